What follows belongs to an exercise in optimizing a design on an open flow for small area; a production flow would make more cautious choices.
At most, simulation tests tie the RTL to the original design; equivalence was not proved.
The runs stand in the order in which they began. Some may have run side by side, so a run need not build on the results above it, and the first need not be the original design.
The series may have gaps, and a smaller design here may also do less where the tests do not look.
Function not checked in runs 1 and 3 to 8: the RTL went through the layout flow alone. The flow treats the clock pin as an ideal source, which a real chip does not have.

==> design/flow/config.mk <==
export PLATFORM = sky130hd
export DESIGN_NAME = tpu
export DESIGN_NICKNAME = tpu
export VERILOG_FILES = /design/flow/design.v
export SDC_FILE = /design/flow/constraint.sdc
export NUM_CORES = 4
export LEC_CHECK = 0
export CAP_MARGIN = 20
export CORE_MARGIN = 2
export CORE_UTILIZATION = 40
export PLACE_DENSITY = 0.6
export SLEW_MARGIN = 20
==> design/flow/constraint.sdc <==
create_clock -name core_clock -period 6.0 [get_ports {s_clk}]
set_input_delay 1.2000 -clock core_clock [delete_from_list [all_inputs] [get_ports {s_clk}]]
set_output_delay 1.2000 -clock core_clock [all_outputs]
set_load 0.01 [all_outputs]
==> design/flow/design.v <==
module FMA_8bit(
input wire [7:0] a,
input wire signed [7:0] b, c,
input wire signed_num,
output wire signed [7:0] result
);
wire [3:0] b_truncated, c_truncated;
assign b_truncated = b[3:0];
assign c_truncated = c[3:0];
wire signed [8:0] summand = (signed_num & a[7]) ? ({1'b1,a}) : ({1'b0,a});
wire signed [8:0] signed_product = b_truncated * c_truncated;
wire signed [9:0] sum = summand + signed_product;
assign result = sum[7:0];  
endmodule
module ProcessingElement(
input wire clk,
input wire reset_n,
input wire signed_num,
input wire weight_ctr, systolic_ctr, FMA_ctr,
input wire [7:0] FMA_input, systolic_input, weight_input,
output wire [7:0] systolic_fwd, weight_fwd,
output wire [7:0] FMA_result
);
reg [7:0] weight;
reg [7:0] systolic;
reg [7:0] add;
assign systolic_fwd = systolic;
assign weight_fwd = weight;
FMA_8bit FMA(.a(add),
             .b(systolic),
             .c(weight),
             .signed_num(signed_num),
             .result(FMA_result));
always @(posedge clk) begin
    if(!reset_n) begin
        weight <= 8'b0;
        systolic <= 8'b0;
        add <= 8'b0;
    end else begin
        if(weight_ctr)
            weight <= weight_input;
        if(systolic_ctr)
            systolic <= systolic_input;
        if(FMA_ctr)
            add <= FMA_input;
    end
end
endmodule
module MatrixArray #(parameter N = 4) (
input wire clk,
input wire reset_n,
input wire weight_ctr, systolic_ctr, FMA_ctr,
input wire [N-1:0][7:0] systolic_input,
input wire [N-1:0][7:0] weight_input,
output wire [N-1:0][7:0] result
);
genvar i, j;
generate
    wire [N-1:0][N-1:0][7:0] systolic_in;
    wire [N-1:0][N-1:0][7:0] systolic_out;
    wire [N-1:0][N-1:0][7:0] weight_in;
    wire [N-1:0][N-1:0][7:0] weight_out;
    wire [N-1:0][N-1:0][7:0] FMA_in;
    wire [N-1:0][N-1:0][7:0] FMA_out;
    for (i = 0; i <= N-1; i=i+1) begin
        for (j = 0; j <= N-1; j=j+1) begin
            ProcessingElement PE (
                .clk(clk),
                .reset_n(reset_n),
                .signed_num(1'b0),  
                .weight_ctr(weight_ctr),
                .systolic_ctr(systolic_ctr),
                .FMA_ctr(FMA_ctr),
                .FMA_input(FMA_in[i][j]),
                .systolic_input(systolic_in[i][j]),
                .weight_input(weight_in[i][j]),
                .systolic_fwd(systolic_out[i][j]),
                .weight_fwd(weight_out[i][j]),
                .FMA_result(FMA_out[i][j])
            );
            assign FMA_in[i][j] = ((i == 0) ? (8'h00) : (FMA_out[i-1][j]));
            assign systolic_in[i][j] = ((j == 0) ? (systolic_input[i]) : (systolic_out[i][j-1]));
            assign weight_in[i][j] = ((i == 0) ? (weight_input[j]) : (weight_out[i-1][j]));
            if (i == N-1) begin : g_result
                assign result[j] = FMA_out[N-1][j];
            end
        end
    end
endgenerate
endmodule
module BitwiseOrN #(parameter N = 4) (
    input logic [N-1:0][7:0] in_values,
    output logic [7:0] out_result
);
    integer i;
    always_comb begin
        out_result = 8'b0;
        for (i = 0; i < N; i = i + 1) begin
            out_result = out_result | in_values[i];
        end
    end
endmodule
module Demux1toN #(
    parameter N = 8   
)(
    input  logic [7:0] data_in,                  
    input  logic [$clog2(N)-1:0] select,        
    output logic [N-1:0][7:0] data_out             
);
    integer i;
    always_comb begin
        for (i = 0; i < N; i = i + 1) begin
            data_out[i] = 8'b0;  
        end
        data_out[select] = data_in;  
    end
endmodule
module SystolicArranger #(parameter N = 4) (
input wire clk,
input wire reset_n,
input wire systolic_ctr,
input wire systolic_en,
input wire [8*N*N-1 : 0] systolic_in,
output wire [N-1:0][7:0] systolic_out
);
reg [8*N*N-1 : 0] systolic;
reg [($clog2(2*N-1)) : 0] count;
reg [N-1:0][N-1:0] counter;
localparam [N-1:0] counter_mask = 1;
always @(posedge clk) begin
    if(!reset_n) begin
        count <= 0;
        for (int i = N-1; i >= 0; i=i-1) begin
            counter[i] <= 0;
        end
        systolic <= 0;
    end else begin
        if(systolic_en) begin
            systolic <= systolic_in;
        end else if(systolic_ctr) begin
            if(count < (2*N-1)) begin
                for (int i = N-1; i >= 1; i=i-1) begin
                    counter[i] <= counter[i-1];
                end
                counter[0] <= (count == 0) ? (8'h1) : (counter[0] << 1);
                count <= count + 1;
            end else begin
                count <= 0;
                for (int i = N-1; i >= 0; i=i-1) begin
                    counter[i] <= 0;
                end
            end
        end else begin
            count <= 0;
            for (int i = N-1; i >= 0; i=i-1) begin
                counter[i] <= 0;
            end
        end
    end
end
genvar k, j;
generate
    wire [N-1:0][N-1:0][7:0] mux_in;
    wire [N-1:0][N-1:0][7:0] mux_out;
    for (k = 0; k <= N-1; k=k+1) begin
        for (j = 0; j <= N-1; j=j+1) begin
            assign mux_in[k][j] = (count == 0) ? (systolic_in[ ((k*N+j)<<3)+7 : ((k*N+j)<<3) ]) : (systolic[ ((k*N+j)<<3)+7 : ((k*N+j)<<3) ]);
            assign mux_out[k][j] = ((counter[k] >> j) & counter_mask) ? (mux_in[k][j]) : (8'h0);
        end
        BitwiseOrN #(N) OR_N (
            .in_values(mux_out[k]),
            .out_result(systolic_out[k])
        );
    end
endgenerate 
endmodule
module WeightArranger #(parameter N = 4) (
input wire clk,
input wire reset_n,
input wire weight_ctr,
input wire weight_en,
input wire [8*N*N-1 : 0] weight_in,
output reg [N-1:0][7:0] weight_out
);
reg [($clog2(N)) : 0] count;
reg [8*N*N-1 : 0] weight;
always @(posedge clk) begin
    if(!reset_n) begin
        count <= 0;
        weight <= 0;
        for (int i = N-1; i >= 0; i=i-1) begin
            weight_out[i] <= 0;
        end
    end else begin
        if(weight_en) begin
            weight <= weight_in;
        end else if(weight_ctr) begin
            if(count < N) begin
                for(int j = N-1; j >= 0; j--) begin
                    weight_out[j] <= (weight >> ((N * j + (N - 1 - count)) << 3));
                end
                count <= count + 1;
            end else begin
                count <= 0;
                for(int j = N-1; j >= 0; j--) begin
                    weight_out[j] <= 0;
                end
            end
        end else begin
            count <= 0;
            for (int i = N-1; i >= 0; i=i-1) begin
                weight_out[i] <= 0;
            end
        end
    end
end
endmodule
module ResultArranger #(parameter N = 4) (
input wire clk,
input wire reset_n,
input wire start_arranging,
input wire [N-1:0][7:0] in_data,
output wire [8*N*N-1 : 0] out_data
);
reg [8*N*N-1 : 0] result;
reg [ $clog2(2*N) : 0 ] count;
wire [8*N*N-1 : 0] merged;
assign out_data = result;
always @(posedge clk) begin
    if(!reset_n) begin
        result <= 0;
        count <= 0;
    end else begin
        if(start_arranging) begin
            if(count < (2*N)) begin
                result <= result | merged;
                count <= count + 1;
            end 
        end else begin
            result <= 0;
            count <= 0;
        end 
    end
end
genvar k;
generate
    wire [N-1:0][N-1:0][7:0] dmux_out;
    wire [N-1:0][7:0] dmux_out_or;
    for (k = 0; k <= N-1; k=k+1) begin
        wire [$clog2(N)-1:0] select = count - k;
        Demux1toN #(N) DEMUX_N (
            .data_in(in_data[k]),         
            .select(select),  
            .data_out(dmux_out[N - 1 - k])       
        );
        BitwiseOrN #(N) OR_N (
            .in_values(dmux_out[N - 1 - k]),
            .out_result(dmux_out_or[k])
        );
        assign merged[ (((N*(k+1)) << 3) - 1):((N*k) << 3) ] = dmux_out_or[k] << ((count - k - 1) << 3);
    end
endgenerate 
endmodule
module sram_reg_file #(
    parameter N = 4,    
    parameter K = 8       
)(
    input  logic clk,              
    input  logic write_enable,     
    input  logic [$clog2(K)-1:0] write_address,  
    input  logic [(8*N*N)-1:0] write_data,  
    input  logic [$clog2(K)-1:0] read_address,  
    input  logic reg_in,
    output logic [(8*N*N)-1:0] read_data  
);
    logic [(8*N*N)-1:0] reg_file [K];
    always_ff @(posedge clk) begin
        if (write_enable & reg_in)
            reg_file[write_address] <= write_data;
    end
    assign read_data = reg_file[read_address];
endmodule
module control #(parameter N = 4, parameter K = 8) (
    input logic clk,
    input logic rst_n,
    input logic s_update,
    input logic [2 + $clog2(K) : 0] instruction,
    output logic [11:0] control_signals,
    output logic [$clog2(K)-1 : 0] instr_reg
);
    typedef enum logic [3:0] {
        Start, Decode, RHM, LW, LW_Wait, LS, LS_Wait, Result_Wait, MM_Result, WHM
    } state_t;
    typedef enum logic [2:0] {
        RHW_op, LW_op, LS_op, MM_op, WHM_op
    } opcode_t;
    state_t current_state, next_state;
    reg [2 + $clog2(K) : 0] instr;
    reg [$clog2(2*N) : 0] count;
    wire [2:0] opcode;
    assign opcode = instr[$clog2(K)+2:$clog2(K)];
    assign instr_reg = instr[$clog2(K)-1 : 0];
    always_ff @(posedge clk or negedge rst_n) begin
        if (!rst_n) begin
            current_state <= Start;
            instr <= '0;
            count <= '0;
        end else begin
            current_state <= next_state;
            instr <= (next_state == Decode) ? (instruction) : ((next_state == Start) ? ('0) : (instr));
            case(next_state)
            LW_Wait:        count <= (current_state != next_state) ? (N) : (count - 1);
            LS_Wait:        count <= (current_state != next_state) ? (N-1) : (count - 1);
            Result_Wait:    count <= (current_state != next_state) ? ((2*N) - 1) : (count - 1);
            default:        count <= '0;
            endcase
        end
    end
    always_comb begin
        next_state = current_state;
        case (current_state)
            Start: begin
                next_state = (s_update) ? (Decode) : (Start);
            end
            Decode: begin
                case (instr[$clog2(K)+2:$clog2(K)])  
                    RHW_op:  next_state = RHM;
                    LW_op:   next_state = LW;
                    LS_op:   next_state = LS;
                    MM_op:   next_state = LS_Wait;
                    WHM_op:  next_state = WHM;
                    default: next_state = Start;
                endcase
            end
            RHM:            next_state = Start;
            LW:             next_state = LW_Wait;
            LW_Wait:        next_state = (count == 0) ? (Start) : (LW_Wait);
            LS:             next_state = Start;
            LS_Wait:        next_state = (count == 0) ? (Result_Wait) : (LS_Wait);
            Result_Wait:    next_state = (count == 0) ? (MM_Result) : (Result_Wait);
            MM_Result:      next_state = Start;
            WHM:            next_state = Start;
            default:        next_state = Start;
        endcase
    end
    always_comb begin
        control_signals = 12'b000000000000;
        case (current_state)
            Start:          control_signals = 12'b000000000000;
            Decode:         control_signals = 12'b000000000000;
            RHM:            control_signals = 12'b010110000000;
            LW:             control_signals = 12'b001001000000;
            LW_Wait:        control_signals = 12'b000000100000;
            LS:             control_signals = 12'b001000010000;
            LS_Wait:        control_signals = 12'b000000001100;
            Result_Wait:    control_signals = 12'b000000001101;
            MM_Result:      control_signals = 12'b000110000010;
            WHM:            control_signals = 12'b101000000000;
            default:        control_signals = 12'b000000000000;
        endcase
    end
endmodule
module scan_chain #(parameter N = 4, parameter K = 8) (
    input  logic s_clk,
    input  logic s_rst_n,
    input  logic s_update,
    input  logic s_in,
    output logic s_out,
    output logic [8*N*N-1 : 0] data,
    input  logic [8*N*N-1 : 0] result,
    output logic [2 + $clog2(K) : 0] instruction,
    input  logic data_out
);
    localparam W = 3 + $clog2(K) + 8*N*N;
    reg [W-1:0] chain;
    always_ff @(posedge s_clk) begin
        if (!s_rst_n) begin
            chain <= '0;
        end else if (data_out) begin
            chain[8*N*N-1:0] <= result;
        end else if (!s_update) begin
            chain <= {s_in, chain[W-1:1]};
        end
    end
    assign s_out       = chain[0];
    assign data        = chain[8*N*N-1:0];
    assign instruction = chain[W-1:8*N*N];
endmodule
module tpu #(parameter N = 4, parameter K = 8) (
    input logic s_clk,              
    input logic s_rst_n,            
    input logic s_update,           
    input logic s_in,               
    output logic s_out              
);
wire [8*N*N-1 : 0] sc_data;
wire [2 + $clog2(K) : 0] sc_instruction;
wire [N-1:0][7:0] matrix_result;
wire [N-1:0][7:0] systolic_out;
wire [N-1:0][7:0] weight_out;
wire [$clog2(K)-1 : 0] instr_reg;
wire [8*N*N-1 : 0] arranged_result;
wire [8*N*N-1 : 0] read_data;
wire [11:0] control_signals;
wire weight_ctr, systolic_ctr, FMA_ctr;
wire write_en; 
wire start_arranging;
wire result_en, data_in, reg_out;
wire weight_en, systolic_en, data_out, reg_in;
wire [8*N*N-1 : 0] bus;
assign bus = (result_en) ? (arranged_result) :
             (data_in)   ? (sc_data)         :
             (reg_out)   ? (read_data)       :
             {(8*N*N){1'b0}};
assign start_arranging =    control_signals[0];
assign result_en =          control_signals[1];
assign FMA_ctr =            control_signals[2];
assign systolic_ctr =       control_signals[3];
assign systolic_en =        control_signals[4];
assign weight_ctr =         control_signals[5];
assign weight_en =          control_signals[6];
assign write_en =           control_signals[7];
assign reg_in =             control_signals[8];
assign reg_out =            control_signals[9];
assign data_in =            control_signals[10];
assign data_out =           control_signals[11];
scan_chain #( .N(N),
              .K(K) ) scan_chain (
              .s_clk(s_clk),              
              .s_rst_n(s_rst_n),            
              .s_update(s_update),           
              .s_in(s_in),               
              .s_out(s_out),             
              .data(sc_data),  
              .result(bus),  
              .instruction(sc_instruction),  
              .data_out(data_out)
);
sram_reg_file #( .N(N),   
                 .K(K) ) REG_FILE (
                 .clk(s_clk),             
                 .write_enable(write_en),    
                 .write_address(instr_reg),
                 .write_data(bus),   
                 .read_address(instr_reg), 
                 .reg_in(reg_in),
                 .read_data(read_data)   
);
SystolicArranger #( .N(N) ) SystolicBuffer (
                    .clk(s_clk),
                    .reset_n(s_rst_n),
                    .systolic_ctr(systolic_ctr),
                    .systolic_en(systolic_en),
                    .systolic_in(bus),  
                    .systolic_out(systolic_out)
);
WeightArranger #( .N(N) ) WeightBuffer (
                  .clk(s_clk),
                  .reset_n(s_rst_n),
                  .weight_ctr(weight_ctr),
                  .weight_en(weight_en),
                  .weight_in(bus),  
                  .weight_out(weight_out)
);
MatrixArray #( .N(N) ) MMU (
               .clk(s_clk),
               .reset_n(s_rst_n),
               .weight_ctr(weight_ctr),
               .systolic_ctr(systolic_ctr),
               .FMA_ctr(FMA_ctr), 
               .systolic_input(systolic_out),
               .weight_input(weight_out),
               .result(matrix_result)
);
ResultArranger #( .N(N) ) ResultBuffer (
                  .clk(s_clk),
                  .reset_n(s_rst_n),
                  .start_arranging(start_arranging),
                  .in_data(matrix_result),
                  .out_data(arranged_result)  
);
control #( .N(N), 
           .K(K)) Control (
           .clk(s_clk),
           .rst_n(s_rst_n),
           .s_update(s_update),
           .instruction(sc_instruction),
           .control_signals(control_signals),
           .instr_reg(instr_reg)  
);
endmodule
==> design/flow/run.sh <==
#!/bin/bash
# synth_recipe.tcl (not shown) runs the flow's synth.tcl, then flattens the netlist and writes it again
# the make line also repeats each setting of config.mk as NAME=value (left out here)
make -C /OpenROAD-flow-scripts/flow DESIGN_CONFIG=/design/flow/config.mk WORK_HOME=/design/flow/orfs CLKGATE_MAP_FILE= SYNTH_SCRIPT=/design/flow/synth_recipe.tcl finish
==> run notes, run 1 <==
Final nets=6584; GPL Wtd Cong=0.858; area grow syn2layout=11.3%; Critical Path Sink Type=register; EDFF count, synth=1024; status=complete, no violations; Avg WL per Cell=24.4 microns; max cap viols=0; dpl hpwl=134 mm; Initial Util=40.4%; Post-DP Area=79700 sq um; Skew-Pair Late Insertion Delay=0.85 ns; worst rel slew slack=15.8%; Die W=443 microns; layout cells sized above 1=10.9%; Hold Fails Final Rpt=0; final setup skew=0.0776 ns; Syn. warnings=9; Cells after DPL=8533; DR vias=51000; Root Buffer Master=clkbuf_16; CP Data Required Time=6.77 ns; Max Buffers Root-to-Sink=3; final cycle utilization of the critical path=70.1%; vias per cell=5.75; die area=196000 sq um; Synth Flop Type=edfxtp_1; fill count=17300; max reg flops=1024; Tmin final=4.21 ns; final worst slack=1.79 ns; most common cell after layout, fill and taps aside=edfxtp_1; post-synth top area share=40.0%; 1st-iter DRT viols=5155; library cells used by synthesis=88; design area=85600 sq um; PortBufs=4; multi-input logic area=29800 sq um; Regs by FF count=REG_FILE.reg_file (1024), scan_chain.chain (134), ResultBuffer.result (128); sequential area share after synthesis=57.5%; Resize count post-CTS=0; # DRC=0; worst-margin pin slew=1.25 ns; postcts setup bufs=0; CP Launch Type=register; H-tree depth=4; Syn Inst Count=6302; GR Overflow Total=0; num rows=160; first drt pass iteration count=8; CTS Buf Count=176; Post-DRT Antenna Nets=0; flip-flop and latch count after synthesis=1695; final hold slack=0.452 ns; Die Y=443 microns; cts hold-fix bufs=0; Post-Syn Area=76900 sq um; commonest cells after routing, fill and taps aside=edfxtp_1, dfxtp_1, nand2_1, a21oi_1, nor2_1; FF+latch area=44300 sq um; largest net degree at the start of global routing=158; largest cells by area after synthesis=edfxtp_1, dfxtp_1, ha_1, mux4_2, fa_1; Worst Hold Class=reg -> reg; unrepaired setup endpoints after global routing=no; Clock Sink Count=1695; Syn Nets=6686; fin. max-slew vios=0; GRT Resource Usage Total=21.9%; vias in the first global route=50200; Worst Path Arrival=4.98 ns; final setup fails=0; initial antenna violation count=4; Setup CP Type=reg -> reg; CTS tree=built; Synth area leader=edfxtp_1; pre-CTS setup slack=1.83 ns; Max Clock Freq=238 MHz; non-filler cells, final=8869; drt total wl=216 mm; Clk pin slew, worst setup/hold paths=0.06 ns; first-pass GRT wire length=327 mm; largest register by flop count=REG_FILE.reg_file; Post-synth ARST share=0.826%; critical path peak fanout=6; I/O pin count=5; Mean Syn Cell Area=12.2 sq um; Core Area=191000 sq um
==> worst paths after layout <==
kind / startpoint / end / slack [ns] / depth (start not counted)
max in group asynchronous: s_rst_n / Control.instr[0] / 4.45 / 2
min in group asynchronous: s_rst_n / Control.count[1] / 0.88 / 2
worst max register to register: MMU.genblk1[3].genblk1[1].PE.systolic[0] / ResultBuffer.result[46] / 1.79 / 11
worst max-delay path: MMU.genblk1[3].genblk1[1].PE.systolic[0] / ResultBuffer.result[46] / 1.79 / 11
worst min-delay path: MMU.genblk1[1].genblk1[0].PE.add[6] / MMU.genblk1[1].genblk1[0].PE.add[6] / 0.45 / 2
worst min register to register: MMU.genblk1[1].genblk1[0].PE.add[6] / MMU.genblk1[1].genblk1[0].PE.add[6] / 0.45 / 2
==> area by class of cell <==
cell class | count | area share (%)
multi-input combinational | 3882 | 34.8
sequential | 1695 | 51.7
antenna | 4 | 0.0117
clock inverter | 84 | 1.04
clock buffer | 248 | 5.90
inverter | 328 | 1.45
timing repair buffer | 117 | 1.39
tap | 2511 | 3.67
==> per-stage QoR <==
step	util (%)	TNS (ns)
5_1_grt	44.9	0
2_1_floorplan	-	-1088.48
4_1_cts	44.9	0
3_3_place_gp	41.8	0
6_report	44.9	0
3_5_place_dp	41.8	0
==> per-layer routing <==
| layer | GRT usage [%] | vias to the layer above | share of wire (%) |
|---|---|---|---|
| li1 | - | 23000 | - |
| met2 | 34.9 | 1819 | 46 |
| met5 | 0 | - | 0.0060 |
| met4 | 7.20 | 2 | 3.1 |
| met1 | 30.6 | 25800 | 44 |
| met3 | 3.04 | 365 | 6.7 |
==> synth_stat cells (all sizes together) (13+ instances only) <==
cell type  count
a211oi        73
a21o          49
a21oi        454
a221o         42
a221oi        85
a22o          63
a22oi        186
a31oi         30
a32o          13
and2         179
buf          168
clkbuf       229
dfrtp         14
dfxtp        657
edfxtp      1024
fa           124
ha           256
inv          326
mux2          87
mux2i        229
mux4         136
nand2        597
nand2b        20
nand3         48
nand4b        15
nor2         368
nor2b         18
nor3          21
nor3b         18
o211ai        20
o21a         105
o21ai        299
o21bai        19
o22a          36
o22ai         37
o2bb2ai       17
or3           20
xnor2         74
xor2          17
==> critical path: stages, from the launching register on <==
cell and delay [ns]:
dfxtp_1 0.41, nand2_1 0.12, fa_1 0.52, fa_1 0.52
fa_1 0.52, inv_1 0.05, ha_1 0.38, nand2_1 0.12
o21a_1 0.20, o311ai_1 0.75, o211ai_1 0.37, o21ai_0 0.23
==> cell families after synthesis <==
family                   count (synthesis)  share of synthesized area (%)
adder cells (fa/ha/maj)                380                           7.39
AO/OA/AOI/OAI                         1580                           13.5
XOR/XNOR                                91                           1.07
AND/OR/NAND/NOR                       1379                           8.28
multiplexers                           452                           8.23
flip-flops                            1695                           57.5
buffers and inverters                  725                           3.98
Power of run 1 is not shown: the default activity estimate is doubtful for this run.
==> inputs of run 2 (changes only) <==
==> design/flow/design.v (replaced) <==
module tpu #(parameter N = 4, parameter K = 8) (
    input  logic s_clk,
    input  logic s_rst_n,
    input  logic s_update,
    input  logic s_in,
    output logic s_out
);
    reg [133:0] chain;
    always @(posedge s_clk)
        if (!s_update) chain <= {s_in, chain[133:1]};
    reg [7:0] zc;
    always @(posedge s_clk)
        if (!s_rst_n) zc <= 8'd134;
        else if (!s_update && zc != 8'd0) zc <= zc - 8'd1;
    reg [1:0] ucnt;
    always @(posedge s_clk)
        if (!s_rst_n || !s_update) ucnt <= 2'd0;
        else if (ucnt != 2'd3) ucnt <= ucnt + 2'd1;
    wire [2:0] opcode = chain[133:131];
    wire [2:0] regno  = chain[130:128];
    wire start = s_rst_n && s_update && (ucnt == 2'd0) && (opcode <= 3'd4);
    reg       act;
    reg [2:0] op;
    reg [2:0] rsel;
    reg [6:0] cnt;
    wire is_rhm = (op == 3'd0);
    wire is_lw  = (op == 3'd1);
    wire is_ls  = (op == 3'd2);
    wire is_mm  = (op == 3'd3);
    wire is_whm = (op == 3'd4);
    wire adv = act && (is_mm || !s_update);
    always @(posedge s_clk) begin
        if (start) begin
            act  <= 1'b1;
            op   <= opcode;
            rsel <= regno;
            cnt  <= 7'd0;
        end else if (adv) begin
            cnt <= cnt + 7'd1;
            if (cnt == 7'd127) act <= 1'b0;
        end
    end
    reg wz, sz, mmz;
    always @(posedge s_clk) begin
        if (!s_rst_n) begin
            wz <= 1'b1;
            sz <= 1'b1;
        end else if (start) begin
            if (opcode == 3'd1) wz <= 1'b0;
            if (opcode == 3'd2) sz <= 1'b0;
        end
        if (start) mmz <= wz | sz;
    end
    reg [127:0] rf [0:K-1];
    wire rout = rf[rsel][0];
    reg [15:0] wk [0:N-1];
    reg [15:0] sk [0:N-1];
    reg [5:0]  acc;
    wire [2:0] q = cnt[2:0];
    wire       slot = !q[2] && !mmz;     
    wire [5:0] psum = ({2'b0, sk[0][0] && slot ? wk[0][3:0] : 4'd0}
                     + {2'b0, sk[1][0] && slot ? wk[1][3:0] : 4'd0})
                    + ({2'b0, sk[2][0] && slot ? wk[2][3:0] : 4'd0}
                     + {2'b0, sk[3][0] && slot ? wk[3][3:0] : 4'd0});
    wire [6:0] msum = {1'b0, (q == 3'd0) ? 6'd0 : acc} + {1'b0, psum};
    wire       mbit = msum[0];
    always @(posedge s_clk)
        if (adv && is_mm) acc <= msum[6:1];
    wire wd = is_mm ? mbit : chain[0];
    wire wr = is_rhm || is_mm;
    genvar r, k;
    generate
        for (r = 0; r < K; r = r + 1) begin : g_rf
            always @(posedge s_clk)
                if (adv && rsel == r)
                    rf[r] <= {wr ? wd : rf[r][0], rf[r][127:1]};
        end
        for (k = 0; k < N; k = k + 1) begin : g_ws
            wire wen = adv && ((is_lw && !cnt[2] && cnt[4:3] == k) ||
                               (is_mm && cnt[4:2] == 3'b111));
            wire sen = adv && ((is_ls && !cnt[2] && cnt[6:5] == k) ||
                               (is_mm && !cnt[2]));
            always @(posedge s_clk) begin
                if (wen) wk[k] <= {is_mm ? wk[k][0] : rout, wk[k][15:1]};
                if (sen) sk[k] <= {is_mm ? sk[k][0] : rout, sk[k][15:1]};
            end
        end
    endgenerate
    wire ovr = act && is_whm && (ucnt[1] == ucnt[0]);
    assign s_out = (zc == 8'd0) && (ovr ? rout : chain[0]);
endmodule
==> run 2 against run 1 <==
Compared with the run above: via count down 72%; wire length is 77% lower; worst setup slack improved by 0.065 ns; clock skew down 0.042 ns; core utilization rose by 1.3 points; non-clock buffer count decreased by 89; worst hold slack lost 0.068 ns; die area fell by 46%; global-route usage decreased by 13 points; cell count decreased by 64%; register-to-register slack better by 0.08 ns; synthesized cell count down 75%; critical path type is now reg -> out; critical endpoint is now s_out; largest cell class unchanged.
==> run notes, run 2 <==
initial antenna violation count=0 (-4); final setup fails=0 (unchanged); Syn. warnings=4 (-5); Crit path largest cell delay=0.62 ns (-0.13 ns); PortBufs=4 (unchanged); Critical Path Sink Type=output port; Post-DRT Antenna Nets=0 (unchanged); Resize count post-CTS=0 (unchanged); FF+latch area=39400 sq um (-11%); min-delay src=rf[5][6]; fill count=8265 (-52%); Hold Path Sink=rf[5][5]; Post-synth ARST share=0% (-0.83 points); Syn Inst Count=1569 (-75%); GPL Wtd Cong=0.735 (-14%); I/O pin count=5 (unchanged); library cells used by synthesis=54 (-39%); GRT Resource Usage Total=9.11% (-13 points); sequential area share after synthesis=95.8% (+38 points); Reg2Reg Depth=12 (+1); Setup CP Type=reg -> out; worst rel slew slack=23.8% (+8.0 points); pre-CTS setup slack=1.88 ns (+0.0546 ns); num rows=117 (-27%); CP Data Required Time=4.80 ns (-1.97 ns); commonest cells after routing, fill and taps aside=edfxtp_1, clkbuf_16, clkinv_2, inv_1, nand2_1; area grow syn2layout=14.6%; first-pass GRT wire length=78.4 mm (-76%); # DRC=0 (unchanged); final cycle utilization of the critical path=69.1% (-1.1 points); Top delay family on crit path=simple AND/OR/NAND/NOR gates; first drt pass iteration count=5 (-3); cells along the critical path=or4_4, nor4b_4, o2111ai_1, nand2_1, clkdlybuf4s50_1; max cap viols=0 (unchanged); Post-Syn Area=41100 sq um (-47%); R2R Path End=acc[4]; largest register by flop count=rf; drt total wl=48.8 mm (-77%); largest cells by area after synthesis=edfxtp_1, dfxtp_1, fa_1, ha_1, inv_1; Post-DP Area=43200 sq um (-46%); Synth Flop Type=edfxtp_1; CTS tree=built; WHS Path Cells=0 (-2); Regs by FF count=rf (1024), chain (134); CTS Buf Count=118 (-33%); top-count cell post-synth=edfxtp_1; Skew-Pair Late Insertion Delay=0.68 ns (-0.17 ns); Hold Fails Final Rpt=0 (unchanged); Die W=325 microns (-27%); Max Buffers Root-to-Sink=3 (unchanged); Mean Syn Cell Area=26.2 sq um (+110%); Die Y=325 microns (-27%); EDFF count, synth=1299 (+27%); Crit-path slowest cell=clkdlybuf4s50_1; Synth area leader=edfxtp_1; critical path peak fanout=6 (unchanged); Core Area=102000 sq um (-47%); CP Launch Type=register; Syn Nets=1599 (-76%); status=complete, no violations; ant diodes=0 (-4); Worst Hold Class=reg -> reg; final setup skew=0.0352 ns (-0.0424 ns); Tmin final=4.14 ns (-0.0648 ns); DR vias=14300 (-72%); unrepaired setup endpoints after global routing=no; H-tree depth=3 (-1); RR Startpoint=cnt[2]; post-synth top area share=94.8% (+55 points); Initial Util=40.4% (about the same); multi-input logic area=1680 sq um (-94%); Clock Sink Count=1319 (-22%); max reg flops=1024 (unchanged); Worst Path Arrival=2.94 ns (-2.04 ns); Avg WL per Cell=15.4 microns (-37%); largest net degree at the start of global routing=129 (-18%); vias per cell=4.49 (-22%); design area=47100 sq um (-45%); GR Overflow Total=0 (unchanged); flip-flop and latch count after synthesis=1319 (-22%); fin. max-slew vios=0 (unchanged); die area=105000 sq um (-46%); Clk pin slew, worst setup/hold paths=0.06 ns (about the same); 1st-iter DRT viols=1386 (-73%); WP buf/inv=1 (unchanged); dpl hpwl=21.0 mm (-84%); Final nets=1737 (-74%); Synth top cells by count=edfxtp_1, inv_1, nand2_1; vias in the first global route=14000 (-72%); Max Clock Freq=241 MHz (+1.6%); cts hold-fix bufs=0 (unchanged); final worst slack=1.86 ns (+0.0648 ns); most common cell after layout, fill and taps aside=edfxtp_1; R2R Setup Slk=1.87 ns (+0.08 ns); layout cells sized above 1=12.3% (+1.4 points); worst-margin pin slew=1.14 ns (-0.113 ns); postcts setup bufs=0 (unchanged); Root Buffer Master=clkbuf_16
-- run 2: worst max-delay path by stage --
stage,from,end,cells after the start
floorplan,s_update,rf[5][0],4
global placement,s_update,rf[5][75],6
detailed placement,s_update,rf[5][76],6
CTS,zc[3],s_out,5
global route,cnt[2],acc[5],11
finish,zc[3],s_out,5
-- run 2: area by class of cell --
type,count,area share [%]
Clock buffer,146,6.69
Sequential cell,1319,83.6
Clock inverter,75,1.55
Timing Repair Buffer,28,0.759
Inverter,27,0.220
Tap cell,1368,3.63
Multi-Input combinational cell,213,3.56
-- run 2: layer usage --
metal	vias to the layer above	routed length, microns	share of wire [%]	track usage [%]
met1	7388	26000	53	14.6
met5	-	0	0	0
met2	209	19400	40	11.7
met4	0	1320	2.7	4.01
met3	101	2050	4.2	2.15
li1	6552	-	-	-
-- run 2: cells by family after synthesis --
| kind of cell | count (synthesis) | share of synthesized area, % |
|---|---|---|
| flops | 1319 | 95.8 |
| fa+ha+maj | 26 | 0.992 |
| xor+xnor | 14 | 0.298 |
| compound gates | 58 | 0.974 |
| buf+inv | 37 | 0.353 |
| mux | 4 | 0.100 |
| simple gates | 111 | 1.47 |
-- run 2: per-stage QoR --
step                      setup TNS [ns]  util [%]  hold slack, ns  cells
after global placement                 0      42.4           0.401   2955
after CTS                              0      46.3           0.378   3176
after global routing                   0      46.3           0.384   3176
after floorplan                 -1688.24         -           0.400   1569
final                                  0      46.3           0.384   3176
after detailed placement               0      42.4           0.405   2955
Power of run 2 is not shown: the default activity estimate is doubtful for this run.
==> inputs of run 3 (changes only) <==
--- a/design/flow/design.v
+++ b/design/flow/design.v
@@ -7,16 +7,28 @@
 );
-    reg [133:0] chain;
+    reg [148:0] pc;
     always @(posedge s_clk)
-        if (!s_update) chain <= {s_in, chain[133:1]};
-    reg [7:0] zc;
-    always @(posedge s_clk)
-        if (!s_rst_n) zc <= 8'd134;
-        else if (!s_update && zc != 8'd0) zc <= zc - 8'd1;
-    reg [1:0] ucnt;
-    always @(posedge s_clk)
-        if (!s_rst_n || !s_update) ucnt <= 2'd0;
-        else if (ucnt != 2'd3) ucnt <= ucnt + 2'd1;
-    wire [2:0] opcode = chain[133:131];
-    wire [2:0] regno  = chain[130:128];
-    wire start = s_rst_n && s_update && (ucnt == 2'd0) && (opcode <= 3'd4);
+        pc <= {s_in, pc[148:1]};
+    reg [3:0] off;      
+    reg [7:0] sc;       
+    reg       zf;       
+    always @(posedge s_clk) begin
+        if (!s_rst_n) begin
+            off <= 4'd0;
+            sc  <= 8'd0;
+            zf  <= 1'b1;
+        end else if (s_update) begin
+            off <= off + 4'd1;
+            sc  <= 8'd0;
+        end else if (sc != 8'd134) begin
+            sc <= sc + 8'd1;
+            if (sc == 8'd133) begin
+                off <= 4'd0;
+                zf  <= 1'b0;
+            end
+        end
+    end
+    wire [2:0] opcode = pc[148:146];
+    wire [2:0] regno  = pc[145:143];
+    wire start = s_rst_n && s_update && (off == 4'd0) && (opcode <= 3'd4);
+    wire chain0 = pc[4'd15 - off];
     reg       act;
@@ -30,3 +42,3 @@
     wire is_whm = (op == 3'd4);
-    wire adv = act && (is_mm || !s_update);
+    wire adv = act && (!is_whm || !s_update);
     always @(posedge s_clk) begin
@@ -68,3 +80,3 @@
         if (adv && is_mm) acc <= msum[6:1];
-    wire wd = is_mm ? mbit : chain[0];
+    wire wd = is_mm ? mbit : pc[14];
     wire wr = is_rhm || is_mm;
@@ -88,4 +100,4 @@
     endgenerate
-    wire ovr = act && is_whm && (ucnt[1] == ucnt[0]);
-    assign s_out = (zc == 8'd0) && (ovr ? rout : chain[0]);
+    wire ovr = act && is_whm && off != 4'd1 && off != 4'd2;
+    assign s_out = !zf && (ovr ? rout : chain0);
 endmodule
--- a/design/flow/config.mk
+++ b/design/flow/config.mk
@@ -10,2 +10,5 @@
 export CORE_UTILIZATION = 40
+export CTS_BUF_LIST = sky130_fd_sc_hd__clkbuf_8
+export CTS_CLUSTER_DIAMETER = 60
+export CTS_CLUSTER_SIZE = 16
 export PLACE_DENSITY = 0.6
==> run 3 against run 2 <==
Compared with the run above: critical path type unchanged; clock skew increased by 0.013 ns; still clean; final area decreased by 6.1%; highest routed layer unchanged; cell count decreased by 2.3%; critical endpoint unchanged.
==> run notes, run 3 <==
status=complete, no violations; library cells used by synthesis=48 (-11%); Core Area=100000 sq um (-1.7%); max reg flops=1024 (unchanged); Resize count post-CTS=0 (unchanged); Post-DRT Antenna Nets=0 (unchanged); EDFF count, synth=1165 (-10%); Die W=322 microns (-0.90%); Tmin final=4.40 ns (+0.259 ns); CTS tree=built; CP Data Required Time=4.80 ns (about the same); 1st-iter DRT viols=1410 (+1.7%); post-layout util=44.2% (-2.1 points); flip-flop and latch count after synthesis=1337 (+1.4%); critical path peak fanout=8 (+2); Post-Syn Area=40400 sq um (-1.8%); largest net degree at the start of global routing=129 (unchanged); DR vias=14100 (-1.0%); die area=104000 sq um (-1.8%); H-tree depth=3 (unchanged); largest register by flop count=rf; GR Overflow Total=0 (unchanged); Mean Syn Cell Area=24.7 sq um (-5.7%); drt total wl=47.8 mm (-2.1%); postcts setup bufs=0 (unchanged); R2R Setup Slk=1.87 ns (about the same); Synth area leader=edfxtp_1; Hold Fails Final Rpt=0 (unchanged); final worst slack=1.60 ns (-0.258 ns); Clk pin slew, worst setup/hold paths=0.09 ns (+0.03 ns); Syn Nets=1668 (+4.3%); I/O pin count=5 (unchanged); Crit path largest cell delay=0.70 ns (+0.08 ns); sequential area share after synthesis=95.2% (-0.66 points); cts hold-fix bufs=0 (unchanged); num rows=116 (-0.85%); vias in the first global route=13800 (-1.4%); Avg WL per Cell=15.4 microns (+0.17%); unrepaired setup endpoints after global routing=no; area grow syn2layout=9.55%; worst-margin pin slew=0.909 ns (-0.231 ns); Final nets=1784 (+2.7%); commonest cells after routing, fill and taps aside=edfxtp_1, dfxtp_1, clkbuf_8, inv_1, nand2_1; top-count cell post-synth=edfxtp_1; final hold slack=0.325 ns (-0.0588 ns); CP Launch Type=register; Syn. warnings=4 (unchanged); Worst Hold Class=reg -> reg; Reg2Reg Depth=12 (unchanged); dpl hpwl=22.3 mm (+6.0%); Worst Path Arrival=3.20 ns (+0.26 ns); cells along the critical path=nand2b_1, o22ai_1, o21bai_1, a221oi_1, clkdlybuf4s50_1; most common cell after layout, fill and taps aside=edfxtp_1; initial antenna violation count=1 (+1); # DRC=0 (unchanged); Regs by FF count=rf (1024), pc (149); Setup CP Type=reg -> out; Crit-path slowest cell=edfxtp_1; CTS Buf Count=100 (-15%); Synth top cells by count=edfxtp_1, dfxtp_1, nand2_1; Max Clock Freq=227 MHz (-5.9%); largest cells by area after synthesis=edfxtp_1, dfxtp_1, ha_1, fa_1, nand2_1; Die Y=322 microns (-0.90%); Initial Util=40.3% (-0.043 points); final cycle utilization of the critical path=73.4% (+4.3 points); Clock Sink Count=1337 (+1.4%); final setup skew=0.0481 ns (+0.0129 ns); Critical Path Sink Type=output port; fill count=8241 (-0.29%); vias per cell=4.55 (+1.3%); pre-CTS setup slack=1.42 ns (-0.460 ns); worst rel slew slack=39.4% (+16 points); Syn Inst Count=1634 (+4.1%); first-pass GRT wire length=76.3 mm (-2.7%); Post-synth ARST share=0% (unchanged); PortBufs=4 (unchanged); WHS Path Cells=0 (unchanged); GPL Wtd Cong=0.758 (+3.1%); Skew-Pair Late Insertion Delay=0.75 ns (+0.07 ns); first drt pass iteration count=5 (unchanged); final setup fails=0 (unchanged); post-synth top area share=86.6% (-8.2 points); Max Buffers Root-to-Sink=3 (unchanged); layout cells sized above 1=9.37% (-3.0 points); fin. max-slew vios=0 (unchanged); Root Buffer Master=clkbuf_8; GRT Resource Usage Total=9.15% (+0.041 points); non-filler cells, final=3103 (-2.3%); Synth Flop Type=edfxtp_1; max cap viols=0 (unchanged); Cells after DPL=2946 (-0.30%)
run 3: worst max-delay path: cells and delay by family, from the launching register on:
kind                   cells  cell delay, ns
AOI/OAI and AO/OA          3            0.83
DFF                        1            0.70
and+or+nand+nor            1            0.29
buffers and inverters      1            0.64
run 3: logic make-up (layout without fill, tap and decap cells):
logic type | after synthesis | in the layout | share of synthesized area (%)
flops | 1337 | 1337 | 95.2
simple gates | 146 | 146 | 1.80
compound gates | 48 | 48 | 0.725
buf+inv | 45 | 215 | 0.489
fa+ha+maj | 30 | 30 | 1.13
xor+xnor | 17 | 17 | 0.369
mux | 11 | 11 | 0.335
other cells | 0 | 1 | 0
run 3: metrics by stage:
| step | TNS [ns] | area, sq um |
|---|---|---|
| after floorplan | -1199.45 | 40500 |
| after global placement | 0 | 42400 |
| after detailed placement | 0 | 42400 |
| after CTS | 0 | 44200 |
| after global routing | 0 | 44200 |
| final | 0 | 44200 |
run 3: path summary, 6_finish.rpt:
check / endpoint / from
setup / recovery: s_out / rsel[0]
hold / removal: pc[25] / pc[26]
hold reg to reg: pc[25] / pc[26]
setup reg to reg: acc[5] / cnt[2]
run 3: area by class of cell:
type / count / area [sq um] / area share, %
sequential: 1337 / 38400 / 86.9
multi-input combinational: 252 / 1870 / 4.24
tap: 1298 / 1620 / 3.67
clock buffer: 101 / 1390 / 3.14
clock inverter: 55 / 415 / 0.939
timing repair buffer: 31 / 405 / 0.916
inverter: 28 / 105 / 0.238
antenna: 1 / 2.50 / 0.00566
run 3: routing by layer:
layer	track usage (%)	vias to the layer above	wire length [microns]
met4	3.69	0	1140
met3	2.30	85	2160
met5	0	-	0
li1	-	6520	-
met1	14.6	7250	25500
met2	11.8	249	19000
Power of run 3 is not shown: the default activity estimate is doubtful for this run.
==> inputs of run 4 (changes only) <==
--- a/design/flow/config.mk
+++ b/design/flow/config.mk
@@ -10,5 +10,5 @@
 export CORE_UTILIZATION = 40
-export CTS_BUF_LIST = sky130_fd_sc_hd__clkbuf_8
-export CTS_CLUSTER_DIAMETER = 60
-export CTS_CLUSTER_SIZE = 16
+export CTS_BUF_LIST = sky130_fd_sc_hd__clkbuf_4 sky130_fd_sc_hd__clkbuf_8
+export CTS_CLUSTER_DIAMETER = 40
+export CTS_CLUSTER_SIZE = 10
 export PLACE_DENSITY = 0.6
==> run 4 against run 3 <==
Compared with the run above: area after synthesis unchanged; worst setup slack worse by 0.0086 ns; cell count up 3.1%; via count up 2.7%; final area up 2.8%; wire length up 3.1%; die area unchanged; critical endpoint unchanged; largest cell class unchanged.
==> run notes, run 4 <==
Final nets=1848 (+3.6%); GRT Resource Usage Total=9.48% (+0.33 points); pre-CTS setup slack=1.42 ns (unchanged); non-filler cells, final=3198 (+3.1%); Cells after DPL=2946 (unchanged); critical path peak fanout=8 (unchanged); post-synth top area share=86.6% (unchanged); Worst Path Arrival=3.21 ns (about the same); largest net degree at the start of global routing=129 (unchanged); WHS Path Cells=0 (unchanged); Synth top cells by count=edfxtp_1, dfxtp_1, nand2_1; fin. max-slew vios=0 (unchanged); H-tree depth=4 (+1); die area=104000 sq um (unchanged); worst-margin pin slew=0.901 ns (-0.00723 ns); CTS tree=built; Setup CP Type=reg -> out; vias per cell=4.53 (-0.33%); num rows=116 (unchanged); Tmin final=4.41 ns (+0.00864 ns); largest cells by area after synthesis=edfxtp_1, dfxtp_1, ha_1, fa_1, nand2_1; Core Area=100000 sq um (unchanged); Post-synth ARST share=0% (unchanged); Synth area leader=edfxtp_1; post-layout util=45.4% (+1.2 points); dpl hpwl=22.3 mm (unchanged); CP Launch Type=register; largest register by flop count=rf; Crit-path slowest cell=edfxtp_1; flip-flop and latch count after synthesis=1337 (unchanged); unrepaired setup endpoints after global routing=no; Regs by FF count=rf (1024), pc (149); Resize count post-CTS=0 (unchanged); RR Startpoint=cnt[2]; Clk pin slew, worst setup/hold paths=0.07 ns (-0.02 ns); Hold Path Sink=pc[25]; Max Buffers Root-to-Sink=3 (unchanged); Die Y=322 microns (unchanged); Synth Area in Simple Gates=1.80% (unchanged); most common cell after layout, fill and taps aside=edfxtp_1; Critical Path Sink Type=output port; status=complete, no violations; Compound-Gate Fraction of Synth Area=0.725% (unchanged); commonest cells after routing, fill and taps aside=edfxtp_1, dfxtp_1, clkbuf_8, clkbuf_4, nand2_1; postcts setup bufs=0 (unchanged); Synth Flop Type=edfxtp_1; final cycle utilization of the critical path=73.5% (+0.14 points); max cap viols=0 (unchanged); Mean Syn Cell Area=24.7 sq um (unchanged); I/O pin count=5 (unchanged); final setup skew=0.0373 ns (-0.0108 ns); Synth Area in Adders=1.13% (unchanged); sequential area share after synthesis=95.2% (unchanged); drt total wl=49.2 mm (+3.1%); cts hold-fix bufs=0 (unchanged); first-pass GRT wire length=78.2 mm (+2.4%); post-synthesis mux area share=0.335% (unchanged); min-delay src=pc[26]; Worst Hold Class=reg -> reg; GR Overflow Total=0 (unchanged); Avg WL per Cell=15.4 microns (about the same); worst rel slew slack=39.8% (+0.48 points); cells along the critical path=nand2b_1, o22ai_1, o21bai_1, a221oi_1, clkdlybuf4s50_1; vias in the first global route=14400 (+4.3%); Reg2Reg Depth=12 (unchanged); Clock Sink Count=1337 (unchanged); 1st-iter DRT viols=1345 (-4.6%); final worst slack=1.59 ns (-0.00864 ns); top-count cell post-synth=edfxtp_1; # DRC=0 (unchanged); Post-DRT Antenna Nets=0 (unchanged); Syn Nets=1668 (unchanged); DR vias=14500 (+2.7%); layout cells sized above 1=15.0% (+5.6 points); Max Clock Freq=227 MHz (-0.20%); Syn. warnings=4 (unchanged); Synth Area in XOR/XNOR=0.369% (unchanged); Crit path largest cell delay=0.70 ns (about the same); CTS Buf Count=164 (+64%); GPL Wtd Cong=0.758 (unchanged); area grow syn2layout=12.6%; PortBufs=4 (unchanged); R2R Setup Slk=1.84 ns (-0.03 ns); R2R Path End=acc[5]; CP Data Required Time=4.80 ns (about the same); Hold Fails Final Rpt=0 (unchanged); Root Buffer Master=clkbuf_8; Initial Util=40.3% (unchanged); fill count=8155 (-1.0%); largest family of logic cells by synthesized area=simple AND/OR/NAND/NOR gates; library cells used by synthesis=48 (unchanged); max reg flops=1024 (unchanged); Skew-Pair Late Insertion Delay=0.80 ns (+0.05 ns); Syn Inst Count=1634 (unchanged); first drt pass iteration count=5 (unchanged); Die W=322 microns (unchanged); Post-Syn Area=40400 sq um (unchanged); final setup fails=0 (unchanged); EDFF count, synth=1165 (unchanged); initial antenna violation count=1 (unchanged)
run 4: cell type report:
cell class	instances	area, sq um	area share (%)
Sequential cell	1337	38400	84.5
Clock buffer	212	2640	5.80
Multi-Input combinational cell	252	1870	4.12
Tap cell	1298	1620	3.57
Timing Repair Buffer	31	405	0.892
Clock inverter	39	388	0.853
Inverter	28	105	0.231
Antenna cell	1	2.50	0.00550
run 4: kinds of logic (layout without fill, tap and decap cells):
family / Yosys count / after routing
flip-flops: 1337 / 1337
AND/OR/NAND/NOR: 146 / 146
AO/OA/AOI/OAI: 48 / 48
buffers and inverters: 45 / 310
adder cells (fa/ha/maj): 30 / 30
XOR/XNOR: 17 / 17
multiplexers: 11 / 11
other: 0 / 1
run 4: critical path, delay by kind of cell (launching register included):
| kind | cells | cell delay [ns] |
|---|---|---|
| flops | 1 | 0.70 |
| compound gates | 3 | 0.80 |
| simple gates | 1 | 0.29 |
| buf+inv | 1 | 0.63 |
run 4: per-stage QoR:
step / setup TNS (ns) / hold slack [ns] / area, sq um
final: 0 / 0.320 / 45500
after CTS: 0 / 0.320 / 45500
after global placement: 0 / 0.312 / 42400
after global routing: 0 / 0.328 / 45500
after detailed placement: 0 / 0.312 / 42400
after floorplan: -1199.45 / 0.310 / 40500
run 4: how the worst max path moves through the flow:
stage / from / end / slack [ns] / depth (start not counted)
finish: rsel[0] / s_out / 1.59 / 5
global route: rsel[0] / s_out / 1.39 / 5
CTS: rsel[0] / s_out / 1.48 / 5
detailed placement: s_update / rf[6][7] / 1.42 / 6
global placement: s_update / rf[6][3] / 1.50 / 6
floorplan: s_update / rf[5][0] / -1.88 / 6
run 4: metal layers:
layer	track usage [%]	vias up	share of wire, %
li1	-	6681	-
met1	14.7	7426	53
met2	12.0	279	40
met3	2.79	102	4.7
met4	4.76	0	2.6
met5	0	-	0
Power of run 4 is not shown: the default activity estimate is doubtful for this run.
==> inputs of run 5 (changes only) <==
==> design/flow/flow/run.sh (new file) <==
#!/bin/bash
# The standard layout, with the clock tree built without dummy loads.
set -euo pipefail
bash standard.sh finish \
  "CTS_ARGS=-sink_clustering_enable -repair_clock_nets -dont_use_dummy_load -sink_clustering_size 16 -sink_clustering_max_diameter 60 -buf_list sky130_fd_sc_hd__clkbuf_8" \
  > make_finish.log 2>&1
==> design/flow/standard.sh (new file) <==
#!/bin/bash
# synth_recipe.tcl (not shown) runs the flow's synth.tcl, then flattens the netlist and writes it again
# the make line also repeats each setting of config.mk as NAME=value (left out here)
make -C /OpenROAD-flow-scripts/flow DESIGN_CONFIG=/design/flow/config.mk WORK_HOME=/design/flow/orfs CLKGATE_MAP_FILE= SYNTH_SCRIPT=/design/flow/synth_recipe.tcl "${@:-finish}"
--- a/design/flow/config.mk
+++ b/design/flow/config.mk
@@ -10,5 +10,2 @@
 export CORE_UTILIZATION = 40
-export CTS_BUF_LIST = sky130_fd_sc_hd__clkbuf_4 sky130_fd_sc_hd__clkbuf_8
-export CTS_CLUSTER_DIAMETER = 40
-export CTS_CLUSTER_SIZE = 10
 export PLACE_DENSITY = 0.6
removed: design/flow/run.sh
==> run 5 against run 4 <==
Compared with the run above: non-clock buffer count unchanged; cell count down 4.7%; critical path depth unchanged; final area down 3.6%.
==> run notes, run 5 <==
Core Area=100000 sq um (unchanged); Synth top cells by count=edfxtp_1, dfxtp_1, nand2_1; Clock Sink Count=1337 (unchanged); M3 GR Usage=2.31% (-0.48 points); routing usage on met2=11.8% (-0.23 points); post-synth top area share=86.6% (unchanged); top-count cell post-synth=edfxtp_1; design area=43800 sq um (-3.6%); commonest cells after routing, fill and taps aside=edfxtp_1, dfxtp_1, clkbuf_8, nand2_1, inv_1; first-pass GRT wire length=75.8 mm (-3.0%); GPL Wtd Cong=0.758 (unchanged); Syn Inst Count=1634 (unchanged); final setup skew=0.113 ns (+0.0757 ns); final cycle utilization of the critical path=72.2% (-1.3 points); Mean Syn Cell Area=24.7 sq um (unchanged); CP Launch Type=register; GRT Resource Usage Total=9.10% (-0.38 points); largest cells by area after synthesis=edfxtp_1, dfxtp_1, ha_1, fa_1, nand2_1; unrepaired setup endpoints after global routing=no; Worst Path Arrival=3.13 ns (-0.08 ns); Avg WL per Cell=15.6 microns (+1.5%); Clk pin slew, worst setup/hold paths=0.09 ns (+0.02 ns); Max Clock Freq=231 MHz (+1.8%); Root Buffer Master=clkbuf_8; final setup fails=0 (unchanged); Max Buffers Root-to-Sink=3 (unchanged); cts hold-fix bufs=0 (unchanged); crit path from=rsel[1]; Final nets=1784 (-3.5%); Tmin final=4.33 ns (-0.0772 ns); Post-DRT Antenna Nets=0 (unchanged); CTS tree=built; Synth area leader=edfxtp_1; CP Data Required Time=4.80 ns (about the same); post-layout util=43.8% (-1.6 points); vias in the first global route=13700 (-4.8%); vias per cell=4.59 (+1.2%); pre-CTS setup slack=1.42 ns (unchanged); Skew-Pair Late Insertion Delay=0.73 ns (-0.07 ns); initial antenna violation count=1 (unchanged); worst-margin pin slew=0.907 ns (+0.00588 ns); Post-DP Area=42400 sq um (unchanged); most common cell after layout, fill and taps aside=edfxtp_1; drt total wl=47.6 mm (-3.3%); GR Util met1=14.5% (-0.18 points); Setup CP Type=reg -> out; dpl hpwl=22.3 mm (unchanged); Syn Nets=1668 (unchanged); H-tree depth=3 (-1); worst rel slew slack=39.5% (-0.39 points); Final TNS setup=0 ns (unchanged); Post-synth ARST share=0% (unchanged); GR Overflow Total=0 (unchanged); Regs by FF count=rf (1024), pc (149); Crit path largest cell delay=0.64 ns (-0.06 ns); I/O pin count=5 (unchanged); max reg flops=1024 (unchanged); first drt pass iteration count=5 (unchanged); status=complete, no violations; max cap viols=0 (unchanged); largest net degree at the start of global routing=129 (unchanged); PortBufs=4 (unchanged); layout cells sized above 1=8.12% (-6.9 points); 1st-iter DRT viols=1465 (+8.9%); Post-Syn Area=40400 sq um (unchanged); flip-flop and latch count after synthesis=1337 (unchanged); cells along the critical path=nand2b_1, o22ai_1, o21bai_1, a221oi_1, clkdlybuf4s50_1; Resize count post-CTS=0 (unchanged); CTS Buf Count=100 (-39%); final worst slack=1.67 ns (+0.0772 ns); sequential area share after synthesis=95.2% (unchanged); gr busiest metal=met1; # DRC=0 (unchanged); DR vias=14000 (-3.5%); Synth Flop Type=edfxtp_1; Die W=322 microns (unchanged); EDFF count, synth=1165 (unchanged); Initial Util=40.3% (unchanged); Hold Fails Final Rpt=0 (unchanged); Syn. warnings=4 (unchanged); Crit-path slowest cell=clkdlybuf4s50_1; Die Y=322 microns (unchanged); area grow syn2layout=8.49%; num rows=116 (unchanged); largest register by flop count=rf; postcts setup bufs=0 (unchanged); library cells used by synthesis=48 (unchanged); Critical Path Sink Type=output port; die area=104000 sq um (unchanged); Worst Hold Class=reg -> reg; critical path peak fanout=9 (+1); fin. max-slew vios=0 (unchanged); min-delay src=pc[144]; RR Startpoint=cnt[2]
==> run 5: changes by cell type in the layout (fill, tap and decap cells not counted), sizes merged <==
cell,previous run,this run
clkbuf,212,100
clkinv,20,0
inv,41,28
bufinv,4,0
clkinvlp,2,0
==> run 5: worst paths after layout <==
path	end	slack, ns	cells past startpoint
max	s_out	1.67	5
min	pc[143]	0.30	0
max reg2reg	acc[4]	1.84	13
min reg2reg	pc[143]	0.30	0
==> run 5: layer usage <==
layer,up-vias,routed length (microns)
met5,-,0
met4,0,1230
met3,88,2120
met2,220,18800
met1,7213,25400
li1,6453,-
==> run 5: stage by stage <==
stage | cells | hold slack [ns]
2_1_floorplan | 1634 | 0.310
3_3_place_gp | 2946 | 0.312
3_5_place_dp | 2946 | 0.312
4_1_cts | 3046 | 0.300
5_1_grt | 3047 | 0.305
6_report | 3047 | 0.300
==> run 5: cell type report <==
type,instances,area [sq um]
sequential,1337,38400
inverter,28,105
tap,1298,1620
clock buffer,100,1380
multi-input combinational,252,1870
antenna,1,2.50
timing repair buffer,31,405
fill,8265,56300
==> run 5: kinds of logic after synthesis <==
kind of cell	count (synthesis)	synth area share, %
multiplexers	11	0.335
AO/OA/AOI/OAI	48	0.725
AND/OR/NAND/NOR	146	1.80
buffers and inverters	45	0.489
XOR/XNOR	17	0.369
adder cells (fa/ha/maj)	30	1.13
flip-flops	1337	95.2
==> run 5: critical path, delay by kind of cell (launching register included) <==
kind                   cells  cell delay (ns)
and+or+nand+nor            1             0.35
DFF                        1             0.60
AOI/OAI and AO/OA          3             0.81
buffers and inverters      1             0.64
Power of run 5 is not shown: the default activity estimate is doubtful for this run.
==> inputs of run 6 (changes only) <==
==> design/flow/flow/run.sh (replaced) <==
#!/bin/bash
# The standard layout, with the clock tree built without dummy loads.
set -euo pipefail
bash standard.sh finish \
  "CTS_ARGS=-sink_clustering_enable -repair_clock_nets -dont_use_dummy_load -sink_clustering_size 8 -sink_clustering_max_diameter 40 -buf_list sky130_fd_sc_hd__clkbuf_4" \
  > make_finish.log 2>&1
==> run 6 against run 5 <==
Compared with the run above: count of clock-buffer cells in the layout grew 92; wire length grew 3.0%; fmax shrank 6.9%; still clean on timing, DRC and antenna; non-clock buffer count is the same; cell count grew 3.2%; global-route usage grew 0.39 points; clock skew grew 0.015 ns; first-iteration DRC count shrank 7.6%; worst setup slack lost 0.32 ns; critical path type unchanged.
==> run notes, run 6 <==
Setup CP Type=reg -> out; Skew-Pair Late Insertion Delay=1.02 ns (+0.29 ns); critical path peak fanout=8 (-1); Syn Nets=1668 (unchanged); postcts setup bufs=0 (unchanged); Synth top cells by count=edfxtp_1, dfxtp_1, nand2_1; # DRC=0 (unchanged); R2R Path End=acc[5]; Crit path largest cell delay=0.70 ns (+0.06 ns); Worst Path Arrival=3.45 ns (+0.32 ns); Regs by FF count=rf (1024), pc (149); min-delay src=pc[18]; cts hold-fix bufs=0 (unchanged); initial antenna violation count=2 (+1); Synth Flop Type=edfxtp_1; fin. max-slew vios=0 (unchanged); sequential area share after synthesis=95.2% (unchanged); Syn Inst Count=1634 (unchanged); largest cells by area after synthesis=edfxtp_1, dfxtp_1, ha_1, fa_1, nand2_1; first drt pass iteration count=5 (unchanged); post-synth top area share=86.6% (unchanged); Syn. warnings=4 (unchanged); EDFF count, synth=1165 (unchanged); top-count cell post-synth=edfxtp_1; Max Buffers Root-to-Sink=3 (unchanged); Max Clock Freq=215 MHz (-6.9%); H-tree depth=4 (+1); final setup fails=0 (unchanged); Resize count post-CTS=0 (unchanged); layout cells sized above 1=12.7% (+4.6 points); Synth area leader=edfxtp_1; cells along the critical path=nand2b_1, o22ai_1, o21bai_1, a221oi_1, clkdlybuf4s50_1; Hold Path Sink=pc[17]; final setup skew=0.128 ns (+0.0154 ns); I/O pin count=5 (unchanged); library cells used by synthesis=48 (unchanged); Die W=322 microns (unchanged); CTS Buf Count=192 (+92%); area grow syn2layout=8.70%; status=complete, no violations; R2R Setup Slk=1.86 ns (+0.02 ns); CP Launch Type=register; vias per cell=4.61 (+0.60%); drt total wl=49.0 mm (+3.0%); GR Overflow Total=0 (unchanged); unrepaired setup endpoints after global routing=no; Hold Fails Final Rpt=0 (unchanged); Root Buffer Master=clkbuf_4; PortBufs=4 (unchanged); Post-synth ARST share=0% (unchanged); num rows=116 (unchanged); vias in the first global route=14500 (+5.8%); Post-Syn Area=40400 sq um (unchanged); 1st-iter DRT viols=1353 (-7.6%); CTS tree=built; largest net degree at the start of global routing=129 (unchanged); DR vias=14500 (+3.9%); worst rel slew slack=39.3% (-0.11 points); largest register by flop count=rf; flip-flop and latch count after synthesis=1337 (unchanged); Die Y=322 microns (unchanged); dpl hpwl=22.3 mm (unchanged); die area=104000 sq um (unchanged); Mean Syn Cell Area=24.7 sq um (unchanged); Clock Sink Count=1337 (unchanged); Reg2Reg Depth=12 (-1); Core Area=100000 sq um (unchanged); Tmin final=4.65 ns (+0.319 ns); Final nets=1876 (+5.2%); max cap viols=0 (unchanged); most common cell after layout, fill and taps aside=edfxtp_1; worst-margin pin slew=0.909 ns (+0.00171 ns); CP Data Required Time=4.80 ns (about the same); RR Startpoint=cnt[2]; commonest cells after routing, fill and taps aside=edfxtp_1, clkbuf_4, dfxtp_1, nand2_1, inv_1; WHS Path Cells=0 (unchanged); first-pass GRT wire length=78.1 mm (+3.0%); GRT Resource Usage Total=9.49% (+0.39 points); Clk pin slew, worst setup/hold paths=0.08 ns (about the same); Final TNS setup=0 ns (unchanged); Worst Hold Class=reg -> reg; GPL Wtd Cong=0.758 (unchanged); Avg WL per Cell=15.6 microns (-0.23%); Crit-path slowest cell=edfxtp_1; max reg flops=1024 (unchanged); Initial Util=40.3% (unchanged); final cycle utilization of the critical path=77.5% (+5.3 points); Critical Path Sink Type=output port; Post-DRT Antenna Nets=0 (unchanged)
## run 6: how the worst max path moves through the flow
stage / start / endpoint / slack (ns) / cells past startpoint
finish: rsel[0] / s_out / 1.35 / 5
global route: rsel[0] / s_out / 1.09 / 5
CTS: rsel[0] / s_out / 1.20 / 5
detailed placement: s_update / rf[6][7] / 1.42 / 6
global placement: s_update / rf[6][3] / 1.50 / 6
floorplan: s_update / rf[5][0] / -1.88 / 6
## run 6: kinds of logic after synthesis
kind of cell | synth area share, %
flip-flops | 95.2
AO/OA/AOI/OAI | 0.725
multiplexers | 0.335
XOR/XNOR | 0.369
AND/OR/NAND/NOR | 1.80
buffers and inverters | 0.489
adder cells (fa/ha/maj) | 1.13
## run 6: cell type report
class                      instances  area, sq um
antenna                            8         20.0
clock buffer                     192         1440
fill                            8327        56200
inverter                          28          105
multi-input combinational        252         1870
sequential                      1337        38400
tap                             1298         1620
timing repair buffer              31          405
## run 6: per-stage QoR
step	util [%]	hold WS, ns	worst slack, ns	area (sq um)	instances
5_1_grt	43.8	0.311	1.09	43900	3142
4_1_cts	43.8	0.300	1.20	43900	3138
6_report	43.8	0.314	1.35	43900	3146
3_3_place_gp	42.4	0.312	1.50	42400	2946
3_5_place_dp	42.4	0.312	1.42	42400	2946
2_1_floorplan	-	0.310	-1.88	40500	1634
## run 6: critical path, delay by kind of cell (launching register included)
family / cells / cell delay, ns
flip-flops: 1 / 0.70
AND/OR/NAND/NOR: 1 / 0.29
buffers and inverters: 1 / 0.64
AO/OA/AOI/OAI: 3 / 0.82
## run 6: per-layer routing
layer / up-vias / wire, microns / GRT usage, %
met5: - / 0 / 0
met4: 0 / 1430 / 4.85
met3: 133 / 2440 / 3.02
met2: 295 / 19400 / 11.8
met1: 7358 / 25800 / 14.7
li1: 6728 / - / -
Power of run 6 is not shown: the default activity estimate is doubtful for this run.
==> inputs of run 7 (changes only) <==
==> design/flow/flow/run.sh (replaced) <==
#!/bin/bash
# The standard layout, with the clock tree built without dummy loads.
set -euo pipefail
bash standard.sh finish \
  "CTS_ARGS=-sink_clustering_enable -repair_clock_nets -dont_use_dummy_load -sink_clustering_size 20 -sink_clustering_max_diameter 50 -buf_list sky130_fd_sc_hd__clkbuf_8" \
  > make_finish.log 2>&1
--- a/design/flow/config.mk
+++ b/design/flow/config.mk
@@ -7,3 +7,3 @@
 export LEC_CHECK = 0
-export CAP_MARGIN = 20
+export CAP_MARGIN = 0
 export CORE_MARGIN = 2
@@ -11,2 +11,2 @@
 export PLACE_DENSITY = 0.6
-export SLEW_MARGIN = 20
+export SLEW_MARGIN = 0
==> run 7 against run 6 <==
Compared with the run above: sequential share of layout area barely moved; synthesized cell count stayed put; worst setup slack better by 0.29 ns; worst hold slack worse by 0.017 ns; clock skew decreased by 0.015 ns; critical path type unchanged.
==> run notes, run 7 <==
status=complete, no violations; vias per cell=4.58 (-0.72%); Worst Hold Class=reg -> reg; Synth area leader=edfxtp_1; Resize count post-CTS=0 (unchanged); design area=43900 sq um (about the same); Worst Path Arrival=3.17 ns (-0.28 ns); Final nets=1792 (-4.5%); Syn. warnings=4 (unchanged); WHS Path Cells=0 (unchanged); Regs by FF count=rf (1024), pc (149); Mean Syn Cell Area=24.7 sq um (unchanged); Setup CP Type=reg -> out; Avg WL per Cell=15.7 microns (+0.54%); Post-DP Area=42400 sq um (unchanged); Core Area=100000 sq um (unchanged); Die W=322 microns (unchanged); post-synth top area share=86.6% (unchanged); first-pass GRT wire length=75.9 mm (-2.8%); PortBufs=4 (unchanged); DR vias=14000 (-3.6%); Max Clock Freq=229 MHz (+6.6%); CTS tree=built; postcts setup bufs=0 (unchanged); Die Y=322 microns (unchanged); R2R Path End=acc[5]; Skew-Pair Late Insertion Delay=0.75 ns (-0.27 ns); fin. max-slew vios=0 (unchanged); critical path peak fanout=8 (unchanged); I/O pin count=5 (unchanged); initial antenna violation count=1 (-1); library cells used by synthesis=48 (unchanged); Clk pin slew, worst setup/hold paths=0.09 ns (about the same); top-count cell post-synth=edfxtp_1; Tmin final=4.37 ns (-0.286 ns); CP Launch Type=register; CTS Buf Count=108 (-44%); Post-synth ARST share=0% (unchanged); GPL Wtd Cong=0.758 (unchanged); final setup fails=0 (unchanged); num rows=116 (unchanged); Critical Path Sink Type=output port; Synth top cells by count=edfxtp_1, dfxtp_1, nand2_1; Hold Fails Final Rpt=0 (unchanged); H-tree depth=3 (-1); first drt pass iteration count=5 (unchanged); Max Buffers Root-to-Sink=3 (unchanged); Reg2Reg Depth=12 (unchanged); max reg flops=1024 (unchanged); flip-flop and latch count after synthesis=1337 (unchanged); CP Data Required Time=4.80 ns (about the same); Post-Syn Area=40400 sq um (unchanged); R2R Setup Slk=1.85 ns (about the same); Hold Path Sink=rf[7][66]; commonest cells after routing, fill and taps aside=edfxtp_1, dfxtp_1, clkbuf_8, nand2_1; worst-margin pin slew=1.26 ns (+0.350 ns); final hold slack=0.298 ns (-0.0168 ns); fill count=8277 (-0.60%); min-delay src=rf[7][67]; max cap viols=0 (unchanged); final setup skew=0.114 ns (-0.0145 ns); 1st-iter DRT viols=1406 (+3.9%); final cycle utilization of the critical path=72.8% (-4.8 points); vias in the first global route=13700 (-5.7%); Final TNS setup=0 ns (unchanged); # DRC=0 (unchanged); Root Buffer Master=clkbuf_8; largest net degree at the start of global routing=129 (unchanged); largest cells by area after synthesis=edfxtp_1, dfxtp_1, ha_1, fa_1, nand2_1; Synth Flop Type=edfxtp_1; drt total wl=47.9 mm (-2.4%); area grow syn2layout=8.75% (about the same); unrepaired setup endpoints after global routing=no; dpl hpwl=22.3 mm (unchanged); Syn Inst Count=1634 (unchanged); die area=104000 sq um (unchanged); GR Overflow Total=0 (unchanged); Syn Nets=1668 (unchanged); worst rel slew slack=15.8% (-24 points); cts hold-fix bufs=0 (unchanged); largest register by flop count=rf; sequential area share after synthesis=95.2% (unchanged); RR Startpoint=cnt[2]; most common cell after layout, fill and taps aside=edfxtp_1; Initial Util=40.3% (unchanged); Clock Sink Count=1337 (unchanged); layout cells sized above 1=8.37% (-4.3 points); Post-DRT Antenna Nets=0 (unchanged); GRT Resource Usage Total=9.13% (-0.36 points); EDFF count, synth=1165 (unchanged)
run 7: worst max-delay path by stage:
stage                  start  endpoint  slack, ns  cells past startpoint
finish               rsel[0]     s_out       1.63                      5
global route         rsel[0]     s_out       1.40                      5
CTS                  rsel[0]     s_out       1.51                      5
detailed placement  s_update  rf[6][7]       1.42                      6
global placement    s_update  rf[6][3]       1.50                      6
floorplan           s_update  rf[5][0]      -1.88                      6
run 7: cell type report:
class	count	area (sq um)	share of cell area [%]
clock buffer	108	1490	3.38
sequential	1337	38400	87.5
multi-input combinational	252	1870	4.25
inverter	28	105	0.239
timing repair buffer	31	405	0.923
antenna	1	2.50	0.00570
tap	1298	1620	3.70
run 7: routing by layer:
layer	vias up	global-route usage (%)	routed length, microns
met5	-	0	0
met4	0	3.74	1450
met3	102	2.44	1930
met2	202	11.8	19000
met1	7222	14.4	25500
li1	6466	-	-
run 7: per-stage QoR:
stage               instances  utilization [%]  setup WS, ns
global placement         2946             42.4          1.50
floorplan                1634                -         -1.88
detailed placement       2946             42.4          1.42
global route             3055             43.9          1.40
CTS                      3054             43.9          1.51
finish                   3055             43.9          1.63
run 7: critical path: stages (launching register included):
cell and delay (ns):
edfxtp_1 0.69, nand2b_1 0.29, o22ai_1 0.28, o21bai_1 0.18, a221oi_1 0.34, clkdlybuf4s50_1 0.64
run 7: cells by family after synthesis:
family / Yosys count / synth area share [%]
flops: 1337 / 95.2
simple gates: 146 / 1.80
compound gates: 48 / 0.725
buf+inv: 45 / 0.489
fa+ha+maj: 30 / 1.13
xor+xnor: 17 / 0.369
mux: 11 / 0.335
Power of run 7 is not shown: the default activity estimate is doubtful for this run.
==> inputs of run 8 (changes only) <==
==> design/flow/flow/run.sh (replaced) <==
#!/bin/bash
# The standard layout, with the clock tree built without dummy loads.
set -euo pipefail
bash standard.sh finish \
  "CTS_ARGS=-sink_clustering_enable -repair_clock_nets -dont_use_dummy_load -sink_clustering_size 32 -sink_clustering_max_diameter 80 -buf_list sky130_fd_sc_hd__clkbuf_16" \
  > make_finish.log 2>&1
--- a/design/flow/config.mk
+++ b/design/flow/config.mk
@@ -7,3 +7,3 @@
 export LEC_CHECK = 0
-export CAP_MARGIN = 0
+export CAP_MARGIN = 20
 export CORE_MARGIN = 2
@@ -11,2 +11,2 @@
 export PLACE_DENSITY = 0.6
-export SLEW_MARGIN = 0
+export SLEW_MARGIN = 20
==> run 8 against run 7 <==
Compared with the run above: first-iteration DRC count increased by 11%; global-route usage is 0.38 points lower; final area shrank 0.47%; area after synthesis stayed put; worst setup slack gained 0.090 ns; core utilization decreased by 0.20 points.
==> run notes, run 8 <==
status=complete, no violations; non-filler cells, final=2997 (-1.9%); CP Launch Type=register; pre-CTS setup slack=1.42 ns (unchanged); final setup fails=0 (unchanged); Crit-path slowest cell=edfxtp_1; ant diodes=0 (-1); sequential area share after synthesis=95.2% (unchanged); Die Y=322 microns (unchanged); Resize count post-CTS=0 (unchanged); worst-margin pin slew=0.900 ns (-0.359 ns); R2R Setup Slk=1.87 ns (+0.02 ns); Synth top cells by count=edfxtp_1, dfxtp_1, nand2_1; largest family of logic cells by synthesized area=simple AND/OR/NAND/NOR gates; Crit path largest cell delay=0.71 ns (+0.02 ns); post-synthesis mux area share=0.335% (unchanged); I/O pin count=5 (unchanged); largest cells by area after synthesis=edfxtp_1, dfxtp_1, ha_1, fa_1, nand2_1; Syn. warnings=4 (unchanged); Regs by FF count=rf (1024), pc (149); vias per cell=4.59 (+0.15%); first drt pass iteration count=8 (+3); Max Buffers Root-to-Sink=3 (unchanged); max reg flops=1024 (unchanged); Post-Syn Area=40400 sq um (unchanged); # DRC=0 (unchanged); Synth Area in Simple Gates=1.80% (unchanged); die area=104000 sq um (unchanged); layout cells sized above 1=5.47% (-2.9 points); Initial Util=40.3% (unchanged); Post-DP Area=42400 sq um (unchanged); Hold Fails Final Rpt=0 (unchanged); Root Buffer Master=clkbuf_16; Tmin final=4.28 ns (-0.0900 ns); DR vias=13700 (-1.8%); Avg WL per Cell=15.5 microns (-1.1%); Syn Nets=1668 (unchanged); dpl hpwl=22.3 mm (unchanged); CTS Buf Count=51 (-53%); drt total wl=46.5 mm (-2.9%); library cells used by synthesis=48 (unchanged); num rows=116 (unchanged); critical path peak fanout=8 (unchanged); Core Area=100000 sq um (unchanged); final setup skew=0.124 ns (+0.0100 ns); flip-flop and latch count after synthesis=1337 (unchanged); R2R Path End=acc[5]; Synth Flop Type=edfxtp_1; GPL Wtd Cong=0.758 (unchanged); Cells after DPL=2946 (unchanged); Synth Area in Adders=1.13% (unchanged); final cycle utilization of the critical path=71.3% (-1.5 points); CTS tree=built; Post-synth ARST share=0% (unchanged); max cap viols=0 (unchanged); largest net degree at the start of global routing=129 (unchanged); Mean Syn Cell Area=24.7 sq um (unchanged); postcts setup bufs=0 (unchanged); largest register by flop count=rf; Skew-Pair Late Insertion Delay=0.65 ns (-0.10 ns); H-tree depth=2 (-1); final worst slack=1.72 ns (+0.0900 ns); unrepaired setup endpoints after global routing=no; Synth Area in XOR/XNOR=0.369% (unchanged); Reg2Reg Depth=12 (unchanged); Worst Path Arrival=3.08 ns (-0.09 ns); Final nets=1735 (-3.2%); RR Startpoint=cnt[2]; cells along the critical path=nand2b_1, o22ai_1, o21bai_1, a221oi_1, clkdlybuf4s50_1; Compound-Gate Fraction of Synth Area=0.725% (unchanged); Post-DRT Antenna Nets=0 (unchanged); first-pass GRT wire length=73.7 mm (-2.9%); min-delay src=pc[124]; post-synth top area share=86.6% (unchanged); Critical Path Sink Type=output port; crit path from=rsel[0]; cts hold-fix bufs=0 (unchanged); Die W=322 microns (unchanged); CP Data Required Time=4.80 ns (about the same); worst rel slew slack=40.0% (+24 points); most common cell after layout, fill and taps aside=edfxtp_1; vias in the first global route=13200 (-4.0%); GR Overflow Total=0 (unchanged); CP Capture Point=s_out; Max Clock Freq=234 MHz (+2.1%); post-layout util=43.6% (-0.20 points); PortBufs=4 (unchanged); design area=43700 sq um (-0.47%); initial antenna violation count=0 (-1); Clk pin slew, worst setup/hold paths=0.11 ns (+0.02 ns); commonest cells after routing, fill and taps aside=edfxtp_1, dfxtp_1, clkbuf_16, nand2_1, inv_1; EDFF count, synth=1165 (unchanged); Setup CP Type=reg -> out; Syn Inst Count=1634 (unchanged); Worst Hold Class=reg -> reg; 1st-iter DRT viols=1555 (+11%); area grow syn2layout=8.24%; Clock Sink Count=1337 (unchanged); Synth area leader=edfxtp_1; fin. max-slew vios=0 (unchanged); top-count cell post-synth=edfxtp_1; GRT Resource Usage Total=8.75% (-0.38 points)
## run 8: cell counts after synthesis
No cell type changed its count.
## run 8: how the worst min path moves through the flow
stage                   end  slack [ns]  cells past startpoint
global placement    pc[128]        0.31                      0
CTS                 pc[123]        0.33                      0
detailed placement  pc[116]        0.31                      0
floorplan           pc[100]        0.31                      0
global route         pc[64]        0.34                      0
finish              pc[123]        0.33                      0
## run 8: worst max-delay path, delay by kind of cell (launching register included)
kind	cells	cell delay, ns
AOI/OAI and AO/OA	3	0.79
and+or+nand+nor	1	0.29
buffers and inverters	1	0.63
DFF	1	0.71
## run 8: layer usage
metal | track usage [%] | vias to the layer above | share of wire [%]
li1 | - | 6373 | -
met1 | 14.3 | 7155 | 54
met2 | 11.6 | 149 | 40
met3 | 1.62 | 70 | 3.4
met4 | 2.81 | 0 | 2.4
met5 | 0 | - | 0
## run 8: cells by family after synthesis
kind of cell               after synthesis
muxes                                   11
and+or+nand+nor                        146
buffers and inverters                   45
xor gates and xnor gates                17
adders and majority gates               30
AOI/OAI and AO/OA                       48
DFF                                   1337
## run 8: area by class of cell
cell class	instances	area, sq um
clock buffers	51	1280
fillers	8273	56400
inverters	28	105
multi-input cells	252	1870
flip-flops and latches	1337	38400
well taps	1298	1620
repair buffers	31	405
## run 8: metrics by stage
step / TNS, ns / hold WS [ns]
2_1_floorplan: -1199.45 / 0.310
3_3_place_gp: 0 / 0.312
3_5_place_dp: 0 / 0.312
4_1_cts: 0 / 0.333
5_1_grt: 0 / 0.340
6_report: 0 / 0.328
Power of run 8 is not shown: the default activity estimate is doubtful for this run.
==> inputs of run 9 (changes only) <==
--- a/design/flow/design.v
+++ b/design/flow/design.v
@@ -100,3 +100,7 @@
     endgenerate
-    wire ovr = act && is_whm && off != 4'd1 && off != 4'd2;
+    reg von;
+    always @(posedge s_clk)
+        if (!s_rst_n) von <= 1'b0;
+        else if (start) von <= (opcode == 3'd4);
+    wire ovr = von && act && off != 4'd1 && off != 4'd2;
     assign s_out = !zf && (ovr ? rout : chain0);
==> design/flow/flow/run.sh (replaced) <==
#!/bin/bash
# The standard layout, with the clock tree built without dummy loads.
set -euo pipefail
bash standard.sh finish \
  "CTS_ARGS=-sink_clustering_enable -repair_clock_nets -dont_use_dummy_load -sink_clustering_size 16 -sink_clustering_max_diameter 60 -buf_list sky130_fd_sc_hd__clkbuf_8" \
  > make_finish.log 2>&1
==> run 9 against run 8 <==
Compared with the run above: first-iteration DRC count fell by 15%; core utilization is essentially flat; worst hold slack got worse by 0.056 ns.
==> run notes, run 9 <==
largest register by flop count=rf; M3 GR Usage=1.99% (+0.37 points); Root Buffer Master=clkbuf_8; commonest cells after routing, fill and taps aside=edfxtp_1, dfxtp_1, clkbuf_8, nand2_1, nor2_1; worst-margin pin slew=0.967 ns (+0.0674 ns); CP Launch Type=register; gr busiest metal=met1; Syn Inst Count=1642 (+0.49%); critical path peak fanout=16 (+8); Clk pin slew, worst setup/hold paths=0.10 ns (about the same); Max Buffers Root-to-Sink=3 (unchanged); Final TNS setup=0 ns (unchanged); fill count=8262 (-0.13%); fin. max-slew vios=0 (unchanged); initial antenna violation count=1 (+1); cts hold-fix bufs=0 (unchanged); flip-flop and latch count after synthesis=1338 (+0.075%); top-count cell post-synth=edfxtp_1; Initial Util=40.4% (+0.075 points); Post-Syn Area=40500 sq um (+0.19%); I/O pin count=5 (unchanged); GPL Wtd Cong=0.748 (-1.3%); Clock Sink Count=1338 (+0.075%); Worst Path Arrival=4.92 ns (+1.84 ns); dpl hpwl=20.8 mm (-6.8%); drt total wl=46.5 mm (about the same); Die Y=322 microns (about the same); sequential area share after synthesis=95.0% (-0.13 points); design area=43700 sq um (about the same); postcts setup bufs=0 (unchanged); max cap viols=0 (unchanged); Worst Hold Class=reg -> reg; Post-DP Area=42400 sq um (about the same); Tmin final=4.41 ns (+0.132 ns); FF+latch area=38400 sq um (about the same); status=complete, no violations; routing usage on met2=11.3% (-0.35 points); Core Area=100000 sq um (unchanged); # DRC=0 (unchanged); unrepaired setup endpoints after global routing=no; largest cells by area after synthesis=edfxtp_1, dfxtp_1, ha_1, fa_1, nand2_1; vias in the first global route=13400 (+2.0%); post-synth top area share=86.5% (-0.16 points); Cells after DPL=2950 (+0.14%); non-filler cells, final=3049 (+1.7%); CTS Buf Count=97 (+90%); vias per cell=4.54 (-1.0%); Avg WL per Cell=15.2 microns (-1.7%); Synth Flop Type=edfxtp_1; Mean Syn Cell Area=24.6 sq um (-0.30%); max reg flops=1024 (unchanged); largest net degree at the start of global routing=129 (unchanged); H-tree depth=3 (+1); library cells used by synthesis=52 (+8.3%); most common cell after layout, fill and taps aside=edfxtp_1; Resize count post-CTS=0 (unchanged); Post-synth ARST share=0% (unchanged); PortBufs=4 (unchanged); Critical Path Sink Type=register; Synth top cells by count=edfxtp_1, dfxtp_1, nand2_1; Final nets=1785 (+2.9%); final setup skew=0.0932 ns (-0.0307 ns); first-pass GRT wire length=74.0 mm (+0.36%); min-delay src=pc[131]; CP Data Required Time=6.51 ns (+1.71 ns); Syn. warnings=4 (unchanged); Hold Fails Final Rpt=0 (unchanged); Regs by FF count=rf (1024), pc (149); DR vias=13800 (+0.72%); multi-input logic area=1910 sq um (+1.7%); Synth area leader=edfxtp_1; first drt pass iteration count=5 (-3); Setup CP Type=reg -> reg; num rows=116 (unchanged); worst rel slew slack=35.3% (-4.6 points); Syn Nets=1676 (+0.48%); layout cells sized above 1=7.78% (+2.3 points); RR Startpoint=cnt[2]; final setup fails=0 (unchanged); GR Util met1=14.3% (-0.066 points); GR Overflow Total=0 (unchanged); 1st-iter DRT viols=1322 (-15%); Max Clock Freq=227 MHz (-3.0%); post-layout util=43.7% (about the same); area grow syn2layout=8.11%; die area=104000 sq um (+0.18%); Post-DRT Antenna Nets=0 (unchanged); EDFF count, synth=1165 (unchanged); final cycle utilization of the critical path=73.5% (+2.2 points); Skew-Pair Late Insertion Delay=0.71 ns (+0.06 ns); GRT Resource Usage Total=8.82% (+0.071 points); CTS tree=built; Die W=322 microns (about the same); crit path from=cnt[2]
## run 9: cell types whose count changed after synthesis, moves of 3 or more
cell and change:
nand2b_1 +5, nor2_1 +4, nor3_1 +4, nand2_1 -3
nor3b_1 -3
## run 9: kinds of logic after synthesis
group | Yosys count | share of synthesized area (%)
simple gates | 151 | 1.90
compound gates | 48 | 0.755
flops | 1338 | 95.0
buf+inv | 46 | 0.492
mux | 12 | 0.328
xor+xnor | 17 | 0.368
fa+ha+maj | 30 | 1.13
## run 9: per-stage QoR
step / hold slack [ns] / setup slack (ns)
floorplan: 0.310 / -1.55
CTS: 0.265 / 1.59
global placement: 0.313 / 1.71
detailed placement: 0.312 / 1.60
global route: 0.279 / 1.26
finish: 0.272 / 1.59
## run 9: layout make-up
type / instances / share of cell area [%]
tap: 1298 / 3.71
sequential: 1338 / 87.9
inverter: 28 / 0.240
clock buffer: 97 / 3.05
antenna: 2 / 0.0114
multi-input combinational: 258 / 4.36
timing repair buffer: 28 / 0.732
## run 9: path summary, 6_finish.rpt
kind	end	slack, ns	cells after the start
worst max-delay path	acc[5]	1.59	12
worst min-delay path	pc[130]	0.27	0
worst max register to register	acc[5]	1.59	12
worst min register to register	pc[130]	0.27	0
## run 9: critical path: stages (launching register included)
cell,delay (ns)
dfxtp_1,0.43
nor2_1,0.64
and3_1,0.28
fa_1,0.45
fa_1,0.54
inv_1,0.06
fa_1,0.52
inv_1,0.07
ha_1,0.29
a21o_1,0.10
a21oi_1,0.10
or4b_2,0.63
o2111ai_1,0.12
## run 9: metal layers
layer  wire [microns]  vias up
li1                 -     6469
met1            25400     7113
met2            18000      177
met3             1820       87
met4             1200        0
met5                0        -
Power of run 9 is not shown: the default activity estimate is doubtful for this run.
==> inputs of run 10 (changes only) <==
==> design/flow/flow/run.sh (replaced) <==
#!/bin/bash
# The standard layout, with the clock tree built without dummy loads.
set -euo pipefail
bash standard.sh finish \
  "CTS_ARGS=-sink_clustering_enable -repair_clock_nets -dont_use_dummy_load -sink_clustering_size 32 -sink_clustering_max_diameter 80 -buf_list sky130_fd_sc_hd__clkbuf_16" \
  > make_finish.log 2>&1
==> run 10 against run 9 <==
Compared with the run above: core utilization decreased by 0.064 points; non-clock buffer count did not move; die area is the same; cell count shrank 1.6%; worst setup slack lost 0.010 ns; via count is 1.6% lower; sequential share of layout area grew 0.13 points; register-to-register slack about the same; critical path type unchanged.
==> run notes, run 10 <==
Mean Syn Cell Area=24.6 sq um (unchanged); Die Y=322 microns (unchanged); vias in the first global route=13000 (-3.4%); GPL Wtd Cong=0.748 (unchanged); sequential area share after synthesis=95.0% (unchanged); PortBufs=4 (unchanged); dpl hpwl=20.8 mm (unchanged); first drt pass iteration count=5 (unchanged); WHS Path Cells=0 (unchanged); Worst Hold Class=reg -> reg; Die W=322 microns (unchanged); drt total wl=45.3 mm (-2.6%); CTS tree=built; Reg2Reg Depth=12 (unchanged); CP Launch Type=register; ant diodes=0 (-2); Core Area=100000 sq um (unchanged); min-delay src=pc[144]; Skew-Pair Late Insertion Delay=0.64 ns (-0.07 ns); status=complete, no violations; largest cells by area after synthesis=edfxtp_1, dfxtp_1, ha_1, fa_1, nand2_1; commonest cells after routing, fill and taps aside=edfxtp_1, dfxtp_1, clkbuf_16, nand2_1, nor2_1; max cap viols=0 (unchanged); final setup skew=0.0876 ns (-0.00561 ns); cells along the critical path=nor2_1, and3_1, fa_1, fa_1, inv_1, fa_1, inv_1, ha_1, a21o_1, a21oi_1, or4b_2, o2111ai_1; library cells used by synthesis=52 (unchanged); die area=104000 sq um (unchanged); CTS Buf Count=51 (-47%); postcts setup bufs=0 (unchanged); EDFF count, synth=1165 (unchanged); Setup CP Type=reg -> reg; R2R Path End=acc[5]; # DRC=0 (unchanged); Tmin final=4.42 ns (+0.0102 ns); fin. max-slew vios=0 (unchanged); Resize count post-CTS=0 (unchanged); Regs by FF count=rf (1024), pc (149); area grow syn2layout=7.95%; Post-synth ARST share=0% (unchanged); Synth Area in XOR/XNOR=0.368% (unchanged); Initial Util=40.4% (unchanged); Hold Path Sink=pc[143]; Worst Path Arrival=4.88 ns (-0.04 ns); max reg flops=1024 (unchanged); Root Buffer Master=clkbuf_16; Post-Syn Area=40500 sq um (unchanged); first-pass GRT wire length=72.2 mm (-2.5%); Syn Inst Count=1642 (unchanged); 1st-iter DRT viols=1372 (+3.8%); post-synthesis mux area share=0.328% (unchanged); post-synth top area share=86.5% (unchanged); most frequent CP cell=fa_1; Synth top cells by count=edfxtp_1, dfxtp_1, nand2_1; Hold Fails Final Rpt=0 (unchanged); final setup fails=0 (unchanged); Post-DP Area=42400 sq um (unchanged); Max Clock Freq=226 MHz (-0.23%); initial antenna violation count=0 (-1); cts hold-fix bufs=0 (unchanged); GR Overflow Total=0 (unchanged); Avg WL per Cell=15.1 microns (-1.0%); flip-flop and latch count after synthesis=1338 (unchanged); Synth Flop Type=edfxtp_1; critical path peak fanout=16 (unchanged); design area=43700 sq um (-0.15%); top-count cell post-synth=edfxtp_1; WP buf/inv=2 (unchanged); Critical Path Sink Type=register; num rows=116 (unchanged); Max Buffers Root-to-Sink=3 (unchanged); worst rel slew slack=35.4% (+0.087 points); most common cell after layout, fill and taps aside=edfxtp_1; Synth Area in Simple Gates=1.90% (unchanged); vias per cell=4.54 (about the same); Synth Area in Adders=1.13% (unchanged); largest net degree at the start of global routing=129 (unchanged); RR Startpoint=cnt[2]; I/O pin count=5 (unchanged); worst-margin pin slew=0.966 ns (-0.00129 ns); largest register by flop count=rf; H-tree depth=2 (-1); Syn Nets=1676 (unchanged); unrepaired setup endpoints after global routing=no; Crit-path slowest cell=nor2_1; Crit path largest cell delay=0.64 ns (about the same); Post-DRT Antenna Nets=0 (unchanged); GRT Resource Usage Total=8.50% (-0.31 points); Syn. warnings=4 (unchanged); final cycle utilization of the critical path=73.6% (+0.17 points); Compound-Gate Fraction of Synth Area=0.755% (unchanged); layout cells sized above 1=5.28% (-2.5 points); Synth area leader=edfxtp_1; CP Data Required Time=6.46 ns (-0.05 ns); Final nets=1739 (-2.6%); R2R Setup Slk=1.58 ns (about the same); DR vias=13600 (-1.6%); Top delay family on crit path=adder cells; Clock Sink Count=1338 (unchanged); Clk pin slew, worst setup/hold paths=0.11 ns (about the same); largest family of logic cells by synthesized area=simple AND/OR/NAND/NOR gates
-- run 10: cell counts after synthesis --
Identical to the previous run, type by type.
-- run 10: stage by stage --
stage | TNS (ns) | setup slack, ns | hold slack [ns] | util, % | std cells
after CTS | 0 | 1.59 | 0.309 | 43.6 | 3001
after floorplan | -758.88 | -1.55 | 0.310 | - | 1642
after global placement | 0 | 1.71 | 0.313 | 42.3 | 2950
final | 0 | 1.58 | 0.314 | 43.6 | 3001
after global routing | 0 | 1.26 | 0.307 | 43.6 | 3001
after detailed placement | 0 | 1.60 | 0.312 | 42.3 | 2950
-- run 10: area by class of cell --
class,instances,area [sq um]
fill,8284,56500
sequential,1338,38400
multi-input combinational,258,1910
tap,1298,1620
clock buffer,51,1280
timing repair buffer,28,320
inverter,28,105
-- run 10: cell families after synthesis --
group,Yosys count
AO/OA/AOI/OAI,48
XOR/XNOR,17
adder cells (fa/ha/maj),30
buffers and inverters,46
flip-flops,1338
multiplexers,12
AND/OR/NAND/NOR,151
-- run 10: worst max path at each step --
stage                end  slack [ns]  cells after the start     start
6_report          acc[5]        1.58                     12    cnt[2]
5_1_grt           acc[5]        1.26                     12    cnt[2]
3_3_place_gp      acc[5]        1.71                     12    cnt[2]
3_5_place_dp   rf[2][82]        1.60                      5  s_update
2_1_floorplan   rf[5][0]       -1.55                      4  s_update
4_1_cts           acc[5]        1.59                     12    cnt[2]
-- run 10: routing by layer --
layer	share of wire, %	GRT usage (%)	routed length [microns]	vias up
li1	-	-	-	6390
met1	55	14.1	24900	7050
met2	39	11.1	17800	120
met3	3.4	1.75	1530	70
met4	2.3	2.48	1030	0
met5	0	0	0	-
Power of run 10 is not shown: the default activity estimate is doubtful for this run.
==> inputs of run 11 (changes only) <==
--- a/design/flow/design.v
+++ b/design/flow/design.v
@@ -11,3 +11,3 @@
     reg [3:0] off;      
-    reg [7:0] sc;       
+    reg [7:0] sc;
     reg       zf;       
@@ -16,3 +16,3 @@
             off <= 4'd0;
-            sc  <= 8'd0;
+            sc  <= 8'h01;
             zf  <= 1'b1;
@@ -20,6 +20,6 @@
             off <= off + 4'd1;
-            sc  <= 8'd0;
-        end else if (sc != 8'd134) begin
-            sc <= sc + 8'd1;
-            if (sc == 8'd133) begin
+            sc  <= 8'h01;
+        end else if (sc != 8'hd2) begin
+            sc <= {sc[6:0], sc[7] ^ sc[5] ^ sc[4] ^ sc[3]};
+            if (sc == 8'h69) begin
                 off <= 4'd0;
@@ -31,3 +31,3 @@
     wire [2:0] regno  = pc[145:143];
-    wire start = s_rst_n && s_update && (off == 4'd0) && (opcode <= 3'd4);
+    wire dec   = s_rst_n && s_update && (off == 4'd0) && (opcode <= 3'd4);
     wire chain0 = pc[4'd15 - off];
@@ -41,14 +41,15 @@
     wire is_mm  = (op == 3'd3);
-    wire is_whm = (op == 3'd4);
-    wire adv = act && (!is_whm || !s_update);
+    wire start = (dec && opcode != 3'd4) ||
+                 (s_rst_n && s_update && off == 4'd2 && op == 3'd4);
+    wire adv = act;
     always @(posedge s_clk) begin
-        if (start) begin
-            act  <= 1'b1;
+        if (dec) begin
             op   <= opcode;
             rsel <= regno;
-            cnt  <= 7'd0;
-        end else if (adv) begin
-            cnt <= cnt + 7'd1;
-            if (cnt == 7'd127) act <= 1'b0;
         end
+        cnt <= start ? 7'd0 : cnt + 7'd1;
+        if (start)
+            act <= 1'b1;
+        else if (cnt == 7'd127)
+            act <= 1'b0;
     end
@@ -59,3 +60,3 @@
             sz <= 1'b1;
-        end else if (start) begin
+        end else if (dec) begin
             if (opcode == 3'd1) wz <= 1'b0;
@@ -63,3 +64,3 @@
         end
-        if (start) mmz <= wz | sz;
+        if (dec) mmz <= wz | sz;
     end
@@ -79,5 +80,4 @@
     always @(posedge s_clk)
-        if (adv && is_mm) acc <= msum[6:1];
-    wire wd = is_mm ? mbit : pc[14];
-    wire wr = is_rhm || is_mm;
+        acc <= msum[6:1];
+    wire wd = is_mm ? mbit : is_rhm ? pc[14] : rout;
     genvar r, k;
@@ -87,3 +87,3 @@
                 if (adv && rsel == r)
-                    rf[r] <= {wr ? wd : rf[r][0], rf[r][127:1]};
+                    rf[r] <= {wd, rf[r][127:1]};
         end
@@ -103,4 +103,4 @@
         if (!s_rst_n) von <= 1'b0;
-        else if (start) von <= (opcode == 3'd4);
-    wire ovr = von && act && off != 4'd1 && off != 4'd2;
+        else if (dec) von <= (opcode == 3'd4);
+    wire ovr = von && act;
     assign s_out = !zf && (ovr ? rout : chain0);
--- a/design/flow/config.mk
+++ b/design/flow/config.mk
@@ -9,4 +9,4 @@
 export CORE_MARGIN = 2
-export CORE_UTILIZATION = 40
-export PLACE_DENSITY = 0.6
+export CORE_UTILIZATION = 60
+export PLACE_DENSITY = 0.75
 export SLEW_MARGIN = 20
==> run 11 against run 10 <==
Compared with the run above: register-to-register slack is essentially flat; first-iteration DRC count shrank 6.5%; sequential cell count is the same; sequential share of layout area grew 1.7 points; wire length grew 6.6%; count of clock-buffer cells in the layout shrank 2; largest cell class unchanged.
==> run notes, run 11 <==
Synth Flop Type=edfxtp_1; post-synth top area share=86.5% (about the same); Worst Hold Class=reg -> reg; Max Clock Freq=227 MHz (+0.19%); Hold Fails Final Rpt=0 (unchanged); Tmin final=4.41 ns (-0.00825 ns); layout cells sized above 1=6.30% (+1.0 points); Post-DRT Antenna Nets=0 (unchanged); final cycle utilization of the critical path=73.5% (-0.14 points); unrepaired setup endpoints after global routing=no; die area=69100 sq um (-33%); PortBufs=4 (unchanged); postcts setup bufs=0 (unchanged); library cells used by synthesis=58 (+12%); sequential area share after synthesis=95.4% (+0.40 points); CTS tree=built; final setup fails=0 (unchanged); RR Startpoint=cnt[2]; I/O pin count=5 (unchanged); Final TNS setup=0 ns (unchanged); Clk pin slew, worst setup/hold paths=0.10 ns (about the same); min-delay src=pc[60]; Hold Path Sink=pc[59]; Die Y=263 microns (-18%); DR vias=13500 (-0.82%); WHS Path Cells=0 (unchanged); EDFF count, synth=1159 (-0.52%); top-count cell post-synth=edfxtp_1; max reg flops=1024 (unchanged); largest net degree at the start of global routing=129 (unchanged); Post-synth ARST share=0% (unchanged); CP Launch Type=register; Synth area leader=edfxtp_1; Critical Path Sink Type=register; Max Buffers Root-to-Sink=3 (unchanged); R2R Path End=acc[5]; cts hold-fix bufs=0 (unchanged); critical path peak fanout=16 (unchanged); Skew-Pair Late Insertion Delay=0.63 ns (about the same); H-tree depth=2 (unchanged); vias per cell=5.37 (+18%); CP Data Required Time=6.51 ns (+0.05 ns); drt total wl=48.3 mm (+6.6%); num rows=94 (-19%); worst-margin pin slew=0.966 ns (+0.000476 ns); fin. max-slew vios=0 (unchanged); Final nets=1684 (-3.2%); worst rel slew slack=35.3% (-0.061 points); commonest cells after routing, fill and taps aside=edfxtp_1, dfxtp_1, clkbuf_16, inv_1, nor2_1; # DRC=0 (unchanged); Resize count post-CTS=0 (unchanged); R2R Setup Slk=1.59 ns (about the same); final setup skew=0.0733 ns (-0.0143 ns); largest register by flop count=rf; most common cell after layout, fill and taps aside=edfxtp_1; status=complete, no violations; Syn Inst Count=1589 (-3.2%); 1st-iter DRT viols=1283 (-6.5%); Post-Syn Area=40200 sq um (-0.57%); Mean Syn Cell Area=25.3 sq um (+2.7%); CTS Buf Count=49 (-3.9%); Setup CP Type=reg -> reg; Avg WL per Cell=19.2 microns (+27%); Syn Nets=1619 (-3.4%); GRT Resource Usage Total=13.6% (+5.1 points); vias in the first global route=13100 (+1.3%); flip-flop and latch count after synthesis=1338 (unchanged); Clock Sink Count=1338 (unchanged); Root Buffer Master=clkbuf_16; Regs by FF count=rf (1024), pc (149); GPL Wtd Cong=0.748 (about the same); Die W=263 microns (-18%); ant diodes=0 (unchanged); first drt pass iteration count=5 (unchanged); first-pass GRT wire length=74.3 mm (+2.9%); area grow syn2layout=6.32%; Initial Util=60.9% (+20 points); dpl hpwl=22.3 mm (+7.0%); Syn. warnings=4 (unchanged); max cap viols=0 (unchanged); fill count=4066 (-51%); Reg2Reg Depth=12 (unchanged); largest cells by area after synthesis=edfxtp_1, dfxtp_1, fa_1, ha_1, inv_1; initial antenna violation count=0 (unchanged); GR Overflow Total=0 (unchanged); Core Area=66100 sq um (-34%); Synth top cells by count=edfxtp_1, dfxtp_1, inv_1; Worst Path Arrival=4.92 ns (+0.04 ns)
[run 11: cell types whose count changed after synthesis, sizes merged, moves of 5 or more]
cell    change
and3        -6
clkbuf      -5
dfxtp       +6
edfxtp      -6
inv         +8
mux2i       -5
nand2      -18
nand3       -6
nor2        -6
xor2        -6
[run 11: worst max-delay path by stage]
stage	startpoint	end	slack, ns	cells after the start
floorplan	rsel[2]	rf[1][0]	-0.66	3
global placement	cnt[2]	acc[5]	1.80	12
detailed placement	cnt[2]	acc[5]	1.68	12
CTS	cnt[2]	acc[5]	1.65	12
global route	cnt[2]	acc[5]	1.37	12
finish	cnt[2]	acc[5]	1.59	12
[run 11: metal layers]
metal	up-vias	global-route usage [%]	wire length [microns]
met2	212	20.5	21600
met5	-	0	0
li1	6202	-	-
met4	0	4.14	1050
met3	68	2.00	1660
met1	7036	21.3	23900
[run 11: critical path: stages, from the launching register on]
cell	delay [ns]
dfxtp_1	0.40
nor2_1	0.76
and3_1	0.29
fa_1	0.45
fa_1	0.54
inv_1	0.05
fa_1	0.53
inv_1	0.07
ha_1	0.30
a21o_1	0.18
a21o_1	0.21
a2111o_1	0.42
o311ai_1	0.11
[run 11: final cells by class]
type / instances / area (sq um) / share of cell area [%]
sequential: 1338 / 38400 / 89.7
tap: 864 / 1080 / 2.53
multi-input combinational: 203 / 1720 / 4.01
clock buffer: 49 / 1230 / 2.87
inverter: 37 / 139 / 0.325
timing repair buffer: 25 / 223 / 0.521
[run 11: per-stage QoR]
step	cells	hold WS (ns)	worst slack [ns]	cell area, sq um	util [%]
final	2516	0.261	1.59	42800	64.7
after CTS	2515	0.261	1.65	42700	64.7
after global placement	2465	0.310	1.80	41500	62.8
after detailed placement	2466	0.312	1.68	41500	62.8
after floorplan	1589	0.310	-0.660	40200	-
after global routing	2516	0.261	1.37	42800	64.7
[run 11: cells by family (layout without fill, tap and decap cells)]
family / count (synthesis) / count (layout) / synth area share [%]
buf+inv: 48 / 111 / 0.491
flops: 1338 / 1338 / 95.4
simple gates: 109 / 109 / 1.51
mux: 10 / 10 / 0.392
fa+ha+maj: 26 / 26 / 1.01
compound gates: 47 / 47 / 0.933
xor+xnor: 11 / 11 / 0.239
Power of run 11 is not shown: the default activity estimate is doubtful for this run.
==> inputs of run 12 (changes only) <==
==> design/flow/flow/run.sh (replaced) <==
#!/bin/bash
# The standard layout, with the clock tree built without dummy loads.
set -euo pipefail
bash standard.sh finish \
  "CTS_ARGS=-sink_clustering_enable -repair_clock_nets -dont_use_dummy_load -sink_clustering_size 36 -sink_clustering_max_diameter 60 -buf_list sky130_fd_sc_hd__clkbuf_16" \
  > make_finish.log 2>&1
--- a/design/flow/config.mk
+++ b/design/flow/config.mk
@@ -9,4 +9,4 @@
 export CORE_MARGIN = 2
-export CORE_UTILIZATION = 60
-export PLACE_DENSITY = 0.75
+export CORE_UTILIZATION = 40
+export PLACE_DENSITY = 0.6
 export SLEW_MARGIN = 20
==> run 12 against run 11 <==
Compared with the run above: final area rose by 2.7%; first-iteration DRC count down 12%; wire length is 6.3% lower; via count decreased by 0.67%; non-clock buffer count increased by 1; area after synthesis is the same; clock skew increased by 0.016 ns; register-to-register slack gained 0.18 ns; global-route usage decreased by 4.9 points; count of clock-buffer cells in the layout is 26 higher; critical path type unchanged; largest cell class unchanged.
==> run notes, run 12 <==
largest net degree at the start of global routing=86 (-33%); Synth top cells by count=edfxtp_1, dfxtp_1, inv_1; Post-synth ARST share=0% (unchanged); 1st-iter DRT viols=1133 (-12%); Mean Syn Cell Area=25.3 sq um (unchanged); EDFF count, synth=1159 (unchanged); final setup skew=0.0898 ns (+0.0165 ns); Setup CP Type=reg -> reg; Skew-Pair Late Insertion Delay=0.65 ns (+0.02 ns); PortBufs=4 (unchanged); RR Startpoint=cnt[2]; Regs by FF count=rf (1024), pc (149); Synth Area in Simple Gates=1.51% (unchanged); vias in the first global route=13300 (+1.6%); vias per cell=4.51 (-16%); first-pass GRT wire length=73.7 mm (-0.77%); largest family of logic cells by synthesized area=simple AND/OR/NAND/NOR gates; crit path from=cnt[2]; critical path peak fanout=16 (unchanged); Cells after DPL=2902 (+18%); most common cell after layout, fill and taps aside=edfxtp_1; commonest cells after routing, fill and taps aside=edfxtp_1, dfxtp_1, clkbuf_16, inv_1, buf_4; CP Data Required Time=6.53 ns (+0.02 ns); Root Buffer Master=clkbuf_16; Tmin final=4.23 ns (-0.179 ns); Max Clock Freq=236 MHz (+4.2%); GRT Resource Usage Total=8.77% (-4.9 points); dpl hpwl=20.7 mm (-7.1%); post-synthesis mux area share=0.392% (unchanged); Worst Hold Class=reg -> reg; top-count cell post-synth=edfxtp_1; Reg2Reg Depth=12 (unchanged); Final nets=1711 (+1.6%); final cycle utilization of the critical path=70.5% (-3.0 points); CTS Buf Count=75 (+53%); Syn. warnings=4 (unchanged); R2R Path End=acc[5]; WHS Path Cells=0 (unchanged); post-synth top area share=86.5% (unchanged); CP Launch Type=register; DR vias=13400 (-0.67%); Synth Area in Adders=1.01% (unchanged); die area=103000 sq um (+49%); Core Area=99900 sq um (+51%); Synth Flop Type=edfxtp_1; worst rel slew slack=33.8% (-1.6 points); non-filler cells, final=2977 (+18%); GPL Wtd Cong=0.756 (+1.1%); library cells used by synthesis=58 (unchanged); min-delay src=pc[141]; # DRC=0 (unchanged); unrepaired setup endpoints after global routing=no; area grow syn2layout=9.24%; Syn Nets=1619 (unchanged); largest cells by area after synthesis=edfxtp_1, dfxtp_1, fa_1, ha_1, inv_1; first drt pass iteration count=7 (+2); Post-Syn Area=40200 sq um (unchanged); Hold Fails Final Rpt=0 (unchanged); postcts setup bufs=0 (unchanged); flip-flop and latch count after synthesis=1338 (unchanged); H-tree depth=3 (+1); ant diodes=0 (unchanged); layout cells sized above 1=7.74% (+1.4 points); final setup fails=0 (unchanged); Synth Area in XOR/XNOR=0.239% (unchanged); status=complete, no violations; Max Buffers Root-to-Sink=3 (unchanged); GR Overflow Total=0 (unchanged); I/O pin count=5 (unchanged); CTS tree=built; R2R Setup Slk=1.77 ns (+0.18 ns); Post-DRT Antenna Nets=0 (unchanged); cts hold-fix bufs=0 (unchanged); Resize count post-CTS=0 (unchanged); Critical Path Sink Type=register; fin. max-slew vios=0 (unchanged); Compound-Gate Fraction of Synth Area=0.933% (unchanged); max cap viols=0 (unchanged); Worst Path Arrival=4.76 ns (-0.16 ns); Die Y=321 microns (+22%); Clk pin slew, worst setup/hold paths=0.08 ns (-0.02 ns); drt total wl=45.2 mm (-6.3%); sequential area share after synthesis=95.4% (unchanged); Initial Util=40.3% (-21 points); Avg WL per Cell=15.2 microns (-21%); Synth area leader=edfxtp_1; largest register by flop count=rf; worst-margin pin slew=0.994 ns (+0.0273 ns); initial antenna violation count=0 (unchanged); Syn Inst Count=1589 (unchanged); num rows=116 (+23%); max reg flops=1024 (unchanged); Hold Path Sink=pc[140]; Die W=321 microns (+22%); Clock Sink Count=1338 (unchanged)
==> run 12: cell counts after synthesis <==
Identical to the previous run, type by type.
==> run 12: per-layer routing <==
metal | up-vias | routed length, microns | share of wire (%) | track usage [%]
met5 | - | 0 | 0 | 0
met4 | 0 | 1250 | 2.8 | 3.69
met3 | 80 | 1740 | 3.9 | 1.94
met2 | 144 | 18100 | 40 | 11.5
met1 | 6943 | 24200 | 53 | 13.9
li1 | 6261 | - | - | -
==> run 12: critical path, stage by stage (launching register included) <==
cell	delay [ns]
dfxtp_1	0.39
nor2_1	0.67
and3_1	0.28
fa_1	0.45
fa_1	0.54
inv_1	0.05
fa_1	0.52
inv_1	0.06
ha_1	0.28
a21o_1	0.17
a21o_1	0.21
a2111o_1	0.42
o311ai_1	0.09
==> run 12: per-stage QoR <==
step / instance area [sq um] / setup TNS (ns) / worst slack (ns) / hold WS [ns] / util [%]
final: 43900 / 0 / 1.77 / 0.305 / 44.0
after detailed placement: 42100 / 0 / 1.76 / 0.312 / 42.1
after floorplan: 40200 / -435.52 / -0.660 / 0.310 / -
after global placement: 42100 / 0 / 1.79 / 0.310 / 42.1
after CTS: 43900 / 0 / 1.76 / 0.308 / 44.0
after global routing: 43900 / 0 / 1.54 / 0.305 / 44.0
==> run 12: layout make-up <==
| class | count | area, sq um |
|---|---|---|
| multi-input combinational | 203 | 1710 |
| fill | 8232 | 55900 |
| clock buffer | 75 | 1880 |
| timing repair buffer | 26 | 205 |
| tap | 1298 | 1620 |
| sequential | 1338 | 38400 |
| inverter | 37 | 139 |
==> run 12: logic make-up after synthesis <==
group / count (synthesis)
DFF: 1338
and+or+nand+nor: 109
buffers and inverters: 48
AOI/OAI and AO/OA: 47
adders and majority gates: 26
xor gates and xnor gates: 11
muxes: 10
==> run 12: worst max path at each step <==
stage               slack [ns]  endpoint  cells after the start
floorplan                -0.66  rf[1][0]                      3
global placement          1.79    acc[5]                     12
detailed placement        1.76    acc[5]                     12
CTS                       1.76    acc[5]                     12
global route              1.54    acc[5]                     12
finish                    1.77    acc[5]                     12
Power of run 12 is not shown: the default activity estimate is doubtful for this run.
==> inputs of run 13 (changes only) <==
==> design/flow/flow/run.sh (replaced) <==
#!/bin/bash
# The standard layout, with the clock tree built without dummy loads.
set -euo pipefail
bash standard.sh finish \
  "CTS_ARGS=-sink_clustering_enable -repair_clock_nets -dont_use_dummy_load -sink_clustering_size 32 -sink_clustering_max_diameter 80 -buf_list sky130_fd_sc_hd__clkbuf_16" \
  > make_finish.log 2>&1
==> run 13 against run 12 <==
Compared with the run above: non-clock buffer count stayed put; final area fell by 1.4%; fmax is 0.30% lower; via count down 0.79%; sequential share of layout area rose by 1.2 points; die area stayed put; first-iteration DRC count up 1.7%; count of clock-buffer cells in the layout decreased by 24; worst setup slack got worse by 0.013 ns; core utilization shrank 0.60 points; synthesized cell count stayed put; clock skew decreased by 0.018 ns.
==> run notes, run 13 <==
max reg flops=1024 (unchanged); PortBufs=4 (unchanged); Post-synth ARST share=0% (unchanged); GR Util met1=13.7% (-0.19 points); ant diodes=0 (unchanged); FF+latch area=38400 sq um (unchanged); pre-CTS setup slack=1.76 ns (unchanged); top-count cell post-synth=edfxtp_1; commonest cells after routing, fill and taps aside=edfxtp_1, dfxtp_1, clkbuf_16, inv_1, buf_4; Worst Path Arrival=4.78 ns (+0.02 ns); Clock Sink Count=1338 (unchanged); Root Buffer Master=clkbuf_16; min-delay src=pc[4]; Crit path largest cell delay=0.67 ns (about the same); Avg WL per Cell=15.1 microns (-0.48%); Clk pin slew, worst setup/hold paths=0.10 ns (+0.02 ns); Hold Fails Final Rpt=0 (unchanged); num rows=116 (unchanged); Post-Syn Area=40200 sq um (unchanged); sequential area share after synthesis=95.4% (unchanged); Top delay family on crit path=adder cells; cells along the critical path=nor2_1, and3_1, fa_1, fa_1, inv_1, fa_1, inv_1, ha_1, a21o_1, a21o_1, a2111o_1, o311ai_1; Syn Nets=1619 (unchanged); post-synth top area share=86.5% (unchanged); area grow syn2layout=7.75%; DR vias=13300 (-0.79%); largest net degree at the start of global routing=86 (unchanged); Tmin final=4.24 ns (+0.0127 ns); drt total wl=44.6 mm (-1.3%); most common cell after layout, fill and taps aside=edfxtp_1; worst-margin pin slew=1.00 ns (+0.00905 ns); I/O pin count=5 (unchanged); Die W=321 microns (unchanged); first drt pass iteration count=4 (-3); CTS tree=built; Mean Syn Cell Area=25.3 sq um (unchanged); Final nets=1687 (-1.4%); max cap viols=0 (unchanged); fin. max-slew vios=0 (unchanged); GRT Resource Usage Total=8.57% (-0.21 points); most frequent CP cell=fa_1; vias in the first global route=13000 (-2.7%); largest cells by area after synthesis=edfxtp_1, dfxtp_1, fa_1, ha_1, inv_1; Synth top cells by count=edfxtp_1, dfxtp_1, inv_1; cts hold-fix bufs=0 (unchanged); CP Data Required Time=6.54 ns (about the same); initial antenna violation count=0 (unchanged); status=complete, no violations; largest register by flop count=rf; dpl hpwl=20.7 mm (unchanged); first-pass GRT wire length=72.4 mm (-1.7%); Regs by FF count=rf (1024), pc (149); die area=103000 sq um (unchanged); Synth area leader=edfxtp_1; GR Overflow Total=0 (unchanged); crit path from=cnt[2]; Syn Inst Count=1589 (unchanged); Worst Hold Class=reg -> reg; final cycle utilization of the critical path=70.7% (+0.21 points); H-tree depth=2 (-1); final worst slack=1.76 ns (-0.0127 ns); postcts setup bufs=0 (unchanged); flip-flop and latch count after synthesis=1338 (unchanged); CTS Buf Count=51 (-32%); library cells used by synthesis=58 (unchanged); gr busiest metal=met1; Max Clock Freq=236 MHz (-0.30%); worst rel slew slack=33.2% (-0.60 points); CP Launch Type=register; Syn. warnings=4 (unchanged); Crit-path slowest cell=nor2_1; layout cells sized above 1=6.40% (-1.3 points); # DRC=0 (unchanged); RR Startpoint=cnt[2]; routing usage on met2=11.5% (-0.077 points); Die Y=321 microns (unchanged); EDFF count, synth=1159 (unchanged); Post-DP Area=42100 sq um (unchanged); Setup CP Type=reg -> reg; final setup skew=0.0719 ns (-0.0178 ns); final setup fails=0 (unchanged); Critical Path Sink Type=register; design area=43300 sq um (-1.4%); 1st-iter DRT viols=1152 (+1.7%); multi-input logic area=1710 sq um (unchanged); GPL Wtd Cong=0.756 (unchanged); unrepaired setup endpoints after global routing=no; Initial Util=40.3% (unchanged); Post-DRT Antenna Nets=0 (unchanged); M3 GR Usage=1.98% (+0.038 points); WP buf/inv=2 (unchanged); Max Buffers Root-to-Sink=3 (unchanged); Core Area=99900 sq um (unchanged); fill count=8280 (+0.58%); Skew-Pair Late Insertion Delay=0.64 ns (about the same); Synth Flop Type=edfxtp_1; critical path peak fanout=16 (unchanged); vias per cell=4.51 (about the same); Resize count post-CTS=0 (unchanged)
-- run 13: cell types whose count changed in the layout (fill, tap and decap cells not counted) --
cell / change
clkbuf_16: -24
-- run 13: cell type report --
type | instances | share of cell area, %
timing repair buffer | 26 | 0.473
inverter | 37 | 0.320
multi-input combinational | 203 | 3.95
sequential | 1338 | 88.6
clock buffer | 51 | 2.94
tap | 1298 | 3.75
-- run 13: kinds of logic after synthesis --
kind of cell	after synthesis	share of synthesized area, %
flip-flops	1338	95.4
AND/OR/NAND/NOR	109	1.51
buffers and inverters	48	0.491
AO/OA/AOI/OAI	47	0.933
adder cells (fa/ha/maj)	26	1.01
XOR/XNOR	11	0.239
multiplexers	10	0.392
-- run 13: per-layer routing --
layer	vias to the layer above	wire length (microns)
met3	72	1580
met1	6909	23900
met2	132	18100
met5	-	0
li1	6209	-
met4	0	1080
-- run 13: through the flow --
step	utilization, %	hold WS, ns	TNS, ns	instances
2_1_floorplan	-	0.310	-435.52	1589
3_3_place_gp	42.1	0.310	0	2902
3_5_place_dp	42.1	0.312	0	2902
4_1_cts	43.4	0.334	0	2953
5_1_grt	43.4	0.342	0	2953
6_report	43.4	0.329	0	2953
-- run 13: path summary, 6_finish.rpt --
check                 to  slack (ns)  cells past startpoint
setup / recovery  acc[5]        1.76                     12
setup reg to reg  acc[5]        1.76                     12
hold reg to reg    pc[3]        0.33                      0
hold / removal     pc[3]        0.33                      0
Power of run 13 is not shown: the default activity estimate is doubtful for this run.
==> inputs of run 14 (changes only) <==
==> design/flow/flow/run.sh (replaced) <==
#!/bin/bash
# The standard layout, with the clock tree built without dummy loads.
set -euo pipefail
bash standard.sh finish \
  "CTS_ARGS=-sink_clustering_enable -repair_clock_nets -dont_use_dummy_load -sink_clustering_size 24 -sink_clustering_max_diameter 80 -buf_list sky130_fd_sc_hd__clkbuf_8 sky130_fd_sc_hd__clkbuf_16" \
  > make_finish.log 2>&1
==> run 14 against run 13 <==
Compared with the run above: the flow now stops in clock tree synthesis; area after synthesis did not move; synthesized cell count unchanged.
==> run notes, run 14 <==
Die W=321 microns (unchanged); Post-DP Area=42100 sq um (unchanged); GPL Wtd Cong=0.756 (unchanged); dpl hpwl=20.7 mm (unchanged); post-synth top area share=86.5% (unchanged); largest cells by area after synthesis=edfxtp_1, dfxtp_1, fa_1, ha_1, inv_1; num rows=116 (unchanged); PortBufs=4 (unchanged); Syn. warnings=4 (unchanged); Syn Inst Count=1589 (unchanged); EDFF count, synth=1159 (unchanged); sequential area share after synthesis=95.4% (unchanged); Fail Step=clock tree synthesis; Post-synth ARST share=0% (unchanged); top-count cell post-synth=edfxtp_1; Die Y=321 microns (unchanged); Post-Syn Area=40200 sq um (unchanged); Initial Util=40.3% (unchanged); Synth Flop Type=edfxtp_1; status=aborted with a tool error; flip-flop and latch count after synthesis=1338 (unchanged); Synth top cells by count=edfxtp_1, dfxtp_1, inv_1; Mean Syn Cell Area=25.3 sq um (unchanged); library cells used by synthesis=58 (unchanged); Synth area leader=edfxtp_1; I/O pin count=5 (unchanged); Error=[ERROR STA-0564] clock_tree_synthesis positional arguments not supported.; Syn Nets=1619 (unchanged)
## run 14: cell counts after synthesis
No cell type changed its count.
## run 14: per-stage QoR
step | cells | worst slack [ns] | TNS (ns) | hold WS (ns)
floorplan | 1589 | -0.660 | -435.52 | 0.310
global placement | 2902 | 1.79 | 0 | 0.310
detailed placement | 2902 | 1.76 | 0 | 0.312
## run 14: worst min path at each step
stage,slack (ns),depth (start not counted),startpoint,end
2_1_floorplan,0.31,0,pc[101],pc[100]
3_3_place_gp,0.31,0,pc[23],pc[22]
3_5_place_dp,0.31,0,pc[121],pc[120]
## run 14: cell families after synthesis
| group | synth area share, % |
|---|---|
| AND/OR/NAND/NOR | 1.51 |
| multiplexers | 0.392 |
| XOR/XNOR | 0.239 |
| buffers and inverters | 0.491 |
| flip-flops | 95.4 |
| adder cells (fa/ha/maj) | 1.01 |
| AO/OA/AOI/OAI | 0.933 |
==> inputs of run 15 (changes only) <==
==> design/flow/flow/run.sh (replaced) <==
#!/bin/bash
# The standard layout, with the clock tree built without dummy loads.
set -euo pipefail
bash standard.sh finish \
  "CTS_ARGS=-sink_clustering_enable -repair_clock_nets -dont_use_dummy_load -sink_clustering_size 32 -sink_clustering_max_diameter 80 -buf_list sky130_fd_sc_hd__clkbuf_16" \
  > make_finish.log 2>&1
--- a/design/flow/config.mk
+++ b/design/flow/config.mk
@@ -10,2 +10,3 @@
 export CORE_UTILIZATION = 40
+export GPL_TIMING_DRIVEN = 0
 export PLACE_DENSITY = 0.6
==> run 15 against run 14 <==
Compared with the run above: the run now finishes clean; area after synthesis did not move; synthesized cell count stayed put.
==> run notes, run 15 <==
status=complete, no violations; largest family of logic cells by synthesized area=simple AND/OR/NAND/NOR gates; unrepaired setup endpoints after global routing=no; ant diodes=0; EDFF count, synth=1159 (unchanged); Synth Area in XOR/XNOR=0.239% (unchanged); Max Clock Freq=225 MHz; Syn Inst Count=1589 (unchanged); Initial Util=40.3% (unchanged); Critical Path Sink Type=register; post-synthesis mux area share=0.392% (unchanged); vias per cell=4.53; dpl hpwl=22.9 mm (+11%); Regs by FF count=rf (1024), pc (149); gr busiest metal=met1; largest register by flop count=rf; Synth top cells by count=edfxtp_1, dfxtp_1, inv_1; fin. max-slew vios=0; first drt pass iteration count=5; first-pass GRT wire length=73.9 mm; final worst slack=1.56 ns; PortBufs=2 (-2); GRT Resource Usage Total=8.69%; Tmin final=4.44 ns; GR Overflow Total=0; Resize count post-CTS=0; sequential area share after synthesis=95.4% (unchanged); flip-flop and latch count after synthesis=1338 (unchanged); post-synth top area share=86.5% (unchanged); Setup CP Type=reg -> reg; CTS Buf Count=50; routing usage on met2=12.1%; GR Util met1=13.9%; cts hold-fix bufs=0; Clk pin slew, worst setup/hold paths=0.11 ns; most common cell after layout, fill and taps aside=edfxtp_1; postcts setup bufs=0; largest net degree at the start of global routing=35; CP Data Required Time=6.52 ns; GPL Wtd Cong=0.770 (+1.8%); worst rel slew slack=36.6%; Post-synth ARST share=0% (unchanged); Avg WL per Cell=15.2 microns; commonest cells after routing, fill and taps aside=edfxtp_1, dfxtp_1, clkbuf_16, inv_1; Synth Area in Simple Gates=1.51% (unchanged); Mean Syn Cell Area=25.3 sq um (unchanged); worst-margin pin slew=0.949 ns; post-layout util=44.1%; Die W=321 microns (unchanged); max cap viols=0; Synth Area in Adders=1.01% (unchanged); Die Y=321 microns (unchanged); 1st-iter DRT viols=1213; Worst Hold Class=reg -> reg; final setup skew=0.115 ns; Worst Path Arrival=4.96 ns; num rows=116 (unchanged); Root Buffer Master=clkbuf_16; drt total wl=45.4 mm; Core Area=99900 sq um; top-count cell post-synth=edfxtp_1; I/O pin count=5 (unchanged); Synth Flop Type=edfxtp_1; Hold Fails Final Rpt=0; initial antenna violation count=0; pre-CTS setup slack=1.61 ns (-0.144 ns); Compound-Gate Fraction of Synth Area=0.933% (unchanged); max reg flops=1024; Clock Sink Count=1338; # DRC=0; CP Launch Type=register; final cycle utilization of the critical path=74.0%; Synth area leader=edfxtp_1; DR vias=13500; largest cells by area after synthesis=edfxtp_1, dfxtp_1, fa_1, ha_1, inv_1; CTS tree=built; Syn Nets=1619 (unchanged); library cells used by synthesis=58 (unchanged); Final nets=1713; critical path peak fanout=10; die area=103000 sq um; layout cells sized above 1=8.03%; final setup fails=0; Post-Syn Area=40200 sq um (unchanged); H-tree depth=2; M3 GR Usage=1.57%; area grow syn2layout=9.36%; vias in the first global route=13500; Post-DRT Antenna Nets=0; Skew-Pair Late Insertion Delay=0.64 ns; Max Buffers Root-to-Sink=3; Syn. warnings=4 (unchanged)
run 15: cell counts after synthesis:
No cell type changed its count.
run 15: kinds of logic after synthesis:
group	Yosys count
fa+ha+maj	26
mux	10
xor+xnor	11
flops	1338
simple gates	109
buf+inv	48
compound gates	47
run 15: final timing paths:
path                             start      to  slack, ns  depth (start not counted)
worst max-delay path            cnt[2]  acc[5]       1.56                         14
worst min-delay path            pc[19]  pc[18]       0.33                          0
worst max register to register  cnt[2]  acc[5]       1.56                         14
worst min register to register  pc[19]  pc[18]       0.33                          0
run 15: final cells by class:
| class | instances | area, sq um |
|---|---|---|
| buffer | 11 | 58.8 |
| clock buffer | 50 | 1250 |
| fill | 8199 | 55900 |
| inverter | 37 | 139 |
| multi-input combinational | 203 | 1730 |
| sequential | 1338 | 38400 |
| tap | 1298 | 1620 |
| timing repair buffer | 42 | 808 |
run 15: stage by stage:
step | hold slack [ns] | std cells | cell area (sq um) | TNS [ns]
after detailed placement | 0.312 | 2929 | 42700 | 0
final | 0.334 | 2979 | 44000 | 0
after CTS | 0.333 | 2979 | 44000 | 0
after global placement | 0.314 | 2889 | 41900 | -1594.34
after floorplan | 0.310 | 1589 | 40200 | -435.52
after global routing | 0.337 | 2979 | 44000 | 0
run 15: layer usage:
| layer | routed length, microns | vias to the layer above |
|---|---|---|
| met5 | 0 | - |
| met4 | 996 | 0 |
| met3 | 1580 | 62 |
| met2 | 18800 | 157 |
| met1 | 24000 | 7009 |
| li1 | - | 6267 |
run 15: critical path, cell delays in order, from the launching register on:
cell	delay, ns
dfxtp_1	0.31
clkbuf_1	0.19
nor2_1	0.36
clkbuf_1	0.35
and3_1	0.25
fa_1	0.44
fa_1	0.55
inv_1	0.06
fa_1	0.52
inv_1	0.07
ha_1	0.29
a21o_1	0.18
a21o_1	0.21
a2111o_1	0.41
o311ai_1	0.10
Power of run 15 is not shown: the default activity estimate is doubtful for this run.
==> inputs of run 16 (changes only) <==
--- a/design/flow/config.mk
+++ b/design/flow/config.mk
@@ -9,5 +9,4 @@
 export CORE_MARGIN = 2
-export CORE_UTILIZATION = 40
-export GPL_TIMING_DRIVEN = 0
-export PLACE_DENSITY = 0.6
+export CORE_UTILIZATION = 50
+export PLACE_DENSITY = 0.7
 export SLEW_MARGIN = 20
==> run 16 against run 15 <==
Compared with the run above: still clean on timing, DRC and antenna; clock skew shrank 0.034 ns; worst setup slack improved by 0.073 ns; cell count shrank 8.9%; sequential share of layout area grew 2.0 points; global-route usage grew 1.9 points; die area is 20% lower; non-clock buffer count fell by 26; count of clock-buffer cells in the layout is 1 lower.
==> run notes, run 16 <==
Syn Inst Count=1589 (unchanged); Initial Util=50.3% (+10 points); postcts setup bufs=0 (unchanged); post-synth top area share=86.5% (unchanged); Clock Sink Count=1338 (unchanged); final setup fails=0 (unchanged); WHS Path Cells=0 (unchanged); top-count cell post-synth=edfxtp_1; largest register by flop count=rf; unrepaired setup endpoints after global routing=no; I/O pin count=5 (unchanged); CP Data Required Time=6.50 ns (-0.02 ns); cts hold-fix bufs=0 (unchanged); GRT Resource Usage Total=10.6% (+1.9 points); initial antenna violation count=0 (unchanged); ant diodes=0 (unchanged); vias in the first global route=12500 (-6.7%); fill count=5812 (-29%); Final nets=1686 (-1.6%); dpl hpwl=21.1 mm (-7.4%); Avg WL per Cell=16.2 microns (+6.5%); layout cells sized above 1=6.29% (-1.7 points); Max Buffers Root-to-Sink=3 (unchanged); Final TNS setup=0 ns (unchanged); DR vias=13300 (-1.7%); GR Overflow Total=0 (unchanged); min-delay src=pc[63]; flip-flop and latch count after synthesis=1338 (unchanged); Synth area leader=edfxtp_1; max cap viols=0 (unchanged); critical path peak fanout=16 (+6); Regs by FF count=rf (1024), pc (149); first drt pass iteration count=5 (unchanged); num rows=104 (-10%); final setup skew=0.0806 ns (-0.0344 ns); CTS tree=built; Resize count post-CTS=0 (unchanged); Die Y=288 microns (-10%); max reg flops=1024 (unchanged); largest cells by area after synthesis=edfxtp_1, dfxtp_1, fa_1, ha_1, inv_1; Setup CP Type=reg -> reg; Reg2Reg Depth=12 (-2); final cycle utilization of the critical path=72.7% (-1.2 points); GPL Wtd Cong=0.758 (-1.5%); Synth Flop Type=edfxtp_1; Die W=288 microns (-10%); Hold Path Sink=pc[62]; R2R Setup Slk=1.64 ns (+0.07 ns); status=complete, no violations; area grow syn2layout=6.94%; largest net degree at the start of global routing=129 (+270%); Syn Nets=1619 (unchanged); Mean Syn Cell Area=25.3 sq um (unchanged); sequential area share after synthesis=95.4% (unchanged); Critical Path Sink Type=register; Worst Path Arrival=4.86 ns (-0.10 ns); R2R Path End=acc[5]; fin. max-slew vios=0 (unchanged); Clk pin slew, worst setup/hold paths=0.11 ns (about the same); H-tree depth=2 (unchanged); most common cell after layout, fill and taps aside=edfxtp_1; Post-Syn Area=40200 sq um (unchanged); library cells used by synthesis=58 (unchanged); worst rel slew slack=37.7% (+1.1 points); Worst Hold Class=reg -> reg; # DRC=0 (unchanged); Skew-Pair Late Insertion Delay=0.66 ns (+0.02 ns); Post-DRT Antenna Nets=0 (unchanged); 1st-iter DRT viols=1270 (+4.7%); commonest cells after routing, fill and taps aside=edfxtp_1, dfxtp_1, clkbuf_16, inv_1, nor2_1; Max Clock Freq=229 MHz (+1.7%); CP Launch Type=register; Core Area=80000 sq um (-20%); RR Startpoint=cnt[2]; vias per cell=4.89 (+7.8%); first-pass GRT wire length=70.2 mm (-5.0%); CTS Buf Count=49 (-2.0%); Syn. warnings=4 (unchanged); Synth top cells by count=edfxtp_1, dfxtp_1, inv_1; PortBufs=4 (+2); worst-margin pin slew=0.934 ns (-0.0140 ns); drt total wl=44.0 mm (-3.0%); Hold Fails Final Rpt=0 (unchanged); Root Buffer Master=clkbuf_16; Post-synth ARST share=0% (unchanged); Tmin final=4.36 ns (-0.0729 ns); die area=82700 sq um (-20%); EDFF count, synth=1159 (unchanged)
[run 16: cell counts after synthesis]
Identical to the previous run, type by type.
[run 16: worst max path at each step]
stage,start,to,slack (ns),depth (start not counted)
floorplan,rsel[2],rf[1][0],-0.66,3
global placement,cnt[2],acc[5],1.70,12
detailed placement,cnt[2],acc[5],1.69,12
CTS,cnt[2],acc[5],1.60,12
global route,cnt[2],acc[5],1.33,12
finish,cnt[2],acc[5],1.64,12
[run 16: routing by layer]
layer  routed length, microns  GRT usage [%]
met1                    23600           17.5
met2                    18000           14.4
met3                     1490           1.85
met4                      977           3.23
met5                        0              0
[run 16: critical path, cell delays in order (launching register included)]
cell	delay, ns
dfxtp_1	0.40
nor2_1	0.69
and3_1	0.30
fa_1	0.46
fa_1	0.55
inv_1	0.06
fa_1	0.53
inv_1	0.07
ha_1	0.28
a21o_1	0.18
a21o_1	0.21
a2111o_1	0.41
o311ai_1	0.09
[run 16: final cells by class]
class | instances | area [sq um] | share of cell area [%]
multi-input cells | 203 | 1710 | 3.98
clock buffers | 49 | 1230 | 2.85
flip-flops and latches | 1338 | 38400 | 89.2
repair buffers | 27 | 229 | 0.532
inverters | 37 | 139 | 0.323
well taps | 1060 | 1330 | 3.08
[run 16: kinds of logic (layout without fill, tap and decap cells)]
kind of cell	Yosys count	count (layout)	share of synthesized area [%]
AND/OR/NAND/NOR	109	109	1.51
flip-flops	1338	1338	95.4
buffers and inverters	48	113	0.491
multiplexers	10	10	0.392
XOR/XNOR	11	11	0.239
adder cells (fa/ha/maj)	26	26	1.01
AO/OA/AOI/OAI	47	47	0.933
[run 16: stage by stage]
stage / std cells / setup WS, ns / util [%] / hold WS [ns] / area, sq um
floorplan: 1589 / -0.660 / - / 0.310 / 40200
global placement: 2663 / 1.70 / 52.2 / 0.312 / 41800
detailed placement: 2664 / 1.69 / 52.2 / 0.312 / 41800
CTS: 2713 / 1.60 / 53.7 / 0.285 / 43000
global route: 2714 / 1.33 / 53.8 / 0.287 / 43000
finish: 2714 / 1.64 / 53.8 / 0.290 / 43000
Power of run 16 is not shown: the default activity estimate is doubtful for this run.
==> inputs of run 17 (changes only) <==
==> design/flow/run.sh (new file) <==
#!/bin/bash
# synth_recipe.tcl (not shown) runs the flow's synth.tcl, then flattens the netlist and writes it again
# the make line also repeats each setting of config.mk as NAME=value (left out here)
make -C /OpenROAD-flow-scripts/flow DESIGN_CONFIG=/design/flow/config.mk WORK_HOME=/design/flow/orfs CLKGATE_MAP_FILE= SYNTH_SCRIPT=/design/flow/synth_recipe.tcl finish
--- a/design/flow/config.mk
+++ b/design/flow/config.mk
@@ -9,4 +9,7 @@
 export CORE_MARGIN = 2
-export CORE_UTILIZATION = 50
-export PLACE_DENSITY = 0.7
+export CORE_UTILIZATION = 40
+export CTS_BUF_LIST = sky130_fd_sc_hd__clkbuf_16
+export CTS_CLUSTER_DIAMETER = 80
+export CTS_CLUSTER_SIZE = 32
+export PLACE_DENSITY = 0.6
 export SLEW_MARGIN = 20
removed: design/flow/flow/run.sh
removed: design/flow/standard.sh
==> run 17 against run 16 <==
Compared with the run above: final area is 1.6% higher; highest routed layer unchanged; non-clock buffer count is 1 lower; first-iteration DRC count is 0.16% higher; sequential cell count stayed put.
==> run notes, run 17 <==
max reg flops=1024 (unchanged); Post-Syn Area=40200 sq um (unchanged); 1st-iter DRT viols=1272 (+0.16%); Syn Inst Count=1589 (unchanged); EDFF count, synth=1159 (unchanged); most frequent CP cell=fa_1; met2 wire length=18.1 mm (+0.31%); Initial Util=40.3% (-10 points); post-synth top area share=86.5% (unchanged); Clock Sink Count=1338 (unchanged); critical path peak fanout=16 (unchanged); Die Y=321 microns (+12%); Core Area=99900 sq um (+25%); Worst Hold Class=reg -> reg; ant diodes=0 (unchanged); layout cells sized above 1=7.33% (+1.0 points); fin. max-slew vios=0 (unchanged); M1 WL=24.1 mm (+2.2%); Resize count post-CTS=0 (unchanged); Crit-path slowest cell=nor2_1; Synth area leader=edfxtp_1; worst rel slew slack=32.7% (-5.0 points); commonest cells after routing, fill and taps aside=edfxtp_1, dfxtp_1, inv_1, clkbuf_16, buf_4; Max Buffers Root-to-Sink=3 (unchanged); unrepaired setup endpoints after global routing=no; dpl hpwl=20.7 mm (-2.2%); sequential area share after synthesis=95.4% (unchanged); GRT Resource Usage Total=8.60% (-2.0 points); Synth Flop Type=edfxtp_1; area grow syn2layout=8.61%; Hold Fails Final Rpt=0 (unchanged); largest cells by area after synthesis=edfxtp_1, dfxtp_1, fa_1, ha_1, inv_1; cts hold-fix bufs=0 (unchanged); final setup skew=0.0412 ns (-0.0393 ns); CTS tree=built; CP Launch Type=register; vias in the first global route=13000 (+3.9%); largest net degree at the start of global routing=86 (-33%); top-count cell post-synth=edfxtp_1; Setup CP Type=reg -> reg; largest register by flop count=rf; Max Clock Freq=235 MHz (+2.4%); max cap viols=0 (unchanged); Regs by FF count=rf (1024), pc (149); DR top layer=met4; vias per cell=4.47 (-8.6%); Synth top cells by count=edfxtp_1, dfxtp_1, inv_1; initial antenna violation count=0 (unchanged); PortBufs=4 (unchanged); Post-DRT Antenna Nets=0 (unchanged); cells along the critical path=nor2_1, and3_1, fa_1, fa_1, inv_1, fa_1, inv_1, ha_1, a21o_1, a21o_1, a2111o_1, o311ai_1; final hold slack=0.333 ns (+0.0429 ns); Avg WL per Cell=15.0 microns (-7.6%); Skew-Pair Late Insertion Delay=0.64 ns (-0.02 ns); WP buf/inv=2 (unchanged); GR Overflow Total=0 (unchanged); die area=103000 sq um (+25%); Crit path largest cell delay=0.67 ns (-0.02 ns); library cells used by synthesis=58 (unchanged); H-tree depth=2 (unchanged); final cycle utilization of the critical path=71.0% (-1.7 points); met3 wire len=1.64 mm (+10%); Tmin final=4.26 ns (-0.103 ns); Top delay family on crit path=adder cells; final setup fails=0 (unchanged); Syn. warnings=4 (unchanged); I/O pin count=5 (unchanged); most common cell after layout, fill and taps aside=edfxtp_1; Syn Nets=1619 (unchanged); Root Buffer Master=clkbuf_16; drt total wl=44.8 mm (+1.8%); Mean Syn Cell Area=25.3 sq um (unchanged); CP Data Required Time=6.55 ns (+0.05 ns); Clk pin slew, worst setup/hold paths=0.11 ns (about the same); first drt pass iteration count=5 (unchanged); first-pass GRT wire length=72.7 mm (+3.4%); flip-flop and latch count after synthesis=1338 (unchanged); post-layout util=43.8% (-10 points); GPL Wtd Cong=0.756 (-0.28%); status=complete, no violations; Die W=321 microns (+12%); postcts setup bufs=0 (unchanged); Critical Path Sink Type=register; # DRC=0 (unchanged); num rows=116 (+12%); Final nets=1687 (+0.059%); Worst Path Arrival=4.81 ns (-0.05 ns); CTS Buf Count=51 (+4.1%); Post-synth ARST share=0% (unchanged); worst-margin pin slew=1.01 ns (+0.0718 ns); DR vias=13400 (+0.72%)
run 17: cell counts after synthesis:
No cell type changed its count.
run 17: kinds of logic after synthesis:
kind of cell	Yosys count	synth area share [%]
flops	1338	95.4
simple gates	109	1.51
buf+inv	48	0.491
compound gates	47	0.933
fa+ha+maj	26	1.01
xor+xnor	11	0.239
mux	10	0.392
run 17: cell type report:
cell class	count	area [sq um]
fill	8260	56200
sequential	1338	38400
multi-input combinational	203	1710
tap	1298	1620
clock buffer	53	1330
clock inverter	35	298
timing repair buffer	26	205
inverter	37	139
run 17: metal layers:
metal | GRT usage [%] | vias up
met1 | 13.8 | 6919
li1 | - | 6246
met4 | 2.68 | 0
met5 | 0 | -
met3 | 1.98 | 72
met2 | 11.5 | 118
run 17: stage by stage:
| stage | cells | setup WS [ns] | cell area (sq um) | setup TNS [ns] |
|---|---|---|---|---|
| 2_1_floorplan | 1589 | -0.660 | 40200 | -435.52 |
| 3_3_place_gp | 2902 | 1.79 | 42100 | 0 |
| 3_5_place_dp | 2902 | 1.76 | 42100 | 0 |
| 4_1_cts | 2990 | 1.73 | 43700 | 0 |
| 5_1_grt | 2990 | 1.51 | 43700 | 0 |
| 6_report | 2990 | 1.74 | 43700 | 0 |
run 17: path summary, 6_finish.rpt:
path,cells past startpoint,slack (ns),startpoint,endpoint
worst max-delay path,12,1.74,cnt[2],acc[5]
worst min-delay path,0,0.33,pc[23],pc[22]
worst max register to register,12,1.74,cnt[2],acc[5]
worst min register to register,0,0.33,pc[23],pc[22]
Power of run 17 is not shown: the default activity estimate is doubtful for this run.
==> inputs of run 18 (changes only) <==
==> design/flow/flow/run.sh (new file) <==
#!/bin/bash
# The standard layout, with the clock tree built without dummy loads.
set -euo pipefail
bash standard.sh finish \
  "CTS_ARGS=-sink_clustering_enable -repair_clock_nets -dont_use_dummy_load -sink_clustering_size 32 -sink_clustering_max_diameter 80 -buf_list sky130_fd_sc_hd__clkbuf_16 -root_buf sky130_fd_sc_hd__clkbuf_8 -tree_buf sky130_fd_sc_hd__clkbuf_8" \
  > make_finish.log 2>&1
==> design/flow/standard.sh (new file) <==
#!/bin/bash
# synth_recipe.tcl (not shown) runs the flow's synth.tcl, then flattens the netlist and writes it again
# the make line also repeats each setting of config.mk as NAME=value (left out here)
make -C /OpenROAD-flow-scripts/flow DESIGN_CONFIG=/design/flow/config.mk WORK_HOME=/design/flow/orfs CLKGATE_MAP_FILE= SYNTH_SCRIPT=/design/flow/synth_recipe.tcl "${@:-finish}"
--- a/design/flow/config.mk
+++ b/design/flow/config.mk
@@ -10,5 +10,2 @@
 export CORE_UTILIZATION = 40
-export CTS_BUF_LIST = sky130_fd_sc_hd__clkbuf_16
-export CTS_CLUSTER_DIAMETER = 80
-export CTS_CLUSTER_SIZE = 32
 export PLACE_DENSITY = 0.6
removed: design/flow/run.sh
==> run 18 against run 17 <==
Compared with the run above: still clean on timing, DRC and antenna; clock skew increased by 0.051 ns; count of clock-buffer cells in the layout fell by 2; final area shrank 0.92%; sequential cell count unchanged; worst hold slack lost 0.011 ns; via count shrank 0.39%.
==> run notes, run 18 <==
status=complete, no violations; EDFF count, synth=1159 (unchanged); flip-flop and latch count after synthesis=1338 (unchanged); Post-synth ARST share=0% (unchanged); Clk pin slew, worst setup/hold paths=0.11 ns (about the same); sequential area share after synthesis=95.4% (unchanged); Syn Inst Count=1589 (unchanged); Max Buffers Root-to-Sink=3 (unchanged); final cycle utilization of the critical path=71.0% (-0.079 points); Synth top cells by count=edfxtp_1, dfxtp_1, inv_1; worst rel slew slack=33.6% (+0.89 points); final setup skew=0.0922 ns (+0.0510 ns); first drt pass iteration count=5 (unchanged); fin. max-slew vios=0 (unchanged); most common cell after layout, fill and taps aside=edfxtp_1; area grow syn2layout=7.61%; layout cells sized above 1=6.40% (-0.92 points); Clock Sink Count=1338 (unchanged); Worst Hold Class=reg -> reg; Post-DRT Antenna Nets=0 (unchanged); DR vias=13300 (-0.39%); max cap viols=0 (unchanged); Die W=321 microns (unchanged); # DRC=0 (unchanged); Initial Util=40.3% (unchanged); Final nets=1687 (unchanged); Synth Flop Type=edfxtp_1; Setup CP Type=reg -> out; Core Area=99900 sq um (unchanged); H-tree depth=2 (unchanged); num rows=116 (unchanged); worst-margin pin slew=0.996 ns (-0.0101 ns); I/O pin count=5 (unchanged); post-synth top area share=86.5% (unchanged); dpl hpwl=20.7 mm (unchanged); max reg flops=1024 (unchanged); critical path peak fanout=8 (-8); Syn Nets=1619 (unchanged); Regs by FF count=rf (1024), pc (149); largest register by flop count=rf; Critical Path Sink Type=output port; top-count cell post-synth=edfxtp_1; library cells used by synthesis=58 (unchanged); CP Data Required Time=4.80 ns (-1.75 ns); Root Buffer Master=clkbuf_8; Worst Path Arrival=3.06 ns (-1.75 ns); CTS Buf Count=51 (unchanged); Avg WL per Cell=15.1 microns (+0.78%); GRT Resource Usage Total=8.55% (-0.041 points); cts hold-fix bufs=0 (unchanged); PortBufs=4 (unchanged); die area=103000 sq um (unchanged); CTS tree=built; commonest cells after routing, fill and taps aside=edfxtp_1, dfxtp_1, clkbuf_16, inv_1, buf_4; Final TNS setup=0 ns (unchanged); drt total wl=44.6 mm (-0.43%); final setup fails=0 (unchanged); largest cells by area after synthesis=edfxtp_1, dfxtp_1, fa_1, ha_1, inv_1; GR Overflow Total=0 (unchanged); 1st-iter DRT viols=1120 (-12%); Hold Fails Final Rpt=0 (unchanged); Cells after DPL=2902 (unchanged); Die Y=321 microns (unchanged); pre-CTS setup slack=1.76 ns (unchanged); unrepaired setup endpoints after global routing=no; final worst slack=1.74 ns (+0.00476 ns); non-filler cells, final=2954 (-1.2%); Max Clock Freq=235 MHz (+0.11%); vias in the first global route=13000 (-0.48%); Syn. warnings=4 (unchanged); Synth area leader=edfxtp_1; Post-Syn Area=40200 sq um (unchanged); first-pass GRT wire length=72.3 mm (-0.42%); Mean Syn Cell Area=25.3 sq um (unchanged); initial antenna violation count=1 (+1); GPL Wtd Cong=0.756 (unchanged); CP Launch Type=register; vias per cell=4.50 (+0.82%); largest net degree at the start of global routing=86 (unchanged); Skew-Pair Late Insertion Delay=0.77 ns (+0.13 ns); postcts setup bufs=0 (unchanged); Tmin final=4.26 ns (-0.00476 ns); post-layout util=43.4% (-0.40 points); Resize count post-CTS=0 (unchanged)
==> run 18: cell counts after synthesis <==
No cell type changed its count.
==> run 18: through the flow <==
stage	hold slack, ns	cell area [sq um]
after CTS	0.328	43300
after detailed placement	0.312	42100
after global routing	0.329	43300
final	0.322	43300
after floorplan	0.310	40200
after global placement	0.310	42100
==> run 18: area by class of cell <==
| class | instances | area, sq um |
|---|---|---|
| Antenna cell | 1 | 2.50 |
| Fill cell | 8289 | 56600 |
| Multi-Input combinational cell | 203 | 1710 |
| Clock buffer | 51 | 1220 |
| Tap cell | 1298 | 1620 |
| Inverter | 37 | 139 |
| Sequential cell | 1338 | 38400 |
| Timing Repair Buffer | 26 | 205 |
==> run 18: cells by family (layout without fill, tap and decap cells) <==
kind of cell / after synthesis / in the layout / share of synthesized area, %
adders and majority gates: 26 / 26 / 1.01
AOI/OAI and AO/OA: 47 / 47 / 0.933
muxes: 10 / 10 / 0.392
DFF: 1338 / 1338 / 95.4
other: 0 / 1 / 0
and+or+nand+nor: 109 / 109 / 1.51
xor gates and xnor gates: 11 / 11 / 0.239
buffers and inverters: 48 / 114 / 0.491
==> run 18: path summary, 6_finish.rpt <==
kind                start      to  slack (ns)  cells after the start
setup reg to reg   cnt[2]  acc[5]        1.74                     12
hold / removal     pc[52]  pc[51]        0.32                      0
hold reg to reg    pc[52]  pc[51]        0.32                      0
setup / recovery  rsel[1]   s_out        1.74                      5
==> run 18: routing by layer <==
metal / up-vias / wire length (microns) / global-route usage, %
li1: 6210 / - / -
met1: 6894 / 23900 / 13.7
met2: 130 / 18000 / 11.5
met3: 69 / 1590 / 1.88
met4: 0 / 1170 / 2.79
met5: - / 0 / 0
==> run 18: critical path: stages (launching register included) <==
cell and delay [ns]:
edfxtp_1 0.56, nand2b_1 0.34, o22ai_2 0.36, o2111ai_1 0.24, a21oi_1 0.23, clkdlybuf4s50_1 0.56
Power of run 18 is not shown: the default activity estimate is doubtful for this run.
==> inputs of run 19 (changes only) <==
==> design/flow/flow/run.sh (replaced) <==
#!/bin/bash
# The standard layout, with the clock tree built without dummy loads.
set -euo pipefail
bash standard.sh finish \
  "CTS_ARGS=-sink_clustering_enable -repair_clock_nets -dont_use_dummy_load -sink_clustering_size 30 -sink_clustering_max_diameter 90 -buf_list sky130_fd_sc_hd__clkbuf_16" \
  > make_finish.log 2>&1
==> run 19 against run 18 <==
Compared with the run above: register-to-register slack better by 0.05 ns; worst setup slack improved by 0.049 ns; clock skew shrank 0.0035 ns; sequential share of layout area down 0.16 points; synthesized cell count unchanged; count of clock-buffer cells in the layout rose by 1; still clean on timing, DRC and antenna; cell count unchanged; die area did not move; critical path type is now reg -> reg; via count is 0.24% lower; first-iteration DRC count down 1.1%; global-route usage fell by 0.051 points.
==> run notes, run 19 <==
GPL Wtd Cong=0.756 (unchanged); Regs by FF count=rf (1024), pc (149); postcts setup bufs=0 (unchanged); Clk pin slew, worst setup/hold paths=0.11 ns (about the same); Post-DP Area=42100 sq um (unchanged); GR Overflow Total=0 (unchanged); Syn Inst Count=1589 (unchanged); Worst Path Arrival=4.77 ns (+1.71 ns); flip-flop and latch count after synthesis=1338 (unchanged); final worst slack=1.79 ns (+0.0488 ns); Max Buffers Root-to-Sink=3 (unchanged); dpl hpwl=20.7 mm (unchanged); Post-Syn Area=40200 sq um (unchanged); num rows=116 (unchanged); Hold Fails Final Rpt=0 (unchanged); Mean Syn Cell Area=25.3 sq um (unchanged); 1st-iter DRT viols=1108 (-1.1%); CP Data Required Time=6.56 ns (+1.76 ns); # DRC=0 (unchanged); sequential area share after synthesis=95.4% (unchanged); Worst Hold Class=reg -> reg; H-tree depth=2 (unchanged); CTS Buf Count=52 (+2.0%); Synth area leader=edfxtp_1; Max Clock Freq=238 MHz (+1.2%); fin. max-slew vios=0 (unchanged); Avg WL per Cell=15.0 microns (-0.60%); Clock Sink Count=1338 (unchanged); initial antenna violation count=0 (-1); vias in the first global route=13100 (+0.77%); Critical Path Sink Type=register; post-layout util=43.4% (+0.079 points); worst rel slew slack=33.4% (-0.16 points); Tmin final=4.21 ns (-0.0488 ns); Skew-Pair Late Insertion Delay=0.64 ns (-0.13 ns); Final nets=1688 (+0.059%); Synth Flop Type=edfxtp_1; top-count cell post-synth=edfxtp_1; pre-CTS setup slack=1.76 ns (unchanged); Syn. warnings=4 (unchanged); Die W=321 microns (unchanged); library cells used by synthesis=58 (unchanged); die area=103000 sq um (unchanged); area grow syn2layout=7.81%; max reg flops=1024 (unchanged); Post-synth ARST share=0% (unchanged); DR vias=13300 (-0.24%); final setup skew=0.0887 ns (-0.00348 ns); largest register by flop count=rf; drt total wl=44.4 mm (-0.60%); GRT Resource Usage Total=8.50% (-0.051 points); Synth top cells by count=edfxtp_1, dfxtp_1, inv_1; fill count=8280 (-0.11%); unrepaired setup endpoints after global routing=no; CTS tree=built; Setup CP Type=reg -> reg; EDFF count, synth=1159 (unchanged); first drt pass iteration count=5 (unchanged); M3 GR Usage=1.66% (-0.23 points); worst-margin pin slew=0.995 ns (-0.000806 ns); final setup fails=0 (unchanged); post-synth top area share=86.5% (unchanged); Root Buffer Master=clkbuf_16; vias per cell=4.49 (-0.24%); final cycle utilization of the critical path=70.1% (-0.81 points); largest cells by area after synthesis=edfxtp_1, dfxtp_1, fa_1, ha_1, inv_1; status=complete, no violations; Syn Nets=1619 (unchanged); first-pass GRT wire length=72.3 mm (about the same); max cap viols=0 (unchanged); CP Launch Type=register; design area=43400 sq um (+0.18%); critical path peak fanout=16 (+8); most common cell after layout, fill and taps aside=edfxtp_1; Die Y=321 microns (unchanged); GR Util met1=13.7% (-0.046 points); I/O pin count=5 (unchanged); cts hold-fix bufs=0 (unchanged); layout cells sized above 1=6.46% (+0.057 points); routing usage on met2=11.6% (+0.11 points); Resize count post-CTS=0 (unchanged); final hold slack=0.321 ns (-0.00157 ns); largest net degree at the start of global routing=86 (unchanged); gr busiest metal=met1; Initial Util=40.3% (unchanged); Post-DRT Antenna Nets=0 (unchanged); Core Area=99900 sq um (unchanged); PortBufs=4 (unchanged); multi-input logic area=1710 sq um (unchanged); ant diodes=0 (-1); commonest cells after routing, fill and taps aside=edfxtp_1, dfxtp_1, clkbuf_16, inv_1, buf_4; FF+latch area=38400 sq um (unchanged)
[run 19: cell counts after synthesis]
Identical to the previous run, type by type.
[run 19: worst paths after layout]
kind                             start  endpoint  slack [ns]  depth (start not counted)
worst min register to register  pc[16]    pc[15]        0.32                          0
worst max-delay path            cnt[2]    acc[5]        1.79                         12
worst min-delay path            pc[16]    pc[15]        0.32                          0
worst max register to register  cnt[2]    acc[5]        1.79                         12
[run 19: kinds of logic (layout without fill, tap and decap cells)]
logic type,Yosys count,count (layout),synth area share [%]
DFF,1338,1338,95.4
and+or+nand+nor,109,109,1.51
buffers and inverters,48,115,0.491
AOI/OAI and AO/OA,47,47,0.933
adders and majority gates,26,26,1.01
xor gates and xnor gates,11,11,0.239
muxes,10,10,0.392
[run 19: per-stage QoR]
step	cells	setup TNS (ns)
detailed placement	2902	0
floorplan	1589	-435.52
global route	2954	0
global placement	2902	0
finish	2954	0
CTS	2954	0
[run 19: per-layer routing]
layer	part of all wire, %	wire length [microns]
met1	54	24100
met2	40	17900
met3	3.0	1320
met4	2.5	1120
met5	0	0
[run 19: layout make-up]
type | count | share of cell area [%]
flip-flops and latches | 1338 | 88.5
multi-input cells | 203 | 3.95
repair buffers | 26 | 0.473
well taps | 1298 | 3.74
inverters | 37 | 0.320
clock buffers | 52 | 3.00
[run 19: worst max-delay path, stage by stage, from the launching register on]
cell	delay, ns
dfxtp_1	0.40
nor2_1	0.66
and3_1	0.28
fa_1	0.45
fa_1	0.54
inv_1	0.05
fa_1	0.52
inv_1	0.06
ha_1	0.28
a21o_1	0.17
a21o_1	0.21
a2111o_1	0.42
o311ai_1	0.09
Power of run 19 is not shown: the default activity estimate is doubtful for this run.
==> inputs of run 20 (changes only) <==
--- a/design/flow/design.v
+++ b/design/flow/design.v
@@ -41,3 +41,5 @@
     wire is_mm  = (op == 3'd3);
-    wire start = (dec && opcode != 3'd4) ||
+    reg [1:0] ph;
+    reg       pnd;
+    wire start = (dec && opcode == 3'd0) || (pnd && ph == 2'd3) ||
                  (s_rst_n && s_update && off == 4'd2 && op == 3'd4);
@@ -45,2 +47,7 @@
     always @(posedge s_clk) begin
+        ph  <= s_rst_n ? ph + 2'd1 : 2'd0;
+        if (!s_rst_n || (pnd && ph == 2'd3))
+            pnd <= 1'b0;
+        else if (dec && opcode != 3'd0 && opcode != 3'd4)
+            pnd <= 1'b1;
         if (dec) begin
@@ -69,3 +76,4 @@
     reg [15:0] wk [0:N-1];
-    reg [15:0] sk [0:N-1];
+    reg [3:0]  sl [0:15];                
+    wire [3:0] sb;                       
     reg [5:0]  acc;
@@ -73,6 +81,6 @@
     wire       slot = !q[2] && !mmz;     
-    wire [5:0] psum = ({2'b0, sk[0][0] && slot ? wk[0][3:0] : 4'd0}
-                     + {2'b0, sk[1][0] && slot ? wk[1][3:0] : 4'd0})
-                    + ({2'b0, sk[2][0] && slot ? wk[2][3:0] : 4'd0}
-                     + {2'b0, sk[3][0] && slot ? wk[3][3:0] : 4'd0});
+    wire [5:0] psum = ({2'b0, sb[0] && slot ? wk[0][3:0] : 4'd0}
+                     + {2'b0, sb[1] && slot ? wk[1][3:0] : 4'd0})
+                    + ({2'b0, sb[2] && slot ? wk[2][3:0] : 4'd0}
+                     + {2'b0, sb[3] && slot ? wk[3][3:0] : 4'd0});
     wire [6:0] msum = {1'b0, (q == 3'd0) ? 6'd0 : acc} + {1'b0, psum};
@@ -92,8 +100,10 @@
                                (is_mm && cnt[4:2] == 3'b111));
-            wire sen = adv && ((is_ls && !cnt[2] && cnt[6:5] == k) ||
-                               (is_mm && !cnt[2]));
-            always @(posedge s_clk) begin
+            always @(posedge s_clk)
                 if (wen) wk[k] <= {is_mm ? wk[k][0] : rout, wk[k][15:1]};
-                if (sen) sk[k] <= {is_mm ? sk[k][0] : rout, sk[k][15:1]};
-            end
+            assign sb[k] = sl[4*k + cnt[4:3]][0];
+        end
+        for (k = 0; k < 16; k = k + 1) begin : g_sl
+            wire sen = adv && is_ls && !cnt[2] && cnt[6:3] == k;
+            always @(posedge s_clk)
+                sl[k] <= {sen ? rout : sl[k][0], sl[k][3:1]};
         end
==> design/flow/flow/run.sh (replaced) <==
#!/bin/bash
# The standard layout, with the clock tree built without dummy loads.
set -euo pipefail
bash standard.sh finish \
  "CTS_ARGS=-sink_clustering_enable -repair_clock_nets -dont_use_dummy_load -sink_clustering_size 32 -sink_clustering_max_diameter 80 -buf_list sky130_fd_sc_hd__clkbuf_16 -root_buf sky130_fd_sc_hd__clkbuf_8 -tree_buf sky130_fd_sc_hd__clkbuf_8" \
  > make_finish.log 2>&1
==> run 20 against run 19 <==
Compared with the run above: still clean on timing, DRC and antenna; global-route usage increased by 0.065 points; area after synthesis decreased by 0.70%; sequential share of layout area decreased by 0.59 points; die area decreased by 0.69%; count of clock-buffer cells in the layout decreased by 1; register-to-register slack got worse by 0.49 ns; fmax decreased by 10%.
==> run notes, run 20 <==
die area=102000 sq um (-0.69%); Resize count post-CTS=0 (unchanged); final setup skew=0.119 ns (+0.0298 ns); post-layout util=43.6% (+0.13 points); first drt pass iteration count=4 (-1); unrepaired setup endpoints after global routing=no; sequential area share after synthesis=94.6% (-0.78 points); Synth top cells by count=edfxtp_1, dfxtp_1, nand2_1; Synth Flop Type=edfxtp_1; area grow syn2layout=7.65%; vias in the first global route=13000 (-0.82%); Final nets=1718 (+1.8%); 1st-iter DRT viols=1161 (+4.8%); largest net degree at the start of global routing=85 (-1.2%); post-synth top area share=82.3% (-4.2 points); dpl hpwl=21.6 mm (+4.4%); Skew-Pair Late Insertion Delay=0.77 ns (+0.13 ns); Post-Syn Area=39900 sq um (-0.70%); largest register by flop count=rf; CP Data Required Time=6.67 ns (+0.11 ns); drt total wl=45.1 mm (+1.6%); Die Y=320 microns (-0.35%); final cycle utilization of the critical path=78.3% (+8.2 points); DR vias=13400 (+0.89%); Die W=320 microns (-0.35%); EDFF count, synth=1095 (-5.5%); WHS Path Cells=0 (unchanged); fin. max-slew vios=0 (unchanged); R2R Setup Slk=1.30 ns (-0.49 ns); max cap viols=0 (unchanged); most common cell after layout, fill and taps aside=edfxtp_1; Tmin final=4.70 ns (+0.489 ns); Clock Sink Count=1341 (+0.22%); largest cells by area after synthesis=edfxtp_1, dfxtp_1, fa_1, ha_1, mux2_2; cts hold-fix bufs=0 (unchanged); Worst Path Arrival=5.37 ns (+0.60 ns); # DRC=0 (unchanged); Core Area=98700 sq um (-1.2%); initial antenna violation count=1 (+1); Max Buffers Root-to-Sink=3 (unchanged); final worst slack=1.30 ns (-0.489 ns); Synth area leader=edfxtp_1; Worst Hold Class=reg -> reg; Syn Inst Count=1626 (+2.3%); pre-CTS setup slack=1.31 ns (-0.444 ns); critical path peak fanout=16 (unchanged); Avg WL per Cell=15.2 microns (+0.98%); first-pass GRT wire length=72.0 mm (-0.36%); Clk pin slew, worst setup/hold paths=0.11 ns (about the same); library cells used by synthesis=48 (-17%); worst rel slew slack=34.6% (+1.2 points); GRT Resource Usage Total=8.57% (+0.065 points); Regs by FF count=rf (1024), pc (149); final setup fails=0 (unchanged); Max Clock Freq=213 MHz (-10%); GR Overflow Total=0 (unchanged); PortBufs=4 (unchanged); Mean Syn Cell Area=24.6 sq um (-3.0%); num rows=115 (-0.86%); CTS Buf Count=51 (-1.9%); status=complete, no violations; Initial Util=40.5% (+0.18 points); commonest cells after routing, fill and taps aside=edfxtp_1, dfxtp_1, clkbuf_16, nand2_1, and2_1; GPL Wtd Cong=0.755 (-0.12%); vias per cell=4.50 (+0.24%); Final TNS setup=0 ns (unchanged); R2R Path End=acc[5]; CP Launch Type=register; postcts setup bufs=0 (unchanged); Hold Fails Final Rpt=0 (unchanged); max reg flops=1024 (unchanged); I/O pin count=5 (unchanged); CTS tree=built; layout cells sized above 1=7.06% (+0.60 points); FF+latch area=37800 sq um (-1.5%); Setup CP Type=reg -> reg; H-tree depth=2 (unchanged); Root Buffer Master=clkbuf_8; multi-input logic area=2070 sq um (+21%); Syn Nets=1657 (+2.3%); Reg2Reg Depth=14 (+2); Hold Path Sink=pc[117]; worst-margin pin slew=0.981 ns (-0.0145 ns); fill count=8181 (-1.2%); RR Startpoint=cnt[3]; flip-flop and latch count after synthesis=1341 (+0.22%); Post-DRT Antenna Nets=0 (unchanged); crit path from=cnt[3]; Syn. warnings=4 (unchanged); Post-synth ARST share=0% (unchanged); min-delay src=pc[118]; Critical Path Sink Type=register; top-count cell post-synth=edfxtp_1
run 20: cell types whose count changed after synthesis, moves of 8 or more:
cell      delta
nor3b_1      +8
clkbuf_1     +8
inv_1       -16
nand2_1     +16
and2_1      +15
dfxtp_1     +67
edfxtp_1    -64
mux2_2      +16
o21ai_2      -8
and3_1       -9
run 20: worst max-delay path: stages (launching register included):
cell	delay [ns]
dfxtp_1	0.74
mux4_2	0.61
nor3b_1	0.19
and2_1	0.22
fa_1	0.52
fa_1	0.56
inv_1	0.06
fa_1	0.55
inv_1	0.08
ha_1	0.30
a21o_1	0.18
a21oi_1	0.22
o21bai_1	0.09
a21oi_1	0.18
xnor2_1	0.13
run 20: cell families after synthesis:
| logic type | after synthesis | share of synthesized area (%) |
|---|---|---|
| fa+ha+maj | 27 | 1.05 |
| mux | 31 | 1.08 |
| simple gates | 143 | 1.99 |
| xor+xnor | 13 | 0.285 |
| flops | 1341 | 94.6 |
| compound gates | 35 | 0.586 |
| buf+inv | 36 | 0.370 |
run 20: layout make-up:
class	count	share of cell area (%)
multi-input cells	249	4.82
flip-flops and latches	1341	87.9
inverters	18	0.157
repair buffers	26	0.524
clock buffers	51	2.84
well taps	1287	3.74
diodes	1	0.00582
run 20: worst max-delay path by stage:
stage	to	slack, ns	cells after the start
5_1_grt	acc[5]	1.00	14
6_report	acc[5]	1.30	14
4_1_cts	acc[5]	1.29	14
3_5_place_dp	acc[5]	1.31	14
3_3_place_gp	acc[4]	1.44	14
2_1_floorplan	rf[1][0]	-0.65	3
run 20: per-stage QoR:
stage / hold slack, ns / cells / area, sq um
2_1_floorplan: 0.310 / 1626 / 40000
3_3_place_gp: 0.310 / 2920 / 41800
3_5_place_dp: 0.312 / 2920 / 41800
4_1_cts: 0.301 / 2971 / 43000
5_1_grt: 0.300 / 2973 / 43000
6_report: 0.297 / 2973 / 43000
run 20: per-layer routing:
metal | part of all wire (%) | wire [microns] | GRT usage [%] | vias up
met3 | 3.3 | 1500 | 1.71 | 67
met4 | 2.2 | 1000 | 2.52 | 0
met2 | 41 | 18400 | 11.7 | 134
li1 | - | - | - | 6265
met5 | 0 | 0 | 0 | -
met1 | 54 | 24200 | 13.8 | 6923
Power of run 20 is not shown: the default activity estimate is doubtful for this run.
==> inputs of run 21 (changes only) <==
--- a/design/flow/design.v
+++ b/design/flow/design.v
@@ -104,6 +104,7 @@
         end
+        wire sload = adv && is_ls && !cnt[2];
         for (k = 0; k < 16; k = k + 1) begin : g_sl
-            wire sen = adv && is_ls && !cnt[2] && cnt[6:3] == k;
+            wire sin = (k == 15) ? rout : sl[(k + 1) % 16][0];
             always @(posedge s_clk)
-                sl[k] <= {sen ? rout : sl[k][0], sl[k][3:1]};
+                sl[k] <= {sload ? sin : sl[k][0], sl[k][3:1]};
         end
==> run 21 against run 20 <==
Compared with the run above: synthesized cell count down 2.2%; fmax about the same; worst setup slack better by 0.0046 ns; area after synthesis down 0.29%; global-route usage down 0.13 points; sequential share of layout area up 0.34 points; clock skew down 0.031 ns; register-to-register slack about the same; final area down 0.39%; largest cell class unchanged; worst hold slack better by 0.0026 ns; critical endpoint unchanged; die area down 0.29%; wire length down 2.8%.
==> run notes, run 21 <==
Post-Syn Area=39800 sq um (-0.29%); Critical Path Sink Type=register; EDFF count, synth=1095 (unchanged); R2R Path End=acc[5]; first-pass GRT wire length=71.2 mm (-1.1%); Mean Syn Cell Area=25.1 sq um (+2.0%); Post-DRT Antenna Nets=0 (unchanged); Worst Path Arrival=5.38 ns (about the same); DR top layer=met4; top-count cell post-synth=edfxtp_1; GRT Resource Usage Total=8.43% (-0.13 points); vias per cell=4.49 (-0.32%); worst-margin pin slew=1.04 ns (+0.0553 ns); Initial Util=40.4% (-0.058 points); Syn. warnings=4 (unchanged); Reg2Reg Depth=13 (-1); PortBufs=4 (unchanged); Synth Flop Type=edfxtp_1; die area=102000 sq um (-0.29%); Hold Fails Final Rpt=0 (unchanged); CTS Buf Count=50 (-2.0%); CP Launch Type=register; Synth Area in Simple Gates=1.55% (-0.44 points); met3 wire len=1.53 mm (+2.1%); fin. max-slew vios=0 (unchanged); Synth area leader=edfxtp_1; first drt pass iteration count=4 (unchanged); cts hold-fix bufs=0 (unchanged); worst rel slew slack=30.9% (-3.7 points); largest cells by area after synthesis=edfxtp_1, dfxtp_1, mux4_2, fa_1, ha_1; Cells after DPL=2889 (-1.1%); final cycle utilization of the critical path=78.2% (about the same); Setup CP Type=reg -> reg; WHS Path Cells=0 (unchanged); postcts setup bufs=0 (unchanged); Max Buffers Root-to-Sink=3 (unchanged); Die Y=320 microns (-0.14%); Clk pin slew, worst setup/hold paths=0.11 ns (about the same); area grow syn2layout=7.54%; H-tree depth=2 (unchanged); final setup fails=0 (unchanged); Regs by FF count=rf (1024), pc (149); Final nets=1685 (-1.9%); max reg flops=1024 (unchanged); critical path peak fanout=11 (-5); Syn Inst Count=1590 (-2.2%); non-filler cells, final=2940 (-1.1%); most common cell after layout, fill and taps aside=edfxtp_1; RR Startpoint=cnt[3]; Final TNS setup=0 ns (unchanged); I/O pin count=5 (unchanged); flip-flop and latch count after synthesis=1341 (unchanged); Post-DP Area=41600 sq um (-0.28%); Post-synth ARST share=0% (unchanged); post-synthesis mux area share=1.19% (+0.11 points); GR Overflow Total=0 (unchanged); Synth Area in XOR/XNOR=0.242% (-0.043 points); DR vias=13200 (-1.4%); Clock Sink Count=1341 (unchanged); Resize count post-CTS=0 (unchanged); CTS tree=built; Tmin final=4.69 ns (-0.00456 ns); post-layout util=43.5% (-0.11 points); initial antenna violation count=2 (+1); largest family of logic cells by synthesized area=simple AND/OR/NAND/NOR gates; Hold Path Sink=pc[97]; design area=42800 sq um (-0.39%); Max Clock Freq=213 MHz (about the same); Die W=320 microns (-0.14%); Synth top cells by count=edfxtp_1, dfxtp_1, nand2_1; CP Data Required Time=6.69 ns (+0.02 ns); max cap viols=0 (unchanged); largest net degree at the start of global routing=129 (+52%); min-delay src=pc[98]; Compound-Gate Fraction of Synth Area=0.678% (+0.093 points); final setup skew=0.0872 ns (-0.0313 ns); met2 wire length=17.9 mm (-3.0%); num rows=115 (unchanged); status=complete, no violations; Worst Hold Class=reg -> reg; R2R Setup Slk=1.31 ns (about the same); # DRC=0 (unchanged); Root Buffer Master=clkbuf_8; commonest cells after routing, fill and taps aside=edfxtp_1, dfxtp_1, clkbuf_16, nand2_1, inv_1; GPL Wtd Cong=0.740 (-2.0%); 1st-iter DRT viols=1254 (+8.0%); largest register by flop count=rf; layout cells sized above 1=6.36% (-0.71 points); library cells used by synthesis=48 (unchanged); Skew-Pair Late Insertion Delay=0.76 ns (about the same); unrepaired setup endpoints after global routing=no; vias in the first global route=12900 (-0.59%); dpl hpwl=20.8 mm (-3.8%); M1 WL=23.5 mm (-2.9%); sequential area share after synthesis=94.9% (+0.27 points); Syn Nets=1621 (-2.2%); Avg WL per Cell=14.9 microns (-1.7%); Synth Area in Adders=1.06% (+0.0030 points); Core Area=98600 sq um (-0.15%); drt total wl=43.8 mm (-2.8%); post-synth top area share=82.6% (+0.24 points)
run 21: changes by cell type in the layout (fill, tap and decap cells not counted), moves of 6 or more:
cell	change
buf_4	-7
inv_1	+6
mux2_2	-9
mux2_4	+8
nand2_1	-6
nand3_1	-7
run 21: cell type report:
cell class                      instances  area [sq um]
Antenna cell                            1          2.50
Clock buffer                           50          1190
Fill cell                            8066         55700
Inverter                               24          90.1
Multi-Input combinational cell        217          1950
Sequential cell                      1341         37800
Tap cell                             1287          1610
Timing Repair Buffer                   20           185
run 21: worst max-delay path by stage:
stage	depth (start not counted)	to	from	slack, ns
3_5_place_dp	13	acc[5]	cnt[3]	1.30
4_1_cts	13	acc[5]	cnt[3]	1.27
5_1_grt	13	acc[5]	cnt[3]	0.97
6_report	13	acc[5]	cnt[3]	1.31
3_3_place_gp	13	acc[5]	cnt[3]	1.36
2_1_floorplan	3	rf[3][0]	act	-0.69
run 21: routing by layer:
metal	vias up	global-route usage, %
li1	6157	-
met1	6855	13.4
met2	117	11.6
met3	69	1.64
met4	0	2.63
met5	-	0
run 21: kinds of logic (layout without fill, tap and decap cells):
kind of cell    after synthesis  count (layout)
compound gates               38              38
fa+ha+maj                    27              27
buf+inv                      32              94
simple gates                111             111
flops                      1341            1341
xor+xnor                     11              11
other cells                   0               1
mux                          30              30
run 21: per-stage QoR:
stage	setup WS, ns	hold WS [ns]
6_report	1.31	0.300
5_1_grt	0.972	0.319
4_1_cts	1.27	0.307
3_5_place_dp	1.30	0.312
3_3_place_gp	1.36	0.310
2_1_floorplan	-0.685	0.310
run 21: worst max-delay path: stages, from the launching register on:
cell and delay, ns:
dfxtp_1 0.66, mux4_2 0.57, nor3b_1 0.19, and2_1 0.22, fa_1 0.51, fa_1 0.54
inv_1 0.05, fa_1 0.59, inv_1 0.06, ha_1 0.27, a21o_1 0.11, a21oi_1 0.10
or4b_2 0.63, o2111ai_1 0.11
Power of run 21 is not shown: the default activity estimate is doubtful for this run.
==> inputs of run 22 (changes only) <==
--- a/design/flow/design.v
+++ b/design/flow/design.v
@@ -11,3 +11,3 @@
     reg [3:0] off;      
-    reg [7:0] sc;
+    reg [7:0] sc;       
     reg       zf;       
@@ -16,3 +16,3 @@
             off <= 4'd0;
-            sc  <= 8'h01;
+            sc  <= 8'd0;
             zf  <= 1'b1;
@@ -20,6 +20,6 @@
             off <= off + 4'd1;
-            sc  <= 8'h01;
-        end else if (sc != 8'hd2) begin
-            sc <= {sc[6:0], sc[7] ^ sc[5] ^ sc[4] ^ sc[3]};
-            if (sc == 8'h69) begin
+            sc  <= 8'd0;
+        end else if (sc != 8'd134) begin
+            sc <= sc + 8'd1;
+            if (sc == 8'd133) begin
                 off <= 4'd0;
@@ -33,2 +33,3 @@
     wire chain0 = pc[4'd15 - off];
+    reg [1:0] ph;
     reg       act;
@@ -36,3 +37,5 @@
     reg [2:0] rsel;
+    reg [1:0] p1;       
     reg [6:0] cnt;
+    reg       pnd;
     wire is_rhm = (op == 3'd0);
@@ -41,12 +44,10 @@
     wire is_mm  = (op == 3'd3);
-    reg [1:0] ph;
-    reg       pnd;
-    wire start = (dec && opcode == 3'd0) || (pnd && ph == 2'd3) ||
-                 (s_rst_n && s_update && off == 4'd2 && op == 3'd4);
+    wire now   = dec && opcode == 3'd4 && ph == 2'd0;
+    wire start = (dec || pnd) && ph == 2'd3;
     wire adv = act;
     always @(posedge s_clk) begin
-        ph  <= s_rst_n ? ph + 2'd1 : 2'd0;
-        if (!s_rst_n || (pnd && ph == 2'd3))
+        ph <= ph + 2'd1;
+        if (!s_rst_n || start)
             pnd <= 1'b0;
-        else if (dec && opcode != 3'd0 && opcode != 3'd4)
+        else if (dec && ph != 2'd3 && !now)
             pnd <= 1'b1;
@@ -55,5 +56,6 @@
             rsel <= regno;
+            p1   <= ph;
         end
-        cnt <= start ? 7'd0 : cnt + 7'd1;
-        if (start)
+        cnt <= now ? 7'd1 : start ? 7'd0 : cnt + 7'd1;
+        if (start || now)
             act <= 1'b1;
@@ -74,3 +76,4 @@
     reg [127:0] rf [0:K-1];
-    wire rout = rf[rsel][0];
+    wire [K-1:0] rbot;
+    wire rout = rbot[dec ? regno : rsel];
     reg [15:0] wk [0:N-1];
@@ -89,9 +92,18 @@
         acc <= msum[6:1];
-    wire wd = is_mm ? mbit : is_rhm ? pc[14] : rout;
-    genvar r, k;
+    wire rtap = pc[4'd11 + {2'b0, p1}];
+    wire wd = (act && is_mm) ? mbit : (act && is_rhm) ? rtap : rout;
+    genvar r, k, m;
     generate
         for (r = 0; r < K; r = r + 1) begin : g_rf
-            always @(posedge s_clk)
-                if (adv && rsel == r)
-                    rf[r] <= {wd, rf[r][127:1]};
+            wire sh = (act && rsel == r) || (now && regno == r);
+            assign rbot[r] = rf[r][0];
+            for (m = 0; m < 128; m = m + 1) begin : g_bit
+                always @(posedge s_clk)
+                    if (m % 4 != 3)
+                        rf[r][m] <= rf[r][m + 1];
+                    else if (m == 127)
+                        rf[r][m] <= sh ? wd : rf[r][m - 3];
+                    else
+                        rf[r][m] <= sh ? rf[r][m + 1] : rf[r][m - 3];
+            end
         end
@@ -112,7 +124,11 @@
     reg von;
-    always @(posedge s_clk)
+    reg [3:1] dl;
+    always @(posedge s_clk) begin
         if (!s_rst_n) von <= 1'b0;
         else if (dec) von <= (opcode == 3'd4);
-    wire ovr = von && act;
-    assign s_out = !zf && (ovr ? rout : chain0);
+        dl <= {dl[2:1], rout};
+    end
+    wire wbit = (p1 == 2'd1) ? rout : (p1 == 2'd2) ? dl[1] : (p1 == 2'd3) ? dl[2] : dl[3];
+    wire ovr = von && off == 4'd3 && !sc[7];
+    assign s_out = !zf && (ovr ? wbit : chain0);
 endmodule
==> run 22 against run 21 <==
Compared with the run above: critical endpoint is now s_out; worst hold slack got worse by 0.027 ns; core utilization rose by 0.066 points; worst setup slack lost 0.72 ns; area after synthesis down 16%; fmax shrank 13%; still clean; largest cell class unchanged; count of clock-buffer cells in the layout stayed put; non-clock buffer count shrank 3; die area down 16%.
==> run notes, run 22 <==
Core Area=82200 sq um (-17%); multi-input logic area=5350 sq um (+170%); commonest cells after routing, fill and taps aside=dfxtp_1, mux2_2, edfxtp_1, clkbuf_16, inv_1; Clock Sink Count=1346 (+0.37%); worst-margin pin slew=1.01 ns (-0.0254 ns); final setup skew=0.114 ns (+0.0267 ns); Resize count post-CTS=0 (unchanged); WHS Path Cells=0 (unchanged); Initial Util=40.5% (about the same); Post-Syn Area=33300 sq um (-16%); Final TNS setup=0 ns (unchanged); largest cells by area after synthesis=dfxtp_1, mux2_2, edfxtp_1, ha_1, mux4_2; Post-synth ARST share=0% (unchanged); GPL Wtd Cong=0.769 (+3.9%); H-tree depth=2 (unchanged); GR Util met1=13.0% (-0.45 points); first-pass GRT wire length=65.6 mm (-7.9%); Hold Fails Final Rpt=0 (unchanged); Crit path largest cell delay=0.71 ns (+0.05 ns); design area=35800 sq um (-16%); PortBufs=4 (unchanged); GR Overflow Total=0 (unchanged); Post-DRT Antenna Nets=0 (unchanged); final cycle utilization of the critical path=90.2% (+12 points); Cells after DPL=3004 (+4.0%); Worst Hold Class=reg -> reg; R2R Setup Slk=1.51 ns (+0.20 ns); Die W=292 microns (-8.5%); cts hold-fix bufs=0 (unchanged); drt total wl=38.1 mm (-13%); Critical Path Sink Type=output port; max cap viols=0 (unchanged); Die Y=292 microns (-8.5%); Synth area leader=dfxtp_1; worst rel slew slack=32.5% (+1.6 points); final hold slack=0.272 ns (-0.0274 ns); R2R Path End=acc[4]; Worst Path Arrival=4.21 ns (-1.17 ns); largest register by flop count=rf; Setup CP Type=in -> out; postcts setup bufs=0 (unchanged); routing usage on met2=13.5% (+1.9 points); Reg2Reg Depth=14 (+1); sequential area share after synthesis=83.1% (-12 points); library cells used by synthesis=63 (+31%); final setup fails=0 (unchanged); M3 GR Usage=1.93% (+0.29 points); num rows=105 (-8.7%); unrepaired setup endpoints after global routing=no; first drt pass iteration count=4 (unchanged); area grow syn2layout=7.60% (about the same); Max Clock Freq=185 MHz (-13%); Skew-Pair Late Insertion Delay=0.75 ns (about the same); non-filler cells, final=3055 (+3.9%); EDFF count, synth=70 (-94%); Mean Syn Cell Area=17.0 sq um (-32%); min-delay src=rf[7][99]; Hold Path Sink=rf[7][98]; CP Launch Type=input pin; CTS Buf Count=50 (unchanged); Syn. warnings=4 (unchanged); CP Data Required Time=4.80 ns (-1.89 ns); initial antenna violation count=1 (-1); # DRC=0 (unchanged); largest net degree at the start of global routing=35 (-73%); 1st-iter DRT viols=653 (-48%); Synth top cells by count=dfxtp_1, mux2_2, edfxtp_1; Regs by FF count=rf (1024), pc (149); flip-flop and latch count after synthesis=1346 (+0.37%); Crit-path slowest cell=clkdlybuf4s50_1; post-synth top area share=76.8% (-5.8 points); Clk pin slew, worst setup/hold paths=0.11 ns (about the same); Root Buffer Master=clkbuf_8; vias in the first global route=13200 (+2.8%); layout cells sized above 1=18.1% (+12 points); Avg WL per Cell=12.5 microns (-16%); critical path peak fanout=12 (+1); vias per cell=4.18 (-6.8%); fill count=7147 (-11%); max reg flops=1024 (unchanged); dpl hpwl=22.2 mm (+6.8%); die area=85500 sq um (-16%); top-count cell post-synth=dfxtp_1; most common cell after layout, fill and taps aside=dfxtp_1; status=complete, no violations; fin. max-slew vios=0 (unchanged); Post-DP Area=34600 sq um (-17%); cells along the critical path=clkdlybuf4s50_1, and3_1, a31oi_1, o311a_1, a221oi_2, o21ai_1, a31oi_1, clkdlybuf4s50_1; Max Buffers Root-to-Sink=3 (unchanged); I/O pin count=5 (unchanged); Synth Flop Type=dfxtp_1; Final nets=2024 (+20%); DR vias=12800 (-3.2%); Tmin final=5.41 ns (+0.721 ns); crit path from=s_rst_n; Syn Inst Count=1958 (+23%); CTS tree=built; gr busiest metal=met2; FF+latch area=27600 sq um (-27%); Syn Nets=1996 (+23%); RR Startpoint=cnt[3]; GRT Resource Usage Total=9.01% (+0.57 points)
## run 22: cell count changes in the layout (fill, tap and decap cells not counted), sizes merged, moves of 7 or more
cell / before / now
dfxtp: 246 / 1276
edfxtp: 1095 / 70
mux2: 15 / 268
o31ai: 0 / 12
inv: 24 / 34
nor2: 18 / 27
ha: 16 / 23
## run 22: metrics by stage
stage                     setup WS, ns  utilization, %
after detailed placement         0.637            42.1
after global routing             0.430            43.5
final                            0.586            43.5
after floorplan                   1.76               -
after CTS                        0.625            43.5
after global placement           0.753            42.1
## run 22: logic make-up (layout without fill, tap and decap cells)
kind of cell             after synthesis  in the layout  synth area share, %
buffers and inverters                 75            101                 1.01
multiplexers                         282            282                 9.91
AO/OA/AOI/OAI                         69             69                 1.69
adder cells (fa/ha/maj)               34             34                 1.53
XOR/XNOR                              16             16                0.421
other                                  0              1                    0
flip-flops                          1346           1346                 83.1
AND/OR/NAND/NOR                      136            136                 2.34
## run 22: worst max path at each step
stage | end | slack (ns) | cells past startpoint
floorplan | acc[4] | 1.76 | 15
global placement | s_out | 0.75 | 10
detailed placement | s_out | 0.64 | 8
CTS | s_out | 0.62 | 8
global route | s_out | 0.43 | 8
finish | s_out | 0.59 | 8
## run 22: layout make-up
type,count,area share (%)
Inverter,34,0.357
Antenna cell,1,0.00699
Timing Repair Buffer,17,0.384
Multi-Input combinational cell,537,14.9
Sequential cell,1346,77.2
Clock buffer,50,3.34
Tap cell,1070,3.74
## run 22: metal layers
| metal | up-vias | wire length (microns) | part of all wire [%] |
|---|---|---|---|
| met1 | 6113 | 19800 | 52 |
| met4 | 0 | 907 | 2.4 |
| li1 | 6488 | - | - |
| met3 | 64 | 1300 | 3.4 |
| met5 | - | 0 | 0 |
| met2 | 111 | 16000 | 42 |
## run 22: critical path: cells and delay by family
| kind | cells | cell delay, ns |
|---|---|---|
| buffers and inverters | 2 | 1.27 |
| and+or+nand+nor | 1 | 0.45 |
| AOI/OAI and AO/OA | 5 | 1.28 |
Power of run 22 is not shown: the default activity estimate is doubtful for this run.
==> inputs of run 23 (changes only) <==
--- a/design/flow/design.v
+++ b/design/flow/design.v
@@ -78,3 +78,4 @@
     wire rout = rbot[dec ? regno : rsel];
-    reg [15:0] wk [0:N-1];
+    reg [3:0]  wt [0:N-1];
+    reg [3:0]  wl [0:N-1][1:3];
     reg [3:0]  sl [0:15];                
@@ -84,6 +85,6 @@
     wire       slot = !q[2] && !mmz;     
-    wire [5:0] psum = ({2'b0, sb[0] && slot ? wk[0][3:0] : 4'd0}
-                     + {2'b0, sb[1] && slot ? wk[1][3:0] : 4'd0})
-                    + ({2'b0, sb[2] && slot ? wk[2][3:0] : 4'd0}
-                     + {2'b0, sb[3] && slot ? wk[3][3:0] : 4'd0});
+    wire [5:0] psum = ({2'b0, sb[0] && slot ? wt[0] : 4'd0}
+                     + {2'b0, sb[1] && slot ? wt[1] : 4'd0})
+                    + ({2'b0, sb[2] && slot ? wt[2] : 4'd0}
+                     + {2'b0, sb[3] && slot ? wt[3] : 4'd0});
     wire [6:0] msum = {1'b0, (q == 3'd0) ? 6'd0 : acc} + {1'b0, psum};
@@ -110,6 +111,10 @@
         for (k = 0; k < N; k = k + 1) begin : g_ws
-            wire wen = adv && ((is_lw && !cnt[2] && cnt[4:3] == k) ||
-                               (is_mm && cnt[4:2] == 3'b111));
-            always @(posedge s_clk)
-                if (wen) wk[k] <= {is_mm ? wk[k][0] : rout, wk[k][15:1]};
+            wire wld = adv && is_lw && !cnt[2] && cnt[4:3] == k;
+            wire wsh = wld || (adv && is_mm && cnt[4:2] == 3'b111);
+            always @(posedge s_clk) begin
+                if (wsh) wt[k] <= {wl[k][1][0], wt[k][3:1]};
+                wl[k][1] <= {wsh ? wl[k][2][0] : wl[k][1][0], wl[k][1][3:1]};
+                wl[k][2] <= {wsh ? wl[k][3][0] : wl[k][2][0], wl[k][2][3:1]};
+                wl[k][3] <= {wld ? rout : wsh ? wt[k][0] : wl[k][3][0], wl[k][3][3:1]};
+            end
             assign sb[k] = sl[4*k + cnt[4:3]][0];
==> run 23 against run 22 <==
Compared with the run above: sequential share of layout area shrank 0.42 points; wire length down 2.5%; clock skew fell by 0.022 ns; critical path type unchanged; still clean.
==> run notes, run 23 <==
post-synth top area share=80.5% (+3.7 points); Syn Inst Count=1947 (-0.56%); Die W=291 microns (-0.50%); Clock Sink Count=1346 (unchanged); Worst Hold Class=reg -> reg; Syn Nets=1985 (-0.55%); Avg WL per Cell=12.2 microns (-2.1%); first drt pass iteration count=4 (unchanged); multi-input logic area=5470 sq um (+2.2%); non-filler cells, final=3042 (-0.43%); postcts setup bufs=0 (unchanged); fin. max-slew vios=0 (unchanged); status=complete, no violations; largest register by flop count=rf; Clk pin slew, worst setup/hold paths=0.11 ns (about the same); EDFF count, synth=22 (-69%); dpl hpwl=21.8 mm (-1.6%); final cycle utilization of the critical path=93.6% (+3.4 points); Post-synth ARST share=0% (unchanged); Resize count post-CTS=0 (unchanged); Core Area=81800 sq um (-0.48%); Syn. warnings=5 (+1); CP Launch Type=input pin; most common cell after layout, fill and taps aside=dfxtp_1; Mean Syn Cell Area=16.9 sq um (-0.46%); final setup fails=0 (unchanged); num rows=105 (unchanged); initial antenna violation count=2 (+1); max cap viols=0 (unchanged); Critical Path Sink Type=output port; sequential area share after synthesis=82.5% (-0.61 points); library cells used by synthesis=65 (+3.2%); area grow syn2layout=7.41%; Hold Fails Final Rpt=0 (unchanged); Synth Flop Type=dfxtp_1; fill count=7119 (-0.39%); CP Data Required Time=4.80 ns (about the same); vias in the first global route=13400 (+0.97%); Die Y=291 microns (-0.50%); post-layout util=43.2% (-0.31 points); cts hold-fix bufs=0 (unchanged); Tmin final=5.62 ns (+0.202 ns); Final TNS setup=0 ns (unchanged); Root Buffer Master=clkbuf_8; max reg flops=1024 (unchanged); Post-DRT Antenna Nets=0 (unchanged); Regs by FF count=rf (1024), pc (149), sl (64); Synth top cells by count=dfxtp_1, mux2_2, mux2_4; GR Overflow Total=0 (unchanged); Worst Path Arrival=4.42 ns (+0.21 ns); final setup skew=0.0924 ns (-0.0215 ns); largest cells by area after synthesis=dfxtp_1, mux2_2, edfxtp_1, mux2_4, ha_1; PortBufs=4 (unchanged); Setup CP Type=in -> out; drt total wl=37.2 mm (-2.5%); # DRC=0 (unchanged); die area=84600 sq um (-1.0%); first-pass GRT wire length=65.3 mm (-0.41%); top-count cell post-synth=dfxtp_1; GPL Wtd Cong=0.753 (-2.1%); commonest cells after routing, fill and taps aside=dfxtp_1, mux2_2, clkbuf_16, mux2_4; H-tree depth=2 (unchanged); FF+latch area=27200 sq um (-1.7%); layout cells sized above 1=18.4% (+0.33 points); Max Buffers Root-to-Sink=3 (unchanged); DR vias=12700 (-0.70%); CTS Buf Count=49 (-2.0%); Max Clock Freq=178 MHz (-3.6%); vias per cell=4.17 (-0.27%); Post-Syn Area=32900 sq um (-1.0%); unrepaired setup endpoints after global routing=no; final hold slack=0.276 ns (+0.00334 ns); worst-margin pin slew=0.834 ns (-0.176 ns); Final nets=2010 (-0.69%); GRT Resource Usage Total=9.01% (about the same); largest net degree at the start of global routing=34 (-2.9%); 1st-iter DRT viols=480 (-26%); Synth area leader=dfxtp_1; CTS tree=built; Cells after DPL=2989 (-0.50%); flip-flop and latch count after synthesis=1346 (unchanged); Skew-Pair Late Insertion Delay=0.74 ns (about the same); critical path peak fanout=12 (unchanged); Initial Util=40.2% (-0.22 points); worst rel slew slack=44.4% (+12 points); I/O pin count=5 (unchanged)
[run 23: cell types whose count changed in the layout (fill, tap and decap cells not counted), sizes merged, moves of 4 or more]
cell    previous run  this run
dfxtp           1276      1324
o32ai              6         1
nand3             11        17
inv               34        29
buf               13         6
mux2             268       280
edfxtp            70        22
nand2             33        29
mux2i              3         7
o31ai             12         3
[run 23: metrics by stage]
stage | setup WS, ns | instance area (sq um)
2_1_floorplan | 1.69 | 32900
3_3_place_gp | 0.629 | 34100
3_5_place_dp | 0.455 | 34100
4_1_cts | 0.439 | 35300
5_1_grt | 0.153 | 35400
6_report | 0.383 | 35400
[run 23: final cells by class]
cell class / count / share of cell area, %
diodes: 2 / 0.0142
clock buffers: 49 / 3.31
inverters: 29 / 0.308
multi-input cells: 536 / 15.5
flip-flops and latches: 1346 / 76.8
well taps: 1070 / 3.79
repair buffers: 10 / 0.318
[run 23: path summary, 6_finish.rpt]
path	from	endpoint	slack, ns	depth (start not counted)
worst max-delay path	s_rst_n	s_out	0.38	9
worst min-delay path	rf[4][69]	rf[4][68]	0.28	0
worst max register to register	cnt[3]	acc[4]	1.48	14
worst min register to register	rf[4][69]	rf[4][68]	0.28	0
[run 23: cells by family (layout without fill, tap and decap cells)]
| group | after synthesis | in the layout | share of synthesized area, % |
|---|---|---|---|
| buffers and inverters | 65 | 88 | 0.999 |
| DFF | 1346 | 1346 | 82.5 |
| other | 0 | 2 | 0 |
| xor gates and xnor gates | 16 | 16 | 0.426 |
| AOI/OAI and AO/OA | 55 | 55 | 1.36 |
| muxes | 298 | 298 | 10.9 |
| and+or+nand+nor | 133 | 133 | 2.24 |
| adders and majority gates | 34 | 34 | 1.54 |
[run 23: routing by layer]
layer | track usage (%) | vias up | part of all wire [%]
li1 | - | 6388 | -
met1 | 12.4 | 6138 | 51
met2 | 14.2 | 105 | 44
met3 | 1.71 | 56 | 3.3
met4 | 3.07 | 0 | 2.5
met5 | 0 | - | 0
[run 23: worst max-delay path: stages]
cell             delay, ns
clkdlybuf4s50_1       0.71
nand3_1               0.32
nor4_2                0.52
o21ai_0               0.22
a221oi_2              0.35
or2_1                 0.19
a21oi_1               0.09
a211oi_1              0.24
clkdlybuf4s50_1       0.57
Power of run 23 is not shown: the default activity estimate is doubtful for this run.
==> inputs of run 24 (changes only) <==
--- a/design/flow/design.v
+++ b/design/flow/design.v
@@ -33,3 +33,3 @@
     wire chain0 = pc[4'd15 - off];
-    reg [1:0] ph;
+    reg [2:0] ph;
     reg       act;
@@ -44,10 +44,10 @@
     wire is_mm  = (op == 3'd3);
-    wire now   = dec && opcode == 3'd4 && ph == 2'd0;
-    wire start = (dec || pnd) && ph == 2'd3;
+    wire now   = dec && opcode == 3'd4 && ph[1:0] == 2'd0;
+    wire start = (dec || pnd) && ph[1:0] == 2'd3;
     wire adv = act;
     always @(posedge s_clk) begin
-        ph <= ph + 2'd1;
+        ph <= ph + 3'd1;
         if (!s_rst_n || start)
             pnd <= 1'b0;
-        else if (dec && ph != 2'd3 && !now)
+        else if (dec && ph[1:0] != 2'd3 && !now)
             pnd <= 1'b1;
@@ -56,3 +56,3 @@
             rsel <= regno;
-            p1   <= ph;
+            p1   <= ph[1:0];
         end
@@ -77,3 +77,3 @@
     wire [K-1:0] rbot;
-    wire rout = rbot[dec ? regno : rsel];
+    wire rout = rbot[dec ? regno : rsel] ^ ph[2];
     reg [3:0]  wt [0:N-1];
@@ -94,3 +94,3 @@
     wire rtap = pc[4'd11 + {2'b0, p1}];
-    wire wd = (act && is_mm) ? mbit : (act && is_rhm) ? rtap : rout;
+    wire wd = ((act && is_mm) ? mbit : (act && is_rhm) ? rtap : rout) ^ ph[2];
     genvar r, k, m;
@@ -105,5 +105,5 @@
                     else if (m == 127)
-                        rf[r][m] <= sh ? wd : rf[r][m - 3];
+                        rf[r][m] <= ~(sh ? wd : rf[r][m - 3]);
                     else
-                        rf[r][m] <= sh ? rf[r][m + 1] : rf[r][m - 3];
+                        rf[r][m] <= ~(sh ? rf[r][m + 1] : rf[r][m - 3]);
             end
==> run 24 against run 23 <==
Compared with the run above: sequential cell count rose by 1; area after synthesis fell by 0.95%; worst hold slack got worse by 0.011 ns; critical path depth rose by 1; still clean; fmax rose by 4.2%; first-iteration DRC count rose by 17%; largest cell class unchanged; highest routed layer unchanged; cell count barely moved; sequential share of layout area rose by 0.76 points.
==> run notes, run 24 <==
status=complete, no violations; Tmin final=5.39 ns (-0.227 ns); worst rel slew slack=28.6% (-16 points); vias per cell=4.13 (-0.92%); Critical Path Sink Type=output port; post-synth top area share=81.3% (+0.84 points); Post-DRT Antenna Nets=0 (unchanged); Reg2Reg Depth=14 (unchanged); Synth area leader=dfxtp_1; Syn Nets=1991 (+0.30%); R2R Setup Slk=1.63 ns (+0.15 ns); critical path peak fanout=11 (-1); Synth Area in Adders=1.56% (+0.015 points); fill count=7078 (-0.58%); Final nets=2020 (+0.50%); largest net degree at the start of global routing=33 (-2.9%); largest cells by area after synthesis=dfxtp_1, mux2i_1, edfxtp_1, mux2_2, ha_1; unrepaired setup endpoints after global routing=no; R2R Path End=acc[5]; Crit path largest cell delay=0.67 ns (-0.04 ns); EDFF count, synth=22 (unchanged); Max Clock Freq=186 MHz (+4.2%); most frequent CP cell=clkdlybuf4s50_1; Worst Hold Class=reg -> reg; Root Buffer Master=clkbuf_8; Initial Util=40.4% (+0.19 points); flip-flop and latch count after synthesis=1347 (+0.074%); Compound-Gate Fraction of Synth Area=1.51% (+0.15 points); GR Overflow Total=0 (unchanged); sequential area share after synthesis=83.4% (+0.86 points); final setup skew=0.0743 ns (-0.0181 ns); num rows=104 (-0.95%); Synth top cells by count=dfxtp_1, mux2i_1, nand2_1; Core Area=80700 sq um (-1.4%); final setup fails=0 (unchanged); Hold Path Sink=rf[3][6]; # DRC=0 (unchanged); CP Launch Type=input pin; Avg WL per Cell=12.3 microns (+0.45%); Top delay family on crit path=buffers and inverters; Setup CP Type=in -> out; Synth Area in XOR/XNOR=0.541% (+0.12 points); die area=83800 sq um (-0.94%); max reg flops=1024 (unchanged); first drt pass iteration count=4 (unchanged); Mean Syn Cell Area=16.7 sq um (-1.3%); GPL Wtd Cong=0.735 (-2.4%); Hold Fails Final Rpt=0 (unchanged); post-synthesis mux area share=9.79% (-1.1 points); top-count cell post-synth=dfxtp_1; dpl hpwl=21.8 mm (-0.12%); min-delay src=rf[3][7]; Post-Syn Area=32600 sq um (-0.95%); first-pass GRT wire length=64.0 mm (-2.0%); max cap viols=0 (unchanged); Die Y=290 microns (-0.47%); CTS Buf Count=50 (+2.0%); postcts setup bufs=0 (unchanged); commonest cells after routing, fill and taps aside=dfxtp_1, mux2i_1, clkbuf_16, nand2_1, inv_1; worst-margin pin slew=1.07 ns (+0.236 ns); PortBufs=4 (unchanged); Synth Flop Type=dfxtp_1; Worst Path Arrival=4.19 ns (-0.23 ns); CP Data Required Time=4.80 ns (about the same); layout cells sized above 1=6.26% (-12 points); DR vias=12600 (-0.95%); most common cell after layout, fill and taps aside=dfxtp_1; Skew-Pair Late Insertion Delay=0.76 ns (+0.02 ns); I/O pin count=5 (unchanged); cells along the critical path=clkdlybuf4s50_1, and3_1, nand2_1, nor2_1, buf_4, mux2_2, mux2i_4, xor2_4, o21ai_1, clkdlybuf4s50_1; final cycle utilization of the critical path=89.8% (-3.8 points); cts hold-fix bufs=0 (unchanged); Post-synth ARST share=0% (unchanged); library cells used by synthesis=63 (-3.1%); 1st-iter DRT viols=562 (+17%); CTS tree=built; H-tree depth=2 (unchanged); WHS Path Cells=0 (unchanged); Die W=290 microns (-0.47%); largest register by flop count=rf; Syn. warnings=5 (unchanged); Resize count post-CTS=0 (unchanged); Crit-path slowest cell=clkdlybuf4s50_1; area grow syn2layout=7.46% (about the same); initial antenna violation count=1 (-1); largest family of logic cells by synthesized area=multiplexers; WP buf/inv=3 (+1); Max Buffers Root-to-Sink=3 (unchanged); RR Startpoint=cnt[3]; fin. max-slew vios=0 (unchanged); post-layout util=43.4% (+0.23 points); Synth Area in Simple Gates=2.13% (-0.11 points); Syn Inst Count=1953 (+0.31%); drt total wl=37.3 mm (+0.41%); vias in the first global route=13100 (-2.4%); GRT Resource Usage Total=9.08% (+0.076 points); Final TNS setup=0 ns (unchanged); Regs by FF count=rf (1024), pc (149), sl (64); Clk pin slew, worst setup/hold paths=0.11 ns (about the same); Clock Sink Count=1347 (+0.074%)
==> run 24: cell count changes in the layout (fill, tap and decap cells not counted), sizes merged, moves of 2 or more <==
cell / previous run / this run
nand2b: 9 / 7
nand3: 17 / 15
a221oi: 2 / 0
inv: 29 / 33
mux2i: 7 / 260
buf: 6 / 9
xnor2: 6 / 8
nor2: 25 / 23
o311a: 2 / 0
nand4: 5 / 3
nand3b: 2 / 4
mux2: 280 / 28
nand2: 29 / 34
a32oi: 2 / 5
==> run 24: layer usage <==
| layer | wire length (microns) | vias up | global-route usage (%) |
|---|---|---|---|
| met2 | 15500 | 97 | 13.8 |
| met1 | 19600 | 5999 | 12.8 |
| met4 | 945 | 0 | 3.08 |
| li1 | - | 6406 | - |
| met5 | 0 | - | 0 |
| met3 | 1250 | 64 | 2.03 |
==> run 24: metrics by stage <==
step | instance area [sq um] | hold slack, ns | cells | worst slack [ns]
final | 35000 | 0.264 | 3041 | 0.611
after global routing | 35000 | 0.273 | 3041 | 0.487
after CTS | 35000 | 0.258 | 3040 | 0.618
after detailed placement | 33900 | 0.312 | 2990 | 0.622
after global placement | 33800 | 0.310 | 2988 | 0.712
after floorplan | 32600 | 0.310 | 1953 | 1.75
==> run 24: layout make-up <==
type                            instances  area [sq um]  share of cell area (%)
Multi-Input combinational cell        537          5080                    14.5
Sequential cell                      1347         27200                    77.6
Inverter                               33           124                   0.353
Tap cell                             1060          1330                    3.78
Timing Repair Buffer                   13           135                   0.386
Clock buffer                           50          1190                    3.41
Antenna cell                            1          2.50                 0.00714
==> run 24: worst max-delay path by stage <==
| stage | from | end | slack, ns | cells past startpoint |
|---|---|---|---|---|
| 3_3_place_gp | s_update | s_out | 0.71 | 10 |
| 3_5_place_dp | s_update | s_out | 0.62 | 10 |
| 6_report | s_update | s_out | 0.61 | 10 |
| 2_1_floorplan | s_rst_n | s_out | 1.75 | 7 |
| 4_1_cts | s_update | s_out | 0.62 | 10 |
| 5_1_grt | s_update | s_out | 0.49 | 10 |
==> run 24: cells by family (layout without fill, tap and decap cells) <==
logic type               after synthesis  in the layout
buffers and inverters                 69             96
multiplexers                         299            299
AO/OA/AOI/OAI                         55             55
other                                  0              1
flip-flops                          1347           1347
AND/OR/NAND/NOR                      131            131
XOR/XNOR                              18             18
adder cells (fa/ha/maj)               34             34
Power of run 24 is not shown: the default activity estimate is doubtful for this run.
==> inputs of run 25 (changes only) <==
--- a/design/flow/design.v
+++ b/design/flow/design.v
@@ -33,3 +33,3 @@
     wire chain0 = pc[4'd15 - off];
-    reg [2:0] ph;
+    reg [3:0] ph;
     reg       act;
@@ -37,3 +37,3 @@
     reg [2:0] rsel;
-    reg [1:0] p1;       
+    reg [2:0] p1;       
     reg [6:0] cnt;
@@ -44,10 +44,11 @@
     wire is_mm  = (op == 3'd3);
-    wire now   = dec && opcode == 3'd4 && ph[1:0] == 2'd0;
-    wire start = (dec || pnd) && ph[1:0] == 2'd3;
+    wire ph7   = ph[2:0] == 3'd7;
+    wire start = ph7 && ((dec && opcode != 3'd4) ||
+                         (pnd && (op != 3'd4 || (von && (off == 4'd3 || (off == 4'd2 && s_update))))));
     wire adv = act;
     always @(posedge s_clk) begin
-        ph <= ph + 3'd1;
-        if (!s_rst_n || start)
+        ph <= ph + 4'd1;
+        if ((!s_rst_n && !is_rhm) || start)
             pnd <= 1'b0;
-        else if (dec && ph[1:0] != 2'd3 && !now)
+        else if (dec)
             pnd <= 1'b1;
@@ -56,6 +57,6 @@
             rsel <= regno;
-            p1   <= ph[1:0];
+            p1   <= ph[2:0];
         end
-        cnt <= now ? 7'd1 : start ? 7'd0 : cnt + 7'd1;
-        if (start || now)
+        cnt <= start ? 7'd0 : cnt + 7'd1;
+        if (start)
             act <= 1'b1;
@@ -77,3 +78,3 @@
     wire [K-1:0] rbot;
-    wire rout = rbot[dec ? regno : rsel] ^ ph[2];
+    wire rout = rbot[rsel] ^ ph[3];
     reg [3:0]  wt [0:N-1];
@@ -93,4 +94,4 @@
         acc <= msum[6:1];
-    wire rtap = pc[4'd11 + {2'b0, p1}];
-    wire wd = ((act && is_mm) ? mbit : (act && is_rhm) ? rtap : rout) ^ ph[2];
+    wire rtap = pc[4'd7 + {1'b0, p1}];
+    wire wd = ((act && is_mm) ? mbit : (act && is_rhm) ? rtap : rout) ^ ph[3];
     genvar r, k, m;
@@ -98,3 +99,3 @@
         for (r = 0; r < K; r = r + 1) begin : g_rf
-            wire sh = (act && rsel == r) || (now && regno == r);
+            wire sh = act && rsel == r;
             assign rbot[r] = rf[r][0];
@@ -102,8 +103,8 @@
                 always @(posedge s_clk)
-                    if (m % 4 != 3)
+                    if (m % 8 != 7)
                         rf[r][m] <= rf[r][m + 1];
                     else if (m == 127)
-                        rf[r][m] <= ~(sh ? wd : rf[r][m - 3]);
+                        rf[r][m] <= ~(sh ? wd : rf[r][m - 7]);
                     else
-                        rf[r][m] <= ~(sh ? rf[r][m + 1] : rf[r][m - 3]);
+                        rf[r][m] <= ~(sh ? rf[r][m + 1] : rf[r][m - 7]);
             end
@@ -129,9 +130,15 @@
     reg von;
-    reg [3:1] dl;
-    always @(posedge s_clk) begin
+    always @(posedge s_clk)
         if (!s_rst_n) von <= 1'b0;
         else if (dec) von <= (opcode == 3'd4);
-        dl <= {dl[2:1], rout};
+    wire [2:0] dw = 3'd5 - p1;
+    wire [3:0] pw = ph + {1'b0, dw};
+    reg  [7:0] low;
+    integer i;
+    always @(*) begin
+        low = 8'd0;
+        for (i = 0; i < K; i = i + 1)
+            if (rsel == i) low = rf[i][7:0];
     end
-    wire wbit = (p1 == 2'd1) ? rout : (p1 == 2'd2) ? dl[1] : (p1 == 2'd3) ? dl[2] : dl[3];
+    wire wbit = low[dw] ^ pw[3];
     wire ovr = von && off == 4'd3 && !sc[7];
==> run 25 against run 24 <==
Compared with the run above: area after synthesis is 2.9% lower; final area decreased by 2.7%; count of clock-buffer cells in the layout grew 1; critical endpoint unchanged; first-iteration DRC count shrank 6.6%; worst setup slack better by 0.12 ns; synthesized cell count decreased by 4.4%; worst hold slack lost 0.035 ns; register-to-register slack lost 0.08 ns; global-route usage grew 0.12 points.
==> run notes, run 25 <==
Regs by FF count=rf (1024), pc (149), sl (64); Cells after DPL=2893 (-3.2%); Worst Hold Class=reg -> reg; Crit path largest cell delay=1.00 ns (+0.33 ns); Synth Area in Simple Gates=2.75% (+0.62 points); CP Data Required Time=4.80 ns (about the same); Syn. warnings=5 (unchanged); Syn Inst Count=1868 (-4.4%); WP buf/inv=2 (-1); crit path from=rsel[1]; post-synth top area share=83.4% (+2.1 points); WHS Path Cells=0 (unchanged); dpl hpwl=22.0 mm (+1.1%); Synth area leader=dfxtp_1; I/O pin count=5 (unchanged); Max Buffers Root-to-Sink=3 (unchanged); largest net degree at the start of global routing=33 (unchanged); Synth Flop Type=dfxtp_1; largest family of logic cells by synthesized area=multiplexers; pre-CTS setup slack=1.55 ns (+0.929 ns); final hold slack=0.229 ns (-0.0349 ns); sequential area share after synthesis=85.9% (+2.5 points); EDFF count, synth=26 (+18%); vias in the first global route=12200 (-6.7%); Crit-path slowest cell=edfxtp_1; initial antenna violation count=1 (unchanged); Final TNS setup=0 ns (unchanged); non-filler cells, final=2945 (-3.2%); status=complete, no violations; Post-synth ARST share=0% (unchanged); first drt pass iteration count=4 (unchanged); postcts setup bufs=0 (unchanged); H-tree depth=2 (unchanged); Worst Path Arrival=4.07 ns (-0.12 ns); post-synthesis mux area share=6.93% (-2.9 points); FF+latch area=27200 sq um (about the same); DR vias=12000 (-4.4%); final worst slack=0.735 ns (+0.124 ns); Resize count post-CTS=0 (unchanged); multi-input logic area=4150 sq um (-18%); GPL Wtd Cong=0.791 (+7.7%); final cycle utilization of the critical path=87.8% (-2.1 points); GR Overflow Total=0 (unchanged); fin. max-slew vios=0 (unchanged); max reg flops=1024 (unchanged); RR Startpoint=cnt[3]; ant diodes=0 (-1); Mean Syn Cell Area=17.0 sq um (+1.6%); fill count=6847 (-3.3%); final setup skew=0.0850 ns (+0.0107 ns); critical path peak fanout=22 (+11); Synth top cells by count=dfxtp_1, mux2i_1, inv_1; final setup fails=0 (unchanged); library cells used by synthesis=60 (-4.8%); largest register by flop count=rf; Compound-Gate Fraction of Synth Area=1.23% (-0.28 points); unrepaired setup endpoints after global routing=no; CP Depth=8 (-2); largest cells by area after synthesis=dfxtp_1, mux2i_1, edfxtp_1, mux4_2, mux2_2; Post-Syn Area=31700 sq um (-2.9%); Post-DRT Antenna Nets=0 (unchanged); CP Launch Type=register; num rows=103 (-0.96%); Reg2Reg Depth=14 (unchanged); GRT Resource Usage Total=9.20% (+0.12 points); die area=81500 sq um (-2.8%); worst rel slew slack=27.2% (-1.4 points); Skew-Pair Late Insertion Delay=0.75 ns (about the same); Hold Fails Final Rpt=0 (unchanged); PortBufs=4 (unchanged); commonest cells after routing, fill and taps aside=dfxtp_1, mux2i_1, clkbuf_16, inv_1, mux2_2; Core Area=78700 sq um (-2.4%); CTS tree=built; top-count cell post-synth=dfxtp_1; area grow syn2layout=7.64%; Synth Area in XOR/XNOR=0.608% (+0.067 points); most common cell after layout, fill and taps aside=dfxtp_1; Avg WL per Cell=12.6 microns (+2.8%); drt total wl=37.1 mm (-0.46%); Synth Area in Adders=1.56% (+0.0065 points); cts hold-fix bufs=0 (unchanged); Setup CP Type=reg -> out; cells along the critical path=buf_4, mux2_2, a22oi_1, o21ai_0, o2111ai_1, nand3_1, o211ai_2, clkdlybuf4s50_1; Syn Nets=1905 (-4.3%); vias per cell=4.08 (-1.3%); Clock Sink Count=1346 (-0.074%); Clk pin slew, worst setup/hold paths=0.11 ns (about the same); Critical Path Sink Type=output port; CTS Buf Count=51 (+2.0%); Final nets=1934 (-4.3%); flip-flop and latch count after synthesis=1346 (-0.074%); Tmin final=5.27 ns (-0.124 ns); # DRC=0 (unchanged); max cap viols=0 (unchanged); Initial Util=40.2% (-0.19 points); layout cells sized above 1=6.12% (-0.14 points); 1st-iter DRT viols=525 (-6.6%); Top delay family on crit path=buffers and inverters; Die Y=285 microns (-1.4%); worst-margin pin slew=1.09 ns (+0.0180 ns); Max Clock Freq=190 MHz (+2.4%); Die W=285 microns (-1.4%); first-pass GRT wire length=62.5 mm (-2.4%); min-delay src=rf[5][76]; Root Buffer Master=clkbuf_8
-- run 25: cell types whose count changed after synthesis, moves of 5 or more --
cell | before | now
mux2i_1 | 259 | 153
nand2_1 | 34 | 24
mux4_2 | 7 | 16
buf_6 | 10 | 2
nand3_1 | 14 | 22
buf_4 | 3 | 10
nor2b_1 | 5 | 11
a21oi_1 | 6 | 11
dfxtp_1 | 1325 | 1320
o211ai_1 | 0 | 5
xnor2_1 | 8 | 13
-- run 25: area by class of cell --
cell class	count	share of cell area [%]
flip-flops and latches	1346	79.8
multi-input cells	458	12.2
well taps	1050	3.85
clock buffers	51	3.58
inverters	30	0.330
repair buffers	10	0.272
-- run 25: per-layer routing --
metal	global-route usage [%]	share of wire [%]	vias to the layer above
met2	13.6	41	139
met5	0	0	-
met3	2.15	3.9	67
li1	-	-	6073
met1	13.4	52	5738
met4	2.89	2.6	0
-- run 25: through the flow --
step	area (sq um)	util [%]
finish	34100	43.3
global placement	32900	41.7
CTS	34100	43.3
global route	34100	43.3
floorplan	31700	-
detailed placement	32900	41.7
-- run 25: worst paths after layout --
| path | endpoint | slack, ns |
|---|---|---|
| setup / recovery | s_out | 0.73 |
| hold / removal | rf[5][75] | 0.23 |
| setup reg to reg | acc[5] | 1.55 |
| hold reg to reg | rf[5][75] | 0.23 |
-- run 25: worst reg2reg max path, delay by kind of cell (launching register included) --
kind                     cells  cell delay (ns)
adder cells (fa/ha/maj)      4             1.88
AO/OA/AOI/OAI                4             0.67
flip-flops                   1             0.60
multiplexers                 1             0.58
AND/OR/NAND/NOR              2             0.40
XOR/XNOR                     1             0.13
buffers and inverters        2             0.11
-- run 25: logic make-up after synthesis --
group           count (synthesis)
compound gates                 56
buf+inv                        64
fa+ha+maj                      33
flops                        1346
simple gates                  151
xor+xnor                       22
mux                           196
Power of run 25 is not shown: the default activity estimate is doubtful for this run.
==> inputs of run 26 (changes only) <==
==> design/flow/flow/run.sh (replaced) <==
#!/bin/bash
# The standard layout, with the clock tree built without dummy loads.
set -euo pipefail
bash standard.sh finish \
  "CTS_ARGS=-sink_clustering_enable -repair_clock_nets -dont_use_dummy_load -sink_clustering_size 30 -sink_clustering_max_diameter 70 -buf_list sky130_fd_sc_hd__clkbuf_16 -root_buf sky130_fd_sc_hd__clkbuf_8 -tree_buf sky130_fd_sc_hd__clkbuf_8" \
  > make_finish.log 2>&1
==> run 26 against run 25 <==
Compared with the run above: worst hold slack worse by 0.015 ns; global-route usage is 0.069 points higher; largest cell class unchanged; non-clock buffer count stayed put; area after synthesis stayed put; cell count is 0.17% higher; critical path depth is 1 lower; final area is 0.30% higher; register-to-register slack better by 0.11 ns; die area stayed put; clock skew is 0.029 ns higher.
==> run notes, run 26 <==
status=complete, no violations; Initial Util=40.2% (unchanged); Root Buffer Master=clkbuf_8; I/O pin count=5 (unchanged); Mean Syn Cell Area=17.0 sq um (unchanged); Worst Path Arrival=4.03 ns (-0.04 ns); CTS tree=built; Post-DRT Antenna Nets=0 (unchanged); GR Util met1=13.3% (-0.14 points); postcts setup bufs=0 (unchanged); final setup fails=0 (unchanged); final setup skew=0.114 ns (+0.0290 ns); Final TNS setup=0 ns (unchanged); Regs by FF count=rf (1024), pc (149), sl (64); gr busiest metal=met2; Reg2Reg Depth=14 (unchanged); EDFF count, synth=26 (unchanged); drt total wl=37.4 mm (+0.61%); Clock Sink Count=1346 (unchanged); Syn Inst Count=1868 (unchanged); worst rel slew slack=27.5% (+0.26 points); first drt pass iteration count=4 (unchanged); commonest cells after routing, fill and taps aside=dfxtp_1, mux2i_1, clkbuf_16, inv_1, mux2_2; CP Launch Type=register; Skew-Pair Late Insertion Delay=0.79 ns (+0.04 ns); RR Startpoint=cnt[3]; PortBufs=4 (unchanged); Hold Fails Final Rpt=0 (unchanged); vias per cell=4.09 (+0.15%); # DRC=0 (unchanged); area grow syn2layout=7.96%; cts hold-fix bufs=0 (unchanged); vias in the first global route=12300 (+1.1%); Clk pin slew, worst setup/hold paths=0.11 ns (about the same); H-tree depth=2 (unchanged); num rows=103 (unchanged); dpl hpwl=22.0 mm (unchanged); largest register by flop count=rf; layout cells sized above 1=6.32% (+0.20 points); Post-Syn Area=31700 sq um (unchanged); GPL Wtd Cong=0.791 (unchanged); initial antenna violation count=1 (unchanged); sequential area share after synthesis=85.9% (unchanged); GRT Resource Usage Total=9.27% (+0.069 points); M3 GR Usage=2.28% (+0.14 points); max cap viols=0 (unchanged); worst-margin pin slew=1.08 ns (-0.00392 ns); 1st-iter DRT viols=504 (-4.0%); Synth top cells by count=dfxtp_1, mux2i_1, inv_1; first-pass GRT wire length=63.0 mm (+0.78%); die area=81500 sq um (unchanged); Synth Flop Type=dfxtp_1; largest cells by area after synthesis=dfxtp_1, mux2i_1, edfxtp_1, mux4_2, mux2_2; Syn Nets=1905 (unchanged); Core Area=78700 sq um (unchanged); Avg WL per Cell=12.7 microns (+0.44%); R2R Path End=acc[5]; unrepaired setup endpoints after global routing=no; most common cell after layout, fill and taps aside=dfxtp_1; largest net degree at the start of global routing=31 (-6.1%); Final nets=1938 (+0.21%); post-synth top area share=83.4% (unchanged); flip-flop and latch count after synthesis=1346 (unchanged); Max Buffers Root-to-Sink=3 (unchanged); Post-synth ARST share=0% (unchanged); fin. max-slew vios=0 (unchanged); critical path peak fanout=25 (+14%); DR vias=12100 (+0.32%); Max Clock Freq=191 MHz (+0.68%); max reg flops=1024 (unchanged); Critical Path Sink Type=output port; Syn. warnings=5 (unchanged); Worst Hold Class=reg -> reg; CP Capture Point=s_out; Synth area leader=dfxtp_1; Resize count post-CTS=0 (unchanged); final cycle utilization of the critical path=87.2% (-0.59 points); library cells used by synthesis=60 (unchanged); routing usage on met2=13.8% (+0.22 points); crit path from=rsel[2]; R2R Setup Slk=1.66 ns (+0.11 ns); Setup CP Type=reg -> out; Die W=285 microns (unchanged); CP Data Required Time=4.80 ns (about the same); Die Y=285 microns (unchanged); GR Overflow Total=0 (unchanged); CTS Buf Count=55 (+7.8%); top-count cell post-synth=dfxtp_1; Tmin final=5.23 ns (-0.0354 ns)
==> run 26: changes by cell type in the layout (fill, tap and decap cells not counted), sizes merged <==
| cell | previous run | this run |
|---|---|---|
| clkbuf | 51 | 55 |
| diode | 0 | 1 |
==> run 26: worst max-delay path: stages (launching register included) <==
cell and delay [ns]:
edfxtp_1 1.03, inv_1 0.35, o211ai_1 0.18, a221oi_1 0.10
or4_1 0.61, a31o_2 0.28, o211ai_2 0.05, clkdlybuf4s50_1 0.63
==> run 26: how the worst min path moves through the flow <==
stage | from | to | slack (ns) | depth (start not counted)
after floorplan | pc[101] | pc[100] | 0.31 | 0
after global placement | rf[6][63] | rf[6][62] | 0.31 | 0
after detailed placement | pc[89] | pc[88] | 0.31 | 0
after CTS | rf[5][76] | rf[5][75] | 0.23 | 0
after global routing | rf[5][76] | rf[5][75] | 0.22 | 0
final | rf[5][76] | rf[5][75] | 0.21 | 0
==> run 26: logic make-up after synthesis <==
group,share of synthesized area [%]
multiplexers,6.93
XOR/XNOR,0.608
adder cells (fa/ha/maj),1.56
flip-flops,85.9
AND/OR/NAND/NOR,2.75
AO/OA/AOI/OAI,1.23
buffers and inverters,1.03
==> run 26: through the flow <==
stage / instance area, sq um / instances / util (%) / setup slack [ns] / hold slack [ns]
2_1_floorplan: 31700 / 1868 / - / 1.93 / 0.310
3_3_place_gp: 32900 / 2893 / 41.7 / 1.62 / 0.310
3_5_place_dp: 32900 / 2893 / 41.7 / 1.55 / 0.312
4_1_cts: 34200 / 2948 / 43.4 / 0.704 / 0.226
5_1_grt: 34200 / 2949 / 43.4 / 0.496 / 0.223
6_report: 34200 / 2950 / 43.4 / 0.770 / 0.215
==> run 26: area by class of cell <==
class	count	area (sq um)
fillers	6853	44500
flip-flops and latches	1346	27200
multi-input cells	458	4150
clock buffers	55	1320
well taps	1050	1310
inverters	30	113
repair buffers	10	92.6
diodes	1	2.50
==> run 26: metal layers <==
layer	part of all wire (%)	vias to the layer above	routed length [microns]
met5	0	-	0
met4	2.9	0	1090
met3	4.0	77	1500
met2	42	118	15600
met1	51	5770	19200
li1	-	6090	-
Power of run 26 is not shown: the default activity estimate is doubtful for this run.
==> inputs of run 27 (changes only) <==
==> design/flow/flow/run.sh (replaced) <==
#!/bin/bash
# The standard layout, with the clock tree built without dummy loads.
set -euo pipefail
bash standard.sh finish \
  "CTS_ARGS=-sink_clustering_enable -repair_clock_nets -dont_use_dummy_load -sink_clustering_size 36 -sink_clustering_max_diameter 90 -buf_list sky130_fd_sc_hd__clkbuf_16 -root_buf sky130_fd_sc_hd__clkbuf_8 -tree_buf sky130_fd_sc_hd__clkbuf_8" \
  > make_finish.log 2>&1
==> run 27 against run 26 <==
Compared with the run above: still clean on timing, DRC and antenna; clock skew down 0.014 ns; global-route usage down 0.093 points; die area unchanged; synthesized cell count unchanged; final area down 0.73%; fmax up 0.23%; highest routed layer unchanged.
==> run notes, run 27 <==
status=complete, no violations; num rows=103 (unchanged); Mean Syn Cell Area=17.0 sq um (unchanged); fin. max-slew vios=0 (unchanged); first-pass GRT wire length=62.3 mm (-1.1%); Crit path largest cell delay=1.01 ns (-0.02 ns); Max Buffers Root-to-Sink=3 (unchanged); Final TNS setup=0 ns (unchanged); Initial Util=40.2% (unchanged); Clock Sink Count=1346 (unchanged); max reg flops=1024 (unchanged); Clk pin slew, worst setup/hold paths=0.12 ns (about the same); Final nets=1928 (-0.52%); PortBufs=4 (unchanged); first drt pass iteration count=4 (unchanged); WP buf/inv=2 (unchanged); sequential area share after synthesis=85.9% (unchanged); largest net degree at the start of global routing=37 (+19%); non-filler cells, final=2940 (-0.34%); Core Area=78700 sq um (unchanged); Syn Inst Count=1868 (unchanged); max cap viols=0 (unchanged); dpl hpwl=22.0 mm (unchanged); Die W=285 microns (unchanged); area grow syn2layout=7.17%; CP Data Required Time=4.80 ns (about the same); Skew-Pair Late Insertion Delay=0.74 ns (-0.05 ns); largest cells by area after synthesis=dfxtp_1, mux2i_1, edfxtp_1, mux4_2, mux2_2; vias per cell=4.10 (+0.26%); Post-Syn Area=31700 sq um (unchanged); critical path peak fanout=22 (-12%); top-count cell post-synth=dfxtp_1; GRT Resource Usage Total=9.18% (-0.093 points); commonest cells after routing, fill and taps aside=dfxtp_1, mux2i_1, clkbuf_16, inv_1, mux2_2; cells along the critical path=buf_4, mux2_2, a22oi_1, o21ai_0, o2111ai_1, nand3_1, o211ai_2, clkdlybuf4s50_1; CTS tree=built; Post-DRT Antenna Nets=0 (unchanged); Worst Hold Class=reg -> reg; postcts setup bufs=0 (unchanged); CP Launch Type=register; Cells after DPL=2893 (unchanged); CTS Buf Count=45 (-18%); Syn. warnings=5 (unchanged); 1st-iter DRT viols=488 (-3.2%); DR vias=12000 (-0.083%); Die Y=285 microns (unchanged); final cycle utilization of the critical path=87.0% (-0.20 points); Root Buffer Master=clkbuf_8; die area=81500 sq um (unchanged); Max Clock Freq=192 MHz (+0.23%); EDFF count, synth=26 (unchanged); Syn Nets=1905 (unchanged); fill count=6875 (+0.32%); layout cells sized above 1=5.82% (-0.50 points); most common cell after layout, fill and taps aside=dfxtp_1; Critical Path Sink Type=output port; post-synth top area share=83.4% (unchanged); Tmin final=5.22 ns (-0.0120 ns); H-tree depth=2 (unchanged); flip-flop and latch count after synthesis=1346 (unchanged); worst-margin pin slew=1.09 ns (+0.00988 ns); final worst slack=0.782 ns (+0.0120 ns); Synth area leader=dfxtp_1; Setup CP Type=reg -> out; worst rel slew slack=26.8% (-0.66 points); Top delay family on crit path=buffers and inverters; GPL Wtd Cong=0.791 (unchanged); Crit-path slowest cell=edfxtp_1; Hold Fails Final Rpt=0 (unchanged); initial antenna violation count=2 (+1); pre-CTS setup slack=1.55 ns (unchanged); I/O pin count=5 (unchanged); Post-synth ARST share=0% (unchanged); Regs by FF count=rf (1024), pc (149), sl (64); vias in the first global route=12200 (-1.1%); largest register by flop count=rf; # DRC=0 (unchanged); Synth top cells by count=dfxtp_1, mux2i_1, inv_1; final hold slack=0.260 ns (+0.0457 ns); Resize count post-CTS=0 (unchanged); library cells used by synthesis=60 (unchanged); final setup skew=0.0999 ns (-0.0141 ns); Worst Path Arrival=4.02 ns (about the same); cts hold-fix bufs=0 (unchanged); Synth Flop Type=dfxtp_1; final setup fails=0 (unchanged); unrepaired setup endpoints after global routing=no; GR Overflow Total=0 (unchanged); Avg WL per Cell=12.6 microns (-0.33%); drt total wl=37.1 mm (-0.66%)
## run 27: cell counts after synthesis
No cell type changed its count.
## run 27: metrics by stage
step | instance area (sq um) | utilization (%)
finish | 34000 | 43.1
global route | 34000 | 43.1
CTS | 33900 | 43.1
detailed placement | 32900 | 41.7
global placement | 32900 | 41.7
floorplan | 31700 | -
## run 27: per-layer routing
layer  vias to the layer above  GRT usage, %  share of wire (%)
met5                         -             0                  0
met4                         0          3.51                3.0
met3                        73          1.71                3.5
met2                       132          13.7                 41
met1                      5778          13.3                 52
li1                       6062             -                  -
## run 27: layout make-up
class	instances	area (sq um)	share of cell area [%]
Sequential cell	1346	27200	80.1
Multi-Input combinational cell	458	4150	12.2
Tap cell	1050	1310	3.87
Clock buffer	45	1070	3.15
Inverter	30	113	0.332
Timing Repair Buffer	10	92.6	0.273
Antenna cell	1	2.50	0.00737
## run 27: cell families after synthesis
logic type / synth area share, %
AOI/OAI and AO/OA: 1.23
xor gates and xnor gates: 0.608
adders and majority gates: 1.56
buffers and inverters: 1.03
DFF: 85.9
muxes: 6.93
and+or+nand+nor: 2.75
## run 27: worst paths after layout
kind	startpoint	endpoint	slack, ns	cells after the start
worst max register to register	cnt[3]	acc[5]	1.58	14
worst max-delay path	rsel[1]	s_out	0.78	8
worst min register to register	rf[0][97]	rf[0][96]	0.26	0
worst min-delay path	rf[0][97]	rf[0][96]	0.26	0
Power of run 27 is not shown: the default activity estimate is doubtful for this run.
==> inputs of run 28 (changes only) <==
--- a/design/flow/design.v
+++ b/design/flow/design.v
@@ -11,4 +11,5 @@
     reg [3:0] off;      
-    reg [7:0] sc;       
+    reg [7:0] sc;
     reg       zf;       
+    reg       wo;
     always @(posedge s_clk) begin
@@ -16,10 +17,14 @@
             off <= 4'd0;
-            sc  <= 8'd0;
+            sc  <= 8'h01;
             zf  <= 1'b1;
+            wo  <= 1'b0;
         end else if (s_update) begin
             off <= off + 4'd1;
-            sc  <= 8'd0;
-        end else if (sc != 8'd134) begin
-            sc <= sc + 8'd1;
-            if (sc == 8'd133) begin
+            sc  <= 8'h01;
+            wo  <= 1'b0;
+        end else if (sc != 8'hd2) begin
+            sc <= {sc[6:0], sc[7] ^ sc[5] ^ sc[4] ^ sc[3]};
+            if (sc == 8'hc5)
+                wo <= 1'b1;
+            if (sc == 8'h69) begin
                 off <= 4'd0;
@@ -120,9 +125,11 @@
             end
-            assign sb[k] = sl[4*k + cnt[4:3]][0];
+            assign sb[k] = sl[4*k][0];
         end
         wire sload = adv && is_ls && !cnt[2];
+        wire sring = adv && is_mm && cnt[2];
         for (k = 0; k < 16; k = k + 1) begin : g_sl
             wire sin = (k == 15) ? rout : sl[(k + 1) % 16][0];
+            wire rin = (k % 4 == 3) ? sl[k - 3][0] : sl[k + 1][0];
             always @(posedge s_clk)
-                sl[k] <= {sload ? sin : sl[k][0], sl[k][3:1]};
+                sl[k] <= {sload ? sin : sring ? rin : sl[k][0], sl[k][3:1]};
         end
@@ -143,3 +150,3 @@
     wire wbit = low[dw] ^ pw[3];
-    wire ovr = von && off == 4'd3 && !sc[7];
+    wire ovr = von && off == 4'd3 && !wo;
     assign s_out = !zf && (ovr ? wbit : chain0);
==> run 28 against run 27 <==
Compared with the run above: still clean on timing, DRC and antenna; first-iteration DRC count grew 14%; via count down 2.1%; sequential cell count rose by 1; clock skew up 0.010 ns; worst hold slack gained 0.0019 ns; sequential share of layout area increased by 0.53 points; final area is 0.58% lower; fmax shrank 5.1%; count of clock-buffer cells in the layout stayed put; worst setup slack got worse by 0.28 ns; critical endpoint unchanged.
==> run notes, run 28 <==
status=complete, no violations; gr busiest metal=met1; Synth Flop Type=dfxtp_1; Syn Inst Count=1845 (-1.2%); Post-Syn Area=31400 sq um (-0.80%); PortBufs=4 (unchanged); layout cells sized above 1=5.04% (-0.78 points); first drt pass iteration count=6 (+2); WHS Path Cells=0 (unchanged); Synth top cells by count=dfxtp_1, mux2i_1, nor2_1; final setup fails=0 (unchanged); Initial Util=40.5% (+0.27 points); critical path peak fanout=17 (-23%); initial antenna violation count=1 (-1); flip-flop and latch count after synthesis=1347 (+0.074%); post-layout util=43.5% (+0.38 points); non-filler cells, final=2906 (-1.2%); Tmin final=5.50 ns (+0.280 ns); cts hold-fix bufs=0 (unchanged); worst-margin pin slew=1.10 ns (+0.00155 ns); EDFF count, synth=26 (unchanged); vias per cell=4.06 (-0.92%); CP Launch Type=register; worst rel slew slack=26.7% (-0.10 points); Regs by FF count=rf (1024), pc (149), sl (64); Hold Path Sink=rf[7][96]; RR Startpoint=cnt[2]; DR vias=11800 (-2.1%); Final nets=1900 (-1.5%); final setup skew=0.110 ns (+0.0103 ns); sequential area share after synthesis=86.6% (+0.75 points); R2R Setup Slk=1.89 ns (+0.31 ns); unrepaired setup endpoints after global routing=no; Root Buffer Master=clkbuf_8; largest net degree at the start of global routing=37 (unchanged); num rows=102 (-0.97%); CP Data Required Time=4.80 ns (about the same); Worst Path Arrival=4.30 ns (+0.28 ns); Setup CP Type=reg -> out; area grow syn2layout=7.41%; GRT Resource Usage Total=8.98% (-0.20 points); H-tree depth=2 (unchanged); Syn. warnings=5 (unchanged); Clock Sink Count=1347 (+0.074%); Die W=284 microns (-0.39%); GPL Wtd Cong=0.781 (-1.3%); first-pass GRT wire length=60.6 mm (-2.8%); Syn Nets=1879 (-1.4%); M3 GR Usage=1.87% (+0.16 points); Mean Syn Cell Area=17.0 sq um (+0.44%); Die Y=284 microns (-0.39%); min-delay src=rf[7][97]; Post-synth ARST share=0% (unchanged); Max Clock Freq=182 MHz (-5.1%); Post-DRT Antenna Nets=0 (unchanged); Worst Hold Class=reg -> reg; library cells used by synthesis=52 (-13%); postcts setup bufs=0 (unchanged); Core Area=77600 sq um (-1.5%); CTS tree=built; Cells after DPL=2859 (-1.2%); Skew-Pair Late Insertion Delay=0.74 ns (about the same); GR Util met1=13.2% (-0.10 points); vias in the first global route=12000 (-1.3%); FF+latch area=27200 sq um (about the same); die area=80800 sq um (-0.79%); drt total wl=36.1 mm (-2.7%); CTS Buf Count=45 (unchanged); Reg2Reg Depth=13 (-1); max cap viols=0 (unchanged); Post-DP Area=32700 sq um (-0.56%); largest register by flop count=rf; Resize count post-CTS=0 (unchanged); most common cell after layout, fill and taps aside=dfxtp_1; Synth area leader=dfxtp_1; largest cells by area after synthesis=dfxtp_1, mux2i_1, edfxtp_1, mux2_2, mux4_1; post-synth top area share=84.2% (+0.73 points); fin. max-slew vios=0 (unchanged); # DRC=0 (unchanged); 1st-iter DRT viols=556 (+14%); fill count=6805 (-1.0%); final cycle utilization of the critical path=91.6% (+4.7 points); dpl hpwl=21.4 mm (-3.1%); Max Buffers Root-to-Sink=3 (unchanged); routing usage on met2=13.2% (-0.50 points); commonest cells after routing, fill and taps aside=dfxtp_1, mux2i_1, clkbuf_16, nor2_1, edfxtp_1; Hold Fails Final Rpt=0 (unchanged); R2R Path End=acc[5]; Clk pin slew, worst setup/hold paths=0.12 ns (about the same); GR Overflow Total=0 (unchanged); I/O pin count=5 (unchanged); max reg flops=1024 (unchanged); Critical Path Sink Type=output port; top-count cell post-synth=dfxtp_1; Avg WL per Cell=12.4 microns (-1.6%); multi-input logic area=3960 sq um (-4.8%); design area=33800 sq um (-0.58%); Final TNS setup=0 ns (unchanged)
## run 28: stage by stage
step | worst slack (ns) | hold WS (ns)
floorplan | 2.21 | 0.310
CTS | 0.411 | 0.260
detailed placement | 1.29 | 0.312
global placement | 1.34 | 0.310
finish | 0.502 | 0.262
global route | 0.281 | 0.255
## run 28: layer usage
layer	wire (microns)	vias to the layer above
li1	-	5989
met1	19200	5646
met2	14700	97
met3	1220	64
met4	955	0
met5	0	-
## run 28: worst max-delay path by stage
stage / slack [ns] / to / startpoint
floorplan: 2.21 / acc[4] / cnt[2]
global placement: 1.34 / s_out / rsel[0]
detailed placement: 1.29 / s_out / rsel[0]
CTS: 0.41 / s_out / rsel[0]
global route: 0.28 / s_out / rsel[0]
finish: 0.50 / s_out / rsel[0]
## run 28: final cells by class
type | count | share of cell area (%)
Clock buffer | 45 | 3.17
Tap cell | 1040 | 3.85
Multi-Input combinational cell | 435 | 11.7
Inverter | 24 | 0.267
Timing Repair Buffer | 13 | 0.319
Sequential cell | 1347 | 80.7
Antenna cell | 2 | 0.0148
## run 28: cells by family (layout without fill, tap and decap cells)
logic type | Yosys count | count (layout) | synth area share [%]
flops | 1347 | 1347 | 86.6
mux | 191 | 191 | 6.98
simple gates | 145 | 145 | 2.51
buf+inv | 63 | 82 | 0.844
compound gates | 50 | 50 | 1.05
fa+ha+maj | 30 | 30 | 1.46
xor+xnor | 19 | 19 | 0.530
other cells | 0 | 2 | 0
## run 28: critical path: stages, from the launching register on
cell	delay, ns
edfxtp_1	0.88
buf_4	0.35
mux4_1	0.57
mux2_2	0.28
nand4b_1	0.11
o2111ai_1	0.14
or4b_1	0.54
nand3_1	0.14
clkdlybuf4s50_1	0.55
Power of run 28 is not shown: the default activity estimate is doubtful for this run.

[separate check: timing with driven ports]
No port has a modelled driver above. Below, the same layouts with a new extraction and two added sets of constraints. Step 1, drivers: a clkbuf_16 drives s_clk and a buf_2 each remaining input, both assumed. Step 2 moves the port delays by t, midway between the first and last clock arrival at a register: inputs arrive t later, outputs are due t later. That takes back most of the time a late clock gives input paths. a / b / c = no drivers / after step 1 / after step 2; a / b = the first two.
run	shift t [ns]	slack for setup (ns)	hold WS [ns]	worst slew at a driven data input, ns
run 1	0.902	1.791 / 1.791 / 1.791	0.452 / 0.452 / 0.452	0.07
run 2	0.726	1.856 / 1.793 / 1.873	0.384 / 0.384 / 0.384	0.04
run 3	0.792	1.598 / 1.538 / 1.477	0.325 / 0.325 / 0.325	0.04
run 4	0.837	1.589 / 1.529 / 1.488	0.320 / 0.320 / 0.320	0.04
run 5	0.741	1.666 / 1.607 / 1.482	0.300 / 0.300 / 0.300	0.04
run 6	1.016	1.348 / 1.289 / 1.441	0.314 / 0.314 / 0.314	0.04
run 7	0.766	1.634 / 1.574 / 1.472	0.298 / 0.298 / 0.298	0.04
run 8	0.657	1.724 / 1.662 / 1.513	0.328 / 0.328 / 0.328	0.04
run 9	0.731	1.592 / 1.592 / 1.592	0.272 / 0.272 / 0.272	0.03
run 10	0.660	1.582 / 1.582 / 1.582	0.314 / 0.314 / 0.314	0.03
run 11	0.643	1.590 / 1.590 / 1.590	0.261 / 0.261 / 0.261	0.03
run 12	0.661	1.768 / 1.768 / 1.768	0.305 / 0.305 / 0.305	0.03
run 13	0.661	1.756 / 1.756 / 1.756	0.329 / 0.329 / 0.329	0.03
run 15	0.645	1.562 / 1.562 / 1.562	0.334 / 0.334 / 0.334	0.03
run 16	0.671	1.635 / 1.635 / 1.635	0.290 / 0.290 / 0.290	0.07
run 17	0.684	1.738 / 1.738 / 1.738	0.333 / 0.333 / 0.333	0.03
run 18	0.781	1.743 / 1.684 / 1.743	0.322 / 0.322 / 0.322	0.03
run 19	0.659	1.791 / 1.791 / 1.791	0.321 / 0.321 / 0.321	0.03
run 20	0.772	1.302 / 1.302 / 1.302	0.297 / 0.297 / 0.297	0.03
run 21	0.782	1.307 / 1.307 / 1.307	0.300 / 0.300 / 0.300	0.05
run 22	0.748	0.586 / 0.560 / 0.560	0.272 / 0.272 / 0.272	0.03
run 23	0.759	0.383 / 0.354 / 0.354	0.276 / 0.276 / 0.276	0.03
run 24	0.774	0.611 / 0.556 / 0.556	0.264 / 0.264 / 0.264	0.05
run 25	0.762	0.735 / 0.679 / 1.441	0.229 / 0.229 / 0.229	0.04
run 26	0.784	0.770 / 0.715 / 1.500	0.215 / 0.215 / 0.215	0.04
run 27	0.748	0.782 / 0.724 / 1.473	0.260 / 0.260 / 0.260	0.04
run 28	0.743	0.502 / 0.446 / 1.188	0.262 / 0.262 / 0.262	0.03
After both steps setup and hold are still met in every run listed. For run 8, which loses most, drivers alone change the setup slack by -0.062 ns; drivers and shift together by -0.211 ns.
